This design comes from an exercise in tuning for small area on the open sky130 flow, not from production work.
RTL that was checked went through simulation tests only; none was proved equivalent to the original.
The runs stand in the order in which they began. Some may have run side by side, so a run need not build on the results above it, and the first need not be the original design.
Not every run is shown, and edits may drop behaviour that the tests do not exercise.
For run 14, only the layout was checked, not whether the RTL still works.
Power and IR drop assume default switching activity.

File: flow/design.v
`timescale 1ns / 1ps
module cla_4(
    input	[3:0]	a,
	input	[3:0]	b,
	input			cin,
	output	[3:0]	sum,
	output			cout
	);
	wire	[3:0]	p;  
	wire	[3:0]	g;  
	wire	c1, c2, c3, c4;
	assign	p = a ^ b;
	assign	g = a & b;
	assign	c1 = g[0] | (p[0] & cin);
	assign	c2 = g[1] | (p[1] & g[0]) | (p[1] & p[0] & cin);
	assign	c3 = g[2] | (p[2] & g[1]) | (p[2] & p[1] & g[0]) | (p[2] & p[1] & p[0] & cin);
	assign	c4 = g[3] | (p[3] & g[2]) | (p[3] & p[2] & g[1]) | (p[3] & p[2] & p[1] & g[0]) | (p[3] & p[2] & p[1] & p[0] & cin);
	assign  sum = p ^ {c3, c2, c1, cin};
	assign  cout = c4;
endmodule
`timescale 1ns / 1ps
module cla_64(
	input	[63:0]	a,
	input	[63:0]	b,
	input 			cin,
	output	[63:0]	sum,
	output			cout,
	output          cin_msb
	);
	wire c4, c8, c12, c16, c20, c24, c28, c32, c36, c40, c44, c48, c52, c56, c60;
	cla_4 cla0 	(.a(a[3:0]),	.b(b[3:0]),		.cin(cin), 	.sum(sum[3:0]),		.cout(c4));
	cla_4 cla1 	(.a(a[7:4]), 	.b(b[7:4]),		.cin(c4) , 	.sum(sum[7:4]),		.cout(c8));
	cla_4 cla2 	(.a(a[11:8]), 	.b(b[11:8]),	.cin(c8) , 	.sum(sum[11:8]),	.cout(c12));
	cla_4 cla3 	(.a(a[15:12]), 	.b(b[15:12]),	.cin(c12) , .sum(sum[15:12]),	.cout(c16));
	cla_4 cla4 	(.a(a[19:16]), 	.b(b[19:16]), 	.cin(c16) , .sum(sum[19:16]), 	.cout(c20));
	cla_4 cla5 	(.a(a[23:20]), 	.b(b[23:20]), 	.cin(c20) , .sum(sum[23:20]), 	.cout(c24));
	cla_4 cla6 	(.a(a[27:24]), 	.b(b[27:24]), 	.cin(c24) , .sum(sum[27:24]), 	.cout(c28));
	cla_4 cla7 	(.a(a[31:28]), 	.b(b[31:28]), 	.cin(c28) , .sum(sum[31:28]),	.cout(c32));
	cla_4 cla8 	(.a(a[35:32]), 	.b(b[35:32]), 	.cin(c32) , .sum(sum[35:32]), 	.cout(c36));
	cla_4 cla9 	(.a(a[39:36]), 	.b(b[39:36]), 	.cin(c36) , .sum(sum[39:36]), 	.cout(c40));
	cla_4 cla10 (.a(a[43:40]), 	.b(b[43:40]), 	.cin(c40) , .sum(sum[43:40]), 	.cout(c44));
	cla_4 cla11 (.a(a[47:44]), 	.b(b[47:44]), 	.cin(c44) , .sum(sum[47:44]), 	.cout(c48));
	cla_4 cla12 (.a(a[51:48]), 	.b(b[51:48]), 	.cin(c48) , .sum(sum[51:48]), 	.cout(c52));
	cla_4 cla13 (.a(a[55:52]), 	.b(b[55:52]), 	.cin(c52) , .sum(sum[55:52]), 	.cout(c56));
	cla_4 cla14 (.a(a[59:56]), 	.b(b[59:56]), 	.cin(c56) , .sum(sum[59:56]),	.cout(c60));
	cla_4 cla15 (.a(a[63:60]), 	.b(b[63:60]), 	.cin(c60) , .sum(sum[63:60]), 	.cout(cout));
	assign cin_msb = a[63] ^ b[63] ^ sum[63];
endmodule
`timescale 1ns / 1ps
module alu_64 #(
	parameter SUB_START = 0,
	parameter SUB_WIDTH = 16
)	(
	input		[63:0]	A,
	input		[63:0]	B,
	output reg	[63:0]	Z,
	output reg			overflow,
	input		[3:0]	aluctrl, 	 
	input 		[63:0]	cmp_val,  
	input		clk,
	input		reset
	);
	reg		[63:0]	result;
	reg             overflow_nxt;
	wire	[63:0]	b_input;  
	wire			cin;
	wire	[63:0]	add_sub_result;
	wire			cout;
	wire            cin_msb;
	assign	b_input = (aluctrl == 4'b0001) ? ~B : B;
	assign	cin = (aluctrl == 4'b0001) ? 1'b1 : 1'b0;
	wire 	[SUB_WIDTH-1:0] sub_a;
	wire 	[SUB_WIDTH-1:0] sub_b;
	assign sub_a = A[SUB_START + SUB_WIDTH - 1 : SUB_START];
	assign sub_b = B[SUB_START + SUB_WIDTH - 1 : SUB_START];
	wire	[63:0]	shifted_data_left;
	wire	[63:0]	shifted_data_right;
	assign	shifted_data_left = A << B[5:0];
	assign	shifted_data_right = A >> B[5:0];
	cla_64 cla_adder(
		.a(A),
		.b(b_input),
		.cin(cin),
		.sum(add_sub_result),
		.cout(cout),
		.cin_msb(cin_msb)
	);
	always@(posedge clk) begin
		if (reset) begin
			Z <= 64'b0;
			overflow <= 0;
		end
		else begin
			Z <= result;
			overflow <= overflow_nxt;
		end
	end
	always@(*) begin
		overflow_nxt = 1'b0;
		case(aluctrl)
			4'b0000: 
			 begin 
			     result = add_sub_result;
			     overflow_nxt = cin_msb ^ cout;
			 end
			4'b0001: 
			 begin 
			     result = add_sub_result;
			     overflow_nxt = cin_msb ^ cout;
			 end
			4'b0010: result = A & B;
			4'b0011: result = A | B;
			4'b0100: result = ~(A ^ B);
			4'b0101: result = {63'b0, (A == B)};
			4'b0110: result = A << B[5:0];
			4'b0111: result = A >> B[5:0];
			4'b1000: result = {63'b0, (sub_a == sub_b)};
			4'b1001: result = {63'b0, (shifted_data_left == cmp_val)};
			4'b1010: result = {63'b0, (shifted_data_right == cmp_val)};
			default: result = 64'b0;
		endcase
	end
endmodule
File: flow/run.sh
#!/bin/bash
# synth_recipe.tcl (not shown) runs the flow's synth.tcl, then flattens the netlist and writes it again
# the make line also repeats each setting of config.mk as NAME=value (left out here)
make -C /OpenROAD-flow-scripts/flow DESIGN_CONFIG=/design/flow/config.mk WORK_HOME=/design/flow/orfs CLKGATE_MAP_FILE= SYNTH_SCRIPT=/design/flow/synth_recipe.tcl finish
File: flow/constraint.sdc
create_clock -name core_clock -period 8.0 [get_ports {clk}]
set_input_delay 1.6000 -clock core_clock [delete_from_list [all_inputs] [get_ports {clk}]]
set_output_delay 1.6000 -clock core_clock [all_outputs]
set_load 0.01 [all_outputs]
File: flow/config.mk
export PLATFORM = sky130hd
export DESIGN_NAME = alu_64
export DESIGN_NICKNAME = alu_64
export VERILOG_FILES = /design/flow/design.v
export SDC_FILE = /design/flow/constraint.sdc
export NUM_CORES = 4
export LEC_CHECK = 0
export CAP_MARGIN = 35
export CORE_MARGIN = 2
export CORE_UTILIZATION = 30
export SETUP_SLACK_MARGIN = 0.2
export SLEW_MARGIN = 30
==> impl_metrics.toml, run 1 <==
[route]
post_drt_wl_per_cell_um = 38.51
routed_wl_mm = 137.3
num_vias = 24510
drt-pass1-iter-count = 6
vias_per_cell = 6.873
ant_nets = 0
drt_iter0_drc = 4412
drc = 0

[clocking]
htree_num_levels = 3
cts_resized = 0
cts_buffer_depth = 2
cts_sinks = 65
post_cts_buffers = 0
cts_hold_buffers = 0
root_buffer = "clkbuf_16"
cts_tree = "done"
clk_pin_slew_ns = 0.07
cts-buffers-inserted = 9

[floorplan]
ios = 263
dieArea_sq_um = 70230
start_util_pct = 30.38
chipWidth_um = 265.0
die_y_um = 265.0
rows = 95
core_sq_um = 67280

[synthesis]
ys_warn_count = 1
netlist_area_sq_um = 20440
synth_area_per_cell_sq_um = 8.104
ys_seq_area_share_pct = 6.367
synth_edf_count = 0
ys.flop_type = "dfxtp_1"
synth.distinct_cells = 90
async_reset_ff_share_pct = 0
synthCells = 2522
synth_seq_cells = 65

[timing]
fin_crit_ns = 7.124
finalSetupViolCount = 0
slew_viol_final = 0
hold_viol = 0
worstMarginPinSlew_ns = 1.123
fmax_ghz = 0.1404
slew_headroom_pct = 25.14
post-route-period-util_pct = 89.05
grt_setup_unrepaired = "false"
fin_setup_tns_ns = 0

[finish]
fin_nets = 3089
area_delta_synth_final_pct = 19.55
drive_above_1_share_pct = 14.99
postLayoutCoreUtil_pct = 36.32
fillers = 7046

[worst_setup_path]
crit_required_ns = 8.26
startpoint = "aluctrl[1]"
worstPathMaxFanout = 36
cp.arrival_ns = 7.38
critical_path_class = "in2reg"
end_kind = "flip-flop"
worstSetupStartpointType = "primary input"

[global_routing]
grt_use_total_pct = 37.73
grt_max_degree = 115
use_met1_pct = 48.68
gr-total-overflow = 0
grt_use_met3_pct = 17.82
use_met2_pct = 52.31
antenna_found_initial = 11
grt_pass1_wl_mm = 185.3
grt_pass1_vias = 22250
busiest_layer = "met2"

[power]
p_leak_nw = 9.516
power_density_nw_per_um2 = 116.6
p_sw_share_pct = 54.41
switching_power_mw = 1.550
peakVddDrop_mv = 0.08676
clkPwrFrac_pct = 15.3
seqPwrFrac_pct = 12.4
p_comb_share_pct = 72.3
p_int_mw = 1.299

[min_path]
hold_depth = 5
hold_path_class = "in2reg"
hold-path-endpoint = "Z[32]"
hold_start = "B[4]"

[placed_design]
port_buffers = 262
dp_hpwl_mm = 108.3
gp_congestion = 1.110

[job]
max_cap_viol_count = 0

[status]
status = "finished clean"
==> worst max path at each step <==
| stage | to | slack (ns) |
|---|---|---|
| 2_1_floorplan | Z[36] | 1.42 |
| 3_3_place_gp | Z[37] | 0.82 |
| 3_5_place_dp | Z[37] | 0.67 |
| 4_1_cts | Z[37] | 1.09 |
| 5_1_grt | Z[37] | 0.57 |
| 6_report | Z[61] | 0.88 |
==> layer usage <==
| metal | wire length [um] | share of wire (%) |
|---|---|---|
| met5 | 207 | 0.15 |
| met4 | 8230 | 6.0 |
| met3 | 21900 | 16 |
| met2 | 53770 | 39 |
| met1 | 53210 | 39 |
==> worst max-delay path: stages <==
cell and delay, ns:
clkdlybuf4s50_1 0.67, nor4b_2 0.49, buf_12 0.30, buf_4 0.35
xnor2_1 0.16, ha_1 0.32, a21o_1 0.22, a21oi_1 0.18
o21bai_1 0.09, a31o_2 0.25, a2111oi_0 0.46, nand4_1 0.49
nand3_1 0.36, nand3_1 0.16, a21oi_1 0.29, fa_1 0.24
xor2_1 0.13, o22ai_1 0.09, a2111oi_0 0.41, nor2_1 0.07
==> registers in the layout (all words and copies together) (netlist names) <==
signal    flops
Z            64
overflow      1
==> synth_stat cells, types with 38 or more instances <==
cell type | n | area, sq um
nor2_1 | 231 | 867.1
nand2_1 | 197 | 739.5
ha_1 | 193 | 2415
inv_1 | 155 | 581.8
mux4_2 | 146 | 3288
a21oi_1 | 137 | 685.7
clkbuf_1 | 126 | 473.0
mux2i_1 | 119 | 1191
xnor2_1 | 106 | 928.4
mux2_2 | 83 | 934.7
o21ai_0 | 80 | 400.4
o22ai_1 | 76 | 475.5
dfxtp_1 | 65 | 1301
o221ai_1 | 55 | 481.7
a221oi_1 | 42 | 367.9
xor2_1 | 42 | 367.9
a22oi_1 | 40 | 300.3
nor3_1 | 39 | 195.2
a21o_1 | 38 | 285.3
==> power groups by stage <==
stage / Sequential (mW) / Clock (mW) / Combinational, mW
after global routing: 0.354 / 0.453 / 2.08
after detailed placement: 0.360 / 0 / 1.91
after floorplan: 0.362 / 0 / 1.04
after global placement: 0.360 / 0 / 1.92
after CTS: 0.353 / 0.444 / 1.92
final: 0.353 / 0.437 / 2.06
==> cells by family (layout without fill, tap and decap cells) <==
logic type               after synthesis  in the layout  synth area share (%)
AO/OA/AOI/OAI                        712            712                 24.27
multiplexers                         365            365                 27.43
flip-flops                            65             65                 6.367
other                                  0              5                     0
AND/OR/NAND/NOR                      654            654                 14.66
buffers and inverters                370            536                 7.646
XOR/XNOR                             148            148                 6.342
adder cells (fa/ha/maj)              208            208                 13.28
==> per-stage QoR <==
step / hold slack [ns] / std cells / area, sq um / total power [mW] / setup WS [ns]
floorplan: 1.904 / 2522 / 20440 / 1.397 / 1.422
global placement: 2.339 / 3533 / 24020 / 2.276 / 0.8183
detailed placement: 2.335 / 3540 / 24090 / 2.272 / 0.6705
CTS: 1.993 / 3556 / 24390 / 2.717 / 1.093
global route: 2.053 / 3561 / 24420 / 2.885 / 0.5658
finish: 2.048 / 3566 / 24430 / 2.849 / 0.8763
==> cells in the final DEF (no fill, tap or decap), types with 29 or more instances in the layout <==
master	instances
nor2_1	227
a211oi_1	29
mux2_2	83
o22ai_1	75
nand3_1	32
ha_1	193
xor2_1	42
a22oi_1	40
buf_4	83
mux2i_1	118
nand2_1	196
mux4_2	146
o21ai_0	76
a21o_1	37
a21oi_1	135
inv_1	155
nor3_1	36
clkdlybuf4s50_1	256
o221ai_1	54
a221oi_1	41
xnor2_1	106
o211ai_1	34
dfxtp_1	65
==> cell type report <==
class	instances	area, sq um	share of cell area (%)
sequential	65	1301	5.326
multi-input combinational	2087	17700	72.46
timing repair buffer	357	3413	13.97
inverter	163	614.3	2.514
antenna	5	12.51	0.05121
clock buffer	9	225.2	0.9218
tap	873	1092	4.471
clock inverter	7	70.07	0.2868
==> run 2: changes to the inputs <==
==> flow/design.v (replaced) <==
`timescale 1ns / 1ps
module alu_omux (input s, input sn, input x, input y, output z);
	assign z = ~((sn | x) & (s | y));
endmodule
module alu_xor2 (input a, input b, output y);
	assign y = a ^ b;
endmodule
module alu_xnor2 (input a, input b, output y);
	assign y = ~(a ^ b);
endmodule
module alu_nand2 (input a, input b, output y);
	assign y = ~(a & b);
endmodule
module alu_ha (input a, input b, output s, output c);
	assign s = a ^ b;
	assign c = a & b;
endmodule
module alu_a222oi (input a1, input a2, input b1, input b2, input c1, input c2, output y);
	assign y = ~((a1 & a2) | (b1 & b2) | (c1 & c2));
endmodule
module alu_cla4 (input [3:0] p, input [3:0] g, input cin, output [3:1] c, output G, output P);
	assign c[1] = g[0] | (p[0] & cin);
	assign c[2] = g[1] | (p[1] & c[1]);
	assign c[3] = g[2] | (p[2] & c[2]);
	assign G = g[3] | (p[3] & g[2]) | (p[3] & p[2] & g[1]) | (p[3] & p[2] & p[1] & g[0]);
	assign P = &p;
endmodule
module alu_64 (
	input		[63:0]	A,
	input		[63:0]	B,
	output reg	[63:0]	Z,
	output reg			overflow,
	input		[3:0]	aluctrl,
	input 		[63:0]	cmp_val,
	input		clk,
	input		reset
	);
	wire	[15:0]	dec = 16'b1 << aluctrl;
	wire	run = ~reset;
	wire	sub = dec[1];
	wire	inv = dec[1] | dec[4];		 
	wire	kA = run & (dec[0] | dec[1]);	 
	wire	kG = run & (dec[2] | dec[3]);	 
	wire	kP = run & (dec[3] | dec[4]);	 
	wire	kS = run & (dec[6] | dec[7]);	 
	wire	kE = run & dec[5];
	wire	kE16 = run & dec[8];
	wire	kT = run & (dec[9] | dec[10]);
	wire	left = ~(aluctrl[3] ^ aluctrl[0]);	 
	wire	leftn = ~left;
	wire	[5:0]	sa = B[5:0];
	wire	[5:0]	san = ~B[5:0];
	genvar i, j, k;
	wire	[63:0]	bx, p, g;
	generate for (i = 0; i < 64; i = i + 1) begin : g_pg
		alu_xor2 u_bx (.a(B[i]), .b(inv), .y(bx[i]));
		alu_ha u_ha (.a(A[i]), .b(bx[i]), .s(p[i]), .c(g[i]));
	end endgenerate
	wire	[64:0]	c;
	wire	[15:0]	G, P;
	wire	[3:0]	SG, SP;
	wire	[4:0]	SC;
	assign SC[0] = sub;
	generate for (j = 0; j < 4; j = j + 1) begin : g_sg
		alu_cla4 u_sg (.p(P[4*j+3:4*j]), .g(G[4*j+3:4*j]), .cin(SC[j]),
			.c({c[16*j+12], c[16*j+8], c[16*j+4]}), .G(SG[j]), .P(SP[j]));
		assign SC[j+1] = SG[j] | (SP[j] & SC[j]);
		assign c[16*j] = SC[j];
	end endgenerate
	assign c[64] = SC[4];
	generate for (j = 0; j < 16; j = j + 1) begin : g_grp
		alu_cla4 u_g (.p(p[4*j+3:4*j]), .g(g[4*j+3:4*j]), .cin(c[4*j]),
			.c(c[4*j+3:4*j+1]), .G(G[j]), .P(P[j]));
	end endgenerate
	wire	[63:0]	y;
	generate for (i = 0; i < 64; i = i + 1) begin : g_sum
		alu_xor2 u_s (.a(p[i]), .b(c[i]), .y(y[i]));
	end endgenerate
	wire	[7*64-1:0]	st;	 
	wire	[63:0]	t;
	generate for (i = 0; i < 64; i = i + 1) begin : g_rin
		alu_omux u (.s(left), .sn(leftn), .x(A[63-i]), .y(A[i]), .z(st[64*(0) + i]));
	end endgenerate
	generate for (k = 0; k < 6; k = k + 1) begin : g_st
		for (i = 0; i < 64; i = i + 1) begin : g_b
			if (i + (1 << k) < 64) begin : g_m
				alu_omux u (.s(sa[k]), .sn(san[k]), .x(st[64*(k) + i + (1 << k)]), .y(st[64*(k) + i]), .z(st[64*(k+1) + i]));
			end else if (k % 2 == 0) begin : g_z0
				assign st[64*(k+1) + i] = ~(sa[k] | st[64*(k) + i]);
			end else begin : g_z1
				assign st[64*(k+1) + i] = ~(san[k] & st[64*(k) + i]);
			end
		end
	end endgenerate
	generate for (i = 0; i < 64; i = i + 1) begin : g_rout
		alu_omux u (.s(left), .sn(leftn), .x(st[64*(6) + 63-i]), .y(st[64*(6) + i]), .z(t[i]));
	end endgenerate
	wire	[63:0]	te;
	generate for (i = 0; i < 64; i = i + 1) begin : g_teq
		alu_xnor2 u (.a(t[i]), .b(cmp_val[i]), .y(te[i]));
	end endgenerate
	wire	teq = &te;
	wire	eq = ~|p;		 
	wire	eq16 = ~|p[15:0];
	wire	[63:0]	w, v, r;
	generate for (i = 0; i < 64; i = i + 1) begin : g_z
		alu_a222oi u_w (.a1(kA), .a2(y[i]), .b1(kP), .b2(p[i]), .c1(kG), .c2(g[i]), .y(w[i]));
		alu_nand2 u_v (.a(kS), .b(t[i]), .y(v[i]));
		alu_nand2 u_r (.a(w[i]), .b(v[i]), .y(r[i]));
	end endgenerate
	always @(posedge clk) begin
		Z <= {r[63:1], r[0] | (kE & eq) | (kE16 & eq16) | (kT & teq)};
		overflow <= kA & (c[63] ^ c[64]);
	end
endmodule
--- a/flow/config.mk
+++ b/flow/config.mk
@@ -10,3 +10,5 @@
 export CORE_UTILIZATION = 30
 export SETUP_SLACK_MARGIN = 0.2
 export SLEW_MARGIN = 30
+export SYNTH_HIERARCHICAL = 1
+export SYNTH_MINIMUM_KEEP_SIZE = 0
==> run 2 against run 1 <==
Final area fell by 45%. Still clean. Via count fell by 45%. Sequential cell count unchanged. Combinational power decreased by 38%. Worst hold slack worse by 0.046 ns. Total power down 25%. Largest power group unchanged. Clock-buffer cell count rose by 3. First-iteration DRC count decreased by 44%. Global-route usage down 6.7 points.
==> impl_metrics.toml, run 2 <==
[floorplan]
start_util_pct = 30.64
rows = 65
chipWidth_um = 184.2
dieArea_sq_um = 33930
core_sq_um = 31800
die_y_um = 184.2
ios = 263

[worst_setup_path]
worstPathMaxFanout = 128
cp.arrival_ns = 7.03
end_kind = "flip-flop"
path_buf_inv = 2
crit_chain = "clkdlybuf4s50_1, xor2_4, buf_12, o22ai_1, o22ai_1, o22ai_1, o22ai_1, o22ai_1, o22ai_1, o22ai_1, o22ai_1, xnor2_1, nand4_1, or4_1, nor3_2, a41oi_1, nand2_1"
worstSetupStartpointType = "primary input"
cp.depth = 17
cp_slowest_cell = "clkdlybuf4s50_1"
slowest_delay_ns = 0.97
cp_common_cell = "o22ai_1"
crit_required_ns = 8.30
critical_path_class = "in2reg"
critical-path-top-delay-family = "compound AO/OA/AOI/OAI gates"

[clocking]
clk_pin_slew_ns = 0.06
cts_hold_buffers = 0
post_cts_buffers = 0
cts_sinks = 65
cts-buffers-inserted = 9
cts_tree = "done"
cts_buffer_depth = 2
htree_num_levels = 3
root_buffer = "clkbuf_16"
cts_resized = 0

[placed_design]
dp_hpwl_mm = 43.20
dpl_cell_area_sq_um = 13130
gp_congestion = 1.007
dp.cells = 2037
port_buffers = 262

[synthesis]
ys.flop_type = "dfxtp_1"
netlist.area_leader.share_pct = 28.83
ys_seq_area_share_pct = 13.36
ys_warn_count = 7
synthTopCellsByCount = "o22ai_1, nand2_1, xor2_1"
yosys.area.top_type = "o22ai_1"
synth_edf_count = 0
synth.distinct_cells = 41
synthCells = 1322
synth_area_per_cell_sq_um = 7.369
synth.most_common_cell = "o22ai_1"
async_reset_ff_share_pct = 0
yosys-top-cells-area = "o22ai_1, dfxtp_1, xor2_1"
netlist_area_sq_um = 9742
synth_seq_cells = 65

[status]
status = "finished clean"

[finish]
final_common_cell = "o22ai_1"
area_delta_synth_final_pct = 38.39
fillers = 3301
seqCellArea_sq_um = 1301
fin_nets = 1875
finalNonFillerCells = 2053
antenna_cells = 0
largest_register_ffs = 64
drive_above_1_share_pct = 3.770
finalInstanceArea_sq_um = 13480
layout_common_cells = "o22ai_1, clkdlybuf4s50_1, nand2_1"
reg_top3 = "Z: 64 flops, overflow: 1 flops"
top_register = "Z"
multi_input_area_sq_um = 8397

[power]
power_density_nw_per_um2 = 157.6
p_leak_nw = 5.254
peakVddDrop_mv = 0.1048

[timing]
fin_crit_ns = 6.729
grt_setup_unrepaired = "false"
post-route-period-util_pct = 84.11
slew_headroom_pct = 43.46
hold_viol = 0
worstMarginPinSlew_ns = 0.8480
slew_viol_final = 0
fmax_ghz = 0.1486
finalSetupViolCount = 0
whs_ns = 2.002

[route]
drt_iter0_drc = 2456
ant_nets = 0
post_drt_wl_per_cell_um = 26.79
num_vias = 13370
routed_wl_mm = 55.00
drt-pass1-iter-count = 10
drc = 0
vias_per_cell = 6.511

[min_path]
hold_depth = 5
hold_path_class = "in2reg"

[global_routing]
grt_max_degree = 129
gr-total-overflow = 0
grt_use_total_pct = 31.04
grt_pass1_wl_mm = 78.45
antenna_found_initial = 1
grt_pass1_vias = 12090

[job]
max_cap_viol_count = 0
-- run 2: cell types whose count changed after synthesis, sizes merged, moves of 100 or more --
cell,previous run,this run
o22ai,76,449
mux4,146,0
inv,160,8
clkbuf,126,5
mux2,100,0
ha,193,64
nor2,231,49
mux2i,119,0
-- run 2: area by class of cell --
cell class	count	area share, %
clock buffer	12	1.903
sequential	65	9.652
tap	435	4.037
timing repair buffer	289	21.16
clock inverter	4	0.7332
multi-input combinational	1240	62.28
inverter	8	0.2320
-- run 2: path summary, 6_finish.rpt --
path                       start    to  slack [ns]
worst max-delay path  aluctrl[3]  Z[0]        1.27
worst min-delay path        B[3]  Z[3]        2.00
-- run 2: report_power, final --
group / leakage, nW / internal (mW) / switching [mW]
clock network: 0.173 / 0.322 / 0.167
logic: 4.55 / 0.519 / 0.758
registers: 0.531 / 0.350 / 0.00736
total: 5.25 / 1.19 / 0.933
-- run 2: Yosys stat by module, one instance, submodules excluded --
module | cells inside | area (sq um) | flip-flops and latches
alu_nand2 | 1 | 3.754 | 0
alu_cla4 | 10 | 57.56 | 0
alu_xor2 | 1 | 8.758 | 0
alu_omux | 1 | 6.256 | 0
alu_ha | 1 | 12.51 | 0
alu_xnor2 | 1 | 8.758 | 0
alu_64 | 225 | 2178 | 65
alu_a222oi | 1 | 10.01 | 0
-- run 2: cells by family after synthesis --
kind of cell | after synthesis | share of synthesized area, %
AND/OR/NAND/NOR | 319 | 14.42
flip-flops | 65 | 13.36
XOR/XNOR | 195 | 17.53
buffers and inverters | 17 | 0.8862
AO/OA/AOI/OAI | 662 | 45.58
adder cells (fa/ha/maj) | 64 | 8.220
-- run 2: per-layer routing --
layer	vias to the layer above	wire length (um)	share of wire, %	GRT usage (%)
li1	6089	-	-	-
met1	6360	24200	44	43.74
met2	826	23970	44	47.68
met3	90	5402	9.8	6.185
met4	2	1415	2.6	8.800
met5	-	13	0.024	0
-- run 2: through the flow --
stage          setup TNS, ns  utilization [%]  setup WS, ns  total power, mW
6_report                   0            42.40         1.271            2.124
5_1_grt                    0            42.40         1.126            2.219
4_1_cts                    0            42.40         1.463            2.089
3_5_place_dp               0            41.28         1.110            1.595
3_3_place_gp               0            41.19         1.003            1.596
2_1_floorplan         -3.821                -       -0.4719            1.126
==> run 3: changes to the inputs <==
==> flow/design.v (replaced) <==
`timescale 1ns / 1ps
module alu_omux (input s, input sn, input x, input y, output z);
	assign z = ~((sn | x) & (s | y));
endmodule
module alu_xor2 (input a, input b, output y);
	assign y = a ^ b;
endmodule
module alu_xnor2 (input a, input b, output y);
	assign y = ~(a ^ b);
endmodule
module alu_nand2 (input a, input b, output y);
	assign y = ~(a & b);
endmodule
module alu_nor2 (input a, input b, output y);
	assign y = ~(a | b);
endmodule
module alu_and2 (input a, input b, output y);
	assign y = a & b;
endmodule
module alu_inv (input a, output y);
	assign y = ~a;
endmodule
module alu_a21oi (input a1, input a2, input b1, output y);
	assign y = ~((a1 & a2) | b1);
endmodule
module alu_o21ai (input a1, input a2, input b1, output y);
	assign y = ~((a1 | a2) & b1);
endmodule
module alu_a21o (input a1, input a2, input b1, output y);
	assign y = (a1 & a2) | b1;
endmodule
module alu_blk8 (input [7:0] pn, input [7:0] gn, input cin, output [7:1] cx, output G, output P);
	wire g10, p10, g32, p32, g54, p54, g76, p76;
	wire g30n, p30n, g74n, p74n, cinn, c4, c4n;
	alu_o21ai u_g10 (.a1(pn[1]), .a2(gn[0]), .b1(gn[1]), .y(g10));
	alu_nor2  u_p10 (.a(pn[1]), .b(pn[0]), .y(p10));
	alu_o21ai u_g32 (.a1(pn[3]), .a2(gn[2]), .b1(gn[3]), .y(g32));
	alu_nor2  u_p32 (.a(pn[3]), .b(pn[2]), .y(p32));
	alu_o21ai u_g54 (.a1(pn[5]), .a2(gn[4]), .b1(gn[5]), .y(g54));
	alu_nor2  u_p54 (.a(pn[5]), .b(pn[4]), .y(p54));
	alu_o21ai u_g76 (.a1(pn[7]), .a2(gn[6]), .b1(gn[7]), .y(g76));
	alu_nor2  u_p76 (.a(pn[7]), .b(pn[6]), .y(p76));
	alu_a21oi u_g30 (.a1(p32), .a2(g10), .b1(g32), .y(g30n));
	alu_nand2 u_p30 (.a(p32), .b(p10), .y(p30n));
	alu_a21oi u_g74 (.a1(p76), .a2(g54), .b1(g76), .y(g74n));
	alu_nand2 u_p74 (.a(p76), .b(p54), .y(p74n));
	alu_o21ai u_G (.a1(p74n), .a2(g30n), .b1(g74n), .y(G));
	alu_nor2  u_P (.a(p74n), .b(p30n), .y(P));
	alu_inv   u_cinn (.a(cin), .y(cinn));
	alu_o21ai u_c1 (.a1(pn[0]), .a2(cinn), .b1(gn[0]), .y(cx[1]));
	alu_a21oi u_c2 (.a1(p10), .a2(cin), .b1(g10), .y(cx[2]));
	alu_o21ai u_c3 (.a1(pn[2]), .a2(cx[2]), .b1(gn[2]), .y(cx[3]));
	alu_o21ai u_c4 (.a1(p30n), .a2(cinn), .b1(g30n), .y(c4));
	alu_inv   u_c4n (.a(c4), .y(c4n));
	assign cx[4] = c4n;
	alu_o21ai u_c5 (.a1(pn[4]), .a2(c4n), .b1(gn[4]), .y(cx[5]));
	alu_a21oi u_c6 (.a1(p54), .a2(c4), .b1(g54), .y(cx[6]));
	alu_o21ai u_c7 (.a1(pn[6]), .a2(cx[6]), .b1(gn[6]), .y(cx[7]));
endmodule
module alu_o221ai (input a1, input a2, input b1, input b2, input c1, output y);
	assign y = ~((a1 | a2) & (b1 | b2) & c1);
endmodule
module alu_a22oi (input a1, input a2, input b1, input b2, output y);
	assign y = ~((a1 & a2) | (b1 & b2));
endmodule
module alu_64 (
	input		[63:0]	A,
	input		[63:0]	B,
	output reg	[63:0]	Z,
	output reg			overflow,
	input		[3:0]	aluctrl,
	input 		[63:0]	cmp_val,
	input		clk,
	input		reset
	);
	wire	[15:0]	dec = 16'b1 << aluctrl;
	wire	run = ~reset;
	wire	sub = dec[1];
	wire	inv = dec[1] | dec[4];		 
	wire	kA = run & (dec[0] | dec[1]);	 
	wire	kG = run & (dec[2] | dec[3]);	 
	wire	kP = run & (dec[3] | dec[4]);	 
	wire	kS = run & (dec[6] | dec[7]);	 
	wire	kE = run & dec[5];
	wire	kE16 = run & dec[8];
	wire	kT = run & (dec[9] | dec[10]);
	wire	left = ~(aluctrl[3] ^ aluctrl[0]);	 
	wire	leftn = ~left;
	wire	[5:0]	sa = B[5:0];
	wire	[5:0]	san = ~B[5:0];
	genvar i, j, k;
	wire	[63:0]	bx, pn, gn;
	generate for (i = 0; i < 64; i = i + 1) begin : g_pg
		alu_xor2 u_bx (.a(B[i]), .b(inv), .y(bx[i]));
		alu_xnor2 u_p (.a(A[i]), .b(bx[i]), .y(pn[i]));
		alu_nand2 u_g (.a(A[i]), .b(bx[i]), .y(gn[i]));
	end endgenerate
	wire	[64:0]	cx;
	wire	[7:0]	G, P;
	assign cx[0] = sub;
	generate for (j = 0; j < 8; j = j + 1) begin : g_blk
		alu_blk8 u_b (.pn(pn[8*j+7:8*j]), .gn(gn[8*j+7:8*j]), .cin(cx[8*j]),
			.cx(cx[8*j+7:8*j+1]), .G(G[j]), .P(P[j]));
		alu_a21o u_c (.a1(P[j]), .a2(cx[8*j]), .b1(G[j]), .y(cx[8*j+8]));
	end endgenerate
	wire	[63:0]	y;
	generate for (i = 0; i < 64; i = i + 1) begin : g_sum
		if (i % 2 == 1 || i % 8 == 0) begin : g_t
			alu_xnor2 u_s (.a(pn[i]), .b(cx[i]), .y(y[i]));
		end else begin : g_n
			alu_xor2 u_s (.a(pn[i]), .b(cx[i]), .y(y[i]));
		end
	end endgenerate
	wire	[7*64-1:0]	st;	 
	wire	[63:0]	t;
	generate for (i = 0; i < 64; i = i + 1) begin : g_rin
		alu_omux u (.s(left), .sn(leftn), .x(A[63-i]), .y(A[i]), .z(st[64*(0) + i]));
	end endgenerate
	generate for (k = 0; k < 6; k = k + 1) begin : g_st
		for (i = 0; i < 64; i = i + 1) begin : g_b
			if (i + (1 << k) < 64) begin : g_m
				alu_omux u (.s(sa[k]), .sn(san[k]), .x(st[64*(k) + i + (1 << k)]), .y(st[64*(k) + i]), .z(st[64*(k+1) + i]));
			end else if (k % 2 == 0) begin : g_z0
				assign st[64*(k+1) + i] = ~(sa[k] | st[64*(k) + i]);
			end else begin : g_z1
				assign st[64*(k+1) + i] = ~(san[k] & st[64*(k) + i]);
			end
		end
	end endgenerate
	generate for (i = 0; i < 64; i = i + 1) begin : g_rout
		alu_omux u (.s(left), .sn(leftn), .x(st[64*(6) + 63-i]), .y(st[64*(6) + i]), .z(t[i]));
	end endgenerate
	wire	[63:0]	te;
	generate for (i = 0; i < 64; i = i + 1) begin : g_teq
		alu_xnor2 u (.a(t[i]), .b(cmp_val[i]), .y(te[i]));
	end endgenerate
	wire	teq = &te;
	wire	eq = &pn;		 
	wire	eq16 = &pn[15:0];
	wire	kPn = ~kP;
	wire	kGn = ~kG;
	wire	[63:0]	w, r;
	generate for (i = 0; i < 64; i = i + 1) begin : g_z
		alu_a22oi u_w (.a1(kA), .a2(y[i]), .b1(kS), .b2(t[i]), .y(w[i]));
		alu_o221ai u_r (.a1(kPn), .a2(pn[i]), .b1(kGn), .b2(gn[i]), .c1(w[i]), .y(r[i]));
	end endgenerate
	always @(posedge clk) begin
		Z <= {r[63:1], r[0] | (kE & eq) | (kE16 & eq16) | (kT & teq)};
		overflow <= kA & (cx[63] ^ cx[64]);
	end
endmodule
==> flow/flow/run.sh (new file) <==
#!/bin/bash
# The standard ORFS layout with three changes:
#  - synthesis maps with an area-oriented ABC script (flow/abc_area.script);
#    the design's small leaf modules are kept apart by SYNTH_HIERARCHICAL,
#    and the netlist is flattened and renamed as synth_recipe.tcl does;
#  - the port buffers are made from the smallest buffer cell;
#  - power (and with it area) recovery after global routing.
# make's full output goes to standard.log; each ORFS step logs under orfs/logs.
set -euo pipefail
here=$(pwd)
{
  head -n 1 synth_recipe.tcl
  cat <<EOT
proc abc {args} {
  set i [lsearch -exact \$args -script]
  if {\$i >= 0} { lset args [expr {\$i + 1}] $here/flow/abc_area.script }
  yosys abc {*}\$args
}
EOT
  tail -n +2 synth_recipe.tcl
} > my_synth.tcl
sed "s#SYNTH_SCRIPT=[^ ]*#SYNTH_SCRIPT=$here/my_synth.tcl#" standard.sh > my_standard.sh
grep -q "SYNTH_SCRIPT=$here/my_synth.tcl" my_standard.sh
bash my_standard.sh \
  BUFFER_PORTS_ARGS="-buffer_cell sky130_fd_sc_hd__buf_1" \
  RECOVER_POWER=100 \
  finish > standard.log 2>&1
==> flow/flow/abc_area.script (new file) <==
strash
dch
amap
topo
stime -c
==> flow/standard.sh (new file) <==
#!/bin/bash
# synth_recipe.tcl (not shown) runs the flow's synth.tcl, then flattens the netlist and writes it again
# the make line also repeats each setting of config.mk as NAME=value (left out here)
make -C /OpenROAD-flow-scripts/flow DESIGN_CONFIG=/design/flow/config.mk WORK_HOME=/design/flow/orfs CLKGATE_MAP_FILE= SYNTH_SCRIPT=/design/flow/synth_recipe.tcl "${@:-finish}"
--- a/flow/config.mk
+++ b/flow/config.mk
@@ -8,6 +8,7 @@
 export CAP_MARGIN = 35
 export CORE_MARGIN = 2
 export CORE_UTILIZATION = 30
+export CTS_BUF_LIST = sky130_fd_sc_hd__clkbuf_8
 export SETUP_SLACK_MARGIN = 0.2
 export SLEW_MARGIN = 30
 export SYNTH_HIERARCHICAL = 1
removed: flow/run.sh
==> run 3 against run 2 <==
Final area down 17%. Area after synthesis fell by 5.1%. Clock-buffer cell count rose by 3. Worst hold slack got worse by 0.40 ns. Maximum frequency is 5.2% lower. Die area fell by 5.0%. First-iteration DRC count shrank 29%. Via count up 6.1%. Sequential share of layout area grew 2.0 points. Synthesized cell count is 18% higher.
==> impl_metrics.toml, run 3 <==
[synthesis]
synth_top_family_by_area = "compound AO/OA/AOI/OAI gates"
yosys-top-cells-area = "o22ai_1, dfxtp_1, o21ai_0"
ys.flop_type = "dfxtp_1"
synth.distinct_cells = 18
async_reset_ff_share_pct = 0
synthCells = 1555
yosys.area_share.adder_pct = 0
synth_area_per_cell_sq_um = 5.944
yosys.area_share.simple_pct = 21.51
netlist.area_leader.share_pct = 30.46
synth_seq_cells = 65
muxShareOfSynthArea_pct = 0
synth_edf_count = 0
ys_warn_count = 7
synth.most_common_cell = "o22ai_1"
synth_compound_area_share_pct = 62.66
yosys.area.top_type = "o22ai_1"
ys_seq_area_share_pct = 14.08
synth-xor-area-share_pct = 0
synthTopCellsByCount = "o22ai_1, nand2_1, o21ai_0"
netlist_area_sq_um = 9243

[global_routing]
gr-total-overflow = 0
grt_pass1_wl_mm = 69.65
grt_pass1_vias = 12190
antenna_found_initial = 0
grt_max_degree = 72
grt_use_total_pct = 27.04

[power]
peakVddDrop_mv = 0.06677
total_power_mw = 1.569
p_leak_nw = 3.393
power_density_nw_per_um2 = 140.8

[floorplan]
rows = 64
dieArea_sq_um = 32230
core_sq_um = 30430
ios = 263
die_y_um = 179.5
chipWidth_um = 179.5
start_util_pct = 30.37

[worst_setup_path]
worstSetupStartpointType = "primary input"
path_buf_inv = 4
slowest_delay_ns = 0.36
cp_slowest_cell = "buf_4"
startpoint = "aluctrl[0]"
critical_path_class = "in2reg"
worstPathMaxFanout = 31
crit_required_ns = 8.25
end_kind = "flip-flop"
cp.arrival_ns = 7.35
cp.depth = 25
critical-path-top-delay-family = "compound AO/OA/AOI/OAI gates"
setup.worst_path.end = "Z[63]"

[placed_design]
dp_hpwl_mm = 35.75
port_buffers = 262
gp_congestion = 1.015

[finish]
fin_nets = 2045
final_common_cell = "o22ai_1"
antenna_cells = 0
drive_above_1_share_pct = 2.970
largest_register_ffs = 64
area_delta_synth_final_pct = 20.54
layout_common_cells = "o22ai_1, nand2_1, buf_1"
reg_top3 = "Z: 64 flops, overflow: 1 flops"
top_register = "Z"

[route]
drt_iter0_drc = 1748
drt-pass1-iter-count = 9
ant_nets = 0
post_drt_wl_per_cell_um = 20.53
num_vias = 14180
drc = 0
routed_wl_mm = 46.15
vias_per_cell = 6.307

[clocking]
clk_pin_slew_ns = 0.08
cts-buffers-inserted = 9
cts_buffer_depth = 2
root_buffer = "clkbuf_8"
htree_num_levels = 3
cts_sinks = 65
cts_resized = 0
post_cts_buffers = 0
cts_hold_buffers = 0
cts_tree = "done"

[timing]
fin_crit_ns = 7.099
fmax_ghz = 0.1409
hold_viol = 0
slew_viol_final = 0
whs_ns = 1.606
slew_headroom_pct = 45.53
grt_setup_unrepaired = "false"
post-route-period-util_pct = 88.74
worstMarginPinSlew_ns = 0.8171
finalSetupViolCount = 0

[min_path]
hold_path_class = "in2reg"

[status]
status = "finished clean"

[job]
max_cap_viol_count = 0
==> run 3: cell types whose count changed after synthesis, sizes merged, moves of 15 or more <==
cell	delta
clkinv	+27
nand4	+15
a21oi	+79
xor2	-129
a222oi	-64
nand2	+90
o221ai	+64
a22oi	+64
ha	-64
o21ai	+230
nor2	+101
xnor2	-66
a21o	-55
a31o	-20
==> run 3: worst min path at each step <==
stage,depth (start not counted),slack [ns],startpoint,to
final,3,1.61,A[5],Z[5]
after global routing,3,1.62,A[59],Z[59]
after CTS,3,1.58,A[5],Z[5]
after detailed placement,1,1.99,Z[58],Z[58]
after global placement,1,1.99,Z[31],Z[31]
after floorplan,3,1.79,reset,Z[0]
==> run 3: power by group <==
group | switching [mW] | internal (mW)
Sequential | 0.00677 | 0.346
Combinational | 0.615 | 0.286
Clock | 0.152 | 0.163
Total | 0.774 | 0.795
==> run 3: stage by stage <==
stage	TNS [ns]	worst slack [ns]	instance area [sq um]	util [%]	instances
floorplan	-24.68	-0.5975	9274	-	1555
global placement	0	0.8626	10930	35.93	2231
detailed placement	0	0.6597	10950	36.00	2232
CTS	0	1.065	11170	36.69	2248
global route	0	0.3191	11140	36.61	2248
finish	0	0.9005	11140	36.61	2248
==> run 3: area by class of cell <==
| class | instances | area, sq um |
|---|---|---|
| fill | 3467 | 19290 |
| multi-input combinational | 1455 | 7806 |
| sequential | 65 | 1301 |
| timing repair buffer | 289 | 1210 |
| tap | 396 | 495.5 |
| clock buffer | 15 | 206.4 |
| inverter | 27 | 116.4 |
| clock inverter | 1 | 5.005 |
==> run 3: logic make-up (layout without fill, tap and decap cells) <==
group	Yosys count	after routing
and+or+nand+nor	496	496
buffers and inverters	35	332
AOI/OAI and AO/OA	959	959
DFF	65	65
==> run 3: tightest hold or removal path: cells and delay by family <==
family,cells,cell delay [ns]
buf+inv,1,0.12
simple gates,1,0.10
compound gates,1,0.11
==> run 3: per-module statistics from Yosys, one instance, submodules excluded <==
module / flops+latches / cell area (sq um) / copies in the design / cells inside
alu_64: 65 / 1959 / 1 / 202
alu_o221ai: 0 / 8.758 / 64 / 1
alu_xnor2: 0 / 8.758 / 168 / 2
alu_xor2: 0 / 8.758 / 88 / 2
alu_a21o: 0 / 7.507 / 8 / 1
alu_a22oi: 0 / 7.507 / 64 / 1
alu_blk8: 0 / 7.507 / 8 / 1
alu_omux: 0 / 6.256 / 449 / 1
alu_a21oi: 0 / 5.005 / 32 / 1
alu_o21ai: 0 / 5.005 / 80 / 1
alu_inv: 0 / 3.754 / 16 / 1
alu_nand2: 0 / 3.754 / 80 / 1
alu_nor2: 0 / 3.754 / 40 / 1
==> run 3: metal layers <==
metal	GRT usage [%]	share of wire, %	vias up	wire (um)
li1	-	-	7006	-
met1	36.76	43	6326	19910
met2	42.79	45	769	20550
met3	4.842	9.1	78	4203
met4	9.593	3.2	0	1489
met5	0	0	-	0
==> run 4: changes to the inputs <==
==> flow/config.mk (replaced) <==
export PLATFORM = sky130hd
export DESIGN_NAME = alu_64
export DESIGN_NICKNAME = alu_64
export VERILOG_FILES = /design/flow/design.v
export SDC_FILE = /design/flow/constraint.sdc
export NUM_CORES = 4
export LEC_CHECK = 0
export CAP_MARGIN = 10
export CORE_MARGIN = 2
export CORE_UTILIZATION = 40
export CTS_BUF_LIST = sky130_fd_sc_hd__clkbuf_8
export SETUP_SLACK_MARGIN = 0.1
export SLEW_MARGIN = 10
export SYNTH_HIERARCHICAL = 1
export SYNTH_MINIMUM_KEEP_SIZE = 0
==> run 4 against run 3 <==
Synthesized cell count unchanged. Largest power group unchanged. Maximum frequency down 4.4%. Total power down 2.8%. Critical path type unchanged.
==> impl_metrics.toml, run 4 <==
[worst_setup_path]
cp.arrival_ns = 7.73
startpoint = "aluctrl[3]"
critical_path_class = "in2reg"
worstPathMaxFanout = 71
end_kind = "flip-flop"
crit_required_ns = 8.31
worstSetupStartpointType = "primary input"
setup.worst_path.end = "Z[0]"

[route]
drt_iter0_drc = 1758
num_vias = 14060
routed_wl_mm = 43.83
vias_per_cell = 6.576
post_drt_wl_per_cell_um = 20.50
drt-pass1-iter-count = 9
ant_nets = 0
drc = 0

[finish]
drive_above_1_share_pct = 2.860
top_register = "Z"
fin_nets = 2046
finalNonFillerCells = 2138
postLayoutCoreUtil_pct = 48.49
reg_top3 = "Z: 64 flops, overflow: 1 flops"
fillers = 2467
layout_common_cells = "o22ai_1, nand2_1, buf_1"
seqCellArea_sq_um = 1301
antenna_cells = 0
final_common_cell = "o22ai_1"
area_delta_synth_final_pct = 18.79
largest_register_ffs = 64
multi_input_area_sq_um = 7820

[synthesis]
synth_edf_count = 0
netlist.area_leader.share_pct = 30.46
async_reset_ff_share_pct = 0
ys_warn_count = 7
ys_seq_area_share_pct = 14.08
synth.most_common_cell = "o22ai_1"
synthCells = 1555
netlist_area_sq_um = 9243
synth.distinct_cells = 18
synth_area_per_cell_sq_um = 5.944
synthTopCellsByCount = "o22ai_1, nand2_1, o21ai_0"
synth_seq_cells = 65
ys.flop_type = "dfxtp_1"
yosys-top-cells-area = "o22ai_1, dfxtp_1, o21ai_0"
yosys.area.top_type = "o22ai_1"

[job]
max_cap_viol_count = 0

[clocking]
cts_buffer_depth = 2
cts_tree = "done"
clk_pin_slew_ns = 0.09
post_cts_buffers = 0
cts_resized = 0
cts-buffers-inserted = 9
root_buffer = "clkbuf_8"
htree_num_levels = 3
cts_sinks = 65
cts_hold_buffers = 0

[timing]
fin_setup_tns_ns = 0
fin_crit_ns = 7.423
post-route-period-util_pct = 92.79
finalSetupViolCount = 0
whs_ns = 1.612
slew_viol_final = 0
grt_setup_unrepaired = "false"
slew_headroom_pct = 17.89
worstMarginPinSlew_ns = 1.225
fmax_ghz = 0.1347
hold_viol = 0
postLayoutSetupSlackWorst_ns = 0.5765

[power]
peakVddDrop_mv = 0.06703
power_density_nw_per_um2 = 138.8
p_leak_nw = 3.384

[global_routing]
grt_max_degree = 129
grt_use_total_pct = 34.03
grt_pass1_vias = 11630
grt_pass1_wl_mm = 65.34
gr-total-overflow = 0
antenna_found_initial = 0

[floorplan]
rows = 55
ios = 263
die_y_um = 156.0
start_util_pct = 40.82
core_sq_um = 22640
dieArea_sq_um = 24340
chipWidth_um = 156.0

[placed_design]
gp_congestion = 0.9626
preCtsSetupSlack_ns = 0.5247
dp.cells = 2122
port_buffers = 262
dp_hpwl_mm = 33.07

[min_path]
hold_depth = 3
hold_path_class = "in2reg"

[status]
status = "finished clean"
run 4: critical path, stage by stage:
cell        delay, ns
clkbuf_1         0.34
clkinv_4         0.14
o22ai_4          0.22
clkinvlp_2       1.00
buf_12           0.56
o22ai_1          0.30
o22ai_1          0.17
o22ai_1          0.38
o22ai_1          0.20
o22ai_1          0.27
o22ai_1          0.12
o22ai_1          0.42
o22ai_1          0.28
o21ai_0          0.21
nand4_1          0.24
nor4_1           0.68
nand4_1          0.32
o21ai_1          0.21
run 4: how the worst min path moves through the flow:
stage | end | start | slack (ns)
after global placement | Z[0] | Z[0] | 1.99
after global routing | Z[29] | A[29] | 1.63
final | Z[29] | A[29] | 1.61
after CTS | Z[29] | A[29] | 1.60
after detailed placement | Z[19] | Z[19] | 1.98
after floorplan | Z[0] | reset | 1.79
run 4: modules after synthesis, one instance, submodules excluded, excerpt:
module,area [sq um],cells inside,flops+latches,copies in the design
alu_xor2,8.758,2,0,88
alu_inv,3.754,1,0,16
alu_64,1959,202,65,1
alu_xnor2,8.758,2,0,168
alu_nor2,3.754,1,0,40
alu_omux,6.256,1,0,449
alu_a22oi,7.507,1,0,64
run 4: cells by family after synthesis:
family | count (synthesis) | share of synthesized area, %
AOI/OAI and AO/OA | 959 | 62.66
buffers and inverters | 35 | 1.746
DFF | 65 | 14.08
and+or+nand+nor | 496 | 21.51
run 4: area by class of cell:
class                   instances  share of cell area [%]
multi-input cells            1455                   71.22
flip-flops and latches         65                   11.85
repair buffers                290                   11.17
well taps                     285                   3.248
clock buffers                   9                   1.128
inverters                      27                   1.094
clock inverters                 7                  0.2849
run 4: layer usage:
| layer | vias up | global-route usage (%) | share of wire (%) | routed length [um] |
|---|---|---|---|---|
| met5 | - | 0 | 0 | 0 |
| met4 | 0 | 8.737 | 2.5 | 1104 |
| met3 | 83 | 5.667 | 9.5 | 4182 |
| met2 | 789 | 52.65 | 43 | 19040 |
| met1 | 6182 | 48.86 | 44 | 19500 |
| li1 | 7005 | - | - | - |
run 4: power by group:
part	leakage, nW	total (mW)	switching [mW]	internal, mW
Sequential	0.532	0.352	0.00564	0.346
Clock	0.0963	0.275	0.167	0.108
Combinational	2.76	0.897	0.610	0.288
run 4: per-stage QoR:
stage	instance area, sq um	power [mW]
4_1_cts	10990	1.505
6_report	10980	1.524
3_5_place_dp	10840	1.226
5_1_grt	10980	1.628
3_3_place_gp	10840	1.221
2_1_floorplan	9274	0.9416
==> run 5: changes to the inputs <==
--- a/flow/flow/run.sh
+++ b/flow/flow/run.sh
@@ -4,7 +4,8 @@
 #    the design's small leaf modules are kept apart by SYNTH_HIERARCHICAL,
 #    and the netlist is flattened and renamed as synth_recipe.tcl does;
 #  - the port buffers are made from the smallest buffer cell;
-#  - power (and with it area) recovery after global routing.
+#  - power (and with it area) recovery after global routing;
+#  - a clock tree with fewer, larger sink clusters and no dummy loads.
 # make's full output goes to standard.log; each ORFS step logs under orfs/logs.
 set -euo pipefail
 here=$(pwd)
@@ -24,4 +25,5 @@
 bash my_standard.sh \
   BUFFER_PORTS_ARGS="-buffer_cell sky130_fd_sc_hd__buf_1" \
   RECOVER_POWER=100 \
+  CTS_ARGS="-sink_clustering_enable -repair_clock_nets -dont_use_dummy_load -buf_list sky130_fd_sc_hd__clkbuf_8 -sink_clustering_size 24 -sink_clustering_max_diameter 120" \
   finish > standard.log 2>&1
==> flow/config.mk (replaced) <==
export PLATFORM = sky130hd
export DESIGN_NAME = alu_64
export DESIGN_NICKNAME = alu_64
export VERILOG_FILES = /design/flow/design.v
export SDC_FILE = /design/flow/constraint.sdc
export NUM_CORES = 4
export LEC_CHECK = 0
export CAP_MARGIN = 35
export CORE_MARGIN = 2
export CORE_UTILIZATION = 30
export CTS_BUF_LIST = sky130_fd_sc_hd__clkbuf_8
export SETUP_SLACK_MARGIN = 0.2
export SLEW_MARGIN = 30
export SYNTH_HIERARCHICAL = 1
export SYNTH_MINIMUM_KEEP_SIZE = 0
==> run 5 against run 4 <==
Area after synthesis is the same. Worst hold slack lost 0.019 ns. Sequential power is essentially flat. Sequential cell count is the same. Still clean on timing, DRC and antenna. Global-route usage shrank 7.1 points. Highest routed layer unchanged.
==> impl_metrics.toml, run 5 <==
[worst_setup_path]
critical_path_class = "in2reg"
cp.arrival_ns = 7.35
slowest_delay_ns = 0.36
worstSetupStartpointType = "primary input"
worstPathMaxFanout = 31
crit_required_ns = 8.26
cp_slowest_cell = "o21ai_0"
end_kind = "flip-flop"

[floorplan]
rows = 64
ios = 263
start_util_pct = 30.37
core_sq_um = 30430
chipWidth_um = 179.5
die_y_um = 179.5
dieArea_sq_um = 32230

[power]
power_density_nw_per_um2 = 135.0
clkPwrFrac_pct = 16.0
p_sw_share_pct = 50.91
p_comb_share_pct = 60.3
p_int_mw = 0.7329
p_leak_nw = 3.349
switching_power_mw = 0.7601
seqPwrFrac_pct = 23.7
peakVddDrop_mv = 0.06993

[synthesis]
synth_compound_area_share_pct = 62.66
yosys.area_share.adder_pct = 0
synthCells = 1555
synth.most_common_cell = "o22ai_1"
netlist_area_sq_um = 9243
synthTopCellsByCount = "o22ai_1, nand2_1, o21ai_0"
yosys.area.top_type = "o22ai_1"
synth_top_family_by_area = "compound AO/OA/AOI/OAI gates"
ys.flop_type = "dfxtp_1"
synth_edf_count = 0
ys_seq_area_share_pct = 14.08
synth_seq_cells = 65
muxShareOfSynthArea_pct = 0
synth_area_per_cell_sq_um = 5.944
async_reset_ff_share_pct = 0
netlist.area_leader.share_pct = 30.46
yosys.area_share.simple_pct = 21.51
synth.distinct_cells = 18
ys_warn_count = 7
yosys-top-cells-area = "o22ai_1, dfxtp_1, o21ai_0"
synth-xor-area-share_pct = 0

[timing]
post-route-period-util_pct = 88.61
slew_headroom_pct = 45.58
postLayoutSetupSlackWorst_ns = 0.9110
finalSetupViolCount = 0
fmax_ghz = 0.1411
fin_setup_tns_ns = 0
worstMarginPinSlew_ns = 0.8163
fin_crit_ns = 7.089
slew_viol_final = 0
grt_setup_unrepaired = "false"
hold_viol = 0

[clocking]
cts-buffers-inserted = 9
cts_resized = 0
htree_num_levels = 3
cts_tree = "done"
cts_hold_buffers = 0
clk_pin_slew_ns = 0.08
root_buffer = "clkbuf_8"
cts_sinks = 65
post_cts_buffers = 0
cts_buffer_depth = 2

[placed_design]
port_buffers = 262
dp_hpwl_mm = 35.75
gp_congestion = 1.015
preCtsSetupSlack_ns = 0.6597

[route]
drt-pass1-iter-count = 9
drc = 0
vias_per_cell = 6.272
num_vias = 14060
drt_iter0_drc = 1752
ant_nets = 0
routed_wl_mm = 45.98
post_drt_wl_per_cell_um = 20.52

[finish]
largest_register_ffs = 64
layout_common_cells = "o22ai_1, nand2_1, buf_1"
fillers = 3472
antenna_cells = 0
seqCellArea_sq_um = 1301
multi_input_area_sq_um = 7806
fin_nets = 2045
area_delta_synth_final_pct = 19.63
reg_top3 = "Z: 64 flops, overflow: 1 flops"
drive_above_1_share_pct = 2.656
top_register = "Z"
final_common_cell = "o22ai_1"

[min_path]
hold_path_class = "in2reg"

[global_routing]
gr-total-overflow = 0
grt_max_degree = 72
grt_use_total_pct = 26.97
grt_pass1_wl_mm = 69.16
antenna_found_initial = 0
grt_pass1_vias = 12130

[job]
max_cap_viol_count = 0

[status]
status = "finished clean"
## run 5: logic make-up after synthesis
family / count (synthesis)
AO/OA/AOI/OAI: 959
AND/OR/NAND/NOR: 496
flip-flops: 65
buffers and inverters: 35
## run 5: layout make-up
type / instances / area share (%)
clock buffers: 9 / 1.120
flip-flops and latches: 65 / 11.77
well taps: 396 / 4.481
multi-input cells: 1455 / 70.60
inverters: 27 / 1.052
repair buffers: 289 / 10.98
## run 5: metrics by stage
step	hold WS (ns)	std cells	power (mW)	util [%]	area, sq um
after floorplan	1.791	1555	0.9416	-	9274
after global placement	1.987	2231	1.228	35.93	10930
after detailed placement	1.986	2232	1.234	36.00	10950
after CTS	1.585	2241	1.475	36.41	11080
after global routing	1.621	2241	1.601	36.34	11060
final	1.593	2241	1.493	36.34	11060
## run 5: final timing paths
check,from,to,depth (start not counted)
worst min-delay path,A[7],Z[7],3
worst max-delay path,aluctrl[0],Z[63],25
## run 5: per-module statistics from Yosys (local to each module, per instance), excerpt
| module | times used | cells |
|---|---|---|
| alu_64 | 1 | 202 |
| alu_a21o | 8 | 1 |
| alu_a21oi | 32 | 1 |
| alu_a22oi | 64 | 1 |
| alu_blk8 | 8 | 1 |
| alu_inv | 16 | 1 |
| alu_o21ai | 80 | 1 |
| alu_omux | 449 | 1 |
## run 5: routing by layer
| metal | routed length, um | up-vias | track usage (%) |
|---|---|---|---|
| met5 | 0 | - | 0 |
| met4 | 1530 | 0 | 9.756 |
| met3 | 4334 | 93 | 5.652 |
| met2 | 20500 | 775 | 42.68 |
| met1 | 19620 | 6177 | 36.09 |
| li1 | - | 7011 | - |
## run 5: critical path: cells and delay by family
kind | cells | cell delay, ns
simple gates | 4 | 0.76
buf+inv | 4 | 1.03
compound gates | 17 | 3.89
## run 5: power groups by stage
stage                     Combinational (mW)  Sequential (mW)  Clock, mW
final                                  0.901            0.354      0.239
after global routing                   0.989            0.356      0.257
after CTS                              0.877            0.354      0.244
after detailed placement               0.873            0.361          0
after global placement                 0.867            0.361          0
after floorplan                        0.569            0.372          0
==> run 6: changes to the inputs <==
--- a/flow/flow/run.sh
+++ b/flow/flow/run.sh
@@ -25,5 +25,5 @@
 bash my_standard.sh \
   BUFFER_PORTS_ARGS="-buffer_cell sky130_fd_sc_hd__buf_1" \
   RECOVER_POWER=100 \
-  CTS_ARGS="-sink_clustering_enable -repair_clock_nets -dont_use_dummy_load -buf_list sky130_fd_sc_hd__clkbuf_8 -sink_clustering_size 24 -sink_clustering_max_diameter 120" \
+  CTS_ARGS="-sink_clustering_enable -repair_clock_nets -dont_use_dummy_load -root_buf sky130_fd_sc_hd__clkbuf_8 -buf_list sky130_fd_sc_hd__clkbuf_4" \
   finish > standard.log 2>&1
==> run 6 against run 5 <==
Largest cell class unchanged. Wire length stayed put. Highest routed layer unchanged. Global-route usage stayed put. Core utilization stayed put. Sequential power hardly changed. Maximum frequency stayed put.
==> impl_metrics.toml, run 6 <==
[status]
status = "finished clean"

[worst_setup_path]
worstSetupStartpointType = "primary input"
worstPathMaxFanout = 31
critical_path_class = "in2reg"
cp.arrival_ns = 7.35
slowest_delay_ns = 0.36
cp_slowest_cell = "o21ai_0"
end_kind = "flip-flop"
crit_required_ns = 8.26

[power]
power_density_nw_per_um2 = 135.0
p_leak_nw = 3.349
peakVddDrop_mv = 0.06993
total_power_mw = 1.493

[synthesis]
synth_seq_cells = 65
async_reset_ff_share_pct = 0
ys_seq_area_share_pct = 14.08
synthTopCellsByCount = "o22ai_1, nand2_1, o21ai_0"
synth.most_common_cell = "o22ai_1"
synth_edf_count = 0
synth_area_per_cell_sq_um = 5.944
ys.flop_type = "dfxtp_1"
synth.distinct_cells = 18
synthCells = 1555
ys_warn_count = 7
yosys-top-cells-area = "o22ai_1, dfxtp_1, o21ai_0"
yosys.area.top_type = "o22ai_1"
netlist.area_leader.share_pct = 30.46
netlist_area_sq_um = 9243

[clocking]
htree_num_levels = 3
cts_hold_buffers = 0
clk_pin_slew_ns = 0.08
cts_buffer_depth = 2
cts_sinks = 65
post_cts_buffers = 0
cts-buffers-inserted = 9
root_buffer = "clkbuf_8"
cts_tree = "done"
cts_resized = 0

[timing]
fin_setup_tns_ns = 0
fin_crit_ns = 7.089
fmax_ghz = 0.1411
hold_viol = 0
finalSetupViolCount = 0
slew_viol_final = 0
grt_setup_unrepaired = "false"
whs_ns = 1.593
worstMarginPinSlew_ns = 0.8163
post-route-period-util_pct = 88.61
slew_headroom_pct = 45.58

[finish]
antenna_cells = 0
fin_nets = 2045
reg_top3 = "Z: 64 flops, overflow: 1 flops"
area_delta_synth_final_pct = 19.63
final_common_cell = "o22ai_1"
layout_common_cells = "o22ai_1, nand2_1, buf_1"
top_register = "Z"
drive_above_1_share_pct = 2.656
largest_register_ffs = 64

[job]
max_cap_viol_count = 0

[global_routing]
gr-total-overflow = 0
grt_max_degree = 72
grt_use_total_pct = 26.97
grt_pass1_vias = 12130
grt_pass1_wl_mm = 69.16
antenna_found_initial = 0

[route]
vias_per_cell = 6.272
ant_nets = 0
post_drt_wl_per_cell_um = 20.52
routed_wl_mm = 45.98
num_vias = 14060
drt_iter0_drc = 1752
drt-pass1-iter-count = 9
drc = 0

[floorplan]
die_y_um = 179.5
rows = 64
start_util_pct = 30.37
dieArea_sq_um = 32230
chipWidth_um = 179.5
core_sq_um = 30430
ios = 263

[placed_design]
dp_hpwl_mm = 35.75
port_buffers = 262
gp_congestion = 1.015

[min_path]
hold_path_class = "in2reg"
==> run 6: cell type report <==
class                      instances  area, sq um
fill                            3472        19370
multi-input combinational       1455         7806
sequential                        65         1301
timing repair buffer             289         1214
tap                              396        495.5
clock buffer                       9        123.9
inverter                          27        116.4
==> run 6: critical path: cells and delay by family <==
kind            cells  cell delay, ns
compound gates     17            3.89
simple gates        4            0.76
buf+inv             4            1.03
==> run 6: kinds of logic after synthesis <==
logic type / count (synthesis) / share of synthesized area (%)
flops: 65 / 14.08
buf+inv: 35 / 1.746
simple gates: 496 / 21.51
compound gates: 959 / 62.66
==> run 6: per-layer routing <==
metal	share of wire, %	track usage, %
met3	9.4	5.652
met1	43	36.09
met2	45	42.68
met5	0	0
met4	3.3	9.756
==> run 6: stage by stage <==
step                instances  worst slack [ns]  cell area [sq um]  util (%)
global placement         2231            0.8626              10930     35.93
floorplan                1555           -0.5975               9274         -
CTS                      2241             1.065              11080     36.41
detailed placement       2232            0.6597              10950     36.00
global route             2241            0.3215              11060     36.34
finish                   2241            0.9110              11060     36.34
==> run 6: worst paths after layout <==
path	start	endpoint	depth (start not counted)
setup / recovery	aluctrl[0]	Z[63]	25
hold / removal	A[7]	Z[7]	3
==> run 6: modules after synthesis (local to each module, per instance), a selection <==
module	cell area [sq um]	cells inside
alu_blk8	7.507	1
alu_xnor2	8.758	2
alu_a22oi	7.507	1
alu_xor2	8.758	2
alu_nor2	3.754	1
alu_omux	6.256	1
alu_inv	3.754	1
alu_nand2	3.754	1
alu_o221ai	8.758	1
==> run 6: power by group <==
| group | internal (mW) | switching, mW |
|---|---|---|
| logic | 0.286 | 0.615 |
| clock network | 0.100 | 0.139 |
| registers | 0.347 | 0.00691 |
==> run 7: changes to the inputs <==
--- a/flow/flow/run.sh
+++ b/flow/flow/run.sh
@@ -25,5 +25,5 @@
 bash my_standard.sh \
   BUFFER_PORTS_ARGS="-buffer_cell sky130_fd_sc_hd__buf_1" \
   RECOVER_POWER=100 \
-  CTS_ARGS="-sink_clustering_enable -repair_clock_nets -dont_use_dummy_load -root_buf sky130_fd_sc_hd__clkbuf_8 -buf_list sky130_fd_sc_hd__clkbuf_4" \
+  CTS_ARGS="-sink_clustering_enable -repair_clock_nets -dont_use_dummy_load -root_buf sky130_fd_sc_hd__clkbuf_8 -tree_buf sky130_fd_sc_hd__clkbuf_4 -buf_list sky130_fd_sc_hd__clkbuf_4 -sink_clustering_buffer sky130_fd_sc_hd__clkbuf_4 -sink_clustering_size 30 -sink_clustering_max_diameter 150" \
   finish > standard.log 2>&1
==> run 7 against run 6 <==
Total power is the same. Sequential share of layout area stayed put. Maximum frequency is the same. Via count unchanged. Sequential power hardly changed. Synthesized cell count unchanged. Core utilization unchanged. Non-clock buffer count unchanged. Die area unchanged. Combinational power about the same. Clock-buffer cell count unchanged.
==> impl_metrics.toml, run 7 <==
[finish]
layout_common_cells = "o22ai_1, nand2_1, buf_1"
postLayoutCoreUtil_pct = 36.34
largest_register_ffs = 64
antenna_cells = 0
reg_top3 = "Z: 64 flops, overflow: 1 flops"
top_register = "Z"
drive_above_1_share_pct = 2.656
fin_nets = 2045
final_common_cell = "o22ai_1"
area_delta_synth_final_pct = 19.63

[worst_setup_path]
worstPathMaxFanout = 31
worstSetupStartpointType = "primary input"
crit_required_ns = 8.26
end_kind = "flip-flop"
cp.arrival_ns = 7.35
critical_path_class = "in2reg"

[floorplan]
dieArea_sq_um = 32230
rows = 64
core_sq_um = 30430
start_util_pct = 30.37
ios = 263
die_y_um = 179.5
chipWidth_um = 179.5

[synthesis]
synth.distinct_cells = 18
synth_edf_count = 0
netlist_area_sq_um = 9243
synth_seq_cells = 65
synth.most_common_cell = "o22ai_1"
ys.flop_type = "dfxtp_1"
ys_seq_area_share_pct = 14.08
synthCells = 1555
synthTopCellsByCount = "o22ai_1, nand2_1, o21ai_0"
async_reset_ff_share_pct = 0
yosys.area.top_type = "o22ai_1"
synth_area_per_cell_sq_um = 5.944
yosys-top-cells-area = "o22ai_1, dfxtp_1, o21ai_0"
netlist.area_leader.share_pct = 30.46
ys_warn_count = 7

[timing]
post-route-period-util_pct = 88.61
slew_headroom_pct = 45.58
fin_setup_tns_ns = 0
fmax_ghz = 0.1411
grt_setup_unrepaired = "false"
fin_crit_ns = 7.089
worstMarginPinSlew_ns = 0.8163
finalSetupViolCount = 0
postLayoutSetupSlackWorst_ns = 0.9110
slew_viol_final = 0
hold_viol = 0

[status]
status = "finished clean"

[power]
total_power_mw = 1.493
power_density_nw_per_um2 = 135.0
p_leak_nw = 3.349
peakVddDrop_mv = 0.06993

[placed_design]
dp_hpwl_mm = 35.75
preCtsSetupSlack_ns = 0.6597
port_buffers = 262
gp_congestion = 1.015

[global_routing]
grt_use_met3_pct = 5.652
antenna_found_initial = 0
grt_pass1_vias = 12130
grt_use_total_pct = 26.97
busiest_layer = "met2"
grt_max_degree = 72
use_met1_pct = 36.09
gr-total-overflow = 0
grt_pass1_wl_mm = 69.16
use_met2_pct = 42.68

[route]
vias_per_cell = 6.272
drt_iter0_drc = 1752
routed_wl_mm = 45.98
ant_nets = 0
num_vias = 14060
drt-pass1-iter-count = 9
post_drt_wl_per_cell_um = 20.52
drc = 0

[min_path]
hold_path_class = "in2reg"

[clocking]
cts_hold_buffers = 0
cts_sinks = 65
root_buffer = "clkbuf_8"
htree_num_levels = 3
cts-buffers-inserted = 9
post_cts_buffers = 0
cts_tree = "done"
cts_resized = 0
clk_pin_slew_ns = 0.08
cts_buffer_depth = 2

[job]
max_cap_viol_count = 0
==> run 7: cell counts after synthesis <==
No cell type changed its count.
==> run 7: area by class of cell <==
type,count,area [sq um]
fill,3472,19370
multi-input combinational,1455,7806
sequential,65,1301
timing repair buffer,289,1214
tap,396,495.5
clock buffer,9,123.9
inverter,27,116.4
==> run 7: final timing paths <==
path	from	to	slack (ns)	depth (start not counted)
max	aluctrl[0]	Z[63]	0.91	25
min	A[7]	Z[7]	1.59	3
==> run 7: cell families (layout without fill, tap and decap cells) <==
logic type / count (synthesis) / after routing / synth area share, %
buf+inv: 35 / 325 / 1.746
flops: 65 / 65 / 14.08
simple gates: 496 / 496 / 21.51
compound gates: 959 / 959 / 62.66
==> run 7: power by group <==
group          switching [mW]  internal (mW)  leakage (nW)
combinational           0.615          0.286          2.75
clock                   0.139          0.100        0.0647
sequential            0.00691          0.347         0.532
==> run 7: modules after synthesis, one instance, submodules excluded, excerpt <==
module | flip-flops and latches | times used | cells inside
alu_64 | 65 | 1 | 202
alu_a21o | 0 | 8 | 1
alu_a21oi | 0 | 32 | 1
alu_a22oi | 0 | 64 | 1
alu_blk8 | 0 | 8 | 1
alu_inv | 0 | 16 | 1
alu_nand2 | 0 | 80 | 1
alu_nor2 | 0 | 40 | 1
alu_o221ai | 0 | 64 | 1
alu_omux | 0 | 449 | 1
alu_xnor2 | 0 | 168 | 2
==> run 7: critical path, stage by stage <==
cell and delay (ns):
clkbuf_1 0.29, nand2_1 0.15, nor3_1 0.20, clkbuf_1 0.27
or2_4 0.33, buf_4 0.35, nor2_1 0.08, a21oi_1 0.19
o21ai_0 0.25, o21ai_0 0.30, a21oi_1 0.13, o21ai_0 0.18
a21o_1 0.21, a21o_1 0.32, a21o_1 0.26, a21o_1 0.24
a21o_1 0.31, a21o_1 0.27, clkinv_1 0.12, o21ai_0 0.27
a21oi_1 0.14, o21ai_0 0.36, o21ai_0 0.15, a22oi_1 0.18
o221ai_1 0.13
==> run 7: stage by stage <==
step / instance area (sq um) / std cells / hold slack [ns]
6_report: 11060 / 2241 / 1.593
5_1_grt: 11060 / 2241 / 1.621
4_1_cts: 11080 / 2241 / 1.585
3_5_place_dp: 10950 / 2232 / 1.986
3_3_place_gp: 10930 / 2231 / 1.987
2_1_floorplan: 9274 / 1555 / 1.791
==> run 7: metal layers <==
| layer | wire (um) | share of wire (%) |
|---|---|---|
| met3 | 4334 | 9.4 |
| met2 | 20500 | 45 |
| met1 | 19620 | 43 |
| met4 | 1530 | 3.3 |
| met5 | 0 | 0 |
==> run 8: changes to the inputs <==
--- a/flow/flow/run.sh
+++ b/flow/flow/run.sh
@@ -25,5 +25,5 @@
 bash my_standard.sh \
   BUFFER_PORTS_ARGS="-buffer_cell sky130_fd_sc_hd__buf_1" \
   RECOVER_POWER=100 \
-  CTS_ARGS="-sink_clustering_enable -repair_clock_nets -dont_use_dummy_load -root_buf sky130_fd_sc_hd__clkbuf_8 -tree_buf sky130_fd_sc_hd__clkbuf_4 -buf_list sky130_fd_sc_hd__clkbuf_4 -sink_clustering_buffer sky130_fd_sc_hd__clkbuf_4 -sink_clustering_size 30 -sink_clustering_max_diameter 150" \
+  CTS_ARGS="-sink_clustering_enable -repair_clock_nets -dont_use_dummy_load -buf_list sky130_fd_sc_hd__clkbuf_8 -sink_clustering_size 24 -sink_clustering_max_diameter 120" \
   finish > standard.log 2>&1
==> flow/config.mk (replaced) <==
export PLATFORM = sky130hd
export DESIGN_NAME = alu_64
export DESIGN_NICKNAME = alu_64
export VERILOG_FILES = /design/flow/design.v
export SDC_FILE = /design/flow/constraint.sdc
export NUM_CORES = 4
export LEC_CHECK = 0
export CAP_MARGIN = 10
export CORE_MARGIN = 2
export CORE_UTILIZATION = 40
export CTS_BUF_LIST = sky130_fd_sc_hd__clkbuf_8
export SETUP_SLACK_MARGIN = 0.1
export SLEW_MARGIN = 10
export SYNTH_HIERARCHICAL = 1
export SYNTH_MINIMUM_KEEP_SIZE = 0
==> run 8 against run 7 <==
Die area decreased by 24%. Sequential power about the same. Core utilization increased by 12 points. Maximum frequency decreased by 5.8%. Worst hold slack improved by 0.032 ns. Clock power increased by 6%. Final cell count decreased by 4.9%. Synthesized cell count unchanged. Largest power group unchanged. Highest routed layer unchanged.
==> impl_metrics.toml, run 8 <==
[finish]
layout_common_cells = "o22ai_1, nand2_1, buf_1"
largest_register_ffs = 64
top_register = "Z"
finalNonFillerCells = 2131
fillers = 2465
fin_nets = 2046
area_delta_synth_final_pct = 18.45
final_common_cell = "o22ai_1"
antenna_cells = 0
drive_above_1_share_pct = 2.654
reg_top3 = "Z: 64 flops, overflow: 1 flops"

[power]
peakVddDrop_mv = 0.06703
seqPwrFrac_pct = 23.4
p_comb_share_pct = 59.7
p_sw_share_pct = 51.07
switching_power_mw = 0.7669
power_density_nw_per_um2 = 137.2
clkPwrFrac_pct = 16.9
p_leak_nw = 3.352
p_int_mw = 0.7348

[placed_design]
port_buffers = 262
dp.cells = 2122
preCtsSetupSlack_ns = 0.5247
gp_congestion = 0.9626
dp_hpwl_mm = 33.07

[job]
max_cap_viol_count = 0

[synthesis]
synth_edf_count = 0
synth_area_per_cell_sq_um = 5.944
netlist.area_leader.share_pct = 30.46
yosys.area.top_type = "o22ai_1"
synth.most_common_cell = "o22ai_1"
synthCells = 1555
async_reset_ff_share_pct = 0
ys_seq_area_share_pct = 14.08
ys.flop_type = "dfxtp_1"
netlist_area_sq_um = 9243
synth.distinct_cells = 18
yosys-top-cells-area = "o22ai_1, dfxtp_1, o21ai_0"
synth_seq_cells = 65
synthTopCellsByCount = "o22ai_1, nand2_1, o21ai_0"
ys_warn_count = 7

[timing]
grt_setup_unrepaired = "false"
slew_headroom_pct = 18.69
slew_viol_final = 0
finalSetupViolCount = 0
worstMarginPinSlew_ns = 1.213
post-route-period-util_pct = 94.10
fin_crit_ns = 7.528
hold_viol = 0
postLayoutSetupSlackWorst_ns = 0.4722
fmax_ghz = 0.1328

[clocking]
cts-buffers-inserted = 9
post_cts_buffers = 0
cts_tree = "done"
clk_pin_slew_ns = 0.08
cts_sinks = 65
root_buffer = "clkbuf_8"
htree_num_levels = 3
cts_resized = 0
cts_hold_buffers = 0
cts_buffer_depth = 2

[worst_setup_path]
crit_chain = "clkbuf_1, clkinv_4, o22ai_4, clkinvlp_2, buf_12, o22ai_1, o22ai_1, o22ai_1, o22ai_1, o22ai_1, o22ai_1, o22ai_1, o22ai_1, o21ai_0, nand4_1, nor4_1, nand4_1, o21ai_1"
critical-path-top-delay-family = "compound AO/OA/AOI/OAI gates"
worstPathMaxFanout = 71
end_kind = "flip-flop"
path_buf_inv = 4
cp.arrival_ns = 7.83
cp_slowest_cell = "clkinvlp_2"
slowest_delay_ns = 0.99
worstSetupStartpointType = "primary input"
crit_required_ns = 8.30
critical_path_class = "in2reg"
cp_common_cell = "o22ai_1"

[route]
ant_nets = 0
routed_wl_mm = 43.86
drt-pass1-iter-count = 7
drt_iter0_drc = 1727
post_drt_wl_per_cell_um = 20.58
vias_per_cell = 6.584
num_vias = 14030
drc = 0

[floorplan]
rows = 55
chipWidth_um = 156.0
dieArea_sq_um = 24340
start_util_pct = 40.82
ios = 263
die_y_um = 156.0
core_sq_um = 22640

[global_routing]
gr-total-overflow = 0
grt_pass1_wl_mm = 65.30
antenna_found_initial = 0
grt_max_degree = 129
grt_pass1_vias = 11650
grt_use_total_pct = 34.02

[status]
status = "finished clean"

[min_path]
hold_path_class = "in2reg"
==> run 8: layout make-up <==
type | instances | area (sq um) | share of cell area (%)
Tap cell | 285 | 356.6 | 3.257
Timing Repair Buffer | 290 | 1226 | 11.20
Multi-Input combinational cell | 1455 | 7820 | 71.43
Sequential cell | 65 | 1301 | 11.89
Inverter | 27 | 120.1 | 1.097
Clock buffer | 9 | 123.9 | 1.131
==> run 8: final timing paths <==
path       start  depth (start not counted)  slack, ns     to
max   aluctrl[3]                         18       0.47   Z[0]
min        A[29]                          3       1.62  Z[29]
==> run 8: layer usage <==
metal | up-vias | GRT usage (%) | routed length [um]
met1 | 6165 | 48.78 | 19470
met3 | 79 | 5.889 | 4186
li1 | 6999 | - | -
met4 | 0 | 9.000 | 1055
met2 | 788 | 52.44 | 19140
met5 | - | 0 | 0
==> run 8: Yosys stat by module (local to each module, per instance), excerpt <==
module,flops+latches,copies in the design,area (sq um),cells inside
alu_64,65,1,1959,202
alu_xor2,0,88,8.758,2
alu_xnor2,0,168,8.758,2
alu_a22oi,0,64,7.507,1
alu_blk8,0,8,7.507,1
alu_a21o,0,8,7.507,1
alu_omux,0,449,6.256,1
alu_a21oi,0,32,5.005,1
alu_o21ai,0,80,5.005,1
alu_nor2,0,40,3.754,1
alu_nand2,0,80,3.754,1
==> run 8: power groups by stage <==
stage               Sequential [mW]  Clock [mW]  Combinational (mW)
detailed placement            0.359           0               0.867
global route                  0.354       0.268               0.983
finish                        0.352       0.253               0.896
global placement              0.359           0               0.862
floorplan                     0.372           0               0.569
CTS                           0.352       0.261               0.871
==> run 8: per-stage QoR <==
| stage | area [sq um] | utilization [%] | setup TNS, ns | power (mW) | hold slack [ns] |
|---|---|---|---|---|---|
| after floorplan | 9274 | - | -24.68 | 0.9416 | 1.791 |
| after global placement | 10840 | 47.86 | 0 | 1.221 | 1.986 |
| after detailed placement | 10840 | 47.86 | 0 | 1.226 | 1.985 |
| after CTS | 10960 | 48.41 | 0 | 1.485 | 1.600 |
| after global routing | 10950 | 48.36 | 0 | 1.605 | 1.642 |
| final | 10950 | 48.36 | 0 | 1.502 | 1.625 |
==> run 8: logic make-up (layout without fill, tap and decap cells) <==
logic type | after synthesis | in the layout | share of synthesized area (%)
AOI/OAI and AO/OA | 959 | 959 | 62.66
and+or+nand+nor | 496 | 496 | 21.51
buffers and inverters | 35 | 326 | 1.746
DFF | 65 | 65 | 14.08
==> run 9: changes to the inputs <==
--- a/flow/config.mk
+++ b/flow/config.mk
@@ -9,7 +9,9 @@
 export CORE_MARGIN = 2
 export CORE_UTILIZATION = 40
 export CTS_BUF_LIST = sky130_fd_sc_hd__clkbuf_8
-export SETUP_SLACK_MARGIN = 0.1
+export GPL_TIMING_DRIVEN = 0
+export PLACE_DENSITY = 0.75
+export SETUP_SLACK_MARGIN = 0
 export SLEW_MARGIN = 10
 export SYNTH_HIERARCHICAL = 1
 export SYNTH_MINIMUM_KEEP_SIZE = 0
==> run 9 against run 8 <==
Synthesized cell count unchanged. Sequential share of layout area fell by 0.28 points. Clock-buffer cell count unchanged. Largest cell class unchanged. Clock power down 4%. Critical path depth rose by 6. Combinational power increased by 3.1%. Non-clock buffer count grew 6. Sequential power hardly changed. Setup slack worse by 0.047 ns. Critical endpoint is now Z[63]. Total power is 1.2% higher. Core utilization increased by 1.2 points. First-iteration DRC count grew 33%. Largest power group unchanged.
==> impl_metrics.toml, run 9 <==
[worst_setup_path]
critical_path_class = "in2reg"
critical-path-top-delay-family = "compound AO/OA/AOI/OAI gates"
end_kind = "flip-flop"
path_buf_inv = 3
cp.arrival_ns = 7.82
startpoint = "aluctrl[3]"
cp_common_cell = "a21o_1"
worstSetupStartpointType = "primary input"
crit_chain = "clkbuf_1, clkinvlp_2, nand2_1, nor2_2, or2_4, a21oi_1, o21ai_0, o21ai_0, a21oi_1, o21ai_0, a21o_1, a21o_1, a21o_1, a21o_1, a21o_1, a21o_1, a21o_1, clkinv_1, o21ai_0, a21oi_1, o21ai_0, o21ai_0, a22oi_1, o221ai_1"
worstPathMaxFanout = 17
cp_slowest_cell = "clkinvlp_2"
crit_required_ns = 8.24
slowest_delay_ns = 0.38

[finish]
seqCellArea_sq_um = 1301
top_register = "Z"
reg_top3 = "Z: 64 flops, overflow: 1 flops"
postLayoutCoreUtil_pct = 49.52
area_delta_synth_final_pct = 21.29
fillers = 2362
drive_above_1_share_pct = 3.668
largest_register_ffs = 64
antenna_cells = 0
finalInstanceArea_sq_um = 11210
layout_common_cells = "o22ai_1, nand2_1, buf_1"
multi_input_area_sq_um = 7846
fin_nets = 2054
final_common_cell = "o22ai_1"

[min_path]
hold_depth = 3
hold_start = "A[41]"
hold-path-endpoint = "Z[41]"
hold_path_class = "in2reg"

[floorplan]
dieArea_sq_um = 24340
rows = 55
core_sq_um = 22640
chipWidth_um = 156.0
die_y_um = 156.0
ios = 263
start_util_pct = 40.82

[status]
status = "finished clean"

[synthesis]
netlist.area_leader.share_pct = 30.46
yosys.area.top_type = "o22ai_1"
ys_warn_count = 7
yosys-top-cells-area = "o22ai_1, dfxtp_1, o21ai_0"
synthCells = 1555
synth_seq_cells = 65
netlist_area_sq_um = 9243
async_reset_ff_share_pct = 0
synth.most_common_cell = "o22ai_1"
synth_edf_count = 0
ys.flop_type = "dfxtp_1"
synthTopCellsByCount = "o22ai_1, nand2_1, o21ai_0"
synth.distinct_cells = 18
ys_seq_area_share_pct = 14.08
synth_area_per_cell_sq_um = 5.944

[clocking]
clk_pin_slew_ns = 0.08
cts-buffers-inserted = 9
root_buffer = "clkbuf_8"
cts_hold_buffers = 0
cts_tree = "done"
htree_num_levels = 3
cts_sinks = 65
post_cts_buffers = 0
cts_resized = 0
cts_buffer_depth = 2

[route]
ant_nets = 0
routed_wl_mm = 44.18
vias_per_cell = 6.789
num_vias = 14520
drc = 0
post_drt_wl_per_cell_um = 20.65
drt_iter0_drc = 2294
drt-pass1-iter-count = 7

[power]
clkPwrFrac_pct = 16.1
p_sw_share_pct = 50.68
seqPwrFrac_pct = 23.2
switching_power_mw = 0.7706
power_density_nw_per_um2 = 135.6
p_comb_share_pct = 60.8
p_int_mw = 0.7499
peakVddDrop_mv = 0.06334
p_leak_nw = 3.493

[global_routing]
grt_use_total_pct = 34.14
grt_pass1_vias = 12180
grt_pass1_wl_mm = 66.09
gr-total-overflow = 0
antenna_found_initial = 1
grt_max_degree = 129

[placed_design]
dp_hpwl_mm = 33.69
port_buffers = 262
gp_congestion = 1.003
dpl_cell_area_sq_um = 11060

[timing]
fmax_ghz = 0.1320
slew_headroom_pct = 43.27
slew_viol_final = 0
grt_setup_unrepaired = "false"
hold_viol = 0
worstMarginPinSlew_ns = 0.8509
post-route-period-util_pct = 94.69
fin_crit_ns = 7.575
finalSetupViolCount = 0

[job]
max_cap_viol_count = 0
run 9: cell count changes in the layout (fill, tap and decap cells not counted), sizes merged:
cell | before | now
buf | 280 | 295
clkbuf | 19 | 10
or2 | 1 | 3
clkinv | 25 | 26
inv | 1 | 0
run 9: how the worst max path moves through the flow:
stage	depth (start not counted)	endpoint	slack, ns
floorplan	15	Z[0]	-0.60
global placement	17	Z[0]	-4.02
detailed placement	24	Z[63]	-0.12
CTS	24	Z[63]	0.27
global route	26	Z[63]	0.03
finish	24	Z[63]	0.42
run 9: tightest hold or removal path, cell delays in order:
cell      delay (ns)
buf_1           0.13
nand2_1         0.10
o221ai_1        0.11
run 9: layout make-up:
class | instances | share of cell area [%]
multi-input cells | 1457 | 69.99
plain buffers | 8 | 0.5357
clock buffers | 9 | 1.105
flip-flops and latches | 65 | 11.61
inverters | 27 | 1.138
repair buffers | 288 | 12.44
well taps | 285 | 3.181
run 9: through the flow:
step                      hold slack, ns  setup TNS (ns)  worst slack [ns]  instances  total power [mW]
after floorplan                    1.791          -24.68           -0.5975       1555            0.9416
after global placement             1.979         -212.90            -4.019       2102             1.211
after detailed placement           1.986         -0.1229           -0.1229       2128             1.241
after CTS                          1.599               0            0.2683       2137             1.486
after global routing               1.659               0           0.02969       2139             1.617
final                              1.619               0            0.4247       2139             1.521
run 9: per-module statistics from Yosys, one instance, submodules excluded:
module / cells inside / times used / flops+latches
alu_xor2: 2 / 88 / 0
alu_blk8: 1 / 8 / 0
alu_a21oi: 1 / 32 / 0
alu_a21o: 1 / 8 / 0
alu_64: 202 / 1 / 65
alu_o21ai: 1 / 80 / 0
alu_xnor2: 2 / 168 / 0
alu_nand2: 1 / 80 / 0
alu_o221ai: 1 / 64 / 0
alu_inv: 1 / 16 / 0
alu_a22oi: 1 / 64 / 0
alu_nor2: 1 / 40 / 0
alu_omux: 1 / 449 / 0
run 9: layer usage:
layer | part of all wire (%) | wire length [um] | vias to the layer above | global-route usage, %
met2 | 43 | 19010 | 1029 | 52.55
met4 | 4.0 | 1773 | 2 | 12.71
met1 | 41 | 18100 | 6329 | 47.50
met3 | 12 | 5285 | 157 | 6.083
li1 | - | - | 7004 | -
met5 | 0.016 | 7 | - | 0
run 9: kinds of logic (layout without fill, tap and decap cells):
family | after synthesis | after routing | share of synthesized area, %
AOI/OAI and AO/OA | 959 | 959 | 62.66
buffers and inverters | 35 | 332 | 1.746
DFF | 65 | 65 | 14.08
and+or+nand+nor | 496 | 498 | 21.51
run 9: power groups by stage:
| stage | sequential (mW) | clock (mW) | combinational [mW] |
|---|---|---|---|
| 2_1_floorplan | 0.372 | 0 | 0.569 |
| 3_3_place_gp | 0.360 | 0 | 0.851 |
| 3_5_place_dp | 0.360 | 0 | 0.881 |
| 4_1_cts | 0.352 | 0.248 | 0.886 |
| 5_1_grt | 0.354 | 0.258 | 1.00 |
| 6_report | 0.352 | 0.244 | 0.924 |
==> run 10: changes to the inputs <==
--- a/flow/design.v
+++ b/flow/design.v
@@ -26,12 +26,9 @@
 module alu_o21ai (input a1, input a2, input b1, output y);
 	assign y = ~((a1 | a2) & b1);
 endmodule
-module alu_a21o (input a1, input a2, input b1, output y);
-	assign y = (a1 & a2) | b1;
-endmodule
-module alu_blk8 (input [7:0] pn, input [7:0] gn, input cin, output [7:1] cx, output G, output P);
+module alu_blk8 (input [7:0] pn, input [7:0] gn, input cin, input cinn, output [7:1] cx, output G, output P);
 	wire g10, p10, g32, p32, g54, p54, g76, p76;
-	wire g30n, p30n, g74n, p74n, cinn, c4, c4n;
+	wire g30n, p30n, g74n, p74n, c4, c4n;
 	alu_o21ai u_g10 (.a1(pn[1]), .a2(gn[0]), .b1(gn[1]), .y(g10));
 	alu_nor2  u_p10 (.a(pn[1]), .b(pn[0]), .y(p10));
 	alu_o21ai u_g32 (.a1(pn[3]), .a2(gn[2]), .b1(gn[3]), .y(g32));
@@ -46,7 +43,6 @@
 	alu_nand2 u_p74 (.a(p76), .b(p54), .y(p74n));
 	alu_o21ai u_G (.a1(p74n), .a2(g30n), .b1(g74n), .y(G));
 	alu_nor2  u_P (.a(p74n), .b(p30n), .y(P));
-	alu_inv   u_cinn (.a(cin), .y(cinn));
 	alu_o21ai u_c1 (.a1(pn[0]), .a2(cinn), .b1(gn[0]), .y(cx[1]));
 	alu_a21oi u_c2 (.a1(p10), .a2(cin), .b1(g10), .y(cx[2]));
 	alu_o21ai u_c3 (.a1(pn[2]), .a2(cx[2]), .b1(gn[2]), .y(cx[3]));
@@ -96,12 +92,15 @@
 		alu_nand2 u_g (.a(A[i]), .b(bx[i]), .y(gn[i]));
 	end endgenerate
 	wire	[64:0]	cx;
+	wire	[8:0]	cn;	 
 	wire	[7:0]	G, P;
 	assign cx[0] = sub;
+	assign cn[0] = ~sub;
 	generate for (j = 0; j < 8; j = j + 1) begin : g_blk
-		alu_blk8 u_b (.pn(pn[8*j+7:8*j]), .gn(gn[8*j+7:8*j]), .cin(cx[8*j]),
+		alu_blk8 u_b (.pn(pn[8*j+7:8*j]), .gn(gn[8*j+7:8*j]), .cin(cx[8*j]), .cinn(cn[j]),
 			.cx(cx[8*j+7:8*j+1]), .G(G[j]), .P(P[j]));
-		alu_a21o u_c (.a1(P[j]), .a2(cx[8*j]), .b1(G[j]), .y(cx[8*j+8]));
+		alu_a21oi u_cn (.a1(P[j]), .a2(cx[8*j]), .b1(G[j]), .y(cn[j+1]));
+		alu_inv u_c (.a(cn[j+1]), .y(cx[8*j+8]));
 	end endgenerate
 	wire	[63:0]	y;
 	generate for (i = 0; i < 64; i = i + 1) begin : g_sum
==> flow/config.mk (replaced) <==
export PLATFORM = sky130hd
export DESIGN_NAME = alu_64
export DESIGN_NICKNAME = alu_64
export VERILOG_FILES = /design/flow/design.v
export SDC_FILE = /design/flow/constraint.sdc
export NUM_CORES = 4
export LEC_CHECK = 0
export CAP_MARGIN = 35
export CORE_MARGIN = 2
export CORE_UTILIZATION = 30
export CTS_BUF_LIST = sky130_fd_sc_hd__clkbuf_8
export SETUP_SLACK_MARGIN = 0.2
export SLEW_MARGIN = 30
export SYNTH_HIERARCHICAL = 1
export SYNTH_MINIMUM_KEEP_SIZE = 0
==> run 10 against run 9 <==
Clock-buffer cell count did not move. Non-clock buffer count grew 49. Die area is 32% higher. Total power up 1.3%. Core utilization is 12 points lower. First-iteration DRC count fell by 33%. Setup slack gained 0.061 ns. Maximum frequency grew 0.81%. Combinational power grew 2.9%. Worst hold slack got worse by 0.017 ns. Final area is 2.4% higher. Highest routed layer is now met4.
==> impl_metrics.toml, run 10 <==
[status]
status = "finished clean"

[global_routing]
gr-total-overflow = 0
grt_max_degree = 129
grt_pass1_wl_mm = 70.34
antenna_found_initial = 0
grt_use_total_pct = 28.26
grt_pass1_vias = 12230

[worst_setup_path]
cp.depth = 20
crit_required_ns = 8.30
cp_slowest_cell = "clkinvlp_2"
critical_path_class = "in2reg"
worstSetupStartpointType = "primary input"
worstPathMaxFanout = 52
path_buf_inv = 6
end_kind = "flip-flop"
cp_common_cell = "o22ai_1"
critical-path-top-delay-family = "compound AO/OA/AOI/OAI gates"
slowest_delay_ns = 1.04
crit_chain = "buf_1, buf_4, clkinv_16, o22ai_1, clkinvlp_2, buf_12, clkbuf_1, o22ai_1, o22ai_1, o22ai_1, o22ai_1, o22ai_1, o22ai_1, o22ai_1, o22ai_1, o21ai_0, nand4_1, nor4_1, nand4_1, o31ai_1"
cp.arrival_ns = 7.82

[synthesis]
synth_area_per_cell_sq_um = 5.930
synthCells = 1556
yosys.area_share.simple_pct = 21.40
netlist.area_leader.share_pct = 30.51
synth_edf_count = 0
ys_seq_area_share_pct = 14.10
yosys.area_share.adder_pct = 0
synth-xor-area-share_pct = 0
synth_top_family_by_area = "compound AO/OA/AOI/OAI gates"
netlist_area_sq_um = 9228
ys.flop_type = "dfxtp_1"
yosys.area.top_type = "o22ai_1"
synth.distinct_cells = 17
synth_seq_cells = 65
muxShareOfSynthArea_pct = 0
synth.most_common_cell = "o22ai_1"
ys_warn_count = 7
yosys-top-cells-area = "o22ai_1, dfxtp_1, o21ai_0"
synth_compound_area_share_pct = 62.67
synthTopCellsByCount = "o22ai_1, nand2_1, o21ai_0"
async_reset_ff_share_pct = 0

[timing]
worstMarginPinSlew_ns = 1.171
hold_viol = 0
whs_ns = 1.603
slew_viol_final = 0
fmax_ghz = 0.1331
grt_setup_unrepaired = "false"
postLayoutSetupSlackWorst_ns = 0.4858
slew_headroom_pct = 21.49
fin_crit_ns = 7.514
post-route-period-util_pct = 93.93
finalSetupViolCount = 0

[finish]
reg_top3 = "Z: 64 flops, overflow: 1 flops"
postLayoutCoreUtil_pct = 37.72
finalInstanceArea_sq_um = 11480
top_register = "Z"
final_common_cell = "o22ai_1"
antenna_cells = 0
area_delta_synth_final_pct = 24.38
drive_above_1_share_pct = 5.152
largest_register_ffs = 64
layout_common_cells = "o22ai_1, nand2_1, buf_1"
fin_nets = 2102

[clocking]
cts_sinks = 65
clk_pin_slew_ns = 0.07
root_buffer = "clkbuf_8"
htree_num_levels = 3
cts_tree = "done"
cts_resized = 0
post_cts_buffers = 0
cts-buffers-inserted = 9
cts_hold_buffers = 0
cts_buffer_depth = 2

[floorplan]
rows = 64
ios = 263
die_y_um = 179.4
start_util_pct = 30.32
dieArea_sq_um = 32180
chipWidth_um = 179.4
core_sq_um = 30430

[power]
power_density_nw_per_um2 = 134.2
peakVddDrop_mv = 0.06947
total_power_mw = 1.540
p_leak_nw = 3.569

[placed_design]
gp_congestion = 1.014
port_buffers = 262
preCtsSetupSlack_ns = 0.8385
dp_hpwl_mm = 36.64
dpl_cell_area_sq_um = 11390

[route]
routed_wl_mm = 47.11
post_drt_wl_per_cell_um = 20.50
vias_per_cell = 6.210
ant_nets = 0
drt-pass1-iter-count = 5
drt_iter0_drc = 1547
drc = 0
num_vias = 14270

[min_path]
hold_path_class = "in2reg"
hold_depth = 2

[job]
max_cap_viol_count = 0
==> run 10: cell types whose count changed after synthesis <==
cell	before	now
clkinv_1	27	29
o21ai_0	251	250
nor4_1	12	11
a41oi_1	0	1
or4_1	1	0
nand4_1	34	35
or2_0	1	0
o31ai_1	0	1
a21o_1	8	0
a21oi_1	120	128
==> run 10: layer usage <==
metal	wire length, um	up-vias	part of all wire, %	global-route usage [%]
li1	-	7100	-	-
met4	1361	0	2.9	9.409
met5	0	-	0	0
met1	20750	6461	44	39.95
met3	3931	71	8.3	3.122
met2	21060	638	45	44.59
==> run 10: per-stage QoR <==
step / TNS (ns) / cells
2_1_floorplan: -24.78 / 1556
3_3_place_gp: 0 / 2288
3_5_place_dp: 0 / 2289
4_1_cts: 0 / 2298
5_1_grt: 0 / 2298
6_report: 0 / 2298
==> run 10: cell type report <==
type | count | area, sq um
inverters | 29 | 141.4
multi-input cells | 1454 | 7791
fillers | 3437 | 18950
flip-flops and latches | 65 | 1301
well taps | 396 | 495.5
clock buffers | 9 | 123.9
repair buffers | 345 | 1624
==> run 10: kinds of logic after synthesis <==
| kind of cell | after synthesis |
|---|---|
| AND/OR/NAND/NOR | 494 |
| buffers and inverters | 37 |
| AO/OA/AOI/OAI | 960 |
| flip-flops | 65 |
==> run 10: modules after synthesis (local to each module, per instance), a selection <==
module / area (sq um) / times used / flip-flops and latches
alu_64: 1964 / 1 / 65
alu_xor2: 8.758 / 88 / 0
alu_o221ai: 8.758 / 64 / 0
alu_xnor2: 8.758 / 168 / 0
alu_blk8: 7.507 / 8 / 0
alu_a22oi: 7.507 / 64 / 0
alu_omux: 6.256 / 449 / 0
alu_a21oi: 5.005 / 40 / 0
alu_nand2: 3.754 / 80 / 0
alu_nor2: 3.754 / 40 / 0
==> run 10: worst paths after layout <==
kind | from | to | slack, ns
worst min-delay path | reset | Z[0] | 1.60
worst max-delay path | aluctrl[3] | Z[0] | 0.49
==> run 10: power breakdown <==
part           switching [mW]  internal [mW]
logic                   0.629          0.322
clock network           0.136          0.100
registers             0.00666          0.347
==> run 11: changes to the inputs <==
--- a/flow/design.v
+++ b/flow/design.v
@@ -26,9 +26,12 @@
 module alu_o21ai (input a1, input a2, input b1, output y);
 	assign y = ~((a1 | a2) & b1);
 endmodule
-module alu_blk8 (input [7:0] pn, input [7:0] gn, input cin, input cinn, output [7:1] cx, output G, output P);
+module alu_a21o (input a1, input a2, input b1, output y);
+	assign y = (a1 & a2) | b1;
+endmodule
+module alu_blk8 (input [7:0] pn, input [7:0] gn, input cin, output [7:1] cx, output G, output P);
 	wire g10, p10, g32, p32, g54, p54, g76, p76;
-	wire g30n, p30n, g74n, p74n, c4, c4n;
+	wire g30n, p30n, g74n, p74n, cinn, c4, c4n;
 	alu_o21ai u_g10 (.a1(pn[1]), .a2(gn[0]), .b1(gn[1]), .y(g10));
 	alu_nor2  u_p10 (.a(pn[1]), .b(pn[0]), .y(p10));
 	alu_o21ai u_g32 (.a1(pn[3]), .a2(gn[2]), .b1(gn[3]), .y(g32));
@@ -43,6 +46,7 @@
 	alu_nand2 u_p74 (.a(p76), .b(p54), .y(p74n));
 	alu_o21ai u_G (.a1(p74n), .a2(g30n), .b1(g74n), .y(G));
 	alu_nor2  u_P (.a(p74n), .b(p30n), .y(P));
+	alu_inv   u_cinn (.a(cin), .y(cinn));
 	alu_o21ai u_c1 (.a1(pn[0]), .a2(cinn), .b1(gn[0]), .y(cx[1]));
 	alu_a21oi u_c2 (.a1(p10), .a2(cin), .b1(g10), .y(cx[2]));
 	alu_o21ai u_c3 (.a1(pn[2]), .a2(cx[2]), .b1(gn[2]), .y(cx[3]));
@@ -92,15 +96,12 @@
 		alu_nand2 u_g (.a(A[i]), .b(bx[i]), .y(gn[i]));
 	end endgenerate
 	wire	[64:0]	cx;
-	wire	[8:0]	cn;	 
 	wire	[7:0]	G, P;
 	assign cx[0] = sub;
-	assign cn[0] = ~sub;
 	generate for (j = 0; j < 8; j = j + 1) begin : g_blk
-		alu_blk8 u_b (.pn(pn[8*j+7:8*j]), .gn(gn[8*j+7:8*j]), .cin(cx[8*j]), .cinn(cn[j]),
+		alu_blk8 u_b (.pn(pn[8*j+7:8*j]), .gn(gn[8*j+7:8*j]), .cin(cx[8*j]),
 			.cx(cx[8*j+7:8*j+1]), .G(G[j]), .P(P[j]));
-		alu_a21oi u_cn (.a1(P[j]), .a2(cx[8*j]), .b1(G[j]), .y(cn[j+1]));
-		alu_inv u_c (.a(cn[j+1]), .y(cx[8*j+8]));
+		alu_a21o u_c (.a1(P[j]), .a2(cx[8*j]), .b1(G[j]), .y(cx[8*j+8]));
 	end endgenerate
 	wire	[63:0]	y;
 	generate for (i = 0; i < 64; i = i + 1) begin : g_sum
--- a/flow/flow/run.sh
+++ b/flow/flow/run.sh
@@ -1,9 +1,11 @@
 #!/bin/bash
-# The standard ORFS layout with three changes:
+# The standard ORFS layout with these changes:
 #  - synthesis maps with an area-oriented ABC script (flow/abc_area.script);
 #    the design's small leaf modules are kept apart by SYNTH_HIERARCHICAL,
 #    and the netlist is flattened and renamed as synth_recipe.tcl does;
 #  - the port buffers are made from the smallest buffer cell;
+#  - no pre-placement timing repair (it only upsizes cells whose high-fanout
+#    nets are not buffered yet);
 #  - power (and with it area) recovery after global routing;
 #  - a clock tree with fewer, larger sink clusters and no dummy loads.
 # make's full output goes to standard.log; each ORFS step logs under orfs/logs.
@@ -25,5 +27,6 @@
 bash my_standard.sh \
   BUFFER_PORTS_ARGS="-buffer_cell sky130_fd_sc_hd__buf_1" \
   RECOVER_POWER=100 \
+  REMOVE_ABC_BUFFERS=1 \
   CTS_ARGS="-sink_clustering_enable -repair_clock_nets -dont_use_dummy_load -buf_list sky130_fd_sc_hd__clkbuf_8 -sink_clustering_size 24 -sink_clustering_max_diameter 120" \
   finish > standard.log 2>&1
==> run 11 against run 10 <==
Clock power hardly changed. Largest power group unchanged. Total power is 3.6% lower. Critical path depth decreased by 2. Core utilization is 1.4 points lower. First-iteration DRC count grew 15%. Setup slack improved by 0.047 ns. Non-clock buffer count decreased by 58. Still clean on timing, DRC and antenna. Area after synthesis up 0.16%.
==> impl_metrics.toml, run 11 <==
[timing]
grt_setup_unrepaired = "false"
fin_crit_ns = 7.467
fin_setup_tns_ns = 0
slew_viol_final = 0
worstMarginPinSlew_ns = 1.040
post-route-period-util_pct = 93.34
hold_viol = 0
finalSetupViolCount = 0
slew_headroom_pct = 30.01
fmax_ghz = 0.1339
whs_ns = 1.622

[clocking]
cts_resized = 0
htree_num_levels = 3
cts_hold_buffers = 0
clk_pin_slew_ns = 0.08
cts_sinks = 65
cts_buffer_depth = 2
root_buffer = "clkbuf_8"
cts_tree = "done"
cts-buffers-inserted = 9
post_cts_buffers = 0

[min_path]
hold-path-endpoint = "Z[15]"
hold_depth = 3
hold_path_class = "in2reg"
hold_start = "A[15]"

[route]
num_vias = 14250
vias_per_cell = 6.365
post_drt_wl_per_cell_um = 20.52
routed_wl_mm = 45.95
drt-pass1-iter-count = 7
drt_iter0_drc = 1776
ant_nets = 0
drc = 0

[synthesis]
ys_warn_count = 7
netlist_area_sq_um = 9243
synth.distinct_cells = 18
async_reset_ff_share_pct = 0
synth_edf_count = 0
synth_seq_cells = 65
ys_seq_area_share_pct = 14.08
synthCells = 1555
synth_area_per_cell_sq_um = 5.944
ys.flop_type = "dfxtp_1"
yosys-top-cells-area = "o22ai_1, dfxtp_1, o21ai_0"
synthTopCellsByCount = "o22ai_1, nand2_1, o21ai_0"
netlist.area_leader.share_pct = 30.46
synth.most_common_cell = "o22ai_1"
yosys.area.top_type = "o22ai_1"

[floorplan]
rows = 64
ios = 263
chipWidth_um = 179.5
start_util_pct = 30.37
dieArea_sq_um = 32230
die_y_um = 179.5
core_sq_um = 30430

[power]
power_density_nw_per_um2 = 134.3
peakVddDrop_mv = 0.07082
p_leak_nw = 3.336

[finish]
area_delta_synth_final_pct = 19.59
reg_top3 = "Z: 64 flops, overflow: 1 flops"
final_common_cell = "o22ai_1"
antenna_cells = 0
layout_common_cells = "o22ai_1, nand2_1, buf_1"
fin_nets = 2043
drive_above_1_share_pct = 2.496
largest_register_ffs = 64
top_register = "Z"

[placed_design]
port_buffers = 262
gp_congestion = 1.008
dp_hpwl_mm = 35.62

[global_routing]
gr-total-overflow = 0
grt_pass1_vias = 12330
grt_max_degree = 129
grt_pass1_wl_mm = 70.16
antenna_found_initial = 0
grt_use_total_pct = 27.05

[worst_setup_path]
critical_path_class = "in2reg"
crit_required_ns = 8.33
cp.arrival_ns = 7.79
worstPathMaxFanout = 25
end_kind = "flip-flop"
worstSetupStartpointType = "primary input"

[status]
status = "finished clean"

[job]
max_cap_viol_count = 0
==> run 11: cell types whose count changed in the layout (fill, tap and decap cells not counted), moves of 4 or more <==
cell	before	now
o21ai_0	197	250
o21ai_1	51	0
buf_4	69	21
a21o_1	0	8
a21oi_1	128	120
clkbuf_1	7	2
clkbuf_4	4	0
==> run 11: metrics by stage <==
step,area [sq um],std cells,util [%],worst slack (ns),total power [mW]
5_1_grt,11050,2239,36.32,0.1721,1.599
2_1_floorplan,9183,1547,-,-5.660,0.9350
3_3_place_gp,10910,2229,35.87,0.6397,1.219
3_5_place_dp,10940,2230,35.96,0.3674,1.228
4_1_cts,11070,2239,36.37,0.7727,1.471
6_report,11050,2239,36.32,0.5331,1.484
==> run 11: how the worst max path moves through the flow <==
stage,slack [ns],to,depth (start not counted),startpoint
after global routing,0.17,Z[0],19,aluctrl[3]
after global placement,0.64,Z[63],24,aluctrl[0]
after floorplan,-5.66,Z[0],15,aluctrl[0]
after CTS,0.77,Z[63],24,aluctrl[0]
final,0.53,Z[0],18,aluctrl[3]
after detailed placement,0.37,Z[63],24,aluctrl[0]
==> run 11: report_power, final <==
part           internal, mW  total [mW]  leakage (nW)  switching, mW
logic                 0.284       0.895          2.74          0.611
registers             0.347       0.353         0.532        0.00671
clock network         0.100       0.236        0.0647          0.136
==> run 11: kinds of logic (layout without fill, tap and decap cells) <==
family,Yosys count,after routing,synth area share [%]
compound gates,959,959,62.66
simple gates,496,496,21.51
flops,65,65,14.08
buf+inv,35,323,1.746
==> run 11: worst max-delay path, stage by stage <==
cell	delay, ns
clkbuf_1	0.25
clkinv_1	0.22
o22ai_1	0.40
clkinvlp_2	0.75
clkbuf_1	0.60
o22ai_1	0.46
o22ai_1	0.25
o22ai_1	0.34
o22ai_1	0.16
o22ai_1	0.27
o22ai_1	0.14
o22ai_1	0.44
o22ai_1	0.28
o21ai_0	0.21
nand4_1	0.17
nor4_1	0.83
nand4_1	0.20
o21ai_0	0.18
==> run 11: area by class of cell <==
type                    count  area, sq um
clock buffers               9        123.9
repair buffers            287         1219
multi-input cells        1455         7811
flip-flops and latches     65         1301
well taps                 396        495.5
inverters                  27        102.6
fillers                  3408        19380
==> run 11: routing by layer <==
metal	vias up	GRT usage, %	routed length (um)
met4	0	12.62	2127
met5	-	0	0
met1	6336	36.42	19560
li1	6988	-	-
met3	127	5.470	4551
met2	801	41.35	19710
==> run 11: Yosys stat by module (local to each module, per instance) <==
module / cells / area [sq um] / flip-flops and latches / times used
alu_64: 202 / 1959 / 65 / 1
alu_o221ai: 1 / 8.758 / 0 / 64
alu_xnor2: 2 / 8.758 / 0 / 168
alu_xor2: 2 / 8.758 / 0 / 88
alu_a21o: 1 / 7.507 / 0 / 8
alu_a22oi: 1 / 7.507 / 0 / 64
alu_blk8: 1 / 7.507 / 0 / 8
alu_omux: 1 / 6.256 / 0 / 449
alu_a21oi: 1 / 5.005 / 0 / 32
alu_o21ai: 1 / 5.005 / 0 / 80
alu_inv: 1 / 3.754 / 0 / 16
alu_nand2: 1 / 3.754 / 0 / 80
alu_nor2: 1 / 3.754 / 0 / 40
==> run 12: changes to the inputs <==
--- a/flow/config.mk
+++ b/flow/config.mk
@@ -9,6 +9,7 @@
 export CORE_MARGIN = 2
 export CORE_UTILIZATION = 30
 export CTS_BUF_LIST = sky130_fd_sc_hd__clkbuf_8
+export GPL_TIMING_DRIVEN = 0
 export SETUP_SLACK_MARGIN = 0.2
 export SLEW_MARGIN = 30
 export SYNTH_HIERARCHICAL = 1
==> run 12 against run 11 <==
Largest power group unchanged. Critical endpoint is now Z[63]. Wire length is 0.79% lower. Via count decreased by 1.2%. Combinational power grew 2.3%. Still clean. Critical path depth up 7.
==> impl_metrics.toml, run 12 <==
[placed_design]
gp_congestion = 0.9621
port_buffers = 262
dp_hpwl_mm = 36.95

[finish]
fin_nets = 2058
fillers = 3401
layout_common_cells = "o22ai_1, nand2_1, buf_1"
area_delta_synth_final_pct = 23.99
final_common_cell = "o22ai_1"
largest_register_ffs = 64
multi_input_area_sq_um = 7829
top_register = "Z"
postLayoutCoreUtil_pct = 37.66
drive_above_1_share_pct = 3.714
seqCellArea_sq_um = 1301
reg_top3 = "Z: 64 flops, overflow: 1 flops"

[synthesis]
synth_area_per_cell_sq_um = 5.944
synthCells = 1555
synth_edf_count = 0
ys_seq_area_share_pct = 14.08
synth.most_common_cell = "o22ai_1"
async_reset_ff_share_pct = 0
synth_seq_cells = 65
netlist.area_leader.share_pct = 30.46
ys_warn_count = 7
yosys-top-cells-area = "o22ai_1, dfxtp_1, o21ai_0"
netlist_area_sq_um = 9243
synth.distinct_cells = 18
yosys.area.top_type = "o22ai_1"
ys.flop_type = "dfxtp_1"
synthTopCellsByCount = "o22ai_1, nand2_1, o21ai_0"

[floorplan]
core_sq_um = 30430
rows = 64
dieArea_sq_um = 32230
die_y_um = 179.5
ios = 263
chipWidth_um = 179.5
start_util_pct = 30.37

[worst_setup_path]
worstPathMaxFanout = 54
crit_required_ns = 8.27
critical_path_class = "in2reg"
end_kind = "flip-flop"
worstSetupStartpointType = "primary input"
cp.arrival_ns = 7.68

[min_path]
hold_path_class = "in2reg"

[status]
status = "finished clean"

[clocking]
clk_pin_slew_ns = 0.08
cts_buffer_depth = 2
cts_resized = 0
htree_num_levels = 3
cts_hold_buffers = 0
root_buffer = "clkbuf_8"
cts_sinks = 65
post_cts_buffers = 0
cts_tree = "done"
cts-buffers-inserted = 9

[timing]
finalSetupViolCount = 0
hold_viol = 0
grt_setup_unrepaired = "false"
slew_headroom_pct = 20.55
fmax_ghz = 0.1350
slew_viol_final = 0
post-route-period-util_pct = 92.59
worstMarginPinSlew_ns = 1.192
fin_setup_tns_ns = 0
fin_crit_ns = 7.407

[global_routing]
gr-total-overflow = 0
grt_max_degree = 73
grt_pass1_vias = 12580
grt_use_total_pct = 27.02
antenna_found_initial = 2
grt_pass1_wl_mm = 70.00

[route]
post_drt_wl_per_cell_um = 20.22
drc = 0
routed_wl_mm = 45.59
drt_iter0_drc = 1375
drt-pass1-iter-count = 6
vias_per_cell = 6.243
ant_nets = 0
num_vias = 14080

[job]
max_cap_viol_count = 0

[power]
power_density_nw_per_um2 = 131.3
p_leak_nw = 3.553
peakVddDrop_mv = 0.06026
-- run 12: area by class of cell --
type                       instances  share of cell area [%]
multi-input combinational       1456                   68.32
timing repair buffer             301                   13.91
sequential                        65                   11.36
tap                              396                   4.324
clock buffer                       9                   1.081
inverter                          27                  0.9936
antenna                            1                 0.02184
-- run 12: metrics by stage --
step | cells | power [mW] | area [sq um] | setup slack (ns) | hold WS, ns
after global routing | 2255 | 1.612 | 11460 | 0.2219 | 1.627
after global placement | 2205 | 1.219 | 10660 | -10.20 | 1.987
after CTS | 2253 | 1.488 | 11450 | 0.3359 | 1.598
after detailed placement | 2244 | 1.248 | 11330 | -0.06175 | 1.984
after floorplan | 1547 | 0.9350 | 9183 | -5.660 | 1.786
final | 2255 | 1.505 | 11460 | 0.5926 | 1.609
-- run 12: metal layers --
metal | wire [um] | part of all wire, % | global-route usage [%]
met5 | 7 | 0.015 | 0
met4 | 1469 | 3.2 | 9.431
met3 | 4071 | 8.9 | 5.733
met2 | 20470 | 45 | 43.68
met1 | 19570 | 43 | 35.52
-- run 12: path summary, 6_finish.rpt --
check             startpoint     to  cells past startpoint
setup / recovery  aluctrl[2]  Z[63]                     25
hold / removal         A[33]  Z[33]                      3
-- run 12: cells by family after synthesis --
family                 after synthesis  synth area share (%)
buffers and inverters               35                 1.746
DFF                                 65                 14.08
AOI/OAI and AO/OA                  959                 62.66
and+or+nand+nor                    496                 21.51
-- run 12: per-module statistics from Yosys (local to each module, per instance), a selection --
module | cell area [sq um] | cells inside
alu_64 | 1959 | 202
alu_blk8 | 7.507 | 1
alu_inv | 3.754 | 1
alu_nand2 | 3.754 | 1
alu_nor2 | 3.754 | 1
alu_omux | 6.256 | 1
-- run 12: report_power, final --
group	internal, mW	total (mW)	switching (mW)
logic	0.302	0.916	0.614
clock network	0.100	0.235	0.135
registers	0.347	0.353	0.00625
-- run 12: critical path, cell delays in order --
cell and delay (ns):
clkbuf_1 0.35, nand2_1 0.20, nor2_2 0.29, or2_4 0.31, buf_12 0.25, nor2_1 0.08, a21oi_1 0.21, o21ai_0 0.26
o21ai_0 0.28, a21oi_1 0.12, o21ai_0 0.17, a21o_1 0.27, a21o_1 0.33, a21o_1 0.34, a21o_1 0.23, a21o_1 0.31
a21o_1 0.34, a21o_1 0.33, clkinv_1 0.12, o21ai_0 0.34, a21oi_1 0.16, o21ai_1 0.29, o21ai_0 0.14, a22oi_1 0.20
o221ai_1 0.14
==> run 13: changes to the inputs <==
--- a/flow/config.mk
+++ b/flow/config.mk
@@ -7,9 +7,9 @@
 export LEC_CHECK = 0
 export CAP_MARGIN = 35
 export CORE_MARGIN = 2
-export CORE_UTILIZATION = 30
+export CORE_UTILIZATION = 45
 export CTS_BUF_LIST = sky130_fd_sc_hd__clkbuf_8
-export GPL_TIMING_DRIVEN = 0
+export PLACE_DENSITY = 0.7
 export SETUP_SLACK_MARGIN = 0.2
 export SLEW_MARGIN = 30
 export SYNTH_HIERARCHICAL = 1
==> run 13 against run 12 <==
Clock-buffer cell count unchanged. Via count increased by 2.7%. Area after synthesis is the same. Final area shrank 4.8%. Clock power about the same. Highest routed layer is now met4.
==> impl_metrics.toml, run 13 <==
[status]
status = "finished clean"

[placed_design]
port_buffers = 262
dp_hpwl_mm = 31.75
gp_congestion = 1.043
dpl_cell_area_sq_um = 10740

[clocking]
cts_hold_buffers = 0
cts_tree = "done"
cts_buffer_depth = 2
post_cts_buffers = 0
clk_pin_slew_ns = 0.09
htree_num_levels = 3
root_buffer = "clkbuf_8"
cts_sinks = 65
cts-buffers-inserted = 9

[synthesis]
synthCells = 1555
synth_edf_count = 0
netlist.area_leader.share_pct = 30.46
ys.flop_type = "dfxtp_1"
yosys.area.top_type = "o22ai_1"
synth_seq_cells = 65
synthTopCellsByCount = "o22ai_1, nand2_1, o21ai_0"
ys_seq_area_share_pct = 14.08
yosys-top-cells-area = "o22ai_1, dfxtp_1, o21ai_0"
synth.most_common_cell = "o22ai_1"
ys_warn_count = 7
synth_area_per_cell_sq_um = 5.944
synth.distinct_cells = 18
async_reset_ff_share_pct = 0
netlist_area_sq_um = 9243

[worst_setup_path]
cp_slowest_cell = "clkinvlp_2"
cp_common_cell = "o22ai_1"
cp.arrival_ns = 7.61
worstPathMaxFanout = 26
worstSetupStartpointType = "primary input"
end_kind = "flip-flop"
slowest_delay_ns = 0.80
crit_chain = "clkbuf_1, clkinv_1, o22ai_4, clkinvlp_2, clkbuf_1, o22ai_1, o22ai_1, o22ai_1, o22ai_1, o22ai_1, o22ai_1, o22ai_1, o22ai_1, o21ai_0, nand4_1, nor4_1, nand4_1, o21ai_0"
setup.worst_path.end = "Z[0]"
critical_path_class = "in2reg"
crit_required_ns = 8.31
startpoint = "aluctrl[3]"

[finish]
finalInstanceArea_sq_um = 10900
seqCellArea_sq_um = 1301
drive_above_1_share_pct = 2.603
multi_input_area_sq_um = 7831
final_common_cell = "o22ai_1"
layout_common_cells = "o22ai_1, nand2_1, buf_1"
area_delta_synth_final_pct = 17.98
fin_nets = 2044
fillers = 2147
reg_top3 = "Z: 64 flops, overflow: 1 flops"
antenna_cells = 0
top_register = "Z"
largest_register_ffs = 64

[power]
p_leak_nw = 3.342
total_power_mw = 1.483
peakVddDrop_mv = 0.07158
power_density_nw_per_um2 = 136.0

[global_routing]
gr-total-overflow = 0
grt_max_degree = 79
grt_use_total_pct = 36.40
grt_pass1_wl_mm = 63.82
antenna_found_initial = 0
grt_pass1_vias = 11800

[timing]
fmax_ghz = 0.1370
slew_viol_final = 0
finalSetupViolCount = 0
slew_headroom_pct = 32.74
grt_setup_unrepaired = "false"
worstMarginPinSlew_ns = 1.009
post-route-period-util_pct = 91.23
hold_viol = 0
fin_crit_ns = 7.299

[route]
ant_nets = 0
post_drt_wl_per_cell_um = 20.11
drt_iter0_drc = 2112
drc = 0
num_vias = 14460
vias_per_cell = 6.840
routed_wl_mm = 42.52
drt-pass1-iter-count = 8

[min_path]
hold_path_class = "in2reg"

[floorplan]
chipWidth_um = 147.3
core_sq_um = 20170
ios = 263
rows = 52
die_y_um = 147.3
start_util_pct = 45.83
dieArea_sq_um = 21700

[job]
max_cap_viol_count = 0
run 13: cell types whose count changed in the layout (fill, tap and decap cells not counted), moves of 8 or more:
cell,previous run,this run
buf_12,9,1
buf_16,9,1
buf_2,14,0
buf_4,8,22
run 13: modules after synthesis, one instance, submodules excluded, a selection:
module,flops+latches,copies in the design,cells
alu_64,65,1,202
alu_o221ai,0,64,1
alu_xor2,0,88,2
alu_a21o,0,8,1
alu_blk8,0,8,1
alu_a22oi,0,64,1
alu_o21ai,0,80,1
alu_a21oi,0,32,1
alu_nor2,0,40,1
alu_inv,0,16,1
run 13: through the flow:
stage	worst slack (ns)	cells	setup TNS [ns]	utilization, %	hold slack (ns)
global placement	0.6585	2103	0	53.27	1.986
global route	0.2714	2114	0	54.06	1.649
detailed placement	0.4480	2103	0	53.27	1.985
finish	0.7012	2114	0	54.06	1.635
floorplan	-5.660	1547	-344.36	-	1.786
CTS	0.8239	2112	0	53.88	1.618
run 13: kinds of logic after synthesis:
group	Yosys count	synth area share [%]
simple gates	496	21.51
buf+inv	35	1.746
compound gates	959	62.66
flops	65	14.08
run 13: timing repair:
action,CTS,global route
hold endpoints to repair,0,0
setup endpoints to repair,0,1
gates resized for setup,0,1
run 13: layout make-up:
cell class,instances,area share [%]
sequential,65,11.93
tap,270,3.098
multi-input combinational,1456,71.82
timing repair buffer,287,11.06
inverter,27,0.9524
clock buffer,9,1.136
run 13: worst min path at each step:
stage          slack, ns     to  cells past startpoint  startpoint
2_1_floorplan       1.79   Z[0]                      3       reset
3_5_place_dp        1.98  Z[31]                      1       Z[31]
3_3_place_gp        1.99  Z[12]                      1       Z[12]
6_report            1.63  Z[53]                      3       A[53]
4_1_cts             1.62  Z[53]                      3       A[53]
5_1_grt             1.65  Z[15]                      3       A[15]
run 13: critical path: cells and delay by family:
family,cells,cell delay [ns]
AO/OA/AOI/OAI,11,2.98
buffers and inverters,4,1.98
AND/OR/NAND/NOR,3,1.03
run 13: report_power, final:
group,total (mW),switching (mW),internal [mW]
Sequential,0.353,0.00614,0.347
Combinational,0.894,0.609,0.284
Clock,0.237,0.136,0.101
Total,1.48,0.752,0.731
run 13: routing by layer:
layer / GRT usage, % / up-vias / routed length [um]
li1: - / 6990 / -
met5: 0 / - / 0
met1: 52.68 / 6398 / 17830
met2: 55.70 / 981 / 18360
met3: 5.714 / 91 / 5078
met4: 10.58 / 0 / 1248
==> run 14: changes to the inputs <==
--- a/flow/design.v
+++ b/flow/design.v
@@ -101,8 +101,22 @@
 	generate for (j = 0; j < 8; j = j + 1) begin : g_blk
 		alu_blk8 u_b (.pn(pn[8*j+7:8*j]), .gn(gn[8*j+7:8*j]), .cin(cx[8*j]),
 			.cx(cx[8*j+7:8*j+1]), .G(G[j]), .P(P[j]));
-		alu_a21o u_c (.a1(P[j]), .a2(cx[8*j]), .b1(G[j]), .y(cx[8*j+8]));
+		if (j != 3 && j != 5) begin : g_c
+			alu_a21o u_c (.a1(P[j]), .a2(cx[8*j]), .b1(G[j]), .y(cx[8*j+8]));
+		end
 	end endgenerate
+	wire	g10n, p10n, g32n, p32n, g30, p30, g54n, p54n, c32n;
+	alu_a21oi u_g10 (.a1(P[1]), .a2(G[0]), .b1(G[1]), .y(g10n));
+	alu_nand2 u_p10 (.a(P[1]), .b(P[0]), .y(p10n));
+	alu_a21oi u_g32 (.a1(P[3]), .a2(G[2]), .b1(G[3]), .y(g32n));
+	alu_nand2 u_p32 (.a(P[3]), .b(P[2]), .y(p32n));
+	alu_o21ai u_g30 (.a1(p32n), .a2(g10n), .b1(g32n), .y(g30));
+	alu_nor2  u_p30 (.a(p32n), .b(p10n), .y(p30));
+	alu_a21oi u_c32n (.a1(p30), .a2(cx[0]), .b1(g30), .y(c32n));
+	alu_inv   u_c32 (.a(c32n), .y(cx[32]));
+	alu_a21oi u_g54 (.a1(P[5]), .a2(G[4]), .b1(G[5]), .y(g54n));
+	alu_nand2 u_p54 (.a(P[5]), .b(P[4]), .y(p54n));
+	alu_o21ai u_c48 (.a1(p54n), .a2(c32n), .b1(g54n), .y(cx[48]));
 	wire	[63:0]	y;
 	generate for (i = 0; i < 64; i = i + 1) begin : g_sum
 		if (i % 2 == 1 || i % 8 == 0) begin : g_t
--- a/flow/config.mk
+++ b/flow/config.mk
@@ -7,9 +7,8 @@
 export LEC_CHECK = 0
 export CAP_MARGIN = 35
 export CORE_MARGIN = 2
-export CORE_UTILIZATION = 45
+export CORE_UTILIZATION = 30
 export CTS_BUF_LIST = sky130_fd_sc_hd__clkbuf_8
-export PLACE_DENSITY = 0.7
 export SETUP_SLACK_MARGIN = 0.2
 export SLEW_MARGIN = 30
 export SYNTH_HIERARCHICAL = 1
==> run 14 against run 13 <==
Still clean. Total power grew 1.3%. Sequential cell count stayed put. Combinational power rose by 2%. Die area up 49%. Final area rose by 2.1%. Area after synthesis increased by 0.37%. Sequential share of layout area shrank 0.24 points. Wire length up 12%. Final cell count increased by 6.6%. Global-route usage is 8.6 points lower. Largest cell class unchanged. Highest routed layer unchanged.
==> impl_metrics.toml, run 14 <==
[synthesis]
synth_area_per_cell_sq_um = 5.931
ys_seq_area_share_pct = 14.03
synth.most_common_cell = "o22ai_1"
netlist.area_leader.share_pct = 30.35
synth_edf_count = 0
yosys-top-cells-area = "o22ai_1, dfxtp_1, o21ai_0"
synth.distinct_cells = 18
async_reset_ff_share_pct = 0
ys_warn_count = 7
synthCells = 1564
synth_seq_cells = 65
netlist_area_sq_um = 9276
yosys.area.top_type = "o22ai_1"
synthTopCellsByCount = "o22ai_1, nand2_1, o21ai_0"
ys.flop_type = "dfxtp_1"

[clocking]
cts_buffer_depth = 2
cts_tree = "done"
clk_pin_slew_ns = 0.08
htree_num_levels = 3
cts_hold_buffers = 0
post_cts_buffers = 0
root_buffer = "clkbuf_8"
cts_sinks = 65
cts_resized = 0
cts-buffers-inserted = 9

[finish]
area_delta_synth_final_pct = 19.96
layout_common_cells = "o22ai_1, nand2_1, buf_1"
multi_input_area_sq_um = 7836
drive_above_1_share_pct = 2.639
fillers = 3358
postLayoutCoreUtil_pct = 36.47
top_register = "Z"
reg_top3 = "Z: 64 flops, overflow: 1 flops"
final_common_cell = "o22ai_1"
seqCellArea_sq_um = 1301
fin_nets = 2057
finalInstanceArea_sq_um = 11130
largest_register_ffs = 64
antenna_cells = 0

[timing]
slew_headroom_pct = 41.30
grt_setup_unrepaired = "false"
worstMarginPinSlew_ns = 0.8725
fmax_ghz = 0.1474
finalSetupViolCount = 0
slew_viol_final = 0
hold_viol = 0
post-route-period-util_pct = 84.82
fin_crit_ns = 6.786
postLayoutSetupSlackWorst_ns = 1.214

[power]
power_density_nw_per_um2 = 135.0
p_leak_nw = 3.362
peakVddDrop_mv = 0.07345

[global_routing]
gr-total-overflow = 0
grt_use_total_pct = 27.81
grt_max_degree = 129
grt_pass1_wl_mm = 71.50
grt_pass1_vias = 12500
antenna_found_initial = 0

[route]
vias_per_cell = 6.403
routed_wl_mm = 47.51
drc = 0
post_drt_wl_per_cell_um = 21.09
drt-pass1-iter-count = 10
num_vias = 14430
drt_iter0_drc = 1916
ant_nets = 0

[status]
status = "finished clean"

[floorplan]
die_y_um = 179.8
core_sq_um = 30510
start_util_pct = 30.41
dieArea_sq_um = 32340
ios = 263
chipWidth_um = 179.8
rows = 64

[min_path]
hold_path_class = "in2reg"

[placed_design]
gp_congestion = 1.006
dpl_cell_area_sq_um = 11000
dp_hpwl_mm = 36.68
port_buffers = 262
preCtsSetupSlack_ns = 1.072

[worst_setup_path]
crit_required_ns = 8.25
worstPathMaxFanout = 25
worstSetupStartpointType = "primary input"
critical_path_class = "in2reg"
cp.arrival_ns = 7.03
end_kind = "flip-flop"

[job]
max_cap_viol_count = 0
==> run 14: cell types whose count changed in the layout (fill, tap and decap cells not counted), moves of 2 or more <==
| cell | previous run | this run |
|---|---|---|
| a21oi_1 | 120 | 124 |
| buf_12 | 1 | 3 |
| nand2_1 | 294 | 297 |
| o21ai_0 | 250 | 252 |
| buf_4 | 22 | 24 |
| a21o_1 | 8 | 6 |
| clkbuf_1 | 2 | 4 |
==> run 14: path summary, 6_finish.rpt <==
check,startpoint,cells past startpoint,slack [ns],to
worst max-delay path,aluctrl[2],24,1.21,Z[63]
worst min-delay path,A[15],3,1.61,Z[15]
==> run 14: per-stage QoR <==
step	cells	setup TNS (ns)	hold WS (ns)	total power, mW
floorplan	1556	-344.02	1.786	0.9365
global placement	2241	0	1.989	1.230
detailed placement	2243	0	1.985	1.241
CTS	2252	0	1.588	1.484
global route	2253	0	1.619	1.606
finish	2253	0	1.614	1.502
==> run 14: worst max-delay path, cell delays in order <==
cell	delay, ns
clkbuf_1	0.26
nand2_1	0.16
nor2_1	0.24
or2_4	0.36
buf_4	0.31
nor2_1	0.08
a21oi_1	0.19
o21ai_0	0.27
nor2_1	0.21
nand2_1	0.08
o21ai_0	0.45
a21oi_1	0.23
o21ai_0	0.21
a21oi_1	0.09
o21ai_0	0.21
clkbuf_1	0.35
a21o_1	0.31
clkinv_1	0.12
o21ai_0	0.28
a21oi_1	0.16
o21ai_0	0.35
o21ai_0	0.15
a22oi_1	0.19
o221ai_1	0.14
==> run 14: report_power, final <==
part           internal (mW)  switching [mW]  total [mW]
Sequential             0.347         0.00645       0.353
Combinational          0.287           0.626       0.913
Clock                  0.100           0.136       0.237
==> run 14: logic make-up after synthesis <==
family,synth area share (%)
AOI/OAI and AO/OA,62.60
and+or+nand+nor,21.59
DFF,14.03
buffers and inverters,1.780
==> run 14: per-layer routing <==
metal  vias up  track usage [%]  part of all wire (%)  wire (um)
met5         -                0                     0          0
met4         0            10.21                   3.6       1708
met3       107            5.186                   9.8       4651
met2       841            44.14                    44      21110
met1      6452            37.43                    42      20040
li1       7027                -                     -          -
==> run 14: final cells by class <==
| class | count | share of cell area (%) |
|---|---|---|
| clock buffers | 9 | 1.113 |
| inverters | 28 | 0.9557 |
| multi-input cells | 1463 | 70.42 |
| flip-flops and latches | 65 | 11.69 |
| well taps | 396 | 4.452 |
| repair buffers | 292 | 11.37 |
==> run 14: modules after synthesis, one instance, submodules excluded <==
module,flip-flops and latches,times used
alu_blk8,0,8
alu_nor2,0,41
alu_o221ai,0,64
alu_nand2,0,83
alu_64,65,1
alu_a21oi,0,36
alu_omux,0,449
alu_a21o,0,6
alu_inv,0,17
alu_a22oi,0,64
alu_xnor2,0,168
alu_o21ai,0,82
alu_xor2,0,88
==> run 15: changes to the inputs <==
--- a/flow/design.v
+++ b/flow/design.v
@@ -101,22 +101,8 @@
 	generate for (j = 0; j < 8; j = j + 1) begin : g_blk
 		alu_blk8 u_b (.pn(pn[8*j+7:8*j]), .gn(gn[8*j+7:8*j]), .cin(cx[8*j]),
 			.cx(cx[8*j+7:8*j+1]), .G(G[j]), .P(P[j]));
-		if (j != 3 && j != 5) begin : g_c
-			alu_a21o u_c (.a1(P[j]), .a2(cx[8*j]), .b1(G[j]), .y(cx[8*j+8]));
-		end
+		alu_a21o u_c (.a1(P[j]), .a2(cx[8*j]), .b1(G[j]), .y(cx[8*j+8]));
 	end endgenerate
-	wire	g10n, p10n, g32n, p32n, g30, p30, g54n, p54n, c32n;
-	alu_a21oi u_g10 (.a1(P[1]), .a2(G[0]), .b1(G[1]), .y(g10n));
-	alu_nand2 u_p10 (.a(P[1]), .b(P[0]), .y(p10n));
-	alu_a21oi u_g32 (.a1(P[3]), .a2(G[2]), .b1(G[3]), .y(g32n));
-	alu_nand2 u_p32 (.a(P[3]), .b(P[2]), .y(p32n));
-	alu_o21ai u_g30 (.a1(p32n), .a2(g10n), .b1(g32n), .y(g30));
-	alu_nor2  u_p30 (.a(p32n), .b(p10n), .y(p30));
-	alu_a21oi u_c32n (.a1(p30), .a2(cx[0]), .b1(g30), .y(c32n));
-	alu_inv   u_c32 (.a(c32n), .y(cx[32]));
-	alu_a21oi u_g54 (.a1(P[5]), .a2(G[4]), .b1(G[5]), .y(g54n));
-	alu_nand2 u_p54 (.a(P[5]), .b(P[4]), .y(p54n));
-	alu_o21ai u_c48 (.a1(p54n), .a2(c32n), .b1(g54n), .y(cx[48]));
 	wire	[63:0]	y;
 	generate for (i = 0; i < 64; i = i + 1) begin : g_sum
 		if (i % 2 == 1 || i % 8 == 0) begin : g_t
--- a/flow/config.mk
+++ b/flow/config.mk
@@ -9,6 +9,7 @@
 export CORE_MARGIN = 2
 export CORE_UTILIZATION = 30
 export CTS_BUF_LIST = sky130_fd_sc_hd__clkbuf_8
+export PLACE_DENSITY = 0.85
 export SETUP_SLACK_MARGIN = 0.2
 export SLEW_MARGIN = 30
 export SYNTH_HIERARCHICAL = 1
==> run 15 against run 14 <==
Critical path type unchanged. Via count down 1.2%. Area after synthesis shrank 0.36%. Sequential power about the same. Wire length down 7.1%. Core utilization shrank 0.35 points. Clock power is 2% higher. Maximum frequency is 6.6% lower.
==> impl_metrics.toml, run 15 <==
[status]
status = "finished clean"

[route]
post_drt_wl_per_cell_um = 19.75
drt_iter0_drc = 2104
num_vias = 14250
routed_wl_mm = 44.16
vias_per_cell = 6.375
drc = 0
ant_nets = 0
drt-pass1-iter-count = 8

[worst_setup_path]
worstPathMaxFanout = 43
cp.arrival_ns = 7.52
crit_required_ns = 8.25
critical_path_class = "in2reg"
end_kind = "flip-flop"
worstSetupStartpointType = "primary input"

[synthesis]
ys.flop_type = "dfxtp_1"
ys_warn_count = 7
yosys.area.top_type = "o22ai_1"
synthTopCellsByCount = "o22ai_1, nand2_1, o21ai_0"
synth_edf_count = 0
yosys-top-cells-area = "o22ai_1, dfxtp_1, o21ai_0"
synth_seq_cells = 65
async_reset_ff_share_pct = 0
synthCells = 1555
synth.distinct_cells = 18
netlist_area_sq_um = 9243
netlist.area_leader.share_pct = 30.46
synth.most_common_cell = "o22ai_1"
ys_seq_area_share_pct = 14.08
synth_area_per_cell_sq_um = 5.944

[floorplan]
start_util_pct = 30.37
ios = 263
rows = 64
die_y_um = 179.5
chipWidth_um = 179.5
core_sq_um = 30430
dieArea_sq_um = 32230

[power]
power_density_nw_per_um2 = 134.0
p_int_mw = 0.7284
switching_power_mw = 0.7448
clkPwrFrac_pct = 16.4
total_power_mw = 1.473
p_leak_nw = 3.308
seqPwrFrac_pct = 24.0
peakVddDrop_mv = 0.08104
p_comb_share_pct = 59.6
p_sw_share_pct = 50.55

[global_routing]
grt_use_total_pct = 25.94
antenna_found_initial = 3
grt_max_degree = 129
grt_pass1_vias = 12420
grt_pass1_wl_mm = 67.88
gr-total-overflow = 0

[min_path]
hold_depth = 3
hold-path-endpoint = "Z[15]"
hold_start = "A[15]"
hold_path_class = "in2reg"

[clocking]
root_buffer = "clkbuf_8"
htree_num_levels = 3
cts-buffers-inserted = 9
cts_buffer_depth = 2
cts_tree = "done"
clk_pin_slew_ns = 0.08
cts_hold_buffers = 0
cts_sinks = 65

[finish]
drive_above_1_share_pct = 2.284
final_common_cell = "o22ai_1"
fin_nets = 2039
finalInstanceArea_sq_um = 10990
fillers = 3406
largest_register_ffs = 64
reg_top3 = "Z: 64 flops, overflow: 1 flops"
top_register = "Z"
multi_input_area_sq_um = 7806
postLayoutCoreUtil_pct = 36.13
layout_common_cells = "o22ai_1, nand2_1, buf_1"
area_delta_synth_final_pct = 18.94
seqCellArea_sq_um = 1301

[timing]
finalSetupViolCount = 0
slew_viol_final = 0
whs_ns = 1.615
grt_setup_unrepaired = "false"
fin_setup_tns_ns = 0
slew_headroom_pct = 37.68
worstMarginPinSlew_ns = 0.9262
fmax_ghz = 0.1377
post-route-period-util_pct = 90.80
fin_crit_ns = 7.264
hold_viol = 0

[placed_design]
dpl_cell_area_sq_um = 10880
gp_congestion = 1.037
port_buffers = 262
dp_hpwl_mm = 34.18

[job]
max_cap_viol_count = 0
==> run 15: layout make-up <==
cell class	count	share of cell area (%)
Inverter	27	0.9447
Tap cell	396	4.507
Timing Repair Buffer	283	10.55
Clock buffer	9	1.127
Sequential cell	65	11.84
Antenna cell	1	0.02276
Multi-Input combinational cell	1455	71.01
==> run 15: kinds of logic (layout without fill, tap and decap cells) <==
kind of cell / Yosys count / count (layout) / synth area share, %
AO/OA/AOI/OAI: 959 / 959 / 62.66
buffers and inverters: 35 / 319 / 1.746
other: 0 / 1 / 0
AND/OR/NAND/NOR: 496 / 496 / 21.51
flip-flops: 65 / 65 / 14.08
==> run 15: per-module statistics from Yosys (local to each module, per instance), excerpt <==
module | area, sq um | copies in the design | flops+latches | cells
alu_64 | 1959 | 1 | 65 | 202
alu_a21o | 7.507 | 8 | 0 | 1
alu_inv | 3.754 | 16 | 0 | 1
alu_blk8 | 7.507 | 8 | 0 | 1
alu_nor2 | 3.754 | 40 | 0 | 1
alu_o221ai | 8.758 | 64 | 0 | 1
alu_o21ai | 5.005 | 80 | 0 | 1
alu_a22oi | 7.507 | 64 | 0 | 1
==> run 15: worst max-delay path, stage by stage <==
cell      delay (ns)
buf_1           0.09
clkinv_1        0.11
nand2_1         0.10
nor3_1          0.63
or2_4           0.56
nor2_1          0.09
a21oi_1         0.21
o21ai_0         0.26
o21ai_0         0.30
a21oi_1         0.12
o21ai_0         0.17
a21o_1          0.24
a21o_1          0.28
a21o_1          0.30
a21o_1          0.22
a21o_1          0.24
a21o_1          0.31
a21o_1          0.28
clkinv_1        0.12
o21ai_0         0.28
a21oi_1         0.15
o21ai_0         0.36
o21ai_0         0.16
a22oi_1         0.19
o221ai_1        0.14
==> run 15: stage by stage <==
stage	setup slack (ns)	std cells
finish	0.7359	2236
global route	0.1516	2235
CTS	0.8254	2235
detailed placement	0.4290	2226
global placement	0.6515	2226
floorplan	-5.660	1547
==> run 15: timing repair <==
action / 4_1_cts / 5_1_grt
resized for setup: 0 / 1
endpoints found under the setup margin: 0 / 2
buffers inserted: 0 / 0
==> run 15: worst max path at each step <==
stage / from / endpoint / slack [ns] / cells past startpoint
after detailed placement: aluctrl[0] / Z[63] / 0.43 / 24
final: aluctrl[1] / Z[63] / 0.74 / 25
after floorplan: aluctrl[0] / Z[0] / -5.66 / 15
after CTS: aluctrl[0] / Z[63] / 0.83 / 24
after global routing: aluctrl[1] / Z[63] / 0.15 / 25
after global placement: aluctrl[0] / Z[63] / 0.65 / 24
==> run 15: power by group through the flow <==
stage | clock (mW) | sequential, mW | combinational (mW)
detailed placement | 0 | 0.361 | 0.844
CTS | 0.246 | 0.354 | 0.848
global placement | 0 | 0.361 | 0.837
floorplan | 0 | 0.372 | 0.563
global route | 0.259 | 0.356 | 0.961
finish | 0.242 | 0.354 | 0.877
==> run 15: layer usage <==
layer	up-vias	wire length [um]	GRT usage (%)
met5	-	25	0
met4	4	2551	14.41
met3	171	4976	6.220
met2	959	18840	39.48
met1	6141	17770	33.62
li1	6979	-	-
==> run 16: changes to the inputs <==
--- a/flow/config.mk
+++ b/flow/config.mk
@@ -9,7 +9,7 @@
 export CORE_MARGIN = 2
 export CORE_UTILIZATION = 30
 export CTS_BUF_LIST = sky130_fd_sc_hd__clkbuf_8
-export PLACE_DENSITY = 0.85
+export PLACE_DENSITY = 0.95
 export SETUP_SLACK_MARGIN = 0.2
 export SLEW_MARGIN = 30
 export SYNTH_HIERARCHICAL = 1
==> run 16 against run 15 <==
The layout now fails its checks (capacitance limit, slew limit). Sequential power about the same. Wire length up 4.1%. Final area up 0.28%. Sequential share of layout area about the same. Critical path depth down 6. Final cell count up 0.18%. Setup slack worse by 0.037 ns. Synthesized cell count unchanged. Die area unchanged. Global-route usage up 0.73 points. First-iteration DRC count up 7.7%. Critical path type unchanged. Largest power group unchanged.
==> impl_metrics.toml, run 16 <==
[floorplan]
start_util_pct = 30.37
ios = 263
core_sq_um = 30430
rows = 64
dieArea_sq_um = 32230
chipWidth_um = 179.5
die_y_um = 179.5

[finish]
finalInstanceArea_sq_um = 11020
antenna_cells = 0
multi_input_area_sq_um = 7818
layout_common_cells = "o22ai_1, nand2_1, buf_1"
finalNonFillerCells = 2240
fillers = 3347
final_common_cell = "o22ai_1"
seqCellArea_sq_um = 1301
top_register = "Z"
largest_register_ffs = 64
fin_nets = 2044
reg_top3 = "Z: 64 flops, overflow: 1 flops"
area_delta_synth_final_pct = 19.28
drive_above_1_share_pct = 2.549
postLayoutCoreUtil_pct = 36.23

[synthesis]
yosys.area.top_type = "o22ai_1"
synthCells = 1555
ys.flop_type = "dfxtp_1"
ys_seq_area_share_pct = 14.08
async_reset_ff_share_pct = 0
synth_seq_cells = 65
ys_warn_count = 7
synth_edf_count = 0
synth.distinct_cells = 18
synth_area_per_cell_sq_um = 5.944
netlist_area_sq_um = 9243
netlist.area_leader.share_pct = 30.46
yosys-top-cells-area = "o22ai_1, dfxtp_1, o21ai_0"
synthTopCellsByCount = "o22ai_1, nand2_1, o21ai_0"
synth.most_common_cell = "o22ai_1"

[clocking]
root_buffer = "clkbuf_8"
cts_buffer_depth = 2
cts_sinks = 65
cts-buffers-inserted = 9
clk_pin_slew_ns = 0.08
cts_tree = "done"
htree_num_levels = 3

[power]
peakVddDrop_mv = 0.07688
p_leak_nw = 3.334
p_comb_share_pct = 60.2
p_sw_share_pct = 50.75
switching_power_mw = 0.7520
seqPwrFrac_pct = 23.9
total_power_mw = 1.482
clkPwrFrac_pct = 15.9
power_density_nw_per_um2 = 134.4
p_int_mw = 0.7297

[route]
post_drt_wl_per_cell_um = 20.52
drt-pass1-iter-count = 7
ant_nets = 0
drt_iter0_drc = 2267
vias_per_cell = 6.574
routed_wl_mm = 45.97
wl_met3_mm = 5.886
dr.max_layer_used = "met5"
dr_wl_met2_mm = 19.36
wl_met1_mm = 17.75
num_vias = 14730
drc = 0

[job]
max_cap_viol_count = 1

[worst_setup_path]
cp.arrival_ns = 7.64
critical_path_class = "in2reg"
crit_required_ns = 8.33
critical-path-top-delay-family = "compound AO/OA/AOI/OAI gates"
end_kind = "flip-flop"
worstPathMaxFanout = 68
crit_chain = "clkbuf_1, clkinv_1, o22ai_1, clkbuf_1, buf_12, o22ai_1, o22ai_1, o22ai_1, o22ai_1, o22ai_1, o22ai_1, nand2_1, o22ai_1, nand2_1, o21ai_0, nand4_1, nor4_1, nand4_1, o21ai_0"
slowest_delay_ns = 1.16
worstSetupStartpointType = "primary input"
cp_common_cell = "o22ai_1"
cp_slowest_cell = "clkbuf_1"
path_buf_inv = 4

[min_path]
hold_path_class = "in2reg"

[timing]
whs_ns = 1.599
fin_crit_ns = 7.301
slew_headroom_pct = -3.271
fmax_ghz = 0.1370
postLayoutSetupSlackWorst_ns = 0.6991
grt_setup_unrepaired = "false"
worstMarginPinSlew_ns = 1.549
post-route-period-util_pct = 91.26
finalSetupViolCount = 0
fin_setup_tns_ns = 0
slew_viol_final = 38
hold_viol = 0

[status]
status = "complete, but fails checks"
so_faults = "capacitance limit, slew limit"

[placed_design]
preCtsSetupSlack_ns = 0.4519
port_buffers = 262
dp.cells = 2228
dpl_cell_area_sq_um = 10880
dp_hpwl_mm = 34.64
gp_congestion = 1.056

[global_routing]
gr-total-overflow = 0
grt_max_degree = 106
grt_pass1_wl_mm = 69.74
antenna_found_initial = 2
grt_pass1_vias = 12710
grt_use_total_pct = 26.67
-- run 16: cell types whose count changed in the layout (fill, tap and decap cells not counted), sizes merged --
| cell | before | now |
|---|---|---|
| buf | 277 | 279 |
| clkbuf | 15 | 17 |
| clkinvlp | 1 | 0 |
| diode | 1 | 0 |
| inv | 0 | 1 |
| or2 | 1 | 2 |
-- run 16: Yosys stat by module, one instance, submodules excluded --
module      cells  flops+latches
alu_o221ai      1              0
alu_o21ai       1              0
alu_inv         1              0
alu_xnor2       2              0
alu_nor2        1              0
alu_xor2        2              0
alu_a21o        1              0
alu_a22oi       1              0
alu_omux        1              0
alu_a21oi       1              0
alu_nand2       1              0
alu_64        202             65
alu_blk8        1              0
-- run 16: cell type report --
| cell class | count | area share [%] |
|---|---|---|
| Sequential cell | 65 | 11.80 |
| Inverter | 27 | 0.9307 |
| Clock buffer | 9 | 1.124 |
| Tap cell | 396 | 4.494 |
| Multi-Input combinational cell | 1456 | 70.91 |
| Timing Repair Buffer | 287 | 10.74 |
-- run 16: power by group through the flow --
| stage | logic [mW] | registers (mW) | clock network, mW |
|---|---|---|---|
| after floorplan | 0.563 | 0.372 | 0 |
| after global placement | 0.834 | 0.360 | 0 |
| after detailed placement | 0.846 | 0.361 | 0 |
| after CTS | 0.851 | 0.354 | 0.239 |
| after global routing | 0.969 | 0.356 | 0.250 |
| final | 0.892 | 0.354 | 0.236 |
-- run 16: what timing repair did --
action                                 CTS  global route
endpoints found under the hold margin    0             0
setup endpoints to repair                0             2
hold buffers                             0             0
setup buffers                            0             0
resized for setup                        0             1
-- run 16: kinds of logic after synthesis --
| logic type | count (synthesis) | share of synthesized area (%) |
|---|---|---|
| simple gates | 496 | 21.51 |
| buf+inv | 35 | 1.746 |
| compound gates | 959 | 62.66 |
| flops | 65 | 14.08 |
-- run 16: worst paths after layout --
kind / from / to / depth (start not counted)
worst max-delay path: aluctrl[3] / Z[0] / 19
worst min-delay path: A[1] / Z[1] / 3
-- run 16: layer usage --
layer  track usage [%]  up-vias
met2             40.38     1158
met3             7.253      229
met4             15.93        4
met1             33.78     6351
met5                 0        -
li1                  -     6983
==> run 17: changes to the inputs <==
--- a/flow/config.mk
+++ b/flow/config.mk
@@ -9,7 +9,7 @@
 export CORE_MARGIN = 2
 export CORE_UTILIZATION = 30
 export CTS_BUF_LIST = sky130_fd_sc_hd__clkbuf_8
-export PLACE_DENSITY = 0.95
+export PLACE_DENSITY = 0.9
 export SETUP_SLACK_MARGIN = 0.2
 export SLEW_MARGIN = 30
 export SYNTH_HIERARCHICAL = 1
==> run 17 against run 16 <==
Still fails the layout checks on capacitance limit, slew limit. Sequential share of layout area about the same. Combinational power down 0.9%. Maximum frequency down 0.82%. Global-route usage down 0.90 points. Die area unchanged. Clock-buffer cell count unchanged. Synthesized cell count unchanged. First-iteration DRC count down 6.0%. Largest power group unchanged.
==> impl_metrics.toml, run 17 <==
[status]
status = "complete, but fails checks"
so_faults = "capacitance limit, slew limit"

[timing]
hold_viol = 0
finalSetupViolCount = 0
slew_viol_final = 48
fin_crit_ns = 7.362
fmax_ghz = 0.1358
grt_setup_unrepaired = "false"
post-route-period-util_pct = 92.02
worstMarginPinSlew_ns = 1.892
slew_headroom_pct = -26.15

[synthesis]
ys_warn_count = 7
netlist_area_sq_um = 9243
synth_seq_cells = 65
yosys.area.top_type = "o22ai_1"
ys_seq_area_share_pct = 14.08
synth_area_per_cell_sq_um = 5.944
synth.most_common_cell = "o22ai_1"
netlist.area_leader.share_pct = 30.46
ys.flop_type = "dfxtp_1"
synth.distinct_cells = 18
synthTopCellsByCount = "o22ai_1, nand2_1, o21ai_0"
async_reset_ff_share_pct = 0
synthCells = 1555
synth_edf_count = 0
yosys-top-cells-area = "o22ai_1, dfxtp_1, o21ai_0"

[finish]
final_common_cell = "o22ai_1"
layout_common_cells = "o22ai_1, nand2_1, buf_1"
fillers = 3376
seqCellArea_sq_um = 1301
largest_register_ffs = 64
top_register = "Z"
area_delta_synth_final_pct = 19.60
reg_top3 = "Z: 64 flops, overflow: 1 flops"
postLayoutCoreUtil_pct = 36.33
finalNonFillerCells = 2242
multi_input_area_sq_um = 7806
fin_nets = 2045
drive_above_1_share_pct = 2.547

[route]
num_vias = 14440
drc = 0
vias_per_cell = 6.441
post_drt_wl_per_cell_um = 20.02
routed_wl_mm = 44.89
ant_nets = 0
drt-pass1-iter-count = 9
drt_iter0_drc = 2131

[worst_setup_path]
worstPathMaxFanout = 82
worstSetupStartpointType = "primary input"
crit_required_ns = 8.31
cp.arrival_ns = 7.67
setup.worst_path.end = "Z[0]"
end_kind = "flip-flop"
startpoint = "aluctrl[3]"
critical_path_class = "in2reg"

[power]
p_leak_nw = 3.343
peakVddDrop_mv = 0.07754
power_density_nw_per_um2 = 133.2

[clocking]
post_cts_buffers = 0
cts_hold_buffers = 0
htree_num_levels = 3
clk_pin_slew_ns = 0.08
cts-buffers-inserted = 9
cts_sinks = 65
root_buffer = "clkbuf_8"
cts_tree = "done"
cts_resized = 0
cts_buffer_depth = 2

[placed_design]
gp_congestion = 1.039
port_buffers = 262
dp.cells = 2230
dp_hpwl_mm = 34.66

[global_routing]
grt_use_met3_pct = 6.503
use_met1_pct = 32.16
use_met2_pct = 39.69
grt_pass1_wl_mm = 66.88
grt_use_total_pct = 25.77
grt_pass1_vias = 12140
antenna_found_initial = 6
grt_max_degree = 106
gr-total-overflow = 0
busiest_layer = "met2"

[min_path]
hold_start = "A[1]"
hold_path_class = "in2reg"

[floorplan]
rows = 64
dieArea_sq_um = 32230
core_sq_um = 30430
die_y_um = 179.5
start_util_pct = 30.37
ios = 263
chipWidth_um = 179.5

[job]
max_cap_viol_count = 1
## run 17: cell counts after synthesis
Identical to the previous run, type by type.
## run 17: how the worst min path moves through the flow
stage | endpoint | slack, ns | cells after the start
floorplan | Z[0] | 1.79 | 3
global placement | Z[42] | 1.99 | 1
detailed placement | Z[22] | 1.99 | 1
CTS | Z[9] | 1.58 | 3
global route | Z[1] | 1.62 | 3
finish | Z[1] | 1.60 | 3
## run 17: stage by stage
| step | setup TNS [ns] | power (mW) | cell area [sq um] | worst slack [ns] | hold WS (ns) |
|---|---|---|---|---|---|
| 3_3_place_gp | 0 | 1.196 | 10900 | 0.8141 | 1.986 |
| 3_5_place_dp | 0 | 1.205 | 10900 | 0.5978 | 1.988 |
| 6_report | 0 | 1.473 | 11050 | 0.6384 | 1.597 |
| 2_1_floorplan | -344.36 | 0.9350 | 9183 | -5.660 | 1.786 |
| 4_1_cts | 0 | 1.440 | 11020 | 0.9616 | 1.579 |
| 5_1_grt | 0 | 1.570 | 11050 | 0.2441 | 1.621 |
## run 17: final cells by class
cell class	instances	share of cell area, %
timing repair buffer	289	11.05
tap	396	4.482
multi-input combinational	1455	70.62
sequential	65	11.77
antenna	1	0.02264
clock buffer	9	1.121
inverter	27	0.9394
## run 17: cells by family after synthesis
family                 after synthesis  share of synthesized area (%)
buffers and inverters               35                          1.746
AO/OA/AOI/OAI                      959                          62.66
AND/OR/NAND/NOR                    496                          21.51
flip-flops                          65                          14.08
## run 17: where the power goes
part	internal (mW)	total [mW]	switching, mW
Clock	0.100	0.233	0.133
Sequential	0.347	0.355	0.00840
Combinational	0.284	0.884	0.600
## run 17: critical path, stage by stage
cell,delay [ns]
clkbuf_1,0.14
clkinv_1,0.12
o22ai_1,0.16
clkinvlp_2,0.11
buf_4,0.57
clkbuf_1,1.42
o22ai_1,0.28
o22ai_1,0.35
o22ai_1,0.16
o22ai_1,0.28
o22ai_1,0.18
o22ai_1,0.45
nand2_1,0.13
o22ai_1,0.35
nand2_1,0.09
o21ai_0,0.10
nand4_1,0.19
nor4_1,0.51
nand4_1,0.19
o21ai_0,0.24
## run 17: modules after synthesis, one instance, submodules excluded, excerpt
module     times used  cells  flops+latches
alu_64              1    202             65
alu_nand2          80      1              0
alu_a22oi          64      1              0
alu_xor2           88      2              0
alu_inv            16      1              0
alu_nor2           40      1              0
alu_a21oi          32      1              0
alu_xnor2         168      2              0
alu_blk8            8      1              0
alu_omux          449      1              0
alu_a21o            8      1              0
## run 17: per-layer routing
layer  share of wire (%)  routed length [um]
met1                  40               17800
met2                  43               19190
met3                  11                5040
met4                 6.2                2803
met5                0.12                  52
==> run 18: changes to the inputs <==
--- a/flow/config.mk
+++ b/flow/config.mk
@@ -7,9 +7,9 @@
 export LEC_CHECK = 0
 export CAP_MARGIN = 35
 export CORE_MARGIN = 2
-export CORE_UTILIZATION = 30
+export CORE_UTILIZATION = 40
 export CTS_BUF_LIST = sky130_fd_sc_hd__clkbuf_8
-export PLACE_DENSITY = 0.9
+export PLACE_DENSITY = 0.85
 export SETUP_SLACK_MARGIN = 0.2
 export SLEW_MARGIN = 30
 export SYNTH_HIERARCHICAL = 1
==> run 18 against run 17 <==
The layout still fails its checks (capacitance limit, slew limit). Area after synthesis stayed put. Setup slack got worse by 0.18 ns. Total power up 1.2%. Via count grew 0.35%. Combinational power increased by 1%. Sequential share of layout area increased by 0.16 points. Core utilization is 12 points higher. Critical path depth down 4. Synthesized cell count unchanged. Clock-buffer cell count stayed put. Critical path type unchanged. Critical endpoint unchanged. Largest cell class unchanged. Highest routed layer is now met4.
==> impl_metrics.toml, run 18 <==
[route]
drt-pass1-iter-count = 9
vias_per_cell = 6.806
routed_wl_mm = 43.98
ant_nets = 0
post_drt_wl_per_cell_um = 20.66
drt_iter0_drc = 2239
drc = 0
num_vias = 14490

[finish]
multi_input_area_sq_um = 7825
finalInstanceArea_sq_um = 10900
drive_above_1_share_pct = 2.495
top_register = "Z"
final_common_cell = "o22ai_1"
layout_common_cells = "o22ai_1, nand2_1, buf_1"
largest_register_ffs = 64
fillers = 2347
seqCellArea_sq_um = 1301
reg_top3 = "Z: 64 flops, overflow: 1 flops"
area_delta_synth_final_pct = 17.95
finalNonFillerCells = 2129
fin_nets = 2044
antenna_cells = 0

[worst_setup_path]
cp_slowest_cell = "clkinv_1"
critical-path-top-delay-family = "buffers and inverters"
slowest_delay_ns = 1.23
startpoint = "B[0]"
worstSetupStartpointType = "primary input"
cp.arrival_ns = 7.85
cp.depth = 16
worstPathMaxFanout = 36
critical_path_class = "in2reg"
setup.worst_path.end = "Z[0]"
crit_chain = "clkbuf_1, clkinv_1, clkbuf_1, o22ai_1, o22ai_1, o22ai_1, o22ai_1, o22ai_1, nand2_1, o22ai_1, nand2_1, o21ai_0, nand4_1, nor4_1, nand4_1, o21ai_0"
cp_common_cell = "o22ai_1"
end_kind = "flip-flop"
path_buf_inv = 3
crit_required_ns = 8.31

[job]
max_cap_viol_count = 1

[power]
switching_power_mw = 0.7592
p_leak_nw = 3.331
p_comb_share_pct = 60.2
power_density_nw_per_um2 = 136.7
seqPwrFrac_pct = 23.7
p_int_mw = 0.7306
clkPwrFrac_pct = 16.1
peakVddDrop_mv = 0.06146
p_sw_share_pct = 50.96

[timing]
worstMarginPinSlew_ns = 1.631
grt_setup_unrepaired = "false"
whs_ns = 1.632
hold_viol = 0
finalSetupViolCount = 0
post-route-period-util_pct = 94.22
slew_headroom_pct = -8.726
fmax_ghz = 0.1327
fin_setup_tns_ns = 0
slew_viol_final = 37
fin_crit_ns = 7.537

[status]
status = "complete, but fails checks"
so_faults = "capacitance limit, slew limit"

[synthesis]
synth.distinct_cells = 18
netlist.area_leader.share_pct = 30.46
synthTopCellsByCount = "o22ai_1, nand2_1, o21ai_0"
synth_area_per_cell_sq_um = 5.944
ys_warn_count = 7
ys.flop_type = "dfxtp_1"
yosys.area.top_type = "o22ai_1"
synth_edf_count = 0
netlist_area_sq_um = 9243
synth_seq_cells = 65
async_reset_ff_share_pct = 0
yosys-top-cells-area = "o22ai_1, dfxtp_1, o21ai_0"
synth.most_common_cell = "o22ai_1"
synthCells = 1555
ys_seq_area_share_pct = 14.08

[floorplan]
chipWidth_um = 156.0
dieArea_sq_um = 24340
ios = 263
start_util_pct = 40.82
core_sq_um = 22640
rows = 55
die_y_um = 156.0

[placed_design]
dpl_cell_area_sq_um = 10780
gp_congestion = 1.011
dp_hpwl_mm = 32.89
dp.cells = 2120
port_buffers = 262

[min_path]
hold_path_class = "in2reg"

[global_routing]
grt_pass1_wl_mm = 65.95
gr-total-overflow = 0
grt_max_degree = 129
antenna_found_initial = 0
grt_pass1_vias = 12280
grt_use_total_pct = 33.99

[clocking]
cts-buffers-inserted = 9
clk_pin_slew_ns = 0.08
htree_num_levels = 3
root_buffer = "clkbuf_8"
cts_buffer_depth = 2
cts_tree = "done"
cts_sinks = 65
==> run 18: cell counts after synthesis <==
Identical to the previous run, type by type.
==> run 18: timing repair <==
action,CTS,global route
hold buffers,0,0
setup buffers,0,0
gates resized for setup,0,1
setup endpoints to repair,0,2
==> run 18: logic make-up after synthesis <==
family	Yosys count	synth area share [%]
AO/OA/AOI/OAI	959	62.66
AND/OR/NAND/NOR	496	21.51
buffers and inverters	35	1.746
flip-flops	65	14.08
==> run 18: cell type report <==
type / count / share of cell area [%]
timing repair buffer: 288 / 10.94
multi-input combinational: 1455 / 71.78
clock buffer: 9 / 1.136
tap: 285 / 3.271
inverter: 27 / 0.9411
sequential: 65 / 11.94
==> run 18: routing by layer <==
metal  global-route usage (%)  part of all wire, %
met1                    46.37                   41
met3                    6.694                   12
met4                    13.59                  4.2
met5                        0                    0
met2                    52.53                   43
==> run 18: worst min-delay path by stage <==
| stage | cells after the start | slack, ns | from | end |
|---|---|---|---|---|
| finish | 3 | 1.63 | A[55] | Z[55] |
| global route | 3 | 1.65 | A[55] | Z[55] |
| CTS | 3 | 1.61 | A[1] | Z[1] |
| detailed placement | 1 | 1.99 | Z[32] | Z[32] |
| global placement | 1 | 1.99 | Z[27] | Z[27] |
| floorplan | 3 | 1.79 | reset | Z[0] |
==> run 18: power by group through the flow <==
stage	Clock (mW)	Combinational, mW	Sequential [mW]
global placement	0	0.843	0.360
CTS	0.244	0.859	0.353
detailed placement	0	0.856	0.360
finish	0.240	0.896	0.353
floorplan	0	0.563	0.372
global route	0.254	0.975	0.355
==> run 18: per-stage QoR <==
stage | utilization (%) | total power, mW | worst slack [ns]
floorplan | - | 0.9350 | -5.660
global placement | 47.60 | 1.203 | 0.6694
detailed placement | 47.60 | 1.216 | 0.3083
CTS | 48.15 | 1.457 | 0.6837
global route | 48.15 | 1.583 | 0.2031
finish | 48.15 | 1.490 | 0.4627
==> run 18: worst min-delay path, stage by stage <==
cell      delay [ns]
buf_1           0.13
nand2_1         0.10
o221ai_1        0.12
==> run 18: Yosys stat by module, one instance, submodules excluded <==
| module | copies in the design | flops+latches | cell area (sq um) | cells |
|---|---|---|---|---|
| alu_64 | 1 | 65 | 1959 | 202 |
| alu_o221ai | 64 | 0 | 8.758 | 1 |
| alu_xnor2 | 168 | 0 | 8.758 | 2 |
| alu_xor2 | 88 | 0 | 8.758 | 2 |
| alu_a21o | 8 | 0 | 7.507 | 1 |
| alu_a22oi | 64 | 0 | 7.507 | 1 |
| alu_blk8 | 8 | 0 | 7.507 | 1 |
| alu_omux | 449 | 0 | 6.256 | 1 |
| alu_a21oi | 32 | 0 | 5.005 | 1 |
| alu_o21ai | 80 | 0 | 5.005 | 1 |
| alu_inv | 16 | 0 | 3.754 | 1 |
| alu_nand2 | 80 | 0 | 3.754 | 1 |
| alu_nor2 | 40 | 0 | 3.754 | 1 |

==> re-timing with driven ports <==
Ports are ideal in the flow. The routed layouts listed here were re-timed in OpenROAD.
Step 1 (the two cells are an assumption about what drives the block):
set clk [get_ports {clk}]
set_driving_cell -lib_cell sky130_fd_sc_hd__clkbuf_16 $clk
set_driving_cell -lib_cell sky130_fd_sc_hd__buf_2 [delete_from_list [all_inputs] $clk]
Step 2, shift: input delay + t, output delay - t, t = (earliest + latest rising clock arrival at the registers) / 2. This alone moves slack from input paths to output paths.
a / b / c = no drivers / after step 1 / after step 2; a / b = the first two.
run | t, ns | setup WS [ns] | worst setup path after step 2 | worst data-port slew with drivers (ns)
run 1 | 0.449 | 0.876 / 0.909 / 0.461 | input to register | 0.18
run 2 | 0.407 | 1.271 / 1.296 / 0.888 | input to register | 0.07
run 3 | 0.436 | 0.901 / 0.920 / 0.484 | input to register | 0.06
run 4 | 0.426 | 0.577 / 0.597 / 0.171 | input to register | 0.05
run 5 | 0.441 | 0.911 / 0.930 / 0.489 | input to register | 0.06
run 6 | 0.441 | 0.911 / 0.930 / 0.489 | input to register | 0.06
run 7 | 0.441 | 0.911 / 0.930 / 0.489 | input to register | 0.06
run 8 | 0.420 | 0.472 / 0.493 / 0.073 | input to register | 0.05
run 9 | 0.420 | 0.425 / 0.438 / 0.018 | input to register | 0.06
run 10 | 0.436 | 0.486 / 0.506 / 0.070 | input to register | 0.06
run 11 | 0.430 | 0.533 / 0.557 / 0.126 | input to register | 0.06
run 12 | 0.438 | 0.593 / 0.615 / 0.177 | input to register | 0.07
run 13 | 0.411 | 0.701 / 0.718 / 0.307 | input to register | 0.05
run 14 | 0.433 | 1.214 / 1.237 / 0.804 | input to register | 0.07
run 15 | 0.435 | 0.736 / 0.757 / 0.322 | input to register | 0.07
run 16 | 0.433 | 0.699 / 0.718 / 0.285 | input to register | 0.08
run 17 | 0.436 | 0.638 / 0.664 / 0.228 | input to register | 0.09
run 18 | 0.416 | 0.463 / 0.462 / 0.046 | input to register | 0.06
